This design comes from an exercise in tuning for small area on the open sky130 flow, not from production work. RTL that was checked went through simulation tests only; none was proved equivalent to the original. Runs are listed by start time; runs that overlapped did not see each other's results, and the first one shown may already differ from the original design. Some runs may be left out. An edit can pass the tests and still lose a function that they never use. No functional check of the RTL was part of runs 1 to 4.

===== flow/run.sh =====
#!/bin/bash
# synth_recipe.tcl (not shown) runs the flow's synth.tcl, then flattens the netlist and writes it again
# the make line also repeats each setting of config.mk as NAME=value (left out here)
make -C /OpenROAD-flow-scripts/flow DESIGN_CONFIG=/design/flow/config.mk WORK_HOME=/design/flow/orfs CLKGATE_MAP_FILE= SYNTH_SCRIPT=/design/flow/synth_recipe.tcl finish

===== flow/config.mk =====
export PLATFORM = sky130hd
export DESIGN_NAME = connect_four
export DESIGN_NICKNAME = connect_four
export VERILOG_FILES = /design/flow/design.v
export SDC_FILE = /design/flow/constraint.sdc
export NUM_CORES = 4
export LEC_CHECK = 0
export CAP_MARGIN = 20
export CORE_MARGIN = 2
export CORE_UTILIZATION = 40
export PLACE_DENSITY = 0.6
export SLEW_MARGIN = 20

===== flow/constraint.sdc =====
create_clock -name core_clock -period 10.0 [get_ports {clock}]
set_input_delay 2.0000 -clock core_clock [delete_from_list [all_inputs] [get_ports {clock}]]
set_output_delay 2.0000 -clock core_clock [all_outputs]
set_load 0.01 [all_outputs]

===== flow/design.v =====
`timescale 1ns / 1ps
module debounce_one_shot(
    input CLK,
    input EN,
    input RST,
    input BTN,
    output logic DB_BTN
    );
    localparam logic [7:0] c_LOW_GOING_HIGH_CLOCKS = 8'h19;  
    localparam logic [7:0] c_HIGH_GOING_LOW_CLOCKS = 8'h33;  
    localparam logic [7:0] c_ONE_SHOT_CLOCKS       = 8'h01;  
    typedef enum { ST_init, ST_BTN_low, ST_BTN_low_to_high, ST_BTN_high, ST_BTN_high_to_low, ST_one_shot} STATES;
    STATES NS, PS;
    logic [7:0] s_db_count;
    logic s_count_rst, s_count_inc;
    always_ff @(posedge CLK) begin
        if (RST == 1'b1)
            s_db_count <= 8'h00;
        else if (EN == 1'b1) begin
            if (s_count_rst == 1'b1)
                s_db_count <= 8'h00;
            else if (s_count_inc == 1'b1)
                s_db_count <= s_db_count + 1;
        end
    end
    always_ff @(posedge CLK) begin
       if (RST == 1'b1)
           PS <= ST_init;
       else if (EN == 1'b1)
           PS <= NS; 
    end
    always_comb begin
        NS = ST_init;
        DB_BTN = 1'b0;
        s_count_rst = 1'b0;
        s_count_inc = 1'b0;
        case (PS)
            ST_init: begin           
                NS = ST_BTN_low;
                DB_BTN = 1'b0;
                s_count_rst = 1'b1;
            end
            ST_BTN_low: begin    
                if (BTN == 1'b1) begin        
                    NS = ST_BTN_low_to_high;  
                    s_count_inc = 1'b1;        
                end
                else begin
                    NS = ST_BTN_low;         
                    s_count_rst = 1'b1;
                end
            end
            ST_BTN_low_to_high: begin    
                if (BTN == 1'b1) begin   
                    if (s_db_count == c_LOW_GOING_HIGH_CLOCKS) begin 
                        NS = ST_BTN_high;
                        s_count_rst = 1'b1;
                    end
                    else begin           
                        NS = ST_BTN_low_to_high;
                        s_count_inc = 1'b1;
                    end
                end
                else begin               
                    NS = ST_BTN_low;
                    s_count_rst = 1'b1;
                end
            end
            ST_BTN_high: begin           
                if (BTN == 1'b1) begin 
                    NS = ST_BTN_high;
                    s_count_rst = 1'b1;
                end
                else begin               
                    NS = ST_BTN_high_to_low;
                    s_count_inc = 1'b1;
                end
            end
            ST_BTN_high_to_low: begin
                if (BTN == 1'b0) begin   
                    if (s_db_count == c_HIGH_GOING_LOW_CLOCKS) begin 
                        NS = ST_one_shot;
                        s_count_rst = 1'b1;
                    end
                    else begin           
                        NS = ST_BTN_high_to_low;
                        s_count_inc = 1'b1;
                    end
                end
                else begin               
                    NS = ST_BTN_high;
                    s_count_rst = 1'b1;
                end 
            end
            ST_one_shot: begin   
                if (s_db_count == c_ONE_SHOT_CLOCKS) begin  
                    NS = ST_init;
                    s_count_rst = 1'b1;
                    DB_BTN = 1'b0;
                end
                else begin               
                    NS = ST_one_shot;
                    s_count_inc = 1'b1;
                    DB_BTN = 1'b1;
                end
            end
            default: begin               
                NS = ST_init;
                s_count_rst = 1'b1;
                s_count_inc = 1'b0;
                DB_BTN = 1'b0;
            end
        endcase
    end
endmodule
`timescale 1ns / 1ps
module position_mover(   
    input RBTN,  
    input LBTN,  
    input clock,
    input en,
    input reset,
    input rst,
    output [2:0] columnPosition
    );
    logic [2:0] position;
    always_ff @(posedge clock) begin
        if (reset)
            position <= 3'b011;
        else if (!en)
            position <= position;
        else if (rst)
            position <= 3'b011;
        else begin
            if(RBTN && !LBTN && position < 6)        
                position <= position + 1;
            else if (LBTN && !RBTN && position > 0)  
                position <= position - 1;
        end
    end   
    assign columnPosition = position;  
endmodule
`timescale 1ns / 1ps
module game_state(
    input clock,
    input en,                                
    input reset,                             
    input rst,                               
    input select,                            
    input [2:0] columnPosition,
    output logic [7:0][7:0] green_grid,        
    output logic [7:0][7:0] blue_grid        
    );
    reg turn;     
    always_ff @ (posedge clock) begin 
        if (reset)
            turn <= 0;
        else if (!en)
            turn <= turn;
        else if (rst)                                 
            turn <= 0;
        else begin
            if (select)                          
                turn <= ~turn;
        end
    end
    reg [7:0] topRow;
    always_comb begin
        case (columnPosition)
            3'b000: topRow = 8'b01111111;                
            3'b001: topRow = 8'b10111111;                
            3'b010: topRow = 8'b11011111;
            3'b011: topRow = 8'b11101111;
            3'b100: topRow = 8'b11110111;
            3'b101: topRow = 8'b11111011;
            3'b110: topRow = 8'b11111101;
            default: topRow = 8'b11111111;
        endcase;
    end
    reg [6:0][2:0] columnCount;                  
    always_ff @ (posedge clock) begin
        if (reset) begin
            for(int i = 0; i < 7; i ++) begin 
                columnCount[i] <= 3'b000; 
            end
        end
        else if (!en) begin
        end
        else if (rst) begin                                 
            for(int i = 0; i < 7; i ++) begin 
                columnCount[i] <= 3'b000; 
            end
        end    
        else begin
            if(select && columnCount[columnPosition] < 5)   
                columnCount[columnPosition] <= columnCount[columnPosition] + 1;
        end
    end
    always_ff @ (posedge clock) begin
      if (reset) begin
        for(int i = 0; i < 8; i++) begin
            green_grid[i] <= 8'b11111111;
            blue_grid[i] <= 8'b11111111;
        end
      end
      else if (en) begin
        case (turn)
            (1'b0): begin 
                    green_grid[0] <= topRow;
                    blue_grid[0] <= 8'b11111111;
             end
            (1'b1): begin
                blue_grid[0] <= topRow;
                green_grid[0] <= 8'b11111111;
             end
        endcase
        if (rst) begin                           
            for(int i = 1; i < 8; i++) begin
                green_grid[i] <= 8'b11111111;
                blue_grid[i] <= 8'b11111111;
            end
        end 
        else begin
            if (select) begin                    
                case (turn)
                    (1'b0):  green_grid[7 - columnCount[columnPosition]][7 - columnPosition] <= 1'b0; 
                    (1'b1): blue_grid[7 - columnCount[columnPosition]][7 - columnPosition] <= 1'b0;
                endcase
            end
        end
      end
    end
endmodule
`timescale 1ns / 1ps
module matrix_driver(
    input clock,  
    input en,
    input reset,
    input [7:0][7:0] green_grid, blue_grid,        
    output logic [7:0] green_driver, blue_driver, row_driver    
    );
    logic [2:0] count;                           
    always_ff @ (posedge clock) begin
        if (reset)
            count <= 3'b000;
        else if (en)
            count <= count + 3'b001;
    end
    always @ (*)  begin                           
        case (count)                             
            3'b000: row_driver = 8'b00000001;        
            3'b001: row_driver = 8'b00000010;       
            3'b010: row_driver = 8'b00000100;
            3'b011: row_driver = 8'b00001000;
            3'b100: row_driver = 8'b00010000;
            3'b101: row_driver = 8'b00100000;
            3'b110: row_driver = 8'b01000000;
            3'b111: row_driver = 8'b10000000;
            default: row_driver = 8'b00000000;
        endcase
    end
    assign green_driver = green_grid[count];         
    assign blue_driver = blue_grid[count];
endmodule
`timescale 1ns / 1ps
module connect_four(
    input clock,
    input reset,                        
    input rbtn, lbtn, mbtn, bbtn,
    output logic [7:0] row, greenColumn, blueColumn  
    );
    logic inter_clock, db_mbtn, db_bbtn, db_lbtn, db_rbtn;
    logic [7:0][7:0] blue_gridTest, green_gridTest;
    logic [2:0] position;
    logic [7:0] topRow;
    clk_div MYCLOCK (
        .clk(clock),
        .reset(reset),
        .sclk(inter_clock)
    );   
    debounce_one_shot debouncer1 (
        .CLK(clock),
        .EN(inter_clock),
        .RST(reset),
        .BTN(mbtn),
        .DB_BTN(db_mbtn)
    );
    debounce_one_shot debouncer2 (
        .CLK(clock),
        .EN(inter_clock),
        .RST(reset),
        .BTN(bbtn),
        .DB_BTN(db_bbtn)
    );
    debounce_one_shot debouncer3 (   
        .CLK(clock),
        .EN(inter_clock),
        .RST(reset),
        .BTN(rbtn),
        .DB_BTN(db_rbtn)
    );
    debounce_one_shot debouncer4 (   
        .CLK(clock),
        .EN(inter_clock),
        .RST(reset),
        .BTN(lbtn),
        .DB_BTN(db_lbtn)
    );
    position_mover mover(
        .RBTN(db_rbtn),
        .LBTN(db_lbtn),
        .rst(db_bbtn),
        .clock(clock),
        .en(inter_clock),
        .reset(reset),
        .columnPosition(position)
    );
    game_state game(
        .clock(clock),
        .en(inter_clock),
        .reset(reset),
        .rst(db_bbtn),
        .select(db_mbtn),
        .columnPosition(position),
        .green_grid(green_gridTest),
        .blue_grid(blue_gridTest)
    );
    matrix_driver driver (
        .clock(clock),
        .en(inter_clock),
        .reset(reset),
        .blue_grid(blue_gridTest),
        .green_grid(green_gridTest),
        .green_driver(greenColumn),
        .blue_driver(blueColumn),
        .row_driver(row)
    );
endmodule
module clk_div (
    input clk,
    input reset,
    output sclk
    );
  localparam integer MAX_COUNT = 60; 
  integer div_cnt;
  reg tmp_clk; 
   always @ (posedge clk)              
   begin
         if (reset)
         begin
            tmp_clk <= 0;
            div_cnt <= 0;
         end else if (div_cnt == MAX_COUNT) 
         begin
            tmp_clk <= ~tmp_clk; 
            div_cnt <= 0;
         end else
            div_cnt <= div_cnt + 1;  
   end 
   assign sclk = (div_cnt == MAX_COUNT) && !tmp_clk; 
endmodule

==> out/metrics.cfg, run 1 <==
[run_status]
status = complete, no violations

[drt]
wire_per_inst_microns = 18.6
route.vias.total = 11585
vias_per_cell = 5.97
drt_iter0_drc = 938
final_antenna_net_count = 0
drc = 0
drt-total-wl_mm = 36.1
drt-pass1-iter-count = 5

[placed_design]
portBuffers = 29
gp_congestion = 0.910
dpl_cell_area_sq_um = 13500
dpl.hpwl_mm = 23.7

[synthesis]
yosysSeqAreaShare_pct = 37.3
synth_largest_area_cell = dfxtp_1
yosys_warnings = 5
syn-cell-area_sq_um = 12900
synth_top_area_share_pct = 37.3
synth-seq-cells = 241
synth_area_leaders = dfxtp_1, a21oi_1, mux4_2, nand2_1, o21ai_0
syn_inst = 1543
async_flop_share_pct = 0
synth_flop_cell = dfxtp_1
synthDistinctLibCells = 91
yosys-top-cells-count = dfxtp_1, a21oi_1, nand2_1, nor2_1, o21ai_0
postSynthAreaPerCell_sq_um = 8.39
synth_edf_count = 0
yosys.cell_count.top_type = dfxtp_1

[worst_setup_path]
arrival_ps = 2760
timing.critical_path.buf_inv = 2
rrSetupSlack_ps = 5680
crit_type = reg2out
worst-path-max-fanout = 34
required_ps = 8000
reg2reg_depth = 12
cp-start-kind = flop
slowest_delay_ps = 600
reg2reg_from = mover.position[1]$_SDFFE_PP1P_
r2r-end = game.blue_grid[45]$_SDFFE_PP1P_
crit_chain = buf_4 > mux4_2 > mux2_2 > clkdlybuf4s50_1
end_kind = output pin
critPathSlowestCell = mux4_2
cp_top_family = buffers and inverters

[global_routing]
grt_pass1_wl_mm = 58.4
grt_overflow = 0
grt_pass1_vias = 10779
track_usage_pct = 21.3
antenna_found_initial = 0
grt_max_degree = 112

[timing]
slew_headroom_pct = 26.3
setup_viol = 0
rsz0062_at_grt = false
fmax_mhz = 210
min_period_ps = 4760
clock_skew_ps = 22.5
finalMaxSlewViolations = 0
fin_setup_tns_ps = 0
fin_crit_sh_pct = 47.6
hold_violations = 0
worstMarginPinSlew_ps = 1100

[flow_run]
max_cap_viol_count = 0

[die]
io_pins = 30
num_rows = 65
die_w_microns = 184
die-height_microns = 184
start_util_pct = 40.8
coreArea_sq_um = 31700
dieArea_sq_um = 33800

[clocking]
hold_buffers = 0
cts_num_sinks = 241
h-tree-depth = 1
clkLatencyLatePin_ps = 560
cts_made_buffers = 27
cts_setup_buffers = 0
clk_pin_slew_worst_paths_ps = 60
cts_resized = 0
cts-root-buf = clkbuf_16
clock_path_buffers = 3
cts_tree = done

[cells_and_area]
syn_to_final_growth_pct = 11.5
diodes = 0
utilization_pct = 45.5
nets = 1550
final_area_sq_um = 14400
fillCellCount = 3071
drive_gt1_share_pct = 10.5

[hold_path]
min-delay-start = game.columnCount[2]$_SDFFE_PP0P_
hp-class = reg2reg
hold_depth = 2
hold_end = game.columnCount[2]$_SDFFE_PP0P_

[routing by layer]
layer,global-route usage (%),share of wire (%),wire length [microns],vias to the layer above
met5,0,0,0,-
met4,5.70,2.2,789,0
met3,3.49,6.5,2360,54
met2,34.4,45,16300,378
met1,29.5,46,16700,5545
li1,-,-,-,5608
[through the flow]
stage / cells / worst slack (ps) / hold slack (ps)
3_3_place_gp: 1890 / 5310 / 443
3_5_place_dp: 1890 / 5280 / 441
4_1_cts: 1940 / 4910 / 460
5_1_grt: 1941 / 5120 / 478
6_report: 1941 / 5240 / 458
2_1_floorplan: 1543 / 5990 / 412
[layout make-up]
type	instances	area (sq um)	share of cell area, %
multi-input cells	1165	7620	52.8
repair buffers	44	422	2.92
flip-flops and latches	241	4830	33.5
clock inverters	7	77.6	0.537
clock buffers	43	836	5.79
inverters	39	146	1.01
well taps	402	503	3.49
[cells by family (layout without fill, tap and decap cells)]
| logic type | Yosys count | in the layout | synth area share (%) |
|---|---|---|---|
| DFF | 241 | 241 | 37.3 |
| buffers and inverters | 137 | 133 | 4.30 |
| adders and majority gates | 26 | 26 | 2.51 |
| AOI/OAI and AO/OA | 443 | 443 | 20.9 |
| and+or+nand+nor | 586 | 586 | 23.6 |
| muxes | 72 | 72 | 8.87 |
| xor gates and xnor gates | 38 | 38 | 2.57 |
[worst max path at each step]
stage	from	end	depth (start not counted)
3_5_place_dp	reset	game.green_grid[17]$_SDFFE_PP1P_	6
2_1_floorplan	driver.count[0]$_SDFFE_PP0P_	blueColumn[2]	4
5_1_grt	driver.count[1]$_SDFFE_PP0P_	greenColumn[0]	4
3_3_place_gp	reset	game.green_grid[18]$_SDFFE_PP1P_	6
4_1_cts	driver.count[0]$_SDFFE_PP0P_	greenColumn[5]	3
6_report	driver.count[1]$_SDFFE_PP0P_	blueColumn[0]	4
[flip-flops by register name, summed over array words and instances, names as in the netlist]
signal	cells
debouncer3.s_db_count	8
mover.position	3
row	8
debouncer1.PS	3
debouncer4.PS	3
debouncer1.s_db_count	8
game.blue_grid	64
debouncer3.PS	3
MYCLOCK.tmp_clk	1
debouncer2.PS	3
game.green_grid	64
driver.count	3
game.columnCount	21
MYCLOCK.div_cnt	32
debouncer4.s_db_count	8
game.turn	1
debouncer2.s_db_count	8
[tightest hold or removal path, cell delays in order (launching register included)]
cell     delay (ps)
dfxtp_1         310
nand2_1          50
mux2i_1          50
[layout by cell type, fill, tap and decap left out, drive strengths merged, types with 11 or more instances in the layout]
cell type | netlist | layout
o211ai | 11 | 11
o31ai | 14 | 14
dfxtp | 241 | 241
or4 | 16 | 16
o311ai | 13 | 13
a21oi | 187 | 187
inv | 39 | 40
nor3b | 12 | 12
and3 | 12 | 12
nor4 | 28 | 28
mux2i | 21 | 21
buf | 32 | 16
clkdlybuf4s50 | 0 | 28
nand2 | 164 | 164
nand2b | 18 | 18
nor2 | 144 | 144
nor2b | 14 | 14
nand3 | 49 | 49
nor3 | 40 | 40
mux2 | 19 | 19
ha | 26 | 26
or3 | 15 | 15
mux4 | 32 | 32
xor2 | 31 | 31
a211oi | 15 | 15
nand4 | 24 | 24
o21ai | 123 | 123
clkbuf | 66 | 43
Power of run 1 is not shown: the default activity estimate is doubtful for this run.
==> run 2: changes to the inputs <==
==> flow/design.v (replaced) <==
`timescale 1ns / 1ps
module debounce_one_shot(
    input CLK,
    input EN,
    input RST,
    input BTN,
    output logic DB_BTN
    );
    logic       ph;
    logic [5:0] c;
    wire forced = ph & c[5] & c[4] & c[2];       
    wire last0  = ~ph & c[4] & c[3] & c[0];      
    wire wrap1  = forced & c[1];                 
    wire adv    = forced | (BTN ^ ph);
    assign DB_BTN = forced & ~c[1] & ~c[0];      
    always_ff @(posedge CLK) begin
        if (RST) begin
            ph <= 1'b1;
            c  <= 6'd54;
        end else if (EN) begin
            if (!adv)
                c <= 6'd0;
            else if (last0 | wrap1) begin
                ph <= ~ph;
                c  <= 6'd0;
            end else
                c <= c + 6'd1;
        end
    end
endmodule
`timescale 1ns / 1ps
module position_mover(
    input RBTN,
    input LBTN,
    input clock,
    input en,
    input reset,
    input rst,
    output [2:0] columnPosition
    );
    logic [2:0] position;
    always_ff @(posedge clock) begin
        if (reset)
            position <= 3'b011;
        else if (en) begin
            if (rst)
                position <= 3'b011;
            else if (RBTN && !LBTN && !(position[2] && position[1]))
                position <= position + 3'd1;
            else if (LBTN && !RBTN && position != 3'd0)
                position <= position - 3'd1;
        end
    end
    assign columnPosition = position;
endmodule
`timescale 1ns / 1ps
module game_state(
    input clock,
    input en,
    input reset,
    input rst,
    input select,
    input [2:0] columnPosition,
    output logic [7:0] green_driver,
    output logic [7:0] blue_driver,
    output logic [7:0] row_driver
    );
    logic       turn;
    logic [2:0] topPos;
    logic       topTurn;
    logic [2:0] scan;
    wire clr = reset | (en & rst);
    always_ff @(posedge clock) begin
        if (reset | (en & rst))
            turn <= 1'b0;
        else if (en & select)
            turn <= ~turn;
    end
    always_ff @(posedge clock) begin
        if (reset) begin
            topPos  <= 3'd7;
            topTurn <= 1'b0;
            scan    <= 3'd0;
        end else if (en) begin
            topPos  <= columnPosition;
            topTurn <= turn;
            scan    <= scan + 3'd1;
        end
    end
    genvar gc;
    generate
        for (gc = 0; gc < 7; gc++) begin : col
            logic [5:0] cw;
            logic og, ob;
            wire [5:0] p = {1'b0, cw[5], |cw[5:4], |cw[5:3], |cw[5:2], |cw[5:1]};
            wire [5:0] t = cw & ~p;
            wire [5:0] push;
            assign push[0] = cw[0] & (turn | ~t[0]);
            assign push[1] = t[0] | (cw[1] & (turn | ~t[1]));
            assign push[2] = t[1] | (cw[2] & (turn | ~t[2]));
            assign push[3] = t[2] | (cw[3] & (turn | ~t[3]));
            assign push[4] = t[3] | (cw[4] & (turn | ~t[4]));
            assign push[5] = t[4] | cw[5];
            wire drop = en & select & (columnPosition == gc);
            always_ff @(posedge clock) begin
                if (clr) begin
                    cw <= 6'b000001;
                    og <= 1'b0;
                    ob <= 1'b0;
                end else if (drop) begin
                    cw <= push;
                    og <= og | (cw[5] & ~turn);
                    ob <= ob | (cw[5] & turn);
                end
            end
            logic litG, litB;
            always_comb begin
                case (scan)
                    3'd0: begin litG = (topPos == gc) & ~topTurn; litB = (topPos == gc) & topTurn; end
                    3'd1: begin litG = 1'b0; litB = 1'b0; end
                    3'd2: begin litG = og; litB = ob; end
                    3'd3: begin litG = p[4] & ~cw[4]; litB = p[4] & cw[4]; end
                    3'd4: begin litG = p[3] & ~cw[3]; litB = p[3] & cw[3]; end
                    3'd5: begin litG = p[2] & ~cw[2]; litB = p[2] & cw[2]; end
                    3'd6: begin litG = p[1] & ~cw[1]; litB = p[1] & cw[1]; end
                    default: begin litG = p[0] & ~cw[0]; litB = p[0] & cw[0]; end
                endcase
            end
            assign green_driver[7 - gc] = ~litG;
            assign blue_driver[7 - gc]  = ~litB;
        end
    endgenerate
    assign green_driver[0] = 1'b1;
    assign blue_driver[0]  = 1'b1;
    assign row_driver = 8'd1 << scan;
endmodule
`timescale 1ns / 1ps
`timescale 1ns / 1ps
module connect_four(
    input clock,
    input reset,                        
    input rbtn, lbtn, mbtn, bbtn,
    output logic [7:0] row, greenColumn, blueColumn
    );
    logic tick, db_mbtn, db_bbtn, db_lbtn, db_rbtn;
    logic [2:0] position;
    clk_div MYCLOCK (.clk(clock), .reset(reset), .sclk(tick));
    debounce_one_shot debouncer1 (.CLK(clock), .EN(tick), .RST(reset), .BTN(mbtn), .DB_BTN(db_mbtn));
    debounce_one_shot debouncer2 (.CLK(clock), .EN(tick), .RST(reset), .BTN(bbtn), .DB_BTN(db_bbtn));
    debounce_one_shot debouncer3 (.CLK(clock), .EN(tick), .RST(reset), .BTN(rbtn), .DB_BTN(db_rbtn));
    debounce_one_shot debouncer4 (.CLK(clock), .EN(tick), .RST(reset), .BTN(lbtn), .DB_BTN(db_lbtn));
    position_mover mover (
        .RBTN(db_rbtn), .LBTN(db_lbtn), .rst(db_bbtn),
        .clock(clock), .en(tick), .reset(reset),
        .columnPosition(position)
    );
    game_state game (
        .clock(clock), .en(tick), .reset(reset),
        .rst(db_bbtn), .select(db_mbtn), .columnPosition(position),
        .green_driver(greenColumn), .blue_driver(blueColumn), .row_driver(row)
    );
endmodule
module clk_div (
    input clk,
    input reset,
    output sclk
    );
    logic [6:0] cnt;
    assign sclk = cnt[6] & cnt[5] & cnt[4] & cnt[3] & cnt[0];
    always_ff @(posedge clk) begin
        if (reset)
            cnt <= 7'd61;
        else if (sclk)
            cnt <= 7'd0;
        else
            cnt <= cnt + 7'd1;
    end
endmodule
==> out/metrics.cfg, run 2 <==
[drt]
drt-pass1-iter-count = 7  ; was 5
drt-total-wl_mm = 15.5  ; was 36.1 mm
drc = 0  ; unchanged
top_layer_used = met4  ; unchanged
wl_met3_microns = 882  ; was 2.36 mm
vias_per_cell = 6.08  ; was 5.97
wl_met1_mm = 7.01  ; was 16.7 mm
route.vias.total = 5562  ; was 11.6k
drt_iter0_drc = 618  ; was 938
wl_met2_mm = 7.36  ; was 16.3 mm
final_antenna_net_count = 0  ; unchanged
wire_per_inst_microns = 17.0  ; was 18.6 microns

[clocking]
clkLatencyLatePin_ps = 350  ; was 560 ps
hold_buffers = 0  ; unchanged
h-tree-depth = 3  ; was 1
cts_resized = 0  ; unchanged
clk_pin_slew_worst_paths_ps = 60  ; about the same
cts_tree = done  ; unchanged
cts_num_sinks = 102  ; was 241
clock_path_buffers = 2  ; was 3
cts_made_buffers = 9  ; was 27
cts-root-buf = clkbuf_16  ; unchanged
cts_setup_buffers = 0  ; unchanged

[placed_design]
dpl_cell_area_sq_um = 6050  ; was 13,500 sq um
dpl.hpwl_mm = 10.5  ; was 23.7 mm
place_ws_ps = 5090  ; was 5280 ps
gp_congestion = 0.934  ; was 0.910
portBuffers = 27  ; was 29

[synthesis]
yosysSeqAreaShare_pct = 35.6  ; was 37.3%
syn_inst = 733  ; was 1,543
async_flop_share_pct = 0  ; unchanged
synth_edf_count = 0  ; unchanged
synth_flop_cell = dfxtp_1  ; unchanged
synth_largest_area_cell = dfxtp_1  ; unchanged
yosys_warnings = 4  ; was 5
syn-cell-area_sq_um = 5740  ; was 12,900 sq um
synthDistinctLibCells = 71  ; was 91
synth_top_area_share_pct = 35.6  ; was 37.3%
postSynthAreaPerCell_sq_um = 7.82  ; was 8.39 sq um
yosys.cell_count.top_type = dfxtp_1  ; unchanged
yosys-top-cells-count = dfxtp_1, nor2_1, nand2_1, a21oi_1, nand3_1  ; was dfxtp_1, a21oi_1, nand2_1, nor2_1, o21ai_0
synth_area_leaders = dfxtp_1, nor2_1, a21oi_1, nand3_1, nand2_1  ; was dfxtp_1, a21oi_1, mux4_2, nand2_1, o21ai_0
synth-seq-cells = 102  ; was 241

[worst_setup_path]
crit_chain = inv_1 > ha_1 > or4_1 > nor2_1 > nand2_1 > o311ai_0 > a21oi_1 > clkdlybuf4s50_1  ; was buf_4 > mux4_2 > mux2_2 > clkdlybuf4s50_1
arrival_ps = 3350  ; was 2760 ps
cp-start-kind = flop  ; unchanged
critPathSlowestCell = or4_1  ; was mux4_2
end_kind = output pin  ; unchanged
r2r-end = debouncer3.c[3]$_SDFFE_PP0P_  ; was game.blue_grid[45]$_SDFFE_PP1P_
required_ps = 8000  ; about the same
reg2reg_depth = 4  ; was 12
slowest_delay_ps = 820  ; was 600 ps
worst-path-max-fanout = 17  ; was 34
crit_start = game.scan[2]$_SDFFE_PP0P_  ; was driver.count[1]$_SDFFE_PP0P_
rrSetupSlack_ps = 7680  ; was 5680 ps
crit_type = reg2out  ; unchanged
reg2reg_from = MYCLOCK.cnt[3]$_SDFF_PP1_  ; was mover.position[1]$_SDFFE_PP1P_

[cells_and_area]
utilization_pct = 45.7  ; was 45.5%
top_register = game.col.cw
final_cell_mix = dfxtp_1, nor2_1, nand2_1, a21oi_1, nand3_1  ; was dfxtp_1, a21oi_1, nand2_1, nor2_1, o21ai_0
diodes = 0  ; unchanged
syn_to_final_growth_pct = 11.0  ; was 11.5%
drive_gt1_share_pct = 5.85  ; was 10.5%
nets = 753  ; was 1,550
final_area_sq_um = 6370  ; was 14,400 sq um
final_common_cell = dfxtp_1  ; unchanged
largest_register_ffs = 42

[global_routing]
grt_pass1_vias = 5061  ; was 10.8k
track_usage_pct = 21.4  ; was 21.3%
grt_max_degree = 51  ; was 112
antenna_found_initial = 0  ; unchanged
grt_pass1_wl_mm = 25.7  ; was 58.4 mm
grt_overflow = 0  ; unchanged

[die]
die-height_microns = 124  ; was 184 microns
start_util_pct = 41.2  ; was 40.8%
io_pins = 30  ; unchanged
die_w_microns = 124  ; was 184 microns
coreArea_sq_um = 13900  ; was 31,700 sq um
num_rows = 43  ; was 65
dieArea_sq_um = 15300  ; was 33,800 sq um

[run_status]
status = complete, no violations  ; unchanged

[timing]
min_period_ps = 5350  ; was 4760 ps
slew_headroom_pct = 36.2  ; was 26.3%
setup_viol = 0  ; unchanged
fin_crit_sh_pct = 53.5  ; was 47.6%
clock_skew_ps = 8.46  ; was 22.5 ps
worstMarginPinSlew_ps = 954  ; was 1100 ps
rsz0062_at_grt = false  ; unchanged
fmax_mhz = 187  ; was 210 MHz
timing.final.ws_setup_ps = 4650  ; was 5240 ps
fin_setup_tns_ps = 0  ; unchanged
hold_violations = 0  ; unchanged
finalMaxSlewViolations = 0  ; unchanged

[hold_path]
min-delay-start = MYCLOCK.cnt[0]$_SDFF_PP1_  ; was game.columnCount[2]$_SDFFE_PP0P_
hp-class = reg2reg  ; unchanged
hold_end = MYCLOCK.cnt[0]$_SDFF_PP1_  ; was game.columnCount[2]$_SDFFE_PP0P_
hold_depth = 1  ; was 2

[flow_run]
max_cap_viol_count = 0  ; unchanged

## run 2: changes by cell type in the layout (fill, tap and decap cells not counted), sizes merged, moves of 18 or more
cell,before,now
xor2,31,2
mux2,19,1
nor2,144,82
o21ai,123,46
nor3,40,17
nand2,164,67
dfxtp,241,102
inv,40,19
clkbuf,43,12
a31oi,5,27
nor4,28,2
mux4,32,0
mux2i,21,1
a21oi,187,54
## run 2: per-layer routing
layer	track usage (%)	vias up
li1	-	2704
met2	34.5	163
met4	6.75	0
met1	28.2	2666
met5	0	-
met3	5.40	29
## run 2: through the flow
step | cells | hold WS [ps]
6_report | 915 | 450
5_1_grt | 915 | 488
4_1_cts | 915 | 460
3_5_place_dp | 899 | 443
3_3_place_gp | 899 | 438
2_1_floorplan | 734 | 408
## run 2: cell type report
| class | count | area, sq um |
|---|---|---|
| clock buffers | 12 | 246 |
| well taps | 180 | 225 |
| flip-flops and latches | 102 | 2040 |
| fillers | 1390 | 7570 |
| clock inverters | 4 | 70.1 |
| repair buffers | 33 | 315 |
| inverters | 19 | 71.3 |
| multi-input cells | 565 | 3400 |
## run 2: worst max-delay path, delay by kind of cell, from the launching register on
| family | cells | cell delay, ps |
|---|---|---|
| compound gates | 2 | 170 |
| fa+ha+maj | 1 | 470 |
| buf+inv | 2 | 590 |
| flops | 1 | 720 |
| simple gates | 3 | 1050 |
## run 2: how the worst max path moves through the flow
stage / endpoint / slack, ps / cells past startpoint
6_report: greenColumn[3] / 4650 / 8
5_1_grt: greenColumn[3] / 4450 / 8
4_1_cts: greenColumn[3] / 4710 / 8
3_5_place_dp: greenColumn[3] / 5090 / 8
3_3_place_gp: greenColumn[3] / 5170 / 8
2_1_floorplan: blueColumn[6] / 5960 / 6
## run 2: kinds of logic (layout without fill, tap and decap cells)
family	after synthesis	in the layout	synth area share, %
simple gates	327	327	29.5
compound gates	209	209	24.3
fa+ha+maj	17	17	3.71
buf+inv	67	68	5.24
flops	102	102	35.6
xor+xnor	8	8	1.22
mux	2	2	0.371
other cells	1	2	0.0654
Power of run 2 is not shown: the default activity estimate is doubtful for this run.
==> run 3: changes to the inputs <==
--- a/flow/design.v
+++ b/flow/design.v
@@ -7,24 +7,22 @@
     output logic DB_BTN
     );
     logic       ph;
-    logic [5:0] c;
-    wire forced = ph & c[5] & c[4] & c[2];       
-    wire last0  = ~ph & c[4] & c[3] & c[0];      
-    wire wrap1  = forced & c[1];                 
-    wire adv    = forced | (BTN ^ ph);
-    assign DB_BTN = forced & ~c[1] & ~c[0];      
+    logic [5:0] q;
+    wire s25 = q[1] & q[3] & q[4];               
+    wire s52 = q[1] & q[2] & q[3] & q[4];        
+    wire s53 = q[2] & q[3] & q[4] & q[5];        
+    wire last = ph ? s53 : s25;                  
+    wire adv  = ph ? (s52 | s53 | ~BTN) : BTN;   
+    wire step = adv & ~last;
+    assign DB_BTN = ph & s52;
     always_ff @(posedge CLK) begin
         if (RST) begin
-            ph <= 1'b1;
-            c  <= 6'd54;
+            ph <= 1'b0;
+            q  <= 6'b100000;
         end else if (EN) begin
-            if (!adv)
-                c <= 6'd0;
-            else if (last0 | wrap1) begin
-                ph <= ~ph;
-                c  <= 6'd0;
-            end else
-                c <= c + 6'd1;
+            ph <= ph ? ~s53 : (BTN & s25);
+            q  <= {(step & q[4]) | (ph & s53),
+                   {5{step}} & {q[3:0], ~(q[5] ^ q[0])}};
         end
     end
 endmodule
@@ -71,7 +69,7 @@
     logic [2:0] scan;
     wire clr = reset | (en & rst);
     always_ff @(posedge clock) begin
-        if (reset | (en & rst))
+        if (clr)
             turn <= 1'b0;
         else if (en & select)
             turn <= ~turn;
@@ -87,47 +85,55 @@
             scan    <= scan + 3'd1;
         end
     end
+    wire       s0 = (scan == 3'd0);
+    wire       s2 = (scan == 3'd2);
+    wire [4:0] lvl;                      
+    wire [5:1] above;                    
+    assign lvl[0] = (scan == 3'd7);
+    assign lvl[1] = (scan == 3'd6);
+    assign lvl[2] = (scan == 3'd5);
+    assign lvl[3] = (scan == 3'd4);
+    assign lvl[4] = (scan == 3'd3);
+    assign above[1] = lvl[0];
+    assign above[2] = scan[2] & scan[1];
+    assign above[3] = scan[2] & (scan[1] | scan[0]);
+    assign above[4] = scan[2];
+    assign above[5] = scan[2] | (scan[1] & scan[0]);
+    wire topTurnRow = s0 & topTurn;
     genvar gc;
     generate
         for (gc = 0; gc < 7; gc++) begin : col
-            logic [5:0] cw;
+            logic [5:0] w;
             logic og, ob;
-            wire [5:0] p = {1'b0, cw[5], |cw[5:4], |cw[5:3], |cw[5:2], |cw[5:1]};
-            wire [5:0] t = cw & ~p;
-            wire [5:0] push;
-            assign push[0] = cw[0] & (turn | ~t[0]);
-            assign push[1] = t[0] | (cw[1] & (turn | ~t[1]));
-            assign push[2] = t[1] | (cw[2] & (turn | ~t[2]));
-            assign push[3] = t[2] | (cw[3] & (turn | ~t[3]));
-            assign push[4] = t[3] | (cw[4] & (turn | ~t[4]));
-            assign push[5] = t[4] | cw[5];
-            wire drop = en & select & (columnPosition == gc);
+            wire [5:0] p = {1'b0, w[5], w[5] | w[4], w[5] | w[4] | w[3],
+                            w[5] | w[4] | w[3] | w[2], w[5] | w[4] | w[3] | w[2] | w[1]};
+            wire [5:0] t = w & ~p;
+            wire d  = en & select & (columnPosition == gc);
+            wire dg = d & ~turn;
+            wire db = d & turn;
             always_ff @(posedge clock) begin
                 if (clr) begin
-                    cw <= 6'b000001;
+                    w  <= 6'b000001;
                     og <= 1'b0;
                     ob <= 1'b0;
-                end else if (drop) begin
-                    cw <= push;
-                    og <= og | (cw[5] & ~turn);
-                    ob <= ob | (cw[5] & turn);
+                end else begin
+                    w[0] <= w[0] & ~(dg & t[0]);
+                    w[1] <= (w[1] & ~(dg & t[1])) | (d & t[0]);
+                    w[2] <= (w[2] & ~(dg & t[2])) | (d & t[1]);
+                    w[3] <= (w[3] & ~(dg & t[3])) | (d & t[2]);
+                    w[4] <= (w[4] & ~(dg & t[4])) | (d & t[3]);
+                    w[5] <= w[5] | (d & t[4]);
+                    og   <= og | (dg & w[5]);
+                    ob   <= ob | (db & w[5]);
                 end
             end
-            logic litG, litB;
-            always_comb begin
-                case (scan)
-                    3'd0: begin litG = (topPos == gc) & ~topTurn; litB = (topPos == gc) & topTurn; end
-                    3'd1: begin litG = 1'b0; litB = 1'b0; end
-                    3'd2: begin litG = og; litB = ob; end
-                    3'd3: begin litG = p[4] & ~cw[4]; litB = p[4] & cw[4]; end
-                    3'd4: begin litG = p[3] & ~cw[3]; litB = p[3] & cw[3]; end
-                    3'd5: begin litG = p[2] & ~cw[2]; litB = p[2] & cw[2]; end
-                    3'd6: begin litG = p[1] & ~cw[1]; litB = p[1] & cw[1]; end
-                    default: begin litG = p[0] & ~cw[0]; litB = p[0] & cw[0]; end
-                endcase
-            end
-            assign green_driver[7 - gc] = ~litG;
-            assign blue_driver[7 - gc]  = ~litB;
+            wire lit = (w[1] & above[1]) | (w[2] & above[2]) | (w[3] & above[3]) |
+                       (w[4] & above[4]) | (w[5] & above[5]) |
+                       (s0 & (topPos == gc));
+            wire blu = (w[0] & lvl[0]) | (w[1] & lvl[1]) | (w[2] & lvl[2]) |
+                       (w[3] & lvl[3]) | (w[4] & lvl[4]) | topTurnRow;
+            assign green_driver[7 - gc] = ~((lit & ~blu) | (s2 & og));
+            assign blue_driver[7 - gc]  = ~((lit & blu) | (s2 & ob));
         end
     endgenerate
     assign green_driver[0] = 1'b1;
@@ -165,14 +171,12 @@
     input reset,
     output sclk
     );
-    logic [6:0] cnt;
-    assign sclk = cnt[6] & cnt[5] & cnt[4] & cnt[3] & cnt[0];
+    logic [6:0] q;
+    assign sclk = ~q[6] & ~q[5] & ~q[3] & q[2] & ~q[1] & ~q[0];
     always_ff @(posedge clk) begin
         if (reset)
-            cnt <= 7'd61;
-        else if (sclk)
-            cnt <= 7'd0;
+            q <= 7'b1011110;
         else
-            cnt <= cnt + 7'd1;
+            q <= {q[5], q[4] | sclk, q[3:0], ~(q[6] ^ q[0])};
     end
 endmodule
==> out/metrics.cfg, run 3 <==
[synthesis]
syn_inst = 647  ; was 733
synth_flop_cell = dfxtp_1  ; unchanged
synthXorXnorAreaFrac_pct = 0.503  ; was 1.22%
yosysSeqAreaShare_pct = 39.1  ; was 35.6%
synth-compound-area-share_pct = 27.8  ; was 24.3%
yosys-top-cells-count = dfxtp_1, a21oi_1, nor2_1, nand2_1, o21ai_0  ; was dfxtp_1, nor2_1, nand2_1, a21oi_1, nand3_1
synthMuxAreaShare_pct = 0.191  ; was 0.371%
synth_edf_count = 0  ; unchanged
postSynthAreaPerCell_sq_um = 8.08  ; was 7.82 sq um
synth-seq-cells = 102  ; unchanged
syn-cell-area_sq_um = 5230  ; was 5740 sq um
yosys.cell_count.top_type = dfxtp_1  ; unchanged
synth_largest_area_cell = dfxtp_1  ; unchanged
synthDistinctLibCells = 61  ; was 71
synth_area_leaders = dfxtp_1, a21oi_1, nor2_1, o21ai_0, nand3_1  ; was dfxtp_1, nor2_1, a21oi_1, nand3_1, nand2_1
async_flop_share_pct = 0  ; unchanged
synth_top_area_share_pct = 39.1  ; was 35.6%
synth_top_family_by_area = compound AO/OA/AOI/OAI gates  ; was simple AND/OR/NAND/NOR gates
yosys_warnings = 4  ; unchanged
yosys.area_share.simple_pct = 22.9  ; was 29.5%
post_synth_fa_ha_maj_area_fraction_pct = 3.11  ; was 3.71%

[placed_design]
gp_congestion = 0.822  ; was 0.934
portBuffers = 27  ; unchanged
dpl.hpwl_mm = 9.57  ; was 10.5 mm

[timing]
fin_setup_tns_ps = 0  ; unchanged
min_period_ps = 5570  ; was 5350 ps
clock_skew_ps = 8.55  ; was 8.46 ps
fmax_mhz = 180  ; was 187 MHz
fin_crit_sh_pct = 55.7  ; was 53.5%
finalMaxSlewViolations = 0  ; unchanged
worstMarginPinSlew_ps = 857  ; was 954 ps
setup_viol = 0  ; unchanged
slew_headroom_pct = 42.4  ; was 36.2%
hold_violations = 0  ; unchanged
rsz0062_at_grt = false  ; unchanged

[clocking]
clk_pin_slew_worst_paths_ps = 70  ; was 60 ps
cts_setup_buffers = 0  ; unchanged
clkLatencyLatePin_ps = 360  ; was 350 ps
cts-root-buf = clkbuf_16  ; unchanged
cts_tree = done  ; unchanged
h-tree-depth = 3  ; unchanged
clock_path_buffers = 2  ; unchanged
hold_buffers = 0  ; unchanged
cts_resized = 0  ; unchanged
cts_made_buffers = 9  ; unchanged
cts_num_sinks = 102  ; unchanged

[die]
coreArea_sq_um = 12700  ; was 13,900 sq um
dieArea_sq_um = 14000  ; was 15,300 sq um
start_util_pct = 41.3  ; was 41.2%
die_w_microns = 118  ; was 124 microns
num_rows = 41  ; was 43
io_pins = 30  ; unchanged
die-height_microns = 118  ; was 124 microns

[global_routing]
track_usage_pct = 20.5  ; was 21.4%
grt_overflow = 0  ; unchanged
grt_pass1_wl_mm = 23.1  ; was 25.7 mm
grt_max_degree = 50  ; was 51
grt_pass1_vias = 4554  ; was 5,061
antenna_found_initial = 0  ; unchanged

[run_status]
status = complete, no violations  ; unchanged

[worst_setup_path]
arrival_ps = 3570  ; was 3350 ps
worst-path-max-fanout = 17  ; unchanged
end_kind = output pin  ; unchanged
required_ps = 8000  ; about the same
crit_type = reg2out  ; unchanged
cp-start-kind = flop  ; unchanged

[drt]
vias_per_cell = 5.95  ; was 6.08
wire_per_inst_microns = 17.1  ; was 17.0 microns
drt_iter0_drc = 481  ; was 618
drc = 0  ; unchanged
final_antenna_net_count = 0  ; unchanged
drt-total-wl_mm = 14.0  ; was 15.5 mm
drt-pass1-iter-count = 6  ; was 7
route.vias.total = 4877  ; was 5,562

[cells_and_area]
final_cell_mix = dfxtp_1, a21oi_1, nor2_1, nand2_1, o21ai_0  ; was dfxtp_1, nor2_1, nand2_1, a21oi_1, nand3_1
utilization_pct = 46.3  ; was 45.7%
diodes = 0  ; unchanged
final_common_cell = dfxtp_1  ; unchanged
drive_gt1_share_pct = 6.17  ; was 5.85%
largest_register_ffs = 42  ; unchanged
syn_to_final_growth_pct = 12.3  ; was 11.0%
top_register = game.col.w  ; was game.col.cw
nets = 662  ; was 753

[hold_path]
hp-class = reg2reg  ; unchanged

[flow_run]
max_cap_viol_count = 0  ; unchanged

run 3: cell types whose count changed after synthesis, moves of 8 or more:
cell,previous run,this run
a222oi_1,0,13
or3_1,11,3
inv_1,19,27
a22oi_1,1,14
nand3_1,54,37
nor2_1,81,62
a21oi_1,54,64
a41oi_1,0,8
a31oi_1,27,18
nand2_1,66,48
run 3: worst paths after layout:
kind | start | to | slack (ps) | cells past startpoint
max | game.scan[1]$_SDFFE_PP0P_ | greenColumn[7] | 4430 | 7
min | MYCLOCK.q[4]$_SDFF_PP1_ | MYCLOCK.q[5]$_SDFF_PP0_ | 450 | 2
max reg2reg | MYCLOCK.q[3]$_SDFF_PP1_ | game.col[1].w[3]$_SDFF_PP0_ | 7520 | 5
min reg2reg | MYCLOCK.q[4]$_SDFF_PP1_ | MYCLOCK.q[5]$_SDFF_PP0_ | 450 | 2
run 3: area by class of cell:
type / count / area [sq um]
timing repair buffer: 31 / 300
multi-input combinational: 470 / 2860
inverter: 29 / 109
sequential: 102 / 2040
clock buffer: 11 / 233
fill: 1247 / 6800
tap: 172 / 215
clock inverter: 5 / 108
run 3: critical path: stages (launching register included):
cell and delay [ps]:
dfxtp_1 410, inv_1 160, ha_1 520, nor2b_1 670, nand2b_1 250, o311ai_0 530
a22oi_1 150, clkdlybuf4s50_1 520
run 3: layer usage:
metal | global-route usage (%) | wire (microns)
met1 | 26.9 | 6550
met5 | 0 | 0
met2 | 31.8 | 6270
met4 | 8.28 | 275
met3 | 5.45 | 952
run 3: kinds of logic after synthesis:
group,after synthesis
simple gates,232
compound gates,219
flops,102
buf+inv,76
fa+ha+maj,13
xor+xnor,3
other cells,1
mux,1
run 3: per-stage QoR:
stage          hold slack (ps)  std cells  instance area, sq um  setup WS, ps
5_1_grt                    464        820                  5870          4240
6_report                   446        820                  5870          4430
4_1_cts                    448        820                  5870          4480
3_5_place_dp               422        804                  5530          4850
3_3_place_gp               419        804                  5530          5100
2_1_floorplan              408        648                  5230          6110
Power of run 3 is not shown: the default activity estimate is doubtful for this run.
==> run 4: changes to the inputs <==
--- a/flow/config.mk
+++ b/flow/config.mk
@@ -8,5 +8,6 @@
 export CAP_MARGIN = 20
 export CORE_MARGIN = 2
 export CORE_UTILIZATION = 40
+export CTS_BUF_LIST = sky130_fd_sc_hd__clkbuf_8
 export PLACE_DENSITY = 0.6
 export SLEW_MARGIN = 20
==> out/metrics.cfg, run 4 <==
[run_status]
status = complete, no violations  ; unchanged

[clocking]
h-tree-depth = 3  ; unchanged
cts_tree = done  ; unchanged
clock_path_buffers = 2  ; unchanged
clk_pin_slew_worst_paths_ps = 100  ; was 70 ps
cts_made_buffers = 9  ; unchanged
cts-root-buf = clkbuf_8  ; was clkbuf_16
cts_resized = 0  ; unchanged
cts_setup_buffers = 0  ; unchanged
clkLatencyLatePin_ps = 390  ; was 360 ps
cts_num_sinks = 102  ; unchanged
hold_buffers = 0  ; unchanged

[drt]
drt_iter0_drc = 485  ; was 481
wire_per_inst_microns = 17.1  ; about the same
vias_per_cell = 6.01  ; was 5.95
drt-total-wl_mm = 14.0  ; about the same
route.vias.total = 4929  ; was 4,877
drc = 0  ; unchanged
final_antenna_net_count = 0  ; unchanged
drt-pass1-iter-count = 6  ; unchanged

[synthesis]
synth_edf_count = 0  ; unchanged
yosys_warnings = 4  ; unchanged
synthMuxAreaShare_pct = 0.191  ; unchanged
syn_inst = 647  ; unchanged
yosys.cell_count.top_type = dfxtp_1  ; unchanged
synth_top_family_by_area = compound AO/OA/AOI/OAI gates  ; unchanged
async_flop_share_pct = 0  ; unchanged
synth_flop_cell = dfxtp_1  ; unchanged
synth-seq-cells = 102  ; unchanged
synth_top_area_share_pct = 39.1  ; unchanged
yosysSeqAreaShare_pct = 39.1  ; unchanged
synthXorXnorAreaFrac_pct = 0.503  ; unchanged
synth_area_leaders = dfxtp_1, a21oi_1, nor2_1, o21ai_0, nand3_1  ; unchanged
yosys-top-cells-count = dfxtp_1, a21oi_1, nor2_1, nand2_1, o21ai_0  ; unchanged
synthDistinctLibCells = 61  ; unchanged
post_synth_fa_ha_maj_area_fraction_pct = 3.11  ; unchanged
syn-cell-area_sq_um = 5230  ; unchanged
synth-compound-area-share_pct = 27.8  ; unchanged
postSynthAreaPerCell_sq_um = 8.08  ; unchanged
synth_largest_area_cell = dfxtp_1  ; unchanged
yosys.area_share.simple_pct = 22.9  ; unchanged

[worst_setup_path]
critPathSlowestCell = nor2b_1  ; unchanged
worst-path-max-fanout = 17  ; unchanged
end_kind = output pin  ; unchanged
crit_type = reg2out  ; unchanged
slowest_delay_ps = 640  ; was 670 ps
arrival_ps = 3570  ; about the same
required_ps = 8000  ; about the same
cp-start-kind = flop  ; unchanged
crit_chain = inv_1 > ha_1 > nor2b_1 > nand2b_1 > o311ai_0 > a22oi_1 > clkdlybuf4s50_1  ; unchanged
rrSetupSlack_ps = 7500  ; was 7520 ps

[placed_design]
gp_congestion = 0.822  ; unchanged
portBuffers = 27  ; unchanged
dpl.hpwl_mm = 9.57  ; unchanged

[die]
num_rows = 41  ; unchanged
coreArea_sq_um = 12700  ; unchanged
die_w_microns = 118  ; unchanged
io_pins = 30  ; unchanged
die-height_microns = 118  ; unchanged
start_util_pct = 41.3  ; unchanged
dieArea_sq_um = 14000  ; unchanged

[timing]
clock_skew_ps = 11.6  ; was 8.55 ps
fin_setup_tns_ps = 0  ; unchanged
setup_viol = 0  ; unchanged
worstMarginPinSlew_ps = 863  ; was 857 ps
rsz0062_at_grt = false  ; unchanged
min_period_ps = 5570  ; about the same
finalMaxSlewViolations = 0  ; unchanged
hold_violations = 0  ; unchanged
fmax_mhz = 179  ; was 180 MHz
slew_headroom_pct = 42.1  ; was 42.4%
fin_crit_sh_pct = 55.7  ; about the same

[global_routing]
grt_max_degree = 50  ; unchanged
grt_pass1_wl_mm = 23.0  ; was 23.1 mm
grt_pass1_vias = 4531  ; was 4,554
track_usage_pct = 20.3  ; was 20.5%
antenna_found_initial = 0  ; unchanged
grt_overflow = 0  ; unchanged

[cells_and_area]
seqCellArea_sq_um = 2040  ; unchanged
top_register = game.col.w  ; unchanged
drive_gt1_share_pct = 6.17  ; unchanged
diodes = 0  ; unchanged
nets = 662  ; unchanged
syn_to_final_growth_pct = 10.3  ; was 12.3%
final_cell_mix = dfxtp_1, a21oi_1, nor2_1, nand2_1, o21ai_0  ; unchanged
largest_register_ffs = 42  ; unchanged
fillCellCount = 1265  ; was 1,247
multi_input_area_sq_um = 2860  ; unchanged
final_common_cell = dfxtp_1  ; unchanged

[flow_run]
max_cap_viol_count = 0  ; unchanged

[hold_path]
hp-class = reg2reg  ; unchanged

## run 4: logic make-up (layout without fill, tap and decap cells)
family                     Yosys count  in the layout
and+or+nand+nor                    232            232
AOI/OAI and AO/OA                  219            219
DFF                                102            102
buffers and inverters               76             76
adders and majority gates           13             13
xor gates and xnor gates             3              3
other                                1              2
muxes                                1              1
## run 4: routing by layer
metal	share of wire [%]	vias up	track usage [%]	wire, microns
met5	0	-	0	0
met4	2.5	0	7.83	346
met3	6.9	35	5.02	970
met2	44	167	31.8	6120
met1	47	2345	26.9	6570
li1	-	2382	-	-
## run 4: worst paths after layout
path                            cells after the start                           to                 startpoint
worst max-delay path                                7               greenColumn[7]  game.scan[1]$_SDFFE_PP0P_
worst min-delay path                                2      MYCLOCK.q[5]$_SDFF_PP0_    MYCLOCK.q[4]$_SDFF_PP1_
worst max register to register                      5  game.col[1].w[3]$_SDFF_PP0_    MYCLOCK.q[3]$_SDFF_PP1_
worst min register to register                      2      MYCLOCK.q[5]$_SDFF_PP0_    MYCLOCK.q[4]$_SDFF_PP1_
## run 4: per-stage QoR
step                      std cells  util, %  setup slack, ps  hold WS, ps  area (sq um)
final                           820     45.5             4430          454          5770
after global placement          804     43.6             5100          419          5530
after CTS                       820     45.5             4440          456          5760
after detailed placement        804     43.6             4850          422          5530
after floorplan                 648        -             6110          408          5230
after global routing            820     45.5             4190          473          5770
## run 4: final cells by class
| class | instances | area share, % |
|---|---|---|
| inverter | 29 | 1.89 |
| multi-input combinational | 470 | 49.6 |
| sequential | 102 | 35.4 |
| clock inverter | 7 | 2.00 |
| timing repair buffer | 31 | 5.21 |
| clock buffer | 9 | 2.15 |
| tap | 172 | 3.73 |
## run 4: worst max-delay path: cells and delay by family (launching register included)
| kind | cells | cell delay, ps |
|---|---|---|
| buffers and inverters | 2 | 690 |
| AO/OA/AOI/OAI | 2 | 690 |
| adder cells (fa/ha/maj) | 1 | 510 |
| AND/OR/NAND/NOR | 2 | 890 |
| flip-flops | 1 | 420 |
Power of run 4 is not shown: the default activity estimate is doubtful for this run.
==> run 5: changes to the inputs <==
--- a/flow/design.v
+++ b/flow/design.v
@@ -15,15 +15,19 @@
     wire adv  = ph ? (s52 | s53 | ~BTN) : BTN;   
     wire step = adv & ~last;
     assign DB_BTN = ph & s52;
+    wire load = EN | RST;                        
+    wire move = EN & step & ~RST;                
+    wire wrap = RST | (EN & ph & s53);           
+    wire hold = ~load;
+    wire fb   = ~(q[5] ^ q[0]);
     always_ff @(posedge CLK) begin
-        if (RST) begin
-            ph <= 1'b0;
-            q  <= 6'b100000;
-        end else if (EN) begin
-            ph <= ph ? ~s53 : (BTN & s25);
-            q  <= {(step & q[4]) | (ph & s53),
-                   {5{step}} & {q[3:0], ~(q[5] ^ q[0])}};
-        end
+        ph   <= (load & ~RST & (ph ? ~s53 : (BTN & s25))) | (hold & ph);
+        q[0] <= (move & fb)   | (hold & q[0]);
+        q[1] <= (move & q[0]) | (hold & q[1]);
+        q[2] <= (move & q[1]) | (hold & q[2]);
+        q[3] <= (move & q[2]) | (hold & q[3]);
+        q[4] <= (move & q[3]) | (hold & q[4]);
+        q[5] <= (move & q[4]) | wrap | (hold & q[5]);
     end
 endmodule
 `timescale 1ns / 1ps
@@ -100,38 +104,38 @@
     assign above[4] = scan[2];
     assign above[5] = scan[2] | (scan[1] & scan[0]);
     wire topTurnRow = s0 & topTurn;
+    logic [5:0] w   [0:6];
+    logic [6:0] sel;                     
+    logic [5:0] cw;                      
+    always_comb begin
+        cw = 6'd0;
+        for (int i = 0; i < 7; i++) begin
+            sel[i] = (columnPosition == i);
+            cw = cw | ({6{sel[i]}} & w[i]);
+        end
+    end
+    wire [5:0] cp = {1'b0, cw[5], cw[5] | cw[4], cw[5] | cw[4] | cw[3],
+                     cw[5] | cw[4] | cw[3] | cw[2], cw[5] | cw[4] | cw[3] | cw[2] | cw[1]};
+    wire [5:0] ct = cw & ~cp;            
+    wire [5:0] nw = {cw[5] | ct[4], (cw[4:0] & ~(ct[4:0] & {5{~turn}})) | {ct[3:0], 1'b0}};
+    wire drop = en & select & ~rst & ~reset;
     genvar gc;
     generate
         for (gc = 0; gc < 7; gc++) begin : col
-            logic [5:0] w;
             logic og, ob;
-            wire [5:0] p = {1'b0, w[5], w[5] | w[4], w[5] | w[4] | w[3],
-                            w[5] | w[4] | w[3] | w[2], w[5] | w[4] | w[3] | w[2] | w[1]};
-            wire [5:0] t = w & ~p;
-            wire d  = en & select & (columnPosition == gc);
-            wire dg = d & ~turn;
-            wire db = d & turn;
+            wire [5:0] cwc = w[gc];
+            wire d    = drop & sel[gc];
+            wire hold = ~(d | clr);
             always_ff @(posedge clock) begin
-                if (clr) begin
-                    w  <= 6'b000001;
-                    og <= 1'b0;
-                    ob <= 1'b0;
-                end else begin
-                    w[0] <= w[0] & ~(dg & t[0]);
-                    w[1] <= (w[1] & ~(dg & t[1])) | (d & t[0]);
-                    w[2] <= (w[2] & ~(dg & t[2])) | (d & t[1]);
-                    w[3] <= (w[3] & ~(dg & t[3])) | (d & t[2]);
-                    w[4] <= (w[4] & ~(dg & t[4])) | (d & t[3]);
-                    w[5] <= w[5] | (d & t[4]);
-                    og   <= og | (dg & w[5]);
-                    ob   <= ob | (db & w[5]);
-                end
+                w[gc] <= ({6{d}} & nw) | ({6{hold}} & cwc) | {5'b0, clr};
+                og    <= ~clr & (og | (d & ~turn & cwc[5]));
+                ob    <= ~clr & (ob | (d & turn & cwc[5]));
             end
-            wire lit = (w[1] & above[1]) | (w[2] & above[2]) | (w[3] & above[3]) |
-                       (w[4] & above[4]) | (w[5] & above[5]) |
+            wire lit = (cwc[1] & above[1]) | (cwc[2] & above[2]) | (cwc[3] & above[3]) |
+                       (cwc[4] & above[4]) | (cwc[5] & above[5]) |
                        (s0 & (topPos == gc));
-            wire blu = (w[0] & lvl[0]) | (w[1] & lvl[1]) | (w[2] & lvl[2]) |
-                       (w[3] & lvl[3]) | (w[4] & lvl[4]) | topTurnRow;
+            wire blu = (cwc[0] & lvl[0]) | (cwc[1] & lvl[1]) | (cwc[2] & lvl[2]) |
+                       (cwc[3] & lvl[3]) | (cwc[4] & lvl[4]) | topTurnRow;
             assign green_driver[7 - gc] = ~((lit & ~blu) | (s2 & og));
             assign blue_driver[7 - gc]  = ~((lit & blu) | (s2 & ob));
         end
==> out/metrics.cfg, run 5 <==
[worst_setup_path]
arrival_ps = 2970  ; was 3570 ps
slowest_delay_ps = 560  ; was 640 ps
critPathSlowestCell = clkdlybuf4s50_1  ; was nor2b_1
timing.critical_path.buf_inv = 2  ; unchanged
crit_chain = inv_1 > ha_1 > a222oi_1 > o211ai_1 > nor2b_1 > a21oi_1 > clkdlybuf4s50_1  ; was inv_1 > ha_1 > nor2b_1 > nand2b_1 > o311ai_0 > a22oi_1 > clkdlybuf4s50_1
required_ps = 8000  ; about the same
cp-start-kind = flop  ; unchanged
crit_type = reg2out  ; unchanged
worst-path-max-fanout = 17  ; unchanged
end_kind = output pin  ; unchanged
cp_top_family = buffers and inverters  ; was simple AND/OR/NAND/NOR gates

[timing]
slew_headroom_pct = 39.5  ; was 42.1%
worstMarginPinSlew_ps = 905  ; was 863 ps
clock_skew_ps = 12.4  ; was 11.6 ps
fin_crit_sh_pct = 49.7  ; was 55.7%
rsz0062_at_grt = false  ; unchanged
min_period_ps = 4970  ; was 5570 ps
finalMaxSlewViolations = 0  ; unchanged
fin_setup_tns_ps = 0  ; unchanged
hold_violations = 0  ; unchanged
fmax_mhz = 201  ; was 179 MHz
setup_viol = 0  ; unchanged

[clocking]
hold_buffers = 0  ; unchanged
cts_num_sinks = 102  ; unchanged
cts_resized = 0  ; unchanged
h-tree-depth = 3  ; unchanged
clk_pin_slew_worst_paths_ps = 100  ; about the same
cts-root-buf = clkbuf_8  ; unchanged
cts_made_buffers = 9  ; unchanged
clkLatencyLatePin_ps = 390  ; about the same
cts_setup_buffers = 0  ; unchanged
cts_tree = done  ; unchanged
clock_path_buffers = 2  ; unchanged

[flow_run]
max_cap_viol_count = 0  ; unchanged

[die]
start_util_pct = 41.1  ; was 41.3%
coreArea_sq_um = 12000  ; was 12,700 sq um
dieArea_sq_um = 13200  ; was 14,000 sq um
num_rows = 40  ; was 41
io_pins = 30  ; unchanged
die_w_microns = 115  ; was 118 microns
die-height_microns = 115  ; was 118 microns

[synthesis]
syn_inst = 550  ; was 647
yosys_warnings = 5  ; was 4
synth_edf_count = 0  ; unchanged
yosysSeqAreaShare_pct = 41.4  ; was 39.1%
async_flop_share_pct = 0  ; unchanged
synthDistinctLibCells = 66  ; was 61
yosys.cell_count.top_type = dfxtp_1  ; unchanged
synth_top_area_share_pct = 41.4  ; was 39.1%
postSynthAreaPerCell_sq_um = 8.97  ; was 8.08 sq um
synth-seq-cells = 102  ; unchanged
synth_flop_cell = dfxtp_1  ; unchanged
yosys-top-cells-count = dfxtp_1, nand3_1, nand2_1, nor2_1, a22oi_1  ; was dfxtp_1, a21oi_1, nor2_1, nand2_1, o21ai_0
synth_area_leaders = dfxtp_1, nand3_1, a22oi_1, a22o_1, ha_1  ; was dfxtp_1, a21oi_1, nor2_1, o21ai_0, nand3_1
syn-cell-area_sq_um = 4930  ; was 5230 sq um
synth_largest_area_cell = dfxtp_1  ; unchanged

[cells_and_area]
final_cell_mix = dfxtp_1, nand3_1, nand2_1, nor2_1  ; was dfxtp_1, a21oi_1, nor2_1, nand2_1, o21ai_0
fillCellCount = 1169  ; was 1,265
diodes = 0  ; unchanged
top_register = game.w  ; was game.col.w
final_common_cell = dfxtp_1  ; unchanged
nets = 576  ; was 662
drive_gt1_share_pct = 9.07  ; was 6.17%
largest_register_ffs = 42  ; unchanged
syn_to_final_growth_pct = 11.1  ; was 10.3%
final_area_sq_um = 5480  ; was 5770 sq um

[drt]
route.vias.total = 4370  ; was 4,929
wire_per_inst_microns = 19.2  ; was 17.1 microns
wl_met3_mm = 1.02  ; was 970 microns
final_antenna_net_count = 0  ; unchanged
drt-pass1-iter-count = 6  ; unchanged
drt_iter0_drc = 367  ; was 485
top_layer_used = met4  ; unchanged
drc = 0  ; unchanged
vias_per_cell = 6.16  ; was 6.01
drt-total-wl_mm = 13.6  ; was 14.0 mm
wl_met2_mm = 5.96  ; was 6.12 mm
wl_met1_mm = 6.35  ; was 6.57 mm

[global_routing]
grt_overflow = 0  ; unchanged
grt_pass1_wl_mm = 22.1  ; was 23.0 mm
grt_max_degree = 42  ; was 50
antenna_found_initial = 0  ; unchanged
track_usage_pct = 21.5  ; was 20.3%
grt_pass1_vias = 4030  ; was 4,531

[placed_design]
dpl_cell_area_sq_um = 5260  ; was 5530 sq um
dpl.hpwl_mm = 9.99  ; was 9.57 mm
gp_congestion = 0.927  ; was 0.822
portBuffers = 27  ; unchanged

[run_status]
status = complete, no violations  ; unchanged

[hold_path]
hp-class = reg2reg  ; unchanged

==> run 5: layer usage <==
metal  vias to the layer above  global-route usage, %
li1                       2095                      -
met1                      2082                   31.0
met2                       173                   31.8
met3                        20                   4.38
met4                         0                   8.03
met5                         -                      0
==> run 5: worst reg2reg max path, delay by kind of cell (launching register included) <==
kind	cells	cell delay, ps
fa+ha+maj	1	450
compound gates	3	790
simple gates	2	850
flops	1	880
buf+inv	1	300
==> run 5: cells by family after synthesis <==
kind of cell / synth area share [%]
AOI/OAI and AO/OA: 29.3
xor gates and xnor gates: 0.888
adders and majority gates: 3.30
buffers and inverters: 4.14
DFF: 41.4
muxes: 0.634
other: 0.0760
and+or+nand+nor: 20.2
==> run 5: layout make-up <==
type	count	area [sq um]	area share, %
clock buffers	11	151	2.76
clock inverters	5	63.8	1.16
inverters	10	37.5	0.685
multi-input cells	403	2700	49.3
flip-flops and latches	102	2040	37.3
well taps	147	184	3.36
repair buffers	31	300	5.48
==> run 5: metrics by stage <==
step	utilization, %	std cells	hold slack [ps]	setup WS, ps
after floorplan	-	551	416	5950
after global placement	43.8	693	427	5470
after detailed placement	43.8	693	431	5490
after CTS	45.6	709	457	5010
after global routing	45.6	709	468	4840
final	45.6	709	452	5030
==> run 5: worst paths after layout <==
kind	start	depth (start not counted)	to	slack (ps)
setup / recovery	game.scan[2]$_SDFFE_PP0P_	7	blueColumn[4]	5030
hold / removal	MYCLOCK.q[1]$_SDFF_PP1_	1	MYCLOCK.q[2]$_SDFF_PP1_	450
setup reg to reg	mover.position[2]$_SDFFE_PP0P_	7	game.w[1][0]$_DFF_P_	6590
hold reg to reg	MYCLOCK.q[1]$_SDFF_PP1_	1	MYCLOCK.q[2]$_SDFF_PP1_	450
Power of run 5 is not shown: the default activity estimate is doubtful for this run.
==> run 6: changes to the inputs <==
--- a/flow/design.v
+++ b/flow/design.v
@@ -105,15 +105,23 @@
     assign above[5] = scan[2] | (scan[1] & scan[0]);
     wire topTurnRow = s0 & topTurn;
     logic [5:0] w   [0:6];
+    logic [6:0] og, ob;
     logic [6:0] sel;                     
     logic [5:0] cw;                      
+    logic       cog, cob;                
     always_comb begin
         cw = 6'd0;
+        cog = 1'b0;
+        cob = 1'b0;
         for (int i = 0; i < 7; i++) begin
             sel[i] = (columnPosition == i);
             cw = cw | ({6{sel[i]}} & w[i]);
+            cog = cog | (sel[i] & og[i]);
+            cob = cob | (sel[i] & ob[i]);
         end
     end
+    wire nog = cog | (cw[5] & ~turn);
+    wire nob = cob | (cw[5] & turn);
     wire [5:0] cp = {1'b0, cw[5], cw[5] | cw[4], cw[5] | cw[4] | cw[3],
                      cw[5] | cw[4] | cw[3] | cw[2], cw[5] | cw[4] | cw[3] | cw[2] | cw[1]};
     wire [5:0] ct = cw & ~cp;            
@@ -122,22 +130,21 @@
     genvar gc;
     generate
         for (gc = 0; gc < 7; gc++) begin : col
-            logic og, ob;
             wire [5:0] cwc = w[gc];
             wire d    = drop & sel[gc];
             wire hold = ~(d | clr);
             always_ff @(posedge clock) begin
                 w[gc] <= ({6{d}} & nw) | ({6{hold}} & cwc) | {5'b0, clr};
-                og    <= ~clr & (og | (d & ~turn & cwc[5]));
-                ob    <= ~clr & (ob | (d & turn & cwc[5]));
+                og[gc] <= (d & nog) | (hold & og[gc]);
+                ob[gc] <= (d & nob) | (hold & ob[gc]);
             end
             wire lit = (cwc[1] & above[1]) | (cwc[2] & above[2]) | (cwc[3] & above[3]) |
                        (cwc[4] & above[4]) | (cwc[5] & above[5]) |
                        (s0 & (topPos == gc));
             wire blu = (cwc[0] & lvl[0]) | (cwc[1] & lvl[1]) | (cwc[2] & lvl[2]) |
                        (cwc[3] & lvl[3]) | (cwc[4] & lvl[4]) | topTurnRow;
-            assign green_driver[7 - gc] = ~((lit & ~blu) | (s2 & og));
-            assign blue_driver[7 - gc]  = ~((lit & blu) | (s2 & ob));
+            assign green_driver[7 - gc] = ~((lit & ~blu) | (s2 & og[gc]));
+            assign blue_driver[7 - gc]  = ~((lit & blu) | (s2 & ob[gc]));
         end
     endgenerate
     assign green_driver[0] = 1'b1;
==> flow/flow/run.sh (new file) <==
#!/bin/bash
# Layout flow: the standard ORFS flow, with the ports buffered by the
# smallest buffer and cells on paths with slack downsized after global
# routing. Each tool's full output goes to a log file in this folder.
set -euo pipefail
bash standard.sh \
  "BUFFER_PORTS_ARGS=-buffer_cell sky130_fd_sc_hd__buf_1" \
  RECOVER_POWER=100 \
  finish > standard_flow.log 2>&1
==> flow/standard.sh (new file) <==
#!/bin/bash
# synth_recipe.tcl (not shown) runs the flow's synth.tcl, then flattens the netlist and writes it again
# the make line also repeats each setting of config.mk as NAME=value (left out here)
make -C /OpenROAD-flow-scripts/flow DESIGN_CONFIG=/design/flow/config.mk WORK_HOME=/design/flow/orfs CLKGATE_MAP_FILE= SYNTH_SCRIPT=/design/flow/synth_recipe.tcl "${@:-finish}"
removed: flow/run.sh
==> out/metrics.cfg, run 6 <==
[synthesis]
synth_area_leaders = dfxtp_1, o21ai_0, nand3_1, a22o_1, a22oi_1  ; was dfxtp_1, nand3_1, a22oi_1, a22o_1, ha_1
yosys_warnings = 5  ; unchanged
synth-seq-cells = 102  ; unchanged
yosys-top-cells-count = dfxtp_1, o21ai_0, nand3_1, nand2_1, a21oi_1  ; was dfxtp_1, nand3_1, nand2_1, nor2_1, a22oi_1
synth_flop_cell = dfxtp_1  ; unchanged
async_flop_share_pct = 0  ; unchanged
synth_edf_count = 0  ; unchanged
yosys.cell_count.top_type = dfxtp_1  ; unchanged
synth_largest_area_cell = dfxtp_1  ; unchanged
syn_inst = 568  ; was 550
yosysSeqAreaShare_pct = 41.7  ; was 41.4%
postSynthAreaPerCell_sq_um = 8.62  ; was 8.97 sq um
synth_top_area_share_pct = 41.7  ; was 41.4%
syn-cell-area_sq_um = 4900  ; was 4930 sq um
synthDistinctLibCells = 54  ; was 66

[worst_setup_path]
crit_chain = clkbuf_1 > or2_2 > or3_1 > nor4_1 > nand2_1 > nand3_1 > o21ai_0  ; was inv_1 > ha_1 > a222oi_1 > o211ai_1 > nor2b_1 > a21oi_1 > clkdlybuf4s50_1
cp_top_family = simple AND/OR/NAND/NOR gates  ; was buffers and inverters
reg2reg_depth = 6  ; was 7
timing.critical_path.buf_inv = 1  ; was 2
crit_type = in2reg  ; was reg2out
reg2reg_from = MYCLOCK.q[5]$_SDFF_PP0_  ; was mover.position[2]$_SDFFE_PP0P_
required_ps = 10250  ; was 8000 ps
end_kind = flop  ; was output pin
r2r-end = game.w[0][4]$_DFF_P_  ; was game.w[1][0]$_DFF_P_
worst-path-max-fanout = 27  ; was 17
critPathSlowestCell = nor4_1  ; was clkdlybuf4s50_1
cp-start-kind = primary input  ; was flop
arrival_ps = 5370  ; was 2970 ps
slowest_delay_ps = 1040  ; was 560 ps
rrSetupSlack_ps = 6440  ; was 6590 ps

[die]
num_rows = 40  ; unchanged
dieArea_sq_um = 13100  ; was 13,200 sq um
die-height_microns = 115  ; about the same
io_pins = 30  ; unchanged
die_w_microns = 115  ; about the same
coreArea_sq_um = 12000  ; about the same
start_util_pct = 41.0  ; was 41.1%

[timing]
finalMaxSlewViolations = 0  ; unchanged
hold_violations = 0  ; unchanged
slew_headroom_pct = 19.4  ; was 39.5%
fin_setup_tns_ps = 0  ; unchanged
worstMarginPinSlew_ps = 1200  ; was 905 ps
min_period_ps = 5110  ; was 4970 ps
rsz0062_at_grt = false  ; unchanged
clock_skew_ps = 9.28  ; was 12.4 ps
fmax_mhz = 196  ; was 201 MHz
timing.final.ws_setup_ps = 4890  ; was 5030 ps
setup_viol = 0  ; unchanged
fin_crit_sh_pct = 51.1  ; was 49.7%

[clocking]
cts_resized = 0  ; unchanged
cts_tree = done  ; unchanged
clock_path_buffers = 2  ; unchanged
h-tree-depth = 3  ; unchanged
cts_made_buffers = 9  ; unchanged
cts-root-buf = clkbuf_8  ; unchanged
hold_buffers = 0  ; unchanged
cts_num_sinks = 102  ; unchanged
clkLatencyLatePin_ps = 390  ; about the same
cts_setup_buffers = 0  ; unchanged
clk_pin_slew_worst_paths_ps = 110  ; was 100 ps

[flow_run]
max_cap_viol_count = 0  ; unchanged

[cells_and_area]
final_cell_mix = dfxtp_1, o21ai_0, nand3_1, nand2_1, a21oi_1  ; was dfxtp_1, nand3_1, nand2_1, nor2_1
fillCellCount = 1215  ; was 1,169
instances_no_fill = 727  ; was 709
syn_to_final_growth_pct = 7.87  ; was 11.1%
largest_register_ffs = 42  ; unchanged
drive_gt1_share_pct = 5.52  ; was 9.07%
nets = 594  ; was 576
diodes = 0  ; unchanged
final_common_cell = dfxtp_1  ; unchanged
top_register = game.w  ; unchanged

[placed_design]
dpl.hpwl_mm = 9.78  ; was 9.99 mm
portBuffers = 27  ; unchanged
dpl.cell_count = 711  ; was 693
gp_congestion = 0.915  ; was 0.927
place_ws_ps = 5150  ; was 5490 ps

[drt]
drt-pass1-iter-count = 6  ; unchanged
final_antenna_net_count = 0  ; unchanged
drc = 0  ; unchanged
route.vias.total = 4522  ; was 4,370
drt-total-wl_mm = 13.4  ; was 13.6 mm
vias_per_cell = 6.22  ; was 6.16
wire_per_inst_microns = 18.5  ; was 19.2 microns
drt_iter0_drc = 388  ; was 367

[hold_path]
min-delay-start = MYCLOCK.q[2]$_SDFF_PP1_  ; was MYCLOCK.q[1]$_SDFF_PP1_
hold_end = MYCLOCK.q[3]$_SDFF_PP1_  ; was MYCLOCK.q[2]$_SDFF_PP1_
hp-class = reg2reg  ; unchanged
hold_depth = 1  ; unchanged

[global_routing]
grt_pass1_vias = 4267  ; was 4,030
grt_max_degree = 50  ; was 42
track_usage_pct = 21.4  ; was 21.5%
grt_pass1_wl_mm = 22.1  ; about the same
grt_overflow = 0  ; unchanged
antenna_found_initial = 0  ; unchanged

[run_status]
status = complete, no violations  ; unchanged

-- run 6: cell type report --
type                    instances  area (sq um)  share of cell area [%]
clock buffers                   9           124                    2.34
clock inverters                 7           114                    2.15
inverters                      14          52.6                   0.995
multi-input cells             417          2640                    49.9
flip-flops and latches        102          2040                    38.6
well taps                     147           184                    3.48
repair buffers                 31           131                    2.49
-- run 6: worst max-delay path by stage --
stage                         startpoint  slack (ps)                   end  cells past startpoint
6_report                           reset        4890  game.w[0][4]$_DFF_P_                      7
5_1_grt                            reset        4460  game.w[2][0]$_DFF_P_                      7
4_1_cts        game.scan[1]$_SDFFE_PP0P_        5230        greenColumn[7]                      9
3_5_place_dp                       reset        5150  game.w[4][0]$_DFF_P_                      7
3_3_place_gp                       reset        5210  game.w[4][0]$_DFF_P_                      7
2_1_floorplan  game.scan[1]$_SDFFE_PP0P_        5950        greenColumn[7]                     10
-- run 6: metal layers --
layer  track usage, %  wire length (microns)
met5                0                      0
met4             9.59                    413
met3             5.51                    930
met2             35.1                   6260
met1             26.4                   5820
-- run 6: kinds of logic after synthesis --
kind of cell	Yosys count	share of synthesized area, %
mux	4	0.868
fa+ha+maj	13	3.32
xor+xnor	5	0.894
simple gates	180	19.0
flops	102	41.7
compound gates	213	29.6
other cells	1	0.0766
buf+inv	50	4.60
-- run 6: per-stage QoR --
| step | util (%) | area, sq um | hold WS (ps) |
|---|---|---|---|
| floorplan | - | 4900 | 408 |
| global placement | 42.3 | 5060 | 424 |
| detailed placement | 42.3 | 5060 | 434 |
| CTS | 44.3 | 5300 | 461 |
| global route | 44.2 | 5280 | 488 |
| finish | 44.2 | 5280 | 452 |
-- run 6: worst reg2reg max path: stages (launching register included) --
cell	delay, ps
dfxtp_1	330
or4b_4	550
or3_1	510
nor4_1	1040
nand2_1	640
nand3_1	240
o21ai_0	110
Power of run 6 is not shown: the default activity estimate is doubtful for this run.
==> run 7: changes to the inputs <==
==> flow/flow/run.sh (replaced) <==
#!/bin/bash
# Layout flow: the standard ORFS flow with three changes.
#  1. After the standard synthesis, the combinational logic of its netlist is
#     mapped again by ABC with an area script. The flip-flops stay exactly as
#     the standard synthesis made them (same cells, same instance names).
#  2. Ports are buffered with the smallest buffer (buf_1).
#  3. Cells on paths with slack are downsized after global routing.
# Each tool's full output goes to a log file in this folder.
set -euo pipefail
HERE=$(pwd)
R=$HERE/orfs/results/$FLOW_PLATFORM/connect_four/base
LIB=$FLOW_HOME/platforms/$FLOW_PLATFORM/lib/sky130_fd_sc_hd__tt_025C_1v80.lib
KNOBS=("BUFFER_PORTS_ARGS=-buffer_cell sky130_fd_sc_hd__buf_1" "RECOVER_POWER=100")

# 1. standard synthesis
bash standard.sh "${KNOBS[@]}" synth > 1_standard_synth.log 2>&1

# 2. re-map the combinational logic
python3 flow/mkmap.py "$LIB" cells_map.v > mkmap.log 2>&1
cp "$R/1_2_yosys.v" 1_2_yosys_standard.v
cat > resynth.ys <<EOT
read_liberty -lib $LIB
read_verilog 1_2_yosys_standard.v
hierarchy -top $FLOW_TOP
techmap -map cells_map.v
techmap
opt -fast
opt_clean -purge
abc -liberty $LIB -dont_use *lpflow* -dont_use *probe* -script $HERE/flow/area.abc
opt_clean -purge
setundef -zero
hilomap -singleton -hicell sky130_fd_sc_hd__conb_1 HI -locell sky130_fd_sc_hd__conb_1 LO
insbuf -buf sky130_fd_sc_hd__buf_4 A X
splitnets
opt_clean -purge
tee -o resynth_stat.txt stat -liberty $LIB
check -assert -mapped
write_verilog -noattr -nohex -nodec 1_2_yosys_resynth.v
EOT
yosys -s resynth.ys > resynth.log 2>&1
# the same flip-flop instances, cell for cell
diff <(grep -oE '^ *sky130_fd_sc_hd__df[a-z0-9_]+ [^ ]+' 1_2_yosys_standard.v | sort) \
     <(grep -oE '^ *sky130_fd_sc_hd__df[a-z0-9_]+ [^ ]+' 1_2_yosys_resynth.v | sort) > ff_check.log 2>&1
cp 1_2_yosys_resynth.v "$R/1_2_yosys.v"
rm -f "$R/1_synth.odb"

# 3. the rest of the standard flow
bash standard.sh "${KNOBS[@]}" finish > 2_standard_finish.log 2>&1
==> flow/flow/area.abc (new file) <==
strash
balance
rewrite
refactor
balance
rewrite
rewrite -z
balance
refactor -z
rewrite -z
balance
&get -n
&dch -f
&nf -a -R 1000
&put
==> flow/flow/mkmap.py (new file) <==
# Writes a Yosys techmap file that turns each combinational sky130 cell into
# its logic function (from the Liberty file), for re-mapping with ABC.
import re, sys
lib = open(sys.argv[1]).read()
def blocks(text, kind):
    for m in re.finditer(r'\b%s\s*\(\s*"?([A-Za-z0-9_]+)"?\s*\)\s*\{' % kind, text):
        i = m.end(); depth = 1
        while depth:
            c = text[i]
            if c == '{': depth += 1
            elif c == '}': depth -= 1
            i += 1
        yield m.group(1), text[m.end():i-1]
out = []
for name, body in blocks(lib, 'cell'):
    if re.search(r'\b(ff|latch|statetable)\s*\(', body): continue
    ins, outs = [], []
    ok = True
    for pin, pb in blocks(body, 'pin'):
        d = re.search(r'direction\s*:\s*"?(\w+)', pb)
        if not d: continue
        if d.group(1) == 'input': ins.append(pin)
        elif d.group(1) == 'output':
            f = re.search(r'function\s*:\s*"([^"]*)"', pb)
            if not f or 'VPWR' in f.group(1) or 'VGND' in f.group(1): ok = False; break
            outs.append((pin, f.group(1)))
        else: ok = False
    if not ok or not outs: continue
    ports = ins + [o for o, _ in outs]
    s = 'module %s(%s);\n' % (name, ', '.join(ports))
    for i in ins: s += '  input %s;\n' % i
    for o, f in outs:
        e = f.replace('!', '~').replace('+', '|').replace('*', '&')
        s += '  output %s;\n  assign %s = %s;\n' % (o, o, e)
    out.append(s + 'endmodule\n')
open(sys.argv[2], 'w').write(''.join(out))
print(len(out), 'cells')
==> out/metrics.cfg, run 7 <==
[run_status]
status = complete, no violations  ; unchanged

[cells_and_area]
final_cell_mix = nand2_1, dfxtp_1, o21ai_0, a21oi_1, nor2_1  ; was dfxtp_1, o21ai_0, nand3_1, nand2_1, a21oi_1
top_register = game.w  ; unchanged
syn_to_final_growth_pct = 11.2  ; was 7.87%
largest_register_ffs = 42  ; unchanged
final_common_cell = nand2_1  ; was dfxtp_1
utilization_pct = 45.0  ; was 44.2%
final_area_sq_um = 5080  ; was 5280 sq um
nets = 602  ; was 594
drive_gt1_share_pct = 3.49  ; was 5.52%
diodes = 0  ; unchanged

[global_routing]
antenna_found_initial = 0  ; unchanged
grt_max_degree = 32  ; was 50
track_usage_pct = 23.1  ; was 21.4%
grt_pass1_wl_mm = 22.3  ; was 22.1 mm
grt_overflow = 0  ; unchanged
grt_pass1_vias = 4106  ; was 4,267

[worst_setup_path]
required_ps = 8000  ; was 10,250 ps
arrival_ps = 3220  ; was 5370 ps
end_kind = output pin  ; was flop
worst-path-max-fanout = 15  ; was 27
cp-start-kind = flop  ; was primary input
crit_type = reg2out  ; was in2reg
rrSetupSlack_ps = 6530  ; was 6440 ps

[clocking]
clock_path_buffers = 2  ; unchanged
cts_resized = 0  ; unchanged
cts_tree = done  ; unchanged
cts-root-buf = clkbuf_8  ; unchanged
hold_buffers = 0  ; unchanged
cts_made_buffers = 9  ; unchanged
clk_pin_slew_worst_paths_ps = 100  ; was 110 ps
h-tree-depth = 3  ; unchanged
clkLatencyLatePin_ps = 390  ; about the same
cts_num_sinks = 102  ; unchanged
cts_setup_buffers = 0  ; unchanged

[timing]
min_period_ps = 5220  ; was 5110 ps
setup_viol = 0  ; unchanged
clock_skew_ps = 12.2  ; was 9.28 ps
fin_setup_tns_ps = 0  ; unchanged
fin_crit_sh_pct = 52.2  ; was 51.1%
hold_violations = 0  ; unchanged
worstMarginPinSlew_ps = 1380  ; was 1200 ps
timing.final.ws_setup_ps = 4780  ; was 4890 ps
finalMaxSlewViolations = 0  ; unchanged
fmax_mhz = 192  ; was 196 MHz
rsz0062_at_grt = false  ; unchanged
slew_headroom_pct = 7.96  ; was 19.4%

[synthesis]
postSynthAreaPerCell_sq_um = 8.21  ; was 8.62 sq um
syn_inst = 556  ; was 568
syn-cell-area_sq_um = 4570  ; was 4900 sq um
yosys_warnings = 5  ; unchanged

[drt]
drt_iter0_drc = 412  ; was 388
route.vias.total = 4521  ; was 4,522
drt-pass1-iter-count = 6  ; unchanged
final_antenna_net_count = 0  ; unchanged
drc = 0  ; unchanged
vias_per_cell = 6.08  ; was 6.22
drt-total-wl_mm = 14.2  ; was 13.4 mm
wire_per_inst_microns = 19.1  ; was 18.5 microns

[hold_path]
hp-class = reg2reg  ; unchanged

[placed_design]
dpl.hpwl_mm = 10.1  ; was 9.78 mm
dpl_cell_area_sq_um = 4870  ; was 5060 sq um
place_ws_ps = 5310  ; was 5150 ps
gp_congestion = 0.957  ; was 0.915
portBuffers = 27  ; unchanged

[die]
io_pins = 30  ; unchanged
start_util_pct = 40.5  ; was 41.0%
num_rows = 39  ; was 40
die_w_microns = 111  ; was 115 microns
die-height_microns = 111  ; was 115 microns
dieArea_sq_um = 12300  ; was 13,100 sq um
coreArea_sq_um = 11300  ; was 12,000 sq um

[flow_run]
max_cap_viol_count = 0  ; unchanged

## run 7: critical path, cell delays in order (launching register included)
cell	delay [ps]
dfxtp_1	650
or2_0	680
nor2_1	270
and2_0	430
a21oi_1	210
nand3_1	160
a22oi_1	240
buf_1	190
## run 7: worst paths after layout
kind	from	to	depth (start not counted)
worst min register to register	MYCLOCK.q[4]$_SDFF_PP1_	MYCLOCK.q[5]$_SDFF_PP0_	2
worst max register to register	mover.position[0]$_SDFFE_PP1P_	game.w[3][4]$_DFF_P_	6
worst max-delay path	game.scan[1]$_SDFFE_PP0P_	blueColumn[2]	7
worst min-delay path	MYCLOCK.q[4]$_SDFF_PP1_	MYCLOCK.q[5]$_SDFF_PP0_	2
## run 7: cell type report
class	count	area (sq um)
clock buffers	9	124
well taps	143	179
clock inverters	7	97.6
inverters	11	41.3
flip-flops and latches	102	2040
fillers	1119	6200
multi-input cells	439	2450
repair buffers	33	143
## run 7: routing by layer
metal	part of all wire, %	vias up	track usage [%]
met5	0	-	0
met4	4.0	0	10.1
met3	8.2	44	7.11
met2	45	213	35.6
met1	43	2103	30.0
li1	-	2161	-
## run 7: stage by stage
stage	instances	hold slack, ps
final	744	454
after global routing	744	486
after CTS	744	460
after detailed placement	728	443
after global placement	728	435
after floorplan	557	416
Power of run 7 is not shown: the default activity estimate is doubtful for this run.
==> run 8: changes to the inputs <==
--- a/flow/flow/run.sh
+++ b/flow/flow/run.sh
@@ -4,13 +4,14 @@
 #     mapped again by ABC with an area script. The flip-flops stay exactly as
 #     the standard synthesis made them (same cells, same instance names).
 #  2. Ports are buffered with the smallest buffer (buf_1).
-#  3. Cells on paths with slack are downsized after global routing.
+#  3. Clock tree synthesis adds no dummy loads.
 # Each tool's full output goes to a log file in this folder.
 set -euo pipefail
 HERE=$(pwd)
 R=$HERE/orfs/results/$FLOW_PLATFORM/connect_four/base
 LIB=$FLOW_HOME/platforms/$FLOW_PLATFORM/lib/sky130_fd_sc_hd__tt_025C_1v80.lib
-KNOBS=("BUFFER_PORTS_ARGS=-buffer_cell sky130_fd_sc_hd__buf_1" "RECOVER_POWER=100")
+KNOBS=("BUFFER_PORTS_ARGS=-buffer_cell sky130_fd_sc_hd__buf_1"
+       "CTS_ARGS=-sink_clustering_enable -repair_clock_nets -buf_list sky130_fd_sc_hd__clkbuf_8 -dont_use_dummy_load")
 
 # 1. standard synthesis
 bash standard.sh "${KNOBS[@]}" synth > 1_standard_synth.log 2>&1
==> out/metrics.cfg, run 8 <==
[run_status]
status = complete, no violations  ; unchanged

[die]
io_pins = 30  ; unchanged
num_rows = 39  ; unchanged
start_util_pct = 40.5  ; unchanged
dieArea_sq_um = 12300  ; unchanged
die-height_microns = 111  ; unchanged
coreArea_sq_um = 11300  ; unchanged
die_w_microns = 111  ; unchanged

[timing]
fmax_mhz = 190  ; was 192 MHz
setup_viol = 0  ; unchanged
finalMaxSlewViolations = 0  ; unchanged
min_period_ps = 5250  ; was 5220 ps
fin_crit_sh_pct = 52.5  ; was 52.2%
slew_headroom_pct = 29.5  ; was 7.96%
rsz0062_at_grt = false  ; unchanged
fin_setup_tns_ps = 0  ; unchanged
worstMarginPinSlew_ps = 1050  ; was 1380 ps
clock_skew_ps = 33.6  ; was 12.2 ps
hold_violations = 0  ; unchanged

[cells_and_area]
drive_gt1_share_pct = 3.03  ; was 3.49%
fillCellCount = 1127  ; was 1,119
multi_input_area_sq_um = 2460  ; was 2450 sq um
top_register = game.w  ; unchanged
final_common_cell = nand2_1  ; unchanged
nets = 602  ; unchanged
final_cell_mix = nand2_1, dfxtp_1, o21ai_0, a21oi_1, nor2_1  ; unchanged
diodes = 0  ; unchanged
seqCellArea_sq_um = 2040  ; unchanged
syn_to_final_growth_pct = 9.42  ; was 11.2%
largest_register_ffs = 42  ; unchanged

[worst_setup_path]
reg2reg_depth = 7  ; was 6
end_kind = output pin  ; unchanged
r2r-end = game.w[5][4]$_DFF_P_  ; was game.w[3][4]$_DFF_P_
crit_start = game.scan[1]$_SDFFE_PP0P_  ; unchanged
crit_end = blueColumn[2]  ; unchanged
rrSetupSlack_ps = 6530  ; about the same
cp-start-kind = flop  ; unchanged
arrival_ps = 3250  ; was 3220 ps
required_ps = 8000  ; about the same
reg2reg_from = mover.position[0]$_SDFFE_PP1P_  ; unchanged
crit_type = reg2out  ; unchanged
worst-path-max-fanout = 15  ; unchanged

[clocking]
cts_tree = done  ; unchanged
clkLatencyLatePin_ps = 400  ; was 390 ps
clk_pin_slew_worst_paths_ps = 100  ; about the same
cts_made_buffers = 9  ; unchanged
clock_path_buffers = 2  ; unchanged
cts_num_sinks = 102  ; unchanged
cts_resized = 0  ; unchanged
hold_buffers = 0  ; unchanged
h-tree-depth = 3  ; unchanged
cts_setup_buffers = 0  ; unchanged
cts-root-buf = clkbuf_8  ; unchanged

[drt]
drt-total-wl_mm = 14.2  ; about the same
vias_per_cell = 6.11  ; was 6.08
drc = 0  ; unchanged
wire_per_inst_microns = 19.3  ; was 19.1 microns
final_antenna_net_count = 0  ; unchanged
route.vias.total = 4500  ; was 4,521
drt-pass1-iter-count = 6  ; unchanged
drt_iter0_drc = 407  ; was 412

[synthesis]
syn_inst = 556  ; unchanged
syn-cell-area_sq_um = 4570  ; unchanged
yosys_warnings = 5  ; unchanged
postSynthAreaPerCell_sq_um = 8.21  ; unchanged

[global_routing]
grt_overflow = 0  ; unchanged
grt_pass1_vias = 4096  ; was 4,106
grt_pass1_wl_mm = 22.2  ; was 22.3 mm
grt_max_degree = 32  ; unchanged
track_usage_pct = 23.0  ; was 23.1%
antenna_found_initial = 0  ; unchanged

[placed_design]
dpl.hpwl_mm = 10.1  ; unchanged
portBuffers = 27  ; unchanged
gp_congestion = 0.957  ; unchanged

[flow_run]
max_cap_viol_count = 0  ; unchanged

[hold_path]
hold_depth = 2  ; unchanged
hp-class = reg2reg  ; unchanged

-- run 8: cell count changes in the layout (fill, tap and decap cells not counted), moves of 2 or more --
cell,previous run,this run
bufinv_16,2,0
clkbuf_1,2,0
clkinv_2,2,0
nor3b_1,4,1
nor3b_2,0,3
-- run 8: stage by stage --
stage | util [%] | area [sq um] | cells | setup slack (ps) | hold slack, ps
floorplan | - | 4570 | 557 | 6010 | 416
global placement | 43.1 | 4860 | 728 | 5340 | 435
detailed placement | 43.2 | 4870 | 728 | 5310 | 443
CTS | 44.3 | 4990 | 737 | 4850 | 458
global route | 44.3 | 5000 | 737 | 4550 | 483
finish | 44.3 | 5000 | 737 | 4750 | 451
-- run 8: critical path, stage by stage, from the launching register on --
cell	delay [ps]
dfxtp_1	660
or2_0	710
nor2_1	260
and2_0	430
a21oi_1	210
nand3_1	150
a22oi_1	240
buf_1	190
-- run 8: worst min path at each step --
stage	from	endpoint	slack (ps)
finish	MYCLOCK.q[4]$_SDFF_PP1_	MYCLOCK.q[5]$_SDFF_PP0_	450
global route	MYCLOCK.q[4]$_SDFF_PP1_	MYCLOCK.q[5]$_SDFF_PP0_	480
CTS	MYCLOCK.q[4]$_SDFF_PP1_	MYCLOCK.q[5]$_SDFF_PP0_	460
detailed placement	MYCLOCK.q[4]$_SDFF_PP1_	MYCLOCK.q[5]$_SDFF_PP0_	440
global placement	MYCLOCK.q[4]$_SDFF_PP1_	MYCLOCK.q[5]$_SDFF_PP0_	430
floorplan	MYCLOCK.q[4]$_SDFF_PP1_	MYCLOCK.q[5]$_SDFF_PP0_	420
-- run 8: routing by layer --
layer / vias to the layer above / routed length, microns / share of wire [%] / GRT usage, %
li1: 2156 / - / - / -
met1: 2088 / 5990 / 42 / 29.8
met2: 210 / 6370 / 45 / 35.5
met3: 46 / 1300 / 9.1 / 7.11
met4: 0 / 561 / 3.9 / 10.1
met5: - / 0 / 0 / 0
-- run 8: cell type report --
class                   count  area share [%]
multi-input cells         439            49.3
repair buffers             33            2.93
clock buffers               9            2.48
well taps                 143            3.58
flip-flops and latches    102            40.9
inverters                  11           0.826
Power of run 8 is not shown: the default activity estimate is doubtful for this run.
==> run 9: changes to the inputs <==
--- a/flow/flow/run.sh
+++ b/flow/flow/run.sh
@@ -11,7 +11,7 @@
 R=$HERE/orfs/results/$FLOW_PLATFORM/connect_four/base
 LIB=$FLOW_HOME/platforms/$FLOW_PLATFORM/lib/sky130_fd_sc_hd__tt_025C_1v80.lib
 KNOBS=("BUFFER_PORTS_ARGS=-buffer_cell sky130_fd_sc_hd__buf_1"
-       "CTS_ARGS=-sink_clustering_enable -repair_clock_nets -buf_list sky130_fd_sc_hd__clkbuf_8 -dont_use_dummy_load")
+       "CTS_ARGS=-sink_clustering_enable -repair_clock_nets -buf_list sky130_fd_sc_hd__clkbuf_16 -sink_clustering_size 51 -sink_clustering_max_diameter 300 -dont_use_dummy_load")
 
 # 1. standard synthesis
 bash standard.sh "${KNOBS[@]}" synth > 1_standard_synth.log 2>&1
==> out/metrics.cfg, run 9 <==
[run_status]
status = complete, no violations  ; unchanged

[hold_path]
hp-class = reg2reg  ; unchanged
hold_end = MYCLOCK.q[5]$_SDFF_PP0_  ; unchanged
hold_depth = 2  ; unchanged
min-delay-start = MYCLOCK.q[4]$_SDFF_PP1_  ; unchanged

[worst_setup_path]
reg2reg_depth = 6  ; was 7
rrSetupSlack_ps = 6520  ; was 6530 ps
r2r-end = game.w[3][4]$_DFF_P_  ; was game.w[5][4]$_DFF_P_
critPathSlowestCell = or2_0  ; unchanged
worst-path-max-fanout = 15  ; unchanged
arrival_ps = 3170  ; was 3250 ps
slowest_delay_ps = 670  ; was 710 ps
crit_type = reg2out  ; unchanged
crit_chain = or2_0 > nor2_1 > and2_0 > a211oi_1 > nand2_1 > a22oi_1 > buf_1  ; was or2_0 > nor2_1 > and2_0 > a21oi_1 > nand3_1 > a22oi_1 > buf_1
end_kind = output pin  ; unchanged
required_ps = 8000  ; about the same
reg2reg_from = mover.position[0]$_SDFFE_PP1P_  ; unchanged
cp-start-kind = flop  ; unchanged

[timing]
slew_headroom_pct = 28.2  ; was 29.5%
worstMarginPinSlew_ps = 1070  ; was 1050 ps
fmax_mhz = 193  ; was 190 MHz
hold_violations = 0  ; unchanged
fin_setup_tns_ps = 0  ; unchanged
clock_skew_ps = 21.2  ; was 33.6 ps
setup_viol = 0  ; unchanged
fin_crit_sh_pct = 51.7  ; was 52.5%
rsz0062_at_grt = false  ; unchanged
finalMaxSlewViolations = 0  ; unchanged
min_period_ps = 5170  ; was 5250 ps

[clocking]
h-tree-depth = 3  ; unchanged
cts_resized = 0  ; unchanged
cts_setup_buffers = 0  ; unchanged
clkLatencyLatePin_ps = 360  ; was 400 ps
hold_buffers = 0  ; unchanged
cts-root-buf = clkbuf_16  ; was clkbuf_8
cts_made_buffers = 9  ; unchanged
cts_tree = done  ; unchanged
cts_num_sinks = 102  ; unchanged
clk_pin_slew_worst_paths_ps = 70  ; was 100 ps
clock_path_buffers = 2  ; unchanged

[drt]
drt_iter0_drc = 388  ; was 407
drc = 0  ; unchanged
drt-pass1-iter-count = 7  ; was 6
final_antenna_net_count = 0  ; unchanged
drt-total-wl_mm = 14.3  ; was 14.2 mm
route.vias.total = 4482  ; was 4,500
vias_per_cell = 6.08  ; was 6.11
wire_per_inst_microns = 19.4  ; was 19.3 microns

[cells_and_area]
diodes = 0  ; unchanged
largest_register_ffs = 42  ; unchanged
final_cell_mix = nand2_1, dfxtp_1, o21ai_0, a21oi_1, nor2_1  ; unchanged
drive_gt1_share_pct = 3.03  ; unchanged
nets = 602  ; unchanged
fillCellCount = 1119  ; was 1,127
final_common_cell = nand2_1  ; unchanged
top_register = game.w  ; unchanged
multi_input_area_sq_um = 2460  ; unchanged
syn_to_final_growth_pct = 11.6  ; was 9.42%
utilization_pct = 45.2  ; was 44.3%
seqCellArea_sq_um = 2040  ; unchanged

[flow_run]
max_cap_viol_count = 0  ; unchanged

[global_routing]
antenna_found_initial = 0  ; unchanged
grt_pass1_vias = 4121  ; was 4,096
grt_pass1_wl_mm = 22.4  ; was 22.2 mm
track_usage_pct = 23.3  ; was 23.0%
grt_overflow = 0  ; unchanged
grt_max_degree = 32  ; unchanged

[die]
dieArea_sq_um = 12300  ; unchanged
io_pins = 30  ; unchanged
start_util_pct = 40.5  ; unchanged
num_rows = 39  ; unchanged
die-height_microns = 111  ; unchanged
die_w_microns = 111  ; unchanged
coreArea_sq_um = 11300  ; unchanged

[placed_design]
dpl.hpwl_mm = 10.1  ; unchanged
portBuffers = 27  ; unchanged
gp_congestion = 0.957  ; unchanged

[synthesis]
postSynthAreaPerCell_sq_um = 8.21  ; unchanged
syn_inst = 556  ; unchanged
syn-cell-area_sq_um = 4570  ; unchanged
yosys_warnings = 5  ; unchanged

==> run 9: cell types whose count changed in the layout (fill, tap and decap cells not counted) <==
cell,change
clkbuf_16,+9
clkbuf_8,-9
==> run 9: metal layers <==
layer,global-route usage [%],up-vias,wire (microns)
met5,0,-,0
met4,12.4,0,590
met3,6.45,42,1080
met2,35.5,200,6360
met1,30.0,2083,6240
li1,-,2157,-
==> run 9: worst max-delay path: cells and delay by family, from the launching register on <==
kind / cells / cell delay [ps]
AO/OA/AOI/OAI: 2 / 520
buffers and inverters: 1 / 170
flip-flops: 1 / 650
AND/OR/NAND/NOR: 4 / 1450
==> run 9: area by class of cell <==
| class | count | share of cell area (%) |
|---|---|---|
| Sequential cell | 102 | 40.0 |
| Clock buffer | 9 | 4.42 |
| Multi-Input combinational cell | 439 | 48.3 |
| Tap cell | 143 | 3.51 |
| Timing Repair Buffer | 33 | 2.87 |
| Inverter | 11 | 0.810 |
==> run 9: worst max path at each step <==
stage                                         start        endpoint  slack, ps  depth (start not counted)
after floorplan           game.scan[2]$_SDFFE_PP0P_  greenColumn[2]       6010                          6
after global placement    game.scan[1]$_SDFFE_PP0P_   blueColumn[2]       5340                          7
after detailed placement  game.scan[1]$_SDFFE_PP0P_   blueColumn[7]       5310                          7
after CTS                 game.scan[1]$_SDFFE_PP0P_   blueColumn[7]       4900                          7
after global routing      game.scan[1]$_SDFFE_PP0P_   blueColumn[7]       4610                          7
final                     game.scan[1]$_SDFFE_PP0P_   blueColumn[7]       4830                          7
==> run 9: metrics by stage <==
| stage | hold slack, ps | cell area [sq um] | instances | setup WS, ps |
|---|---|---|---|---|
| finish | 446 | 5100 | 737 | 4830 |
| global route | 477 | 5100 | 737 | 4610 |
| detailed placement | 443 | 4870 | 728 | 5310 |
| floorplan | 416 | 4570 | 557 | 6010 |
| global placement | 435 | 4860 | 728 | 5340 |
| CTS | 452 | 5090 | 737 | 4900 |
Power of run 9 is not shown: the default activity estimate is doubtful for this run.
==> run 10: changes to the inputs <==
--- a/flow/design.v
+++ b/flow/design.v
@@ -105,23 +105,15 @@
     assign above[5] = scan[2] | (scan[1] & scan[0]);
     wire topTurnRow = s0 & topTurn;
     logic [5:0] w   [0:6];
-    logic [6:0] og, ob;
     logic [6:0] sel;                     
     logic [5:0] cw;                      
-    logic       cog, cob;                
     always_comb begin
         cw = 6'd0;
-        cog = 1'b0;
-        cob = 1'b0;
         for (int i = 0; i < 7; i++) begin
             sel[i] = (columnPosition == i);
             cw = cw | ({6{sel[i]}} & w[i]);
-            cog = cog | (sel[i] & og[i]);
-            cob = cob | (sel[i] & ob[i]);
         end
     end
-    wire nog = cog | (cw[5] & ~turn);
-    wire nob = cob | (cw[5] & turn);
     wire [5:0] cp = {1'b0, cw[5], cw[5] | cw[4], cw[5] | cw[4] | cw[3],
                      cw[5] | cw[4] | cw[3] | cw[2], cw[5] | cw[4] | cw[3] | cw[2] | cw[1]};
     wire [5:0] ct = cw & ~cp;            
@@ -130,21 +122,22 @@
     genvar gc;
     generate
         for (gc = 0; gc < 7; gc++) begin : col
+            logic og, ob;
             wire [5:0] cwc = w[gc];
             wire d    = drop & sel[gc];
             wire hold = ~(d | clr);
             always_ff @(posedge clock) begin
                 w[gc] <= ({6{d}} & nw) | ({6{hold}} & cwc) | {5'b0, clr};
-                og[gc] <= (d & nog) | (hold & og[gc]);
-                ob[gc] <= (d & nob) | (hold & ob[gc]);
+                og    <= ~clr & (og | (d & ~turn & cwc[5]));
+                ob    <= ~clr & (ob | (d & turn & cwc[5]));
             end
             wire lit = (cwc[1] & above[1]) | (cwc[2] & above[2]) | (cwc[3] & above[3]) |
                        (cwc[4] & above[4]) | (cwc[5] & above[5]) |
                        (s0 & (topPos == gc));
             wire blu = (cwc[0] & lvl[0]) | (cwc[1] & lvl[1]) | (cwc[2] & lvl[2]) |
                        (cwc[3] & lvl[3]) | (cwc[4] & lvl[4]) | topTurnRow;
-            assign green_driver[7 - gc] = ~((lit & ~blu) | (s2 & og[gc]));
-            assign blue_driver[7 - gc]  = ~((lit & blu) | (s2 & ob[gc]));
+            assign green_driver[7 - gc] = ~((lit & ~blu) | (s2 & og));
+            assign blue_driver[7 - gc]  = ~((lit & blu) | (s2 & ob));
         end
     endgenerate
     assign green_driver[0] = 1'b1;
==> flow/flow/run.sh (replaced) <==
#!/bin/bash
# Layout flow: the standard ORFS flow with these changes.
#  1. The design is synthesized again from design.v with the same Yosys
#     front end as the standard synthesis (synth -flatten -nofsm -noshare,
#     the same $func$ renaming) but an area-oriented ABC script. Each
#     flip-flop is then given the instance name of the standard synthesis's
#     flip-flop on the same Q net; the two must pair one to one with the
#     same cell types. If they do not, the standard netlist's combinational
#     logic is re-mapped with the same ABC script instead, keeping its
#     flip-flops as they are.
#  2. Ports are buffered with the smallest buffer (buf_1).
#  3. Clock tree synthesis adds no dummy loads.
# Each tool's full output goes to a log file in this folder.
set -euo pipefail
HERE=$(pwd)
R=$HERE/orfs/results/$FLOW_PLATFORM/connect_four/base
LIB=$FLOW_HOME/platforms/$FLOW_PLATFORM/lib/sky130_fd_sc_hd__tt_025C_1v80.lib
KNOBS=("BUFFER_PORTS_ARGS=-buffer_cell sky130_fd_sc_hd__buf_1"
       "CTS_ARGS=-sink_clustering_enable -repair_clock_nets -buf_list sky130_fd_sc_hd__clkbuf_8 -dont_use_dummy_load")
ABC="abc -liberty $LIB -dont_use *lpflow* -dont_use *probe* -script $HERE/flow/area.abc"
FINISH="opt_clean -purge
setundef -zero
hilomap -singleton -hicell sky130_fd_sc_hd__conb_1 HI -locell sky130_fd_sc_hd__conb_1 LO
insbuf -buf sky130_fd_sc_hd__buf_4 A X
splitnets
opt_clean -purge
check -assert -mapped"

ffs() { grep -oE '^ *sky130_fd_sc_hd__df[a-z0-9_]+ [^ ]+' "$1" | sort; }

bash standard.sh "${KNOBS[@]}" synth > 1_standard_synth.log 2>&1
cp "$R/1_2_yosys.v" 1_2_yosys_standard.v

# 2a. own synthesis from the design
cat > own_synth.ys <<EOT
read_verilog -sv $FLOW_DESIGN
synth -flatten -top $FLOW_TOP -nofsm -noshare
rename -hide w:*\$func\$*
dfflibmap -liberty $LIB -dont_use *lpflow* -dont_use *probe*
opt
$ABC
$FINISH
write_verilog -noattr -nohex -nodec own_unnamed.v
EOT
CHOSEN=""
if yosys -s own_synth.ys > own_synth.log 2>&1 &&
   python3 flow/ffnames.py 1_2_yosys_standard.v own_unnamed.v own_rename.ys > ffnames.log 2>&1; then
  cat > own_rename_apply.ys <<EOT
read_liberty -lib $LIB
read_verilog own_unnamed.v
hierarchy -top $FLOW_TOP
cd $FLOW_TOP
script own_rename.ys
cd
tee -o own_stat.txt stat -liberty $LIB
write_verilog -noattr -nohex -nodec own_named.v
EOT
  if yosys -s own_rename_apply.ys > own_rename_apply.log 2>&1 &&
     diff <(ffs 1_2_yosys_standard.v) <(ffs own_named.v) > ff_check_own.log 2>&1; then
    CHOSEN=own_named.v
  fi
fi

# 2b. otherwise re-map the standard netlist's combinational logic
if [[ -z "$CHOSEN" ]]; then
  python3 flow/mkmap.py "$LIB" cells_map.v > mkmap.log 2>&1
  cat > resynth.ys <<EOT
read_liberty -lib $LIB
read_verilog 1_2_yosys_standard.v
hierarchy -top $FLOW_TOP
techmap -map cells_map.v
techmap
opt -fast
opt_clean -purge
$ABC
$FINISH
tee -o resynth_stat.txt stat -liberty $LIB
write_verilog -noattr -nohex -nodec 1_2_yosys_resynth.v
EOT
  yosys -s resynth.ys > resynth.log 2>&1
  diff <(ffs 1_2_yosys_standard.v) <(ffs 1_2_yosys_resynth.v) > ff_check_resynth.log 2>&1
  CHOSEN=1_2_yosys_resynth.v
fi
echo "netlist used: $CHOSEN" > netlist_choice.log
cp "$CHOSEN" "$R/1_2_yosys.v"
rm -f "$R/1_synth.odb"

# 3. the rest of the standard flow
bash standard.sh "${KNOBS[@]}" finish > 2_standard_finish.log 2>&1
==> flow/flow/ffnames.py (new file) <==
# Usage: ffnames.py standard.v own.v out.ys
# Pairs each flip-flop of own.v with the standard synthesis's flip-flop that
# drives the same Q net and writes Yosys rename commands giving it the
# standard instance name. Exits 1 unless the pairing is one-to-one with the
# same cell types.
import re, sys
def flops(path):
    text = open(path).read()
    res = {}
    for m in re.finditer(r'(sky130_fd_sc_hd__df\w+)\s+(\\\S+|\S+)\s*\((.*?)\);', text, re.S):
        cell, name, body = m.groups()
        q = re.search(r'\.Q\(\s*(.*?)\s*\)\s*(,|$)', body, re.S)
        if not q: sys.exit('no Q on ' + name)
        net = q.group(1).replace(' ', '')
        if net in res: sys.exit('two flops on ' + net)
        res[net] = (cell, name)
    return res
std, own = flops(sys.argv[1]), flops(sys.argv[2])
if set(std) != set(own): sys.exit('Q nets differ: %s' % sorted(set(std) ^ set(own))[:10])
with open(sys.argv[3], 'w') as f:
    for net, (cell, name) in own.items():
        scell, sname = std[net]
        if scell != cell: sys.exit('cell type differs on ' + net)
        f.write('rename %s %s\n' % (name if name.startswith('\\') else '\\' + name, sname))
print(len(own), 'flip-flops paired')
==> out/metrics.cfg, run 10 <==
[global_routing]
antenna_found_initial = 0  ; unchanged
grt_overflow = 0  ; unchanged
grt_pass1_wl_mm = 21.8  ; was 22.4 mm
grt_max_degree = 33  ; was 32
track_usage_pct = 24.1  ; was 23.3%
grt_pass1_vias = 3976  ; was 4,121

[timing]
rsz0062_at_grt = false  ; unchanged
fin_crit_sh_pct = 51.1  ; was 51.7%
hold_violations = 0  ; unchanged
timing.final.ws_setup_ps = 4890  ; was 4830 ps
clock_skew_ps = 32.3  ; was 21.2 ps
fmax_mhz = 196  ; was 193 MHz
fin_setup_tns_ps = 0  ; unchanged
setup_viol = 0  ; unchanged
worstMarginPinSlew_ps = 1110  ; was 1070 ps
slew_headroom_pct = 25.6  ; was 28.2%
min_period_ps = 5110  ; was 5170 ps
finalMaxSlewViolations = 0  ; unchanged

[synthesis]
yosys_warnings = 5  ; unchanged
syn_inst = 539  ; was 556
syn-cell-area_sq_um = 4510  ; was 4570 sq um
postSynthAreaPerCell_sq_um = 8.37  ; was 8.21 sq um

[die]
io_pins = 30  ; unchanged
start_util_pct = 41.3  ; was 40.5%
dieArea_sq_um = 12100  ; was 12,300 sq um
die-height_microns = 110  ; was 111 microns
coreArea_sq_um = 10900  ; was 11,300 sq um
num_rows = 38  ; was 39
die_w_microns = 110  ; was 111 microns

[worst_setup_path]
worst-path-max-fanout = 16  ; was 15
crit_type = reg2out  ; unchanged
required_ps = 8000  ; about the same
end_kind = output pin  ; unchanged
arrival_ps = 3110  ; was 3170 ps
cp-start-kind = flop  ; unchanged

[drt]
drc = 0  ; unchanged
drt_iter0_drc = 400  ; was 388
drt-total-wl_mm = 13.7  ; was 14.3 mm
drt-pass1-iter-count = 5  ; was 7
wire_per_inst_microns = 19.0  ; was 19.4 microns
route.vias.total = 4388  ; was 4,482
final_antenna_net_count = 0  ; unchanged
vias_per_cell = 6.11  ; was 6.08

[cells_and_area]
final_common_cell = dfxtp_1  ; was nand2_1
drive_gt1_share_pct = 3.63  ; was 3.03%
nets = 586  ; was 602
diodes = 0  ; unchanged
largest_register_ffs = 42  ; unchanged
top_register = game.w  ; unchanged
final_area_sq_um = 4950  ; was 5100 sq um
fillCellCount = 1123  ; was 1,119
syn_to_final_growth_pct = 9.68  ; was 11.6%
final_cell_mix = dfxtp_1, nand2_1, o21ai_0, a21oi_1, nor2_1  ; was nand2_1, dfxtp_1, o21ai_0, a21oi_1, nor2_1

[placed_design]
place_ws_ps = 5470  ; was 5310 ps
portBuffers = 27  ; unchanged
dpl.hpwl_mm = 9.80  ; was 10.1 mm
dpl_cell_area_sq_um = 4820  ; was 4870 sq um
gp_congestion = 0.969  ; was 0.957

[clocking]
cts_num_sinks = 102  ; unchanged
h-tree-depth = 3  ; unchanged
cts_tree = done  ; unchanged
cts_made_buffers = 9  ; unchanged
clk_pin_slew_worst_paths_ps = 100  ; was 70 ps
clkLatencyLatePin_ps = 400  ; was 360 ps
clock_path_buffers = 2  ; unchanged
cts_resized = 0  ; unchanged
cts-root-buf = clkbuf_8  ; was clkbuf_16
hold_buffers = 0  ; unchanged
cts_setup_buffers = 0  ; unchanged

[flow_run]
max_cap_viol_count = 0  ; unchanged

[hold_path]
hp-class = reg2reg  ; unchanged

[run_status]
status = complete, no violations  ; unchanged

[run 10: routing by layer]
layer,up-vias,part of all wire (%),global-route usage (%)
met1,2078,46,33.1
met3,27,7.7,5.58
met2,181,43,35.9
li1,2102,-,-
met4,0,2.9,11.3
met5,-,0,0
[run 10: final cells by class]
class / instances / area, sq um / share of cell area [%]
Multi-Input combinational cell: 426 / 2430 / 49.1
Sequential cell: 102 / 2040 / 41.3
Tap cell: 140 / 175 / 3.54
Timing Repair Buffer: 34 / 154 / 3.11
Clock buffer: 9 / 124 / 2.50
Inverter: 7 / 26.3 / 0.531
[run 10: path summary, 6_finish.rpt]
check                                               startpoint                      end  slack [ps]  cells past startpoint
worst max register to register  mover.position[1]$_SDFFE_PP1P_     game.w[0][3]$_DFF_P_        6030                      7
worst min-delay path                   MYCLOCK.q[3]$_SDFF_PP1_  MYCLOCK.q[4]$_SDFF_PP1_         450                      1
worst min register to register         MYCLOCK.q[3]$_SDFF_PP1_  MYCLOCK.q[4]$_SDFF_PP1_         450                      1
worst max-delay path                 game.scan[1]$_SDFFE_PP0P_            blueColumn[2]        4890                      7
[run 10: worst max-delay path: stages (launching register included)]
cell and delay [ps]:
dfxtp_1 650, or2_0 570, nor2_1 220, and2_0 370, a211oi_1 440, nand2_1 100, a22oi_1 180, buf_1 170
[run 10: stage by stage]
step / utilization (%) / std cells / hold slack [ps]
after floorplan: - / 540 / 406
after global placement: 44.1 / 709 / 421
after detailed placement: 44.1 / 709 / 430
after CTS: 45.2 / 718 / 453
after global routing: 45.3 / 718 / 472
final: 45.3 / 718 / 449
Power of run 10 is not shown: the default activity estimate is doubtful for this run.
==> run 11: changes to the inputs <==
--- a/flow/flow/run.sh
+++ b/flow/flow/run.sh
@@ -2,7 +2,7 @@
 # Layout flow: the standard ORFS flow with these changes.
 #  1. The design is synthesized again from design.v with the same Yosys
 #     front end as the standard synthesis (synth -flatten -nofsm -noshare,
-#     the same $func$ renaming) but an area-oriented ABC script. Each
+#     the same $func$ renaming) but an area-oriented ABC script (deepsyn). Each
 #     flip-flop is then given the instance name of the standard synthesis's
 #     flip-flop on the same Q net; the two must pair one to one with the
 #     same cell types. If they do not, the standard netlist's combinational
@@ -18,6 +18,7 @@
 KNOBS=("BUFFER_PORTS_ARGS=-buffer_cell sky130_fd_sc_hd__buf_1"
        "CTS_ARGS=-sink_clustering_enable -repair_clock_nets -buf_list sky130_fd_sc_hd__clkbuf_8 -dont_use_dummy_load")
 ABC="abc -liberty $LIB -dont_use *lpflow* -dont_use *probe* -script $HERE/flow/area.abc"
+ABC_DEEP="abc -liberty $LIB -dont_use *lpflow* -dont_use *probe* -script $HERE/flow/deep.abc"
 FINISH="opt_clean -purge
 setundef -zero
 hilomap -singleton -hicell sky130_fd_sc_hd__conb_1 HI -locell sky130_fd_sc_hd__conb_1 LO
@@ -33,12 +34,13 @@
 
 # 2a. own synthesis from the design
 cat > own_synth.ys <<EOT
+read_liberty -lib $LIB
 read_verilog -sv $FLOW_DESIGN
 synth -flatten -top $FLOW_TOP -nofsm -noshare
 rename -hide w:*\$func\$*
 dfflibmap -liberty $LIB -dont_use *lpflow* -dont_use *probe*
 opt
-$ABC
+$ABC_DEEP
 $FINISH
 write_verilog -noattr -nohex -nodec own_unnamed.v
 EOT
==> flow/flow/deep.abc (new file) <==
strash
&get -n
&deepsyn -T 60 -S 2
&put
&get -n
&dch -f
&nf -a -R 1000
&put
==> out/metrics.cfg, run 11 <==
[die]
start_util_pct = 40.7  ; was 41.3%
dieArea_sq_um = 11800  ; was 12,100 sq um
num_rows = 38  ; unchanged
coreArea_sq_um = 10800  ; was 10,900 sq um
die-height_microns = 109  ; was 110 microns
die_w_microns = 109  ; was 110 microns
io_pins = 30  ; unchanged

[global_routing]
antenna_found_initial = 0  ; unchanged
grt_pass1_wl_mm = 20.6  ; was 21.8 mm
track_usage_pct = 22.7  ; was 24.1%
grt_max_degree = 27  ; was 33
grt_pass1_vias = 3873  ; was 3,976
grt_overflow = 0  ; unchanged

[clocking]
clk_pin_slew_worst_paths_ps = 100  ; about the same
cts_resized = 0  ; unchanged
clkLatencyLatePin_ps = 380  ; was 400 ps
cts_made_buffers = 9  ; unchanged
cts-root-buf = clkbuf_8  ; unchanged
cts_tree = done  ; unchanged
clock_path_buffers = 2  ; unchanged
cts_num_sinks = 102  ; unchanged
cts_setup_buffers = 0  ; unchanged
hold_buffers = 0  ; unchanged
h-tree-depth = 3  ; unchanged

[placed_design]
portBuffers = 27  ; unchanged
dpl.hpwl_mm = 9.42  ; was 9.80 mm
place_ws_ps = 5420  ; was 5470 ps
gp_congestion = 0.920  ; was 0.969

[hold_path]
hold_end = MYCLOCK.q[6]$_SDFF_PP1_  ; was MYCLOCK.q[4]$_SDFF_PP1_
min-delay-start = MYCLOCK.q[5]$_SDFF_PP0_  ; was MYCLOCK.q[3]$_SDFF_PP1_
hold_depth = 1  ; unchanged
hp-class = reg2reg  ; unchanged

[drt]
drt_iter0_drc = 385  ; was 400
route.vias.total = 4171  ; was 4,388
wire_per_inst_microns = 19.6  ; was 19.0 microns
drt-pass1-iter-count = 5  ; unchanged
final_antenna_net_count = 0  ; unchanged
drt-total-wl_mm = 13.0  ; was 13.7 mm
vias_per_cell = 6.31  ; was 6.11
drc = 0  ; unchanged

[worst_setup_path]
crit_chain = clkinv_1 > nor3b_1 > a222oi_1 > and3_1 > a31oi_1 > a21oi_1 > buf_1  ; was or2_0 > nor2_1 > and2_0 > a211oi_1 > nand2_1 > a22oi_1 > buf_1
crit_start = game.scan[2]$_SDFFE_PP0P_  ; was game.scan[1]$_SDFFE_PP0P_
r2r-end = game.w[4][1]$_DFF_P_  ; was game.w[0][3]$_DFF_P_
crit_type = reg2out  ; unchanged
critPathSlowestCell = nor3b_1  ; was dfxtp_1
rrSetupSlack_ps = 6230  ; was 6030 ps
cp_top_family = simple AND/OR/NAND/NOR gates  ; unchanged
worst-path-max-fanout = 12  ; was 16
end_kind = output pin  ; unchanged
reg2reg_from = mover.position[1]$_SDFFE_PP1P_  ; unchanged
reg2reg_depth = 10  ; was 7
cp-start-kind = flop  ; unchanged
timing.critical_path.buf_inv = 2  ; was 1
arrival_ps = 3100  ; was 3110 ps
slowest_delay_ps = 990  ; was 650 ps
required_ps = 8000  ; about the same

[cells_and_area]
drive_gt1_share_pct = 3.45  ; was 3.63%
syn_to_final_growth_pct = 10.2  ; was 9.68%
final_cell_mix = dfxtp_1, nand2_1, a22o_1, a21oi_1, nor2_1  ; was dfxtp_1, nand2_1, o21ai_0, a21oi_1, nor2_1
fillCellCount = 1071  ; was 1,123
largest_register_ffs = 42  ; unchanged
top_register = game.w  ; unchanged
final_common_cell = dfxtp_1  ; unchanged
nets = 529  ; was 586
diodes = 0  ; unchanged

[timing]
clock_skew_ps = 29.6  ; was 32.3 ps
min_period_ps = 5100  ; was 5110 ps
rsz0062_at_grt = false  ; unchanged
fin_setup_tns_ps = 0  ; unchanged
fin_crit_sh_pct = 51.0  ; was 51.1%
hold_violations = 0  ; unchanged
setup_viol = 0  ; unchanged
whs_ps = 460  ; was 449 ps
finalMaxSlewViolations = 0  ; unchanged
worstMarginPinSlew_ps = 1130  ; was 1110 ps
timing.final.ws_setup_ps = 4900  ; was 4890 ps
slew_headroom_pct = 24.3  ; was 25.6%
fmax_mhz = 196  ; about the same

[synthesis]
syn_inst = 480  ; was 539
postSynthAreaPerCell_sq_um = 9.15  ; was 8.37 sq um
syn-cell-area_sq_um = 4390  ; was 4510 sq um
yosys_warnings = 5  ; unchanged

[run_status]
status = complete, no violations  ; unchanged

[flow_run]
max_cap_viol_count = 0  ; unchanged

-- run 11: cell count changes in the layout (fill, tap and decap cells not counted), moves of 4 or more --
cell	previous run	this run
a21oi_1	54	40
a222oi_1	1	6
a22o_1	22	53
a22oi_1	26	14
a32o_1	2	7
and2_0	6	13
clkinv_1	7	3
nand2_1	83	59
nand3_1	21	8
nor2_1	45	32
nor2b_1	12	2
nor3_1	5	16
o21ai_0	55	31
-- run 11: worst max-delay path by stage --
stage	depth (start not counted)	slack [ps]	to
floorplan	4	5770	game.col[0].og$_DFF_P_
detailed placement	6	5420	greenColumn[2]
global placement	6	5420	greenColumn[2]
finish	7	4900	blueColumn[1]
CTS	6	5000	greenColumn[2]
global route	7	4650	blueColumn[1]
-- run 11: final cells by class --
| cell class | instances | area [sq um] | share of cell area, % |
|---|---|---|---|
| Clock buffer | 9 | 124 | 2.56 |
| Tap cell | 140 | 175 | 3.62 |
| Inverter | 3 | 11.3 | 0.233 |
| Timing Repair Buffer | 33 | 146 | 3.02 |
| Multi-Input combinational cell | 374 | 2340 | 48.4 |
| Sequential cell | 102 | 2040 | 42.2 |
-- run 11: per-stage QoR --
| step | instances | instance area (sq um) | utilization (%) |
|---|---|---|---|
| finish | 661 | 4840 | 44.8 |
| global route | 661 | 4840 | 44.8 |
| CTS | 661 | 4830 | 44.8 |
| detailed placement | 652 | 4710 | 43.6 |
| global placement | 652 | 4710 | 43.6 |
| floorplan | 481 | 4390 | - |
-- run 11: worst register-to-register path, delay by kind of cell (launching register included) --
kind            cells  cell delay (ps)
flops               1              690
simple gates        7             2270
compound gates      3              730
-- run 11: layer usage --
metal  part of all wire [%]  global-route usage, %  vias up
li1                       -                      -     1969
met1                     46                   32.4     1966
met2                     43                   33.1      199
met3                    8.3                   4.06       37
met4                    2.7                   10.8        0
met5                      0                      0        -
Power of run 11 is not shown: the default activity estimate is doubtful for this run.
==> run 12: changes to the inputs <==
--- a/flow/flow/run.sh
+++ b/flow/flow/run.sh
@@ -6,7 +6,7 @@
 #     flip-flop is then given the instance name of the standard synthesis's
 #     flip-flop on the same Q net; the two must pair one to one with the
 #     same cell types. If they do not, the standard netlist's combinational
-#     logic is re-mapped with the same ABC script instead, keeping its
+#     logic is re-mapped with an area ABC script instead, keeping its
 #     flip-flops as they are.
 #  2. Ports are buffered with the smallest buffer (buf_1).
 #  3. Clock tree synthesis adds no dummy loads.
==> out/metrics.cfg, run 12 <==
[run_status]
status = complete, no violations  ; unchanged

[worst_setup_path]
cp-start-kind = flop  ; unchanged
crit_type = reg2out  ; unchanged
cp_top_family = simple AND/OR/NAND/NOR gates  ; unchanged
slowest_delay_ps = 990  ; about the same
arrival_ps = 3100  ; about the same
critPathSlowestCell = nor3b_1  ; unchanged
end_kind = output pin  ; unchanged
timing.critical_path.buf_inv = 2  ; unchanged
worst-path-max-fanout = 12  ; unchanged
required_ps = 8000  ; about the same
crit_chain = clkinv_1 > nor3b_1 > a222oi_1 > and3_1 > a31oi_1 > a21oi_1 > buf_1  ; unchanged
reg2reg_from = mover.position[1]$_SDFFE_PP1P_  ; unchanged
crit_start = game.scan[2]$_SDFFE_PP0P_  ; unchanged

[timing]
fmax_mhz = 196  ; unchanged
setup_viol = 0  ; unchanged
rsz0062_at_grt = false  ; unchanged
slew_headroom_pct = 24.3  ; unchanged
hold_violations = 0  ; unchanged
fin_setup_tns_ps = 0  ; unchanged
finalMaxSlewViolations = 0  ; unchanged
fin_crit_sh_pct = 51.0  ; unchanged
worstMarginPinSlew_ps = 1130  ; unchanged
clock_skew_ps = 29.6  ; unchanged
min_period_ps = 5100  ; unchanged

[drt]
vias_per_cell = 6.31  ; unchanged
drt_iter0_drc = 385  ; unchanged
final_antenna_net_count = 0  ; unchanged
drt-pass1-iter-count = 5  ; unchanged
wire_per_inst_microns = 19.6  ; unchanged
drc = 0  ; unchanged
route.vias.total = 4171  ; unchanged
drt-total-wl_mm = 13.0  ; unchanged

[die]
dieArea_sq_um = 11800  ; unchanged
coreArea_sq_um = 10800  ; unchanged
die-height_microns = 109  ; unchanged
num_rows = 38  ; unchanged
start_util_pct = 40.7  ; unchanged
io_pins = 30  ; unchanged
die_w_microns = 109  ; unchanged

[global_routing]
met1_usage_pct = 32.4  ; unchanged
grt_max_degree = 27  ; unchanged
grt_pass1_wl_mm = 20.6  ; unchanged
track_usage_pct = 22.7  ; unchanged
grt_pass1_vias = 3873  ; unchanged
grt_overflow = 0  ; unchanged
met2_usage_pct = 33.1  ; unchanged
grtUsageMet3_pct = 4.06  ; unchanged
antenna_found_initial = 0  ; unchanged
busiest_layer = met2  ; unchanged

[clocking]
clkLatencyLatePin_ps = 380  ; about the same
cts_tree = done  ; unchanged
clk_pin_slew_worst_paths_ps = 100  ; about the same
cts_made_buffers = 9  ; unchanged
cts_resized = 0  ; unchanged
hold_buffers = 0  ; unchanged
cts-root-buf = clkbuf_8  ; unchanged
clock_path_buffers = 2  ; unchanged
cts_num_sinks = 102  ; unchanged
h-tree-depth = 3  ; unchanged
cts_setup_buffers = 0  ; unchanged

[synthesis]
postSynthAreaPerCell_sq_um = 9.15  ; unchanged
syn_inst = 480  ; unchanged
syn-cell-area_sq_um = 4390  ; unchanged
yosys_warnings = 5  ; unchanged

[cells_and_area]
top_register = game.w  ; unchanged
final_cell_mix = dfxtp_1, nand2_1, a22o_1, a21oi_1, nor2_1  ; unchanged
drive_gt1_share_pct = 3.45  ; unchanged
nets = 529  ; unchanged
diodes = 0  ; unchanged
largest_register_ffs = 42  ; unchanged
fillCellCount = 1071  ; unchanged
multi_input_area_sq_um = 2340  ; unchanged
seqCellArea_sq_um = 2040  ; unchanged
final_common_cell = dfxtp_1  ; unchanged
utilization_pct = 44.8  ; unchanged
syn_to_final_growth_pct = 10.2  ; unchanged

[hold_path]
min-delay-start = MYCLOCK.q[5]$_SDFF_PP0_  ; unchanged
hp-class = reg2reg  ; unchanged

[placed_design]
gp_congestion = 0.920  ; unchanged
dpl.hpwl_mm = 9.42  ; unchanged
portBuffers = 27  ; unchanged

[flow_run]
max_cap_viol_count = 0  ; unchanged

==> run 12: cell counts in the layout (fill, tap and decap cells not counted) <==
No cell type changed its count.
==> run 12: cell type report <==
class | instances | share of cell area [%]
flip-flops and latches | 102 | 42.2
repair buffers | 33 | 3.02
clock buffers | 9 | 2.56
inverters | 3 | 0.233
multi-input cells | 374 | 48.4
well taps | 140 | 3.62
==> run 12: worst paths after layout <==
path | cells after the start | endpoint | slack (ps)
worst max-delay path | 7 | blueColumn[1] | 4900
worst min-delay path | 1 | MYCLOCK.q[6]$_SDFF_PP1_ | 460
worst max register to register | 10 | game.w[4][1]$_DFF_P_ | 6230
worst min register to register | 1 | MYCLOCK.q[6]$_SDFF_PP1_ | 460
==> run 12: per-stage QoR <==
stage	worst slack (ps)	std cells	area, sq um	hold slack [ps]
2_1_floorplan	5770	481	4390	409
3_3_place_gp	5420	652	4710	433
3_5_place_dp	5420	652	4710	439
4_1_cts	5000	661	4830	467
5_1_grt	4650	661	4840	475
6_report	4900	661	4840	460
==> run 12: routing by layer <==
metal	vias to the layer above	part of all wire, %
li1	1969	-
met1	1966	46
met2	199	43
met3	37	8.3
met4	0	2.7
met5	-	0
Power of run 12 is not shown: the default activity estimate is doubtful for this run.
==> run 13: changes to the inputs <==
--- a/flow/flow/run.sh
+++ b/flow/flow/run.sh
@@ -10,6 +10,8 @@
 #     flip-flops as they are.
 #  2. Ports are buffered with the smallest buffer (buf_1).
 #  3. Clock tree synthesis adds no dummy loads.
+#  4. The layout steps after synthesis do not use buffers of drive 4 and up
+#     (the platform's own don't-use cells stay don't-use).
 # Each tool's full output goes to a log file in this folder.
 set -euo pipefail
 HERE=$(pwd)
@@ -88,4 +90,6 @@
 rm -f "$R/1_synth.odb"
 
 # 3. the rest of the standard flow
-bash standard.sh "${KNOBS[@]}" finish > 2_standard_finish.log 2>&1
+PLATFORM_DONT_USE="sky130_fd_sc_hd__probe_p_8 sky130_fd_sc_hd__probec_p_8 sky130_fd_sc_hd__lpflow_bleeder_1 sky130_fd_sc_hd__lpflow_clkbufkapwr_1 sky130_fd_sc_hd__lpflow_clkbufkapwr_16 sky130_fd_sc_hd__lpflow_clkbufkapwr_2 sky130_fd_sc_hd__lpflow_clkbufkapwr_4 sky130_fd_sc_hd__lpflow_clkbufkapwr_8 sky130_fd_sc_hd__lpflow_clkinvkapwr_1 sky130_fd_sc_hd__lpflow_clkinvkapwr_16 sky130_fd_sc_hd__lpflow_clkinvkapwr_2 sky130_fd_sc_hd__lpflow_clkinvkapwr_4 sky130_fd_sc_hd__lpflow_clkinvkapwr_8 sky130_fd_sc_hd__lpflow_decapkapwr_12 sky130_fd_sc_hd__lpflow_decapkapwr_3 sky130_fd_sc_hd__lpflow_decapkapwr_4 sky130_fd_sc_hd__lpflow_decapkapwr_6 sky130_fd_sc_hd__lpflow_decapkapwr_8 sky130_fd_sc_hd__lpflow_inputiso0n_1 sky130_fd_sc_hd__lpflow_inputiso0p_1 sky130_fd_sc_hd__lpflow_inputiso1n_1 sky130_fd_sc_hd__lpflow_inputiso1p_1 sky130_fd_sc_hd__lpflow_inputisolatch_1 sky130_fd_sc_hd__lpflow_isobufsrc_1 sky130_fd_sc_hd__lpflow_isobufsrc_16 sky130_fd_sc_hd__lpflow_isobufsrc_2 sky130_fd_sc_hd__lpflow_isobufsrc_4 sky130_fd_sc_hd__lpflow_isobufsrc_8 sky130_fd_sc_hd__lpflow_isobufsrckapwr_16 sky130_fd_sc_hd__lpflow_lsbuf_lh_hl_isowell_tap_1 sky130_fd_sc_hd__lpflow_lsbuf_lh_hl_isowell_tap_2 sky130_fd_sc_hd__lpflow_lsbuf_lh_hl_isowell_tap_4 sky130_fd_sc_hd__lpflow_lsbuf_lh_isowell_4 sky130_fd_sc_hd__lpflow_lsbuf_lh_isowell_tap_1 sky130_fd_sc_hd__lpflow_lsbuf_lh_isowell_tap_2 sky130_fd_sc_hd__lpflow_lsbuf_lh_isowell_tap_4"
+SMALL_BUFFERS_ONLY="sky130_fd_sc_hd__buf_4 sky130_fd_sc_hd__buf_6 sky130_fd_sc_hd__buf_8 sky130_fd_sc_hd__buf_12 sky130_fd_sc_hd__buf_16 sky130_fd_sc_hd__bufbuf_8 sky130_fd_sc_hd__bufbuf_16 sky130_fd_sc_hd__bufinv_8 sky130_fd_sc_hd__bufinv_16"
+bash standard.sh "${KNOBS[@]}" "DONT_USE_CELLS=$PLATFORM_DONT_USE $SMALL_BUFFERS_ONLY" finish > 2_standard_finish.log 2>&1
==> out/metrics.cfg, run 13 <==
[worst_setup_path]
critPathSlowestCell = nor3b_1  ; unchanged
cp_top_family = simple AND/OR/NAND/NOR gates  ; unchanged
reg2reg_depth = 10  ; unchanged
reg2reg_from = mover.position[0]$_SDFFE_PP1P_  ; was mover.position[1]$_SDFFE_PP1P_
cp-start-kind = flop  ; unchanged
crit_chain = clkinv_1 > nor3b_1 > a22o_1 > a221oi_1 > a32oi_1 > buf_1  ; was clkinv_1 > nor3b_1 > a222oi_1 > and3_1 > a31oi_1 > a21oi_1 > buf_1
arrival_ps = 3070  ; was 3100 ps
required_ps = 8000  ; about the same
end_kind = output pin  ; unchanged
slowest_delay_ps = 980  ; was 990 ps
rrSetupSlack_ps = 6190  ; was 6230 ps
timing.critical_path.buf_inv = 2  ; unchanged
crit_type = reg2out  ; unchanged
r2r-end = game.w[3][1]$_DFF_P_  ; was game.w[4][1]$_DFF_P_
worst-path-max-fanout = 12  ; unchanged

[drt]
wire_per_inst_microns = 20.1  ; was 19.6 microns
final_antenna_net_count = 0  ; unchanged
drt-pass1-iter-count = 6  ; was 5
drt_iter0_drc = 373  ; was 385
route.vias.total = 4207  ; was 4,171
drt-total-wl_mm = 13.3  ; was 13.0 mm
drc = 0  ; unchanged
vias_per_cell = 6.35  ; was 6.31

[global_routing]
grtUsageMet3_pct = 6.22  ; was 4.06%
antenna_found_initial = 0  ; unchanged
track_usage_pct = 23.4  ; was 22.7%
met1_usage_pct = 32.2  ; was 32.4%
grt_pass1_wl_mm = 21.1  ; was 20.6 mm
grt_overflow = 0  ; unchanged
grt_max_degree = 25  ; was 27
grt_pass1_vias = 3959  ; was 3,873
busiest_layer = met2  ; unchanged
met2_usage_pct = 35.4  ; was 33.1%

[hold_path]
hold_end = MYCLOCK.q[3]$_SDFF_PP1_  ; was MYCLOCK.q[6]$_SDFF_PP1_
hp-class = reg2reg  ; unchanged
hold_depth = 1  ; unchanged
min-delay-start = MYCLOCK.q[2]$_SDFF_PP1_  ; was MYCLOCK.q[5]$_SDFF_PP0_

[cells_and_area]
largest_register_ffs = 42  ; unchanged
syn_to_final_growth_pct = 10.0  ; was 10.2%
final_cell_mix = dfxtp_1, nand2_1, a22o_1, a21oi_1, buf_1  ; was dfxtp_1, nand2_1, a22o_1, a21oi_1, nor2_1
utilization_pct = 44.7  ; was 44.8%
final_common_cell = dfxtp_1  ; unchanged
diodes = 0  ; unchanged
drive_gt1_share_pct = 2.68  ; was 3.45%
fillCellCount = 1087  ; was 1,071
multi_input_area_sq_um = 2340  ; unchanged
nets = 531  ; was 529
seqCellArea_sq_um = 2040  ; unchanged
top_register = game.w  ; unchanged

[timing]
fmax_mhz = 197  ; was 196 MHz
clock_skew_ps = 25.3  ; was 29.6 ps
worstMarginPinSlew_ps = 1110  ; was 1130 ps
fin_crit_sh_pct = 50.7  ; was 51.0%
slew_headroom_pct = 25.9  ; was 24.3%
rsz0062_at_grt = false  ; unchanged
setup_viol = 0  ; unchanged
finalMaxSlewViolations = 0  ; unchanged
hold_violations = 0  ; unchanged
whs_ps = 460  ; about the same
fin_setup_tns_ps = 0  ; unchanged
min_period_ps = 5070  ; was 5100 ps

[clocking]
cts-root-buf = clkbuf_8  ; unchanged
hold_buffers = 0  ; unchanged
cts_tree = done  ; unchanged
clk_pin_slew_worst_paths_ps = 100  ; about the same
h-tree-depth = 3  ; unchanged
cts_setup_buffers = 0  ; unchanged
clock_path_buffers = 2  ; unchanged
cts_resized = 0  ; unchanged
cts_made_buffers = 9  ; unchanged
cts_num_sinks = 102  ; unchanged
clkLatencyLatePin_ps = 380  ; about the same

[die]
die-height_microns = 109  ; unchanged
die_w_microns = 109  ; unchanged
io_pins = 30  ; unchanged
num_rows = 38  ; unchanged
dieArea_sq_um = 11800  ; unchanged
start_util_pct = 40.7  ; unchanged
coreArea_sq_um = 10800  ; unchanged

[synthesis]
syn-cell-area_sq_um = 4390  ; unchanged
postSynthAreaPerCell_sq_um = 9.15  ; unchanged
yosys_warnings = 5  ; unchanged
syn_inst = 480  ; unchanged

[flow_run]
max_cap_viol_count = 0  ; unchanged

[run_status]
status = complete, no violations  ; unchanged

[placed_design]
dpl.hpwl_mm = 9.57  ; was 9.42 mm
portBuffers = 27  ; unchanged
gp_congestion = 0.909  ; was 0.920

-- run 13: cell count changes in the layout (fill, tap and decap cells not counted), sizes merged --
cell and delta:
clkbuf +2
-- run 13: worst max path at each step --
stage | slack (ps) | endpoint | cells after the start | from
after global placement | 5280 | game.col[4].og$_DFF_P_ | 8 | reset
after CTS | 4900 | blueColumn[1] | 7 | game.scan[2]$_SDFFE_PP0P_
final | 4930 | greenColumn[2] | 6 | game.scan[2]$_SDFFE_PP0P_
after floorplan | 5770 | game.col[0].og$_DFF_P_ | 4 | reset
after detailed placement | 5160 | game.col[0].og$_DFF_P_ | 8 | reset
after global routing | 4760 | blueColumn[3] | 7 | game.scan[2]$_SDFFE_PP0P_
-- run 13: routing by layer --
metal	vias to the layer above	wire [microns]
met4	0	287
met3	29	956
met2	184	5850
met1	2027	6210
met5	-	0
li1	1967	-
-- run 13: final cells by class --
class	instances	area share (%)
multi-input combinational	374	48.5
sequential	102	42.3
inverter	3	0.233
clock buffer	9	2.56
timing repair buffer	35	2.82
tap	140	3.63
-- run 13: through the flow --
step,area (sq um),instances,worst slack [ps]
3_5_place_dp,4690,653,5160
2_1_floorplan,4390,481,5770
4_1_cts,4810,662,4900
3_3_place_gp,4690,653,5280
5_1_grt,4830,663,4760
6_report,4830,663,4930
Power of run 13 is not shown: the default activity estimate is doubtful for this run.
==> run 14: changes to the inputs <==
--- a/flow/flow/run.sh
+++ b/flow/flow/run.sh
@@ -2,7 +2,8 @@
 # Layout flow: the standard ORFS flow with these changes.
 #  1. The design is synthesized again from design.v with the same Yosys
 #     front end as the standard synthesis (synth -flatten -nofsm -noshare,
-#     the same $func$ renaming) but an area-oriented ABC script (deepsyn). Each
+#     the same $func$ renaming) but an area-oriented ABC script (deepsyn, three seeds,
+#     smallest result kept). Each
 #     flip-flop is then given the instance name of the standard synthesis's
 #     flip-flop on the same Q net; the two must pair one to one with the
 #     same cell types. If they do not, the standard netlist's combinational
@@ -20,7 +21,6 @@
 KNOBS=("BUFFER_PORTS_ARGS=-buffer_cell sky130_fd_sc_hd__buf_1"
        "CTS_ARGS=-sink_clustering_enable -repair_clock_nets -buf_list sky130_fd_sc_hd__clkbuf_8 -dont_use_dummy_load")
 ABC="abc -liberty $LIB -dont_use *lpflow* -dont_use *probe* -script $HERE/flow/area.abc"
-ABC_DEEP="abc -liberty $LIB -dont_use *lpflow* -dont_use *probe* -script $HERE/flow/deep.abc"
 FINISH="opt_clean -purge
 setundef -zero
 hilomap -singleton -hicell sky130_fd_sc_hd__conb_1 HI -locell sky130_fd_sc_hd__conb_1 LO
@@ -34,24 +34,38 @@
 bash standard.sh "${KNOBS[@]}" synth > 1_standard_synth.log 2>&1
 cp "$R/1_2_yosys.v" 1_2_yosys_standard.v
 
-# 2a. own synthesis from the design
-cat > own_synth.ys <<EOT
+# 2a. own synthesis from the design, with three ABC seeds run side by side;
+#     the smallest netlist that checks out is kept
+own_synth() {  # $1: seed
+  cat > own_synth_$1.ys <<EOT
 read_liberty -lib $LIB
 read_verilog -sv $FLOW_DESIGN
 synth -flatten -top $FLOW_TOP -nofsm -noshare
 rename -hide w:*\$func\$*
 dfflibmap -liberty $LIB -dont_use *lpflow* -dont_use *probe*
 opt
-$ABC_DEEP
+abc -liberty $LIB -dont_use *lpflow* -dont_use *probe* -script $HERE/flow/deep$1.abc
 $FINISH
-write_verilog -noattr -nohex -nodec own_unnamed.v
+tee -o own_stat_$1.txt stat -liberty $LIB
+write_verilog -noattr -nohex -nodec own_unnamed_$1.v
 EOT
+  yosys -s own_synth_$1.ys > own_synth_$1.log 2>&1
+}
+for s in 1 2 3; do own_synth $s & done
+wait || true
+BEST=""; BEST_AREA=""
+for s in 1 2 3; do
+  [[ -f own_unnamed_$s.v && -f own_stat_$s.txt ]] || continue
+  A=$(awk '/Chip area/ {print $NF}' own_stat_$s.txt)
+  if [[ -z "$BEST" ]] || awk -v a="$A" -v b="$BEST_AREA" 'BEGIN {exit !(a < b)}'; then BEST=$s; BEST_AREA=$A; fi
+done
+echo "own synthesis areas: $(grep -h 'Chip area' own_stat_*.txt 2>/dev/null | awk '{print $NF}' | tr '\n' ' ') best seed: $BEST" > own_choice.log
 CHOSEN=""
-if yosys -s own_synth.ys > own_synth.log 2>&1 &&
-   python3 flow/ffnames.py 1_2_yosys_standard.v own_unnamed.v own_rename.ys > ffnames.log 2>&1; then
+if [[ -n "$BEST" ]] &&
+   python3 flow/ffnames.py 1_2_yosys_standard.v own_unnamed_$BEST.v own_rename.ys > ffnames.log 2>&1; then
   cat > own_rename_apply.ys <<EOT
 read_liberty -lib $LIB
-read_verilog own_unnamed.v
+read_verilog own_unnamed_$BEST.v
 hierarchy -top $FLOW_TOP
 cd $FLOW_TOP
 script own_rename.ys
==> flow/flow/deep1.abc (new file) <==
strash
&get -n
&deepsyn -T 60 -S 1
&put
&get -n
&dch -f
&nf -F 20 -A 20 -E 100 -R 1000
&put
==> flow/flow/deep2.abc (new file) <==
strash
&get -n
&deepsyn -T 60 -S 2
&put
&get -n
&dch -f
&nf -F 20 -A 20 -E 100 -R 1000
&put
==> flow/flow/deep3.abc (new file) <==
strash
&get -n
&deepsyn -T 60 -S 3
&put
&get -n
&dch -f
&nf -F 20 -A 20 -E 100 -R 1000
&put
removed: flow/flow/deep.abc
==> out/metrics.cfg, run 14 <==
[timing]
clock_skew_ps = 37.1  ; was 25.3 ps
finalMaxSlewViolations = 0  ; unchanged
rsz0062_at_grt = false  ; unchanged
hold_violations = 0  ; unchanged
worstMarginPinSlew_ps = 1110  ; about the same
slew_headroom_pct = 25.8  ; was 25.9%
min_period_ps = 5040  ; was 5070 ps
fmax_mhz = 198  ; was 197 MHz
timing.final.ws_setup_ps = 4960  ; was 4930 ps
fin_crit_sh_pct = 50.4  ; was 50.7%
setup_viol = 0  ; unchanged
fin_setup_tns_ps = 0  ; unchanged

[die]
dieArea_sq_um = 11700  ; was 11,800 sq um
die_w_microns = 108  ; was 109 microns
die-height_microns = 108  ; was 109 microns
start_util_pct = 40.6  ; was 40.7%
io_pins = 30  ; unchanged
num_rows = 38  ; unchanged
coreArea_sq_um = 10700  ; was 10,800 sq um

[cells_and_area]
nets = 521  ; was 531
fillCellCount = 1118  ; was 1,087
seqCellArea_sq_um = 2040  ; unchanged
top_register = game.w  ; unchanged
syn_to_final_growth_pct = 9.99  ; was 10.0%
largest_register_ffs = 42  ; unchanged
drive_gt1_share_pct = 2.34  ; was 2.68%
final_common_cell = dfxtp_1  ; unchanged
utilization_pct = 44.6  ; was 44.7%
multi_input_area_sq_um = 2290  ; was 2340 sq um
diodes = 0  ; unchanged
final_cell_mix = dfxtp_1, a22o_1, nand2_1, a21oi_1, buf_1  ; was dfxtp_1, nand2_1, a22o_1, a21oi_1, buf_1
instances_no_fill = 653  ; was 663

[global_routing]
grt_max_degree = 20  ; was 25
grt_overflow = 0  ; unchanged
track_usage_pct = 23.9  ; was 23.4%
grt_pass1_vias = 3969  ; was 3,959
antenna_found_initial = 0  ; unchanged
grt_pass1_wl_mm = 21.4  ; was 21.1 mm

[hold_path]
hold_end = MYCLOCK.q[3]$_SDFF_PP1_  ; unchanged
min-delay-start = MYCLOCK.q[2]$_SDFF_PP1_  ; unchanged
hp-class = reg2reg  ; unchanged
hold_depth = 1  ; unchanged

[clocking]
h-tree-depth = 3  ; unchanged
clock_path_buffers = 2  ; unchanged
cts-root-buf = clkbuf_8  ; unchanged
cts_tree = done  ; unchanged
hold_buffers = 0  ; unchanged
cts_setup_buffers = 0  ; unchanged
cts_resized = 0  ; unchanged
clkLatencyLatePin_ps = 380  ; about the same
clk_pin_slew_worst_paths_ps = 90  ; was 100 ps
cts_num_sinks = 102  ; unchanged
cts_made_buffers = 9  ; unchanged

[drt]
final_antenna_net_count = 0  ; unchanged
drt-pass1-iter-count = 6  ; unchanged
vias_per_cell = 6.41  ; was 6.35
wire_per_inst_microns = 20.5  ; was 20.1 microns
drt-total-wl_mm = 13.4  ; was 13.3 mm
drc = 0  ; unchanged
route.vias.total = 4183  ; was 4,207
drt_iter0_drc = 449  ; was 373

[synthesis]
postSynthAreaPerCell_sq_um = 9.29  ; was 9.15 sq um
syn-cell-area_sq_um = 4360  ; was 4390 sq um
yosys_warnings = 5  ; unchanged
syn_inst = 469  ; was 480

[placed_design]
dpl.cell_count = 644  ; was 653
dpl.hpwl_mm = 9.85  ; was 9.57 mm
place_ws_ps = 4990  ; was 5160 ps
gp_congestion = 0.974  ; was 0.909
portBuffers = 27  ; unchanged

[worst_setup_path]
rrSetupSlack_ps = 5890  ; was 6190 ps
reg2reg_depth = 7  ; was 10
critPathSlowestCell = dfxtp_1  ; was nor3b_1
timing.critical_path.buf_inv = 1  ; was 2
end_kind = output pin  ; unchanged
reg2reg_from = MYCLOCK.q[5]$_SDFF_PP0_  ; was mover.position[0]$_SDFFE_PP1P_
crit_chain = or2_0 > nor2_1 > and2_0 > a21oi_1 > nand2_1 > a221oi_1 > nor2_1 > a21oi_1 > buf_1  ; was clkinv_1 > nor3b_1 > a22o_1 > a221oi_1 > a32oi_1 > buf_1
crit_type = reg2out  ; unchanged
slowest_delay_ps = 640  ; was 980 ps
arrival_ps = 3040  ; was 3070 ps
cp-start-kind = flop  ; unchanged
required_ps = 8000  ; about the same
cp_top_family = simple AND/OR/NAND/NOR gates  ; unchanged
worst-path-max-fanout = 16  ; was 12
r2r-end = game.w[0][2]$_DFF_P_  ; was game.w[3][1]$_DFF_P_

[flow_run]
max_cap_viol_count = 0  ; unchanged

[run_status]
status = complete, no violations  ; unchanged

run 14: changes by cell type in the layout (fill, tap and decap cells not counted), sizes merged, moves of 3 or more:
cell    delta
a22o       +8
o21ai     -14
nor2b      +7
and2       -5
buf        +3
a22oi      +4
clkinv     +3
nand3      +4
a32oi      -6
nand4      +6
nand2     -12
and3       -4
run 14: per-layer routing:
metal	vias up	global-route usage, %	routed length [microns]
met5	-	0	0
met4	0	8.06	323
met3	36	5.24	1010
met2	201	38.1	6110
met1	2008	32.1	5940
li1	1938	-	-
run 14: layout make-up:
type	instances	share of cell area [%]
repair buffers	36	2.85
clock buffers	9	2.58
multi-input cells	360	47.8
inverters	6	0.470
flip-flops and latches	102	42.6
well taps	140	3.65
run 14: worst max path at each step:
stage,startpoint,cells past startpoint,end
after floorplan,reset,4,game.col[1].og$_DFF_P_
after global placement,reset,7,game.w[0][3]$_DFF_P_
after detailed placement,reset,7,game.w[3][3]$_DFF_P_
after CTS,game.scan[1]$_SDFFE_PP0P_,9,blueColumn[7]
after global routing,game.scan[1]$_SDFFE_PP0P_,9,blueColumn[7]
final,game.scan[1]$_SDFFE_PP0P_,9,blueColumn[7]
run 14: metrics by stage:
step / instance area (sq um) / hold WS [ps]
final: 4790 / 450
after global routing: 4790 / 486
after CTS: 4790 / 459
after floorplan: 4360 / 409
after global placement: 4660 / 421
after detailed placement: 4670 / 441
Power of run 14 is not shown: the default activity estimate is doubtful for this run.
==> run 15: changes to the inputs <==
--- a/flow/design.v
+++ b/flow/design.v
@@ -105,15 +105,23 @@
     assign above[5] = scan[2] | (scan[1] & scan[0]);
     wire topTurnRow = s0 & topTurn;
     logic [5:0] w   [0:6];
+    logic [6:0] og, ob;
     logic [6:0] sel;                     
     logic [5:0] cw;                      
+    logic       cog, cob;                
     always_comb begin
         cw = 6'd0;
+        cog = 1'b0;
+        cob = 1'b0;
         for (int i = 0; i < 7; i++) begin
             sel[i] = (columnPosition == i);
             cw = cw | ({6{sel[i]}} & w[i]);
+            cog = cog | (sel[i] & og[i]);
+            cob = cob | (sel[i] & ob[i]);
         end
     end
+    wire nog = cog | (cw[5] & ~turn);
+    wire nob = cob | (cw[5] & turn);
     wire [5:0] cp = {1'b0, cw[5], cw[5] | cw[4], cw[5] | cw[4] | cw[3],
                      cw[5] | cw[4] | cw[3] | cw[2], cw[5] | cw[4] | cw[3] | cw[2] | cw[1]};
     wire [5:0] ct = cw & ~cp;            
@@ -122,22 +130,21 @@
     genvar gc;
     generate
         for (gc = 0; gc < 7; gc++) begin : col
-            logic og, ob;
             wire [5:0] cwc = w[gc];
             wire d    = drop & sel[gc];
             wire hold = ~(d | clr);
             always_ff @(posedge clock) begin
                 w[gc] <= ({6{d}} & nw) | ({6{hold}} & cwc) | {5'b0, clr};
-                og    <= ~clr & (og | (d & ~turn & cwc[5]));
-                ob    <= ~clr & (ob | (d & turn & cwc[5]));
+                og[gc] <= (d & nog) | (hold & og[gc]);
+                ob[gc] <= (d & nob) | (hold & ob[gc]);
             end
             wire lit = (cwc[1] & above[1]) | (cwc[2] & above[2]) | (cwc[3] & above[3]) |
                        (cwc[4] & above[4]) | (cwc[5] & above[5]) |
                        (s0 & (topPos == gc));
             wire blu = (cwc[0] & lvl[0]) | (cwc[1] & lvl[1]) | (cwc[2] & lvl[2]) |
                        (cwc[3] & lvl[3]) | (cwc[4] & lvl[4]) | topTurnRow;
-            assign green_driver[7 - gc] = ~((lit & ~blu) | (s2 & og));
-            assign blue_driver[7 - gc]  = ~((lit & blu) | (s2 & ob));
+            assign green_driver[7 - gc] = ~((lit & ~blu) | (s2 & og[gc]));
+            assign blue_driver[7 - gc]  = ~((lit & blu) | (s2 & ob[gc]));
         end
     endgenerate
     assign green_driver[0] = 1'b1;
--- a/flow/flow/run.sh
+++ b/flow/flow/run.sh
@@ -2,7 +2,7 @@
 # Layout flow: the standard ORFS flow with these changes.
 #  1. The design is synthesized again from design.v with the same Yosys
 #     front end as the standard synthesis (synth -flatten -nofsm -noshare,
-#     the same $func$ renaming) but an area-oriented ABC script (deepsyn, three seeds,
+#     the same $func$ renaming) but an area-oriented ABC script (deepsyn, four seeds,
 #     smallest result kept). Each
 #     flip-flop is then given the instance name of the standard synthesis's
 #     flip-flop on the same Q net; the two must pair one to one with the
@@ -34,7 +34,7 @@
 bash standard.sh "${KNOBS[@]}" synth > 1_standard_synth.log 2>&1
 cp "$R/1_2_yosys.v" 1_2_yosys_standard.v
 
-# 2a. own synthesis from the design, with three ABC seeds run side by side;
+# 2a. own synthesis from the design, with four ABC seeds run side by side;
 #     the smallest netlist that checks out is kept
 own_synth() {  # $1: seed
   cat > own_synth_$1.ys <<EOT
@@ -51,10 +51,10 @@
 EOT
   yosys -s own_synth_$1.ys > own_synth_$1.log 2>&1
 }
-for s in 1 2 3; do own_synth $s & done
+for s in 1 2 3 4; do own_synth $s & done
 wait || true
 BEST=""; BEST_AREA=""
-for s in 1 2 3; do
+for s in 1 2 3 4; do
   [[ -f own_unnamed_$s.v && -f own_stat_$s.txt ]] || continue
   A=$(awk '/Chip area/ {print $NF}' own_stat_$s.txt)
   if [[ -z "$BEST" ]] || awk -v a="$A" -v b="$BEST_AREA" 'BEGIN {exit !(a < b)}'; then BEST=$s; BEST_AREA=$A; fi
==> flow/flow/deep4.abc (new file) <==
strash
&get -n
&deepsyn -T 60 -S 4
&put
&get -n
&dch -f
&nf -F 20 -A 20 -E 100 -R 1000
&put
--- a/flow/config.mk
+++ b/flow/config.mk
@@ -7,7 +7,7 @@
 export LEC_CHECK = 0
 export CAP_MARGIN = 20
 export CORE_MARGIN = 2
-export CORE_UTILIZATION = 40
+export CORE_UTILIZATION = 70
 export CTS_BUF_LIST = sky130_fd_sc_hd__clkbuf_8
-export PLACE_DENSITY = 0.6
+export PLACE_DENSITY = 0.8
 export SLEW_MARGIN = 20
==> out/metrics.cfg, run 15 <==
[cells_and_area]
diodes = 0  ; unchanged
drive_gt1_share_pct = 1.85  ; was 2.34%
final_cell_mix = dfxtp_1, nand2_1, o21ai_0, a21oi_1  ; was dfxtp_1, a22o_1, nand2_1, a21oi_1, buf_1
instances_no_fill = 617  ; was 653
final_common_cell = dfxtp_1  ; unchanged
largest_register_ffs = 42  ; unchanged
final_area_sq_um = 4660  ; was 4790 sq um
syn_to_final_growth_pct = 7.81  ; was 9.99%
top_register = game.w  ; unchanged
nets = 550  ; was 521
utilization_pct = 78.3  ; was 44.6%

[drt]
drc = 0  ; unchanged
drt-total-wl_mm = 12.4  ; was 13.4 mm
wire_per_inst_microns = 20.1  ; was 20.5 microns
final_antenna_net_count = 0  ; unchanged
drt_iter0_drc = 706  ; was 449
drt-pass1-iter-count = 8  ; was 6
vias_per_cell = 7.20  ; was 6.41
route.vias.total = 4441  ; was 4,183

[clocking]
clkLatencyLatePin_ps = 360  ; was 380 ps
cts_setup_buffers = 0  ; unchanged
clk_pin_slew_worst_paths_ps = 90  ; about the same
cts_resized = 0  ; unchanged
clock_path_buffers = 2  ; unchanged
cts-root-buf = clkbuf_8  ; unchanged
cts_tree = done  ; unchanged
h-tree-depth = 3  ; unchanged
cts_num_sinks = 102  ; unchanged
cts_made_buffers = 9  ; unchanged
hold_buffers = 0  ; unchanged

[placed_design]
dpl_cell_area_sq_um = 4530  ; was 4670 sq um
dpl.hpwl_mm = 8.60  ; was 9.85 mm
dpl.cell_count = 608  ; was 644
portBuffers = 27  ; unchanged
gp_congestion = 0.996  ; was 0.974

[hold_path]
hp-class = reg2reg  ; unchanged
min-delay-start = game.ob[3]$_DFF_P_  ; was MYCLOCK.q[2]$_SDFF_PP1_

[timing]
min_period_ps = 4950  ; was 5040 ps
fin_crit_sh_pct = 49.5  ; was 50.4%
rsz0062_at_grt = false  ; unchanged
clock_skew_ps = 16.7  ; was 37.1 ps
finalMaxSlewViolations = 0  ; unchanged
fmax_mhz = 202  ; was 198 MHz
setup_viol = 0  ; unchanged
hold_violations = 0  ; unchanged
slew_headroom_pct = 31.1  ; was 25.8%
worstMarginPinSlew_ps = 1030  ; was 1110 ps
fin_setup_tns_ps = 0  ; unchanged

[worst_setup_path]
arrival_ps = 2950  ; was 3040 ps
worst-path-max-fanout = 11  ; was 16
cp-start-kind = flop  ; unchanged
reg2reg_from = mover.position[0]$_SDFFE_PP1P_  ; was MYCLOCK.q[5]$_SDFF_PP0_
required_ps = 8000  ; about the same
crit_start = game.scan[1]$_SDFFE_PP0P_  ; unchanged
crit_type = reg2out  ; unchanged
end_kind = output pin  ; unchanged

[die]
dieArea_sq_um = 6820  ; was 11,700 sq um
num_rows = 28  ; was 38
die-height_microns = 82.6  ; was 108 microns
io_pins = 30  ; unchanged
die_w_microns = 82.6  ; was 108 microns
coreArea_sq_um = 5960  ; was 10,700 sq um
start_util_pct = 72.6  ; was 40.6%

[run_status]
status = complete, no violations  ; unchanged

[synthesis]
yosys_warnings = 5  ; unchanged
postSynthAreaPerCell_sq_um = 8.62  ; was 9.29 sq um
syn_inst = 502  ; was 469
syn-cell-area_sq_um = 4330  ; was 4360 sq um

[global_routing]
grt_pass1_vias = 3881  ; was 3,969
track_usage_pct = 38.0  ; was 23.9%
grt_overflow = 0  ; unchanged
grt_pass1_wl_mm = 19.4  ; was 21.4 mm
grt_max_degree = 24  ; was 20
antenna_found_initial = 0  ; unchanged

[flow_run]
max_cap_viol_count = 0  ; unchanged

-- run 15: routing by layer --
metal | vias up | global-route usage, % | wire [microns]
met5 | - | 0 | 0
met3 | 87 | 9.78 | 1590
met1 | 2039 | 51.4 | 4980
met2 | 320 | 56.3 | 5190
li1 | 1995 | - | -
met4 | 0 | 19.2 | 657
-- run 15: stage by stage --
| step | worst slack, ps | hold WS [ps] |
|---|---|---|
| after global routing | 4930 | 493 |
| final | 5050 | 459 |
| after CTS | 5150 | 464 |
| after global placement | 5380 | 426 |
| after detailed placement | 5330 | 445 |
| after floorplan | 6010 | 409 |
-- run 15: worst max-delay path: stages, from the launching register on --
cell and delay, ps:
dfxtp_1 560, or2_0 550, nor2_1 220, and2_0 390, a21oi_1 190, o311ai_0 200, nor2b_1 190, a21oi_1 130
buf_1 170
-- run 15: worst paths after layout --
kind                          endpoint  slack (ps)  depth (start not counted)
setup / recovery         blueColumn[5]        5050                          8
hold / removal      game.ob[3]$_DFF_P_         460                          2
setup reg to reg  game.w[6][3]$_DFF_P_        6160                          8
hold reg to reg     game.ob[3]$_DFF_P_         460                          2
-- run 15: final cells by class --
| type | instances | area, sq um |
|---|---|---|
| timing repair buffer | 32 | 120 |
| fill | 436 | 1290 |
| tap | 75 | 93.8 |
| sequential | 102 | 2040 |
| clock buffer | 9 | 124 |
| inverter | 9 | 33.8 |
| multi-input combinational | 390 | 2250 |
Power of run 15 is not shown: the default activity estimate is doubtful for this run.
==> run 16: changes to the inputs <==
--- a/flow/config.mk
+++ b/flow/config.mk
@@ -7,7 +7,7 @@
 export LEC_CHECK = 0
 export CAP_MARGIN = 20
 export CORE_MARGIN = 2
-export CORE_UTILIZATION = 70
+export CORE_UTILIZATION = 40
 export CTS_BUF_LIST = sky130_fd_sc_hd__clkbuf_8
-export PLACE_DENSITY = 0.8
+export PLACE_DENSITY = 0.6
 export SLEW_MARGIN = 20
==> out/metrics.cfg, run 16 <==
[timing]
min_period_ps = 5150  ; was 4950 ps
finalMaxSlewViolations = 0  ; unchanged
fin_setup_tns_ps = 0  ; unchanged
fmax_mhz = 194  ; was 202 MHz
clock_skew_ps = 33.7  ; was 16.7 ps
worstMarginPinSlew_ps = 931  ; was 1030 ps
fin_crit_sh_pct = 51.5  ; was 49.5%
hold_violations = 0  ; unchanged
slew_headroom_pct = 37.5  ; was 31.1%
setup_viol = 0  ; unchanged
rsz0062_at_grt = false  ; unchanged

[worst_setup_path]
arrival_ps = 3150  ; was 2950 ps
cp-start-kind = flop  ; unchanged
end_kind = output pin  ; unchanged
crit_type = reg2out  ; unchanged
required_ps = 8000  ; about the same
worst-path-max-fanout = 15  ; was 11

[clocking]
clkLatencyLatePin_ps = 390  ; was 360 ps
cts_setup_buffers = 0  ; unchanged
cts-root-buf = clkbuf_8  ; unchanged
hold_buffers = 0  ; unchanged
cts_resized = 0  ; unchanged
clk_pin_slew_worst_paths_ps = 100  ; was 90 ps
cts_tree = done  ; unchanged
h-tree-depth = 3  ; unchanged
cts_num_sinks = 102  ; unchanged
clock_path_buffers = 2  ; unchanged
cts_made_buffers = 9  ; unchanged

[global_routing]
antenna_found_initial = 0  ; unchanged
grt_pass1_vias = 3750  ; was 3,881
grt_max_degree = 26  ; was 24
grt_overflow = 0  ; unchanged
track_usage_pct = 21.8  ; was 38.0%
grt_pass1_wl_mm = 19.6  ; was 19.4 mm

[die]
start_util_pct = 40.5  ; was 72.6%
num_rows = 38  ; was 28
die_w_microns = 108  ; was 82.6 microns
io_pins = 30  ; unchanged
coreArea_sq_um = 10700  ; was 5960 sq um
die-height_microns = 108  ; was 82.6 microns
dieArea_sq_um = 11700  ; was 6820 sq um

[placed_design]
dpl.hpwl_mm = 8.63  ; was 8.60 mm
gp_congestion = 0.900  ; was 0.996
dpl_cell_area_sq_um = 4620  ; was 4530 sq um
portBuffers = 27  ; unchanged

[cells_and_area]
drive_gt1_share_pct = 2.03  ; was 1.85%
final_cell_mix = dfxtp_1, nand2_1, o21ai_0, a21oi_1, nand3_1  ; was dfxtp_1, nand2_1, o21ai_0, a21oi_1
largest_register_ffs = 42  ; unchanged
final_area_sq_um = 4750  ; was 4660 sq um
diodes = 0  ; unchanged
final_common_cell = dfxtp_1  ; unchanged
top_register = game.w  ; unchanged
multi_input_area_sq_um = 2260  ; was 2250 sq um
utilization_pct = 44.4  ; was 78.3%
fillCellCount = 1114  ; was 436
syn_to_final_growth_pct = 9.46  ; was 7.81%
nets = 549  ; was 550
seqCellArea_sq_um = 2040  ; unchanged

[drt]
wire_per_inst_microns = 18.2  ; was 20.1 microns
drt_iter0_drc = 491  ; was 706
vias_per_cell = 6.11  ; was 7.20
final_antenna_net_count = 0  ; unchanged
drt-pass1-iter-count = 5  ; was 8
drc = 0  ; unchanged
drt-total-wl_mm = 12.4  ; about the same
route.vias.total = 4158  ; was 4,441

[synthesis]
postSynthAreaPerCell_sq_um = 8.66  ; was 8.62 sq um
yosys_warnings = 5  ; unchanged
syn-cell-area_sq_um = 4340  ; was 4330 sq um
syn_inst = 501  ; was 502

[flow_run]
max_cap_viol_count = 0  ; unchanged

[hold_path]
hp-class = reg2reg  ; unchanged

[run_status]
status = complete, no violations  ; unchanged

-- run 16: area by class of cell --
class,instances,share of cell area (%)
multi-input combinational,392,47.6
sequential,102,43.0
tap,140,3.69
clock buffer,9,2.61
timing repair buffer,32,2.58
inverter,6,0.474
-- run 16: worst paths after layout --
check                                                     from                       to  slack (ps)  cells past startpoint
worst max-delay path                 game.scan[2]$_SDFFE_PP0P_           greenColumn[5]        4850                      7
worst min register to register         MYCLOCK.q[5]$_SDFF_PP0_  MYCLOCK.q[6]$_SDFF_PP1_         450                      1
worst max register to register  mover.position[1]$_SDFFE_PP1P_     game.w[4][1]$_DFF_P_        5520                     11
worst min-delay path                   MYCLOCK.q[5]$_SDFF_PP0_  MYCLOCK.q[6]$_SDFF_PP1_         450                      1
-- run 16: layer usage --
layer,share of wire (%),wire (microns),GRT usage [%],vias up
met5,0,0,0,-
met4,2.7,335,10.1,0
met3,6.8,845,5.12,29
met2,44,5460,32.9,169
met1,46,5750,29.5,1966
li1,-,-,-,1994
-- run 16: through the flow --
| step | instances | hold slack, ps | setup slack (ps) |
|---|---|---|---|
| floorplan | 502 | 409 | 5960 |
| global placement | 671 | 427 | 5140 |
| detailed placement | 671 | 427 | 5010 |
| CTS | 680 | 451 | 4850 |
| global route | 681 | 482 | 4730 |
| finish | 681 | 449 | 4850 |
-- run 16: critical path, stage by stage, from the launching register on --
cell and delay [ps]:
dfxtp_1 510, clkinv_1 470, nor3_1 860, a222oi_1 250, o311ai_0 240, a31oi_1 90, a21oi_1 160, buf_1 190
Power of run 16 is not shown: the default activity estimate is doubtful for this run.

==> separate check: timing with driven ports <==
The flow's constraints put no driver on any port. The routed layouts listed below were extracted and timed again, unchanged, in two steps. Step 1 assumes that a clkbuf_16 drives the clock port and a buf_2 every other input. Step 2, shift: input delay + t, output delay - t, t = (earliest + latest rising clock arrival at the registers) / 2. This alone moves slack from input paths to output paths. Slacks: no drivers / after step 1 / after step 2; pairs: no drivers / after step 1.
run | t (ns) | slack for setup (ns) | worst setup path after step 2
run 1 | 0.598 | 5.238 / 5.187 / 5.241 | input to register
run 2 | 0.388 | 4.654 / 4.613 / 5.001 | register to output
run 3 | 0.397 | 4.433 / 4.391 / 4.787 | register to output
run 4 | 0.419 | 4.428 / 4.392 / 4.811 | register to output
run 5 | 0.416 | 5.030 / 4.993 / 5.409 | register to output
run 6 | 0.422 | 4.888 / 4.897 / 4.474 | input to register
run 7 | 0.418 | 4.780 / 4.746 / 5.164 | register to output
run 8 | 0.415 | 4.746 / 4.712 / 5.127 | register to output
run 9 | 0.392 | 4.829 / 4.788 / 5.180 | register to output
run 10 | 0.419 | 4.894 / 4.855 / 5.274 | register to output
run 11 | 0.399 | 4.899 / 4.865 / 5.264 | register to output
run 12 | 0.399 | 4.899 / 4.865 / 5.264 | register to output
run 13 | 0.405 | 4.931 / 4.896 / 5.301 | register to output
run 14 | 0.391 | 4.961 / 4.928 / 5.001 | input to register
run 15 | 0.386 | 5.046 / 5.014 / 5.164 | input to register
run 16 | 0.408 | 4.851 / 4.818 / 5.226 | register to output
After both steps setup and hold are still met in every run listed. For run 6, which loses most, drivers alone change the setup slack by +0.009 ns; drivers and shift together by -0.414 ns.
